What follows belongs to an exercise in optimizing a design on an open flow for small area, a short achievable clock period and few clock cycles per item; a production flow would make more cautious choices. At most, simulation tests tie the RTL to the original design; equivalence was not proved. The runs stand in the order in which they began. Some may have run side by side, so a run need not build on the results above it, and the first need not be the original design. Some runs may be left out. An edit can pass the tests and still lose a function that they never use. The RTL of runs 3 to 6 was laid out without a check of its function.

[run.sh]
#!/bin/bash
# synth_recipe.tcl (not shown) runs the flow's synth.tcl, then flattens the netlist and writes it again
# the make line also repeats each setting of config.mk as NAME=value (left out here)
make -C /OpenROAD-flow-scripts/flow DESIGN_CONFIG=/design/flow/config.mk WORK_HOME=/design/flow/orfs CLKGATE_MAP_FILE= SYNTH_SCRIPT=/design/flow/synth_recipe.tcl finish
[config.mk]
export PLATFORM = sky130hd
export DESIGN_NAME = dct8x8_top
export DESIGN_NICKNAME = dct8x8_top
export VERILOG_FILES = /design/flow/design.v
export SDC_FILE = /design/flow/constraint.sdc
export NUM_CORES = 4
export LEC_CHECK = 0
export CAP_MARGIN = 20
export CORE_MARGIN = 2
export CORE_UTILIZATION = 40
export SLEW_MARGIN = 20
[constraint.sdc]
create_clock -name core_clock -period 10.0 [get_ports {clk}]
set_input_delay 2.0000 -clock core_clock [delete_from_list [all_inputs] [get_ports {clk}]]
set_output_delay 2.0000 -clock core_clock [all_outputs]
set_load 0.01 [all_outputs]
[design.v]
module dct8x8_cal#(
    parameter DATA_WIDTH = 8
)(
    input  [8*DATA_WIDTH-1:0]    dct8x8_cal_data_in,
    output [8*(DATA_WIDTH+4)-1:0]dct8x8_cal_data_out
);
wire signed [DATA_WIDTH-1:0]    dct8x8_i0;
wire signed [DATA_WIDTH-1:0]    dct8x8_i1;
wire signed [DATA_WIDTH-1:0]    dct8x8_i2;
wire signed [DATA_WIDTH-1:0]    dct8x8_i3;
wire signed [DATA_WIDTH-1:0]    dct8x8_i4;
wire signed [DATA_WIDTH-1:0]    dct8x8_i5;
wire signed [DATA_WIDTH-1:0]    dct8x8_i6;
wire signed [DATA_WIDTH-1:0]    dct8x8_i7;
wire signed [DATA_WIDTH:0]      dct8x8_p0;
wire signed [DATA_WIDTH:0]      dct8x8_p1;
wire signed [DATA_WIDTH:0]      dct8x8_p2;
wire signed [DATA_WIDTH:0]      dct8x8_p3;
wire signed [DATA_WIDTH:0]      dct8x8_p4;
wire signed [DATA_WIDTH:0]      dct8x8_p5;
wire signed [DATA_WIDTH:0]      dct8x8_p6;
wire signed [DATA_WIDTH:0]      dct8x8_p7;
wire signed [DATA_WIDTH+1:0]    dct8x8_q0;
wire signed [DATA_WIDTH+1:0]    dct8x8_q1;
wire signed [DATA_WIDTH+1:0]    dct8x8_q2;
wire signed [DATA_WIDTH+1:0]    dct8x8_q3;
wire signed [DATA_WIDTH+1:0]    dct8x8_q4;
wire signed [DATA_WIDTH+1:0]    dct8x8_q5;
wire signed [DATA_WIDTH+1:0]    dct8x8_q6;
wire signed [DATA_WIDTH+1:0]    dct8x8_q7;
wire signed [DATA_WIDTH+3:0]    dct8x8_tmp0;
wire signed [DATA_WIDTH+3:0]    dct8x8_tmp1;
wire signed [DATA_WIDTH+3:0]    dct8x8_tmp2;
wire signed [DATA_WIDTH+3:0]    dct8x8_tmp3;
wire signed [DATA_WIDTH+3:0]    dct8x8_tmp4;
wire signed [DATA_WIDTH+3:0]    dct8x8_tmp5;
wire signed [DATA_WIDTH+3:0]    dct8x8_tmp6;
wire signed [DATA_WIDTH+3:0]    dct8x8_tmp7;
assign dct8x8_i0 = dct8x8_cal_data_in[1*DATA_WIDTH-1:0*DATA_WIDTH];
assign dct8x8_i1 = dct8x8_cal_data_in[2*DATA_WIDTH-1:1*DATA_WIDTH];
assign dct8x8_i2 = dct8x8_cal_data_in[3*DATA_WIDTH-1:2*DATA_WIDTH];
assign dct8x8_i3 = dct8x8_cal_data_in[4*DATA_WIDTH-1:3*DATA_WIDTH];
assign dct8x8_i4 = dct8x8_cal_data_in[5*DATA_WIDTH-1:4*DATA_WIDTH];
assign dct8x8_i5 = dct8x8_cal_data_in[6*DATA_WIDTH-1:5*DATA_WIDTH];
assign dct8x8_i6 = dct8x8_cal_data_in[7*DATA_WIDTH-1:6*DATA_WIDTH];
assign dct8x8_i7 = dct8x8_cal_data_in[8*DATA_WIDTH-1:7*DATA_WIDTH];
assign dct8x8_p0 = dct8x8_i0 + dct8x8_i7;
assign dct8x8_p1 = dct8x8_i3 - dct8x8_i4;
assign dct8x8_p2 = dct8x8_i1 + dct8x8_i6;
assign dct8x8_p3 = dct8x8_i2 - dct8x8_i5;
assign dct8x8_p4 = dct8x8_i2 + dct8x8_i5;
assign dct8x8_p5 = dct8x8_i1 - dct8x8_i6;
assign dct8x8_p6 = dct8x8_i3 + dct8x8_i4;
assign dct8x8_p7 = dct8x8_i0 - dct8x8_i7;
assign dct8x8_q0 =  dct8x8_p0       +  dct8x8_p6      ;
assign dct8x8_q1 =  dct8x8_p1       - (dct8x8_p7>>>2) ;
assign dct8x8_q2 =  dct8x8_p2       +  dct8x8_p4      ;
assign dct8x8_q3 =  dct8x8_p3       + (dct8x8_p5>>>2) ;
assign dct8x8_q4 =  dct8x8_p2       -  dct8x8_p4      ;
assign dct8x8_q5 = (dct8x8_p3>>>2)  -  dct8x8_p5      ;
assign dct8x8_q6 =  dct8x8_p0       -  dct8x8_p6      ;
assign dct8x8_q7 = (dct8x8_p1>>>2)  +  dct8x8_p7      ;
assign dct8x8_tmp0 =  dct8x8_q0      + dct8x8_q2                                        ;
assign dct8x8_tmp1 =  dct8x8_q3      - dct8x8_q5     + dct8x8_q7      +(dct8x8_q7>>>1)  ;
assign dct8x8_tmp2 = (dct8x8_q4>>>1) + dct8x8_q6                                        ;
assign dct8x8_tmp3 = -dct8x8_q1      - dct8x8_q3     -(dct8x8_q3>>>1) + dct8x8_q7       ;
assign dct8x8_tmp4 =  dct8x8_q0      - dct8x8_q2                                        ;
assign dct8x8_tmp5 =  dct8x8_q1      + dct8x8_q5     +(dct8x8_q5>>>1) + dct8x8_q7       ;
assign dct8x8_tmp6 = -dct8x8_q4      +(dct8x8_q6>>>1)                                   ;
assign dct8x8_tmp7 = -dct8x8_q1      -(dct8x8_q1>>>1)+ dct8x8_q3      + dct8x8_q5       ;
assign dct8x8_cal_data_out = {dct8x8_tmp7,
                              dct8x8_tmp6,
                              dct8x8_tmp5,
                              dct8x8_tmp4,
                              dct8x8_tmp3,
                              dct8x8_tmp2,
                              dct8x8_tmp1,
                              dct8x8_tmp0};
endmodule
module dct8x8_buf_ctrl(
input            clk,
input            rst_n,
input            dct8x8_buf_vld_i,
output wire      dct8x8_buf_rdy_i,
output wire      dct8x8_buf_vld_o,
input            dct8x8_buf_rdy_o,
output wire      dct8x8_buf_wen,
output reg [2:0] dct8x8_buf_wptr,
output wire      dct8x8_buf_ren,
output reg [2:0] dct8x8_buf_rptr
);
localparam      IDLE     = 3'd0;
localparam      SAVED_01 = 3'd1;
localparam      SAVED_03 = 3'd2;
localparam      SAVED_05 = 3'd3;
localparam      SAVED_07 = 3'd4;
localparam      SENT_01  = 3'd5;
localparam      SENT_03  = 3'd6;
localparam      SENT_05  = 3'd7;
wire data_i_en;
wire data_o_en;
assign data_i_en = dct8x8_buf_vld_i && dct8x8_buf_rdy_i;
assign data_o_en = dct8x8_buf_vld_o && dct8x8_buf_rdy_o;
assign dct8x8_buf_wen = data_i_en;
assign dct8x8_buf_ren = data_o_en;
reg     [2:0]   buf_cur_state;
reg     [2:0]   buf_nxt_state;
always @( posedge clk or negedge rst_n ) begin
    if( ~rst_n ) begin
        buf_cur_state <= IDLE;
    end
    else begin
        buf_cur_state <= buf_nxt_state;
    end
end      
always @(*) begin
    case(buf_cur_state)
        IDLE     :  buf_nxt_state = dct8x8_buf_wen ? SAVED_01 : buf_cur_state;
        SAVED_01 :  buf_nxt_state = dct8x8_buf_wen ? SAVED_03 : buf_cur_state;
        SAVED_03 :  buf_nxt_state = dct8x8_buf_wen ? SAVED_05 : buf_cur_state;
        SAVED_05 :  buf_nxt_state = dct8x8_buf_wen ? SAVED_07 : buf_cur_state;
        SAVED_07 :  buf_nxt_state = dct8x8_buf_ren ? SENT_01  : buf_cur_state;
        SENT_01  :  buf_nxt_state = dct8x8_buf_ren ? SENT_03  : buf_cur_state;
        SENT_03  :  buf_nxt_state = dct8x8_buf_ren ? SENT_05  : buf_cur_state;
        default  :  buf_nxt_state = dct8x8_buf_ren ? IDLE     : buf_cur_state;
    endcase
end
assign dct8x8_buf_rdy_i = ~buf_cur_state[2];
assign dct8x8_buf_vld_o = buf_cur_state[2];
always @(*) begin
    case(buf_cur_state[1:0])
        2'b00   : dct8x8_buf_wptr = 3'd0;
        2'b01   : dct8x8_buf_wptr = 3'd2;
        2'b10   : dct8x8_buf_wptr = 3'd4;
        default : dct8x8_buf_wptr = 3'd6;
    endcase
end
always @(*) begin
    case(buf_cur_state[1:0])
        2'b00   : dct8x8_buf_rptr = 3'd0;
        2'b01   : dct8x8_buf_rptr = 3'd2;
        2'b10   : dct8x8_buf_rptr = 3'd4;
        default : dct8x8_buf_rptr = 3'd6;
    endcase
end
endmodule
module dct8x8_buf_data
#(
parameter DATA_WIDTH    = 8
)(
  input                                                  clk                           ,
  input                                                  dct8x8_buf_wen                ,
  input                                                  dct8x8_buf_wr_row_flag        ,
  input          [               2:               0]     dct8x8_buf_wptr               ,
  input          [ DATA_WIDTH*16-1:               0]     dct8x8_buf_wdata              ,
  input                                                  dct8x8_buf_rd_row_flag        ,
  input          [               2:               0]     dct8x8_buf_rptr               ,
  output reg     [ DATA_WIDTH*16-1:               0]     dct8x8_buf_rdata               
);
  reg            [  DATA_WIDTH*8-1:               0]     dct8x8_buf          [0:7]  ;
  reg            [               6:               0]     bit_offset_w_0                ;
  reg            [               6:               0]     bit_offset_r_0                ;
  reg            [               6:               0]     bit_offset_w_1                ;
  reg            [               6:               0]     bit_offset_r_1                ;
always @(*) begin
    case(dct8x8_buf_wptr[2:1])
        3'd0:   bit_offset_w_0 = 0*DATA_WIDTH;
        3'd1:   bit_offset_w_0 = 2*DATA_WIDTH;
        3'd2:   bit_offset_w_0 = 4*DATA_WIDTH;
        default:bit_offset_w_0 = 6*DATA_WIDTH;
    endcase
end
always @(*) begin
    case(dct8x8_buf_wptr[2:1])
        3'd0:   bit_offset_w_1 = 1*DATA_WIDTH;
        3'd1:   bit_offset_w_1 = 3*DATA_WIDTH;
        3'd2:   bit_offset_w_1 = 5*DATA_WIDTH;
        default:bit_offset_w_1 = 7*DATA_WIDTH;
    endcase
end
always @( posedge clk ) begin
    if(dct8x8_buf_wen)begin
        if( dct8x8_buf_wr_row_flag == 1'b1 ) begin
            dct8x8_buf[{dct8x8_buf_wptr[2:1],1'b0}] <= dct8x8_buf_wdata[ DATA_WIDTH*8 -1:0 ];
            dct8x8_buf[{dct8x8_buf_wptr[2:1],1'b1}] <= dct8x8_buf_wdata[ DATA_WIDTH*16 -1:DATA_WIDTH*8 ];
        end
        else begin
            dct8x8_buf[0][bit_offset_w_0+:DATA_WIDTH] <= dct8x8_buf_wdata[1*DATA_WIDTH-1 : 0*DATA_WIDTH];
            dct8x8_buf[1][bit_offset_w_0+:DATA_WIDTH] <= dct8x8_buf_wdata[2*DATA_WIDTH-1 : 1*DATA_WIDTH];
            dct8x8_buf[2][bit_offset_w_0+:DATA_WIDTH] <= dct8x8_buf_wdata[3*DATA_WIDTH-1 : 2*DATA_WIDTH];
            dct8x8_buf[3][bit_offset_w_0+:DATA_WIDTH] <= dct8x8_buf_wdata[4*DATA_WIDTH-1 : 3*DATA_WIDTH];
            dct8x8_buf[4][bit_offset_w_0+:DATA_WIDTH] <= dct8x8_buf_wdata[5*DATA_WIDTH-1 : 4*DATA_WIDTH];
            dct8x8_buf[5][bit_offset_w_0+:DATA_WIDTH] <= dct8x8_buf_wdata[6*DATA_WIDTH-1 : 5*DATA_WIDTH];
            dct8x8_buf[6][bit_offset_w_0+:DATA_WIDTH] <= dct8x8_buf_wdata[7*DATA_WIDTH-1 : 6*DATA_WIDTH];
            dct8x8_buf[7][bit_offset_w_0+:DATA_WIDTH] <= dct8x8_buf_wdata[8*DATA_WIDTH-1 : 7*DATA_WIDTH];
            dct8x8_buf[0][bit_offset_w_1+:DATA_WIDTH] <= dct8x8_buf_wdata[9*DATA_WIDTH-1 : 8*DATA_WIDTH];
            dct8x8_buf[1][bit_offset_w_1+:DATA_WIDTH] <= dct8x8_buf_wdata[10*DATA_WIDTH-1: 9*DATA_WIDTH];
            dct8x8_buf[2][bit_offset_w_1+:DATA_WIDTH] <= dct8x8_buf_wdata[11*DATA_WIDTH-1:10*DATA_WIDTH];
            dct8x8_buf[3][bit_offset_w_1+:DATA_WIDTH] <= dct8x8_buf_wdata[12*DATA_WIDTH-1:11*DATA_WIDTH];
            dct8x8_buf[4][bit_offset_w_1+:DATA_WIDTH] <= dct8x8_buf_wdata[13*DATA_WIDTH-1:12*DATA_WIDTH];
            dct8x8_buf[5][bit_offset_w_1+:DATA_WIDTH] <= dct8x8_buf_wdata[14*DATA_WIDTH-1:13*DATA_WIDTH];
            dct8x8_buf[6][bit_offset_w_1+:DATA_WIDTH] <= dct8x8_buf_wdata[15*DATA_WIDTH-1:14*DATA_WIDTH];
            dct8x8_buf[7][bit_offset_w_1+:DATA_WIDTH] <= dct8x8_buf_wdata[16*DATA_WIDTH-1:15*DATA_WIDTH];
        end
    end
end
always @(*) begin
    case(dct8x8_buf_rptr[2:1])
        3'd0:   bit_offset_r_0 = 0*DATA_WIDTH;
        3'd1:   bit_offset_r_0 = 2*DATA_WIDTH;
        3'd2:   bit_offset_r_0 = 4*DATA_WIDTH;
        default:bit_offset_r_0 = 6*DATA_WIDTH;
    endcase
end
always @(*) begin
    case(dct8x8_buf_rptr[2:1])
        3'd0:   bit_offset_r_1 = 1*DATA_WIDTH;
        3'd1:   bit_offset_r_1 = 3*DATA_WIDTH;
        3'd2:   bit_offset_r_1 = 5*DATA_WIDTH;
        default:bit_offset_r_1 = 7*DATA_WIDTH;
    endcase
end
always @(*) begin
    if(dct8x8_buf_rd_row_flag == 1'b1)begin
        dct8x8_buf_rdata = {dct8x8_buf[{dct8x8_buf_rptr[2:1],1'b1}],
                            dct8x8_buf[{dct8x8_buf_rptr[2:1],1'b0}]};
        end
    else begin
        dct8x8_buf_rdata = {dct8x8_buf[7][bit_offset_r_1+:DATA_WIDTH],
                            dct8x8_buf[6][bit_offset_r_1+:DATA_WIDTH],
                            dct8x8_buf[5][bit_offset_r_1+:DATA_WIDTH],
                            dct8x8_buf[4][bit_offset_r_1+:DATA_WIDTH],
                            dct8x8_buf[3][bit_offset_r_1+:DATA_WIDTH],
                            dct8x8_buf[2][bit_offset_r_1+:DATA_WIDTH],
                            dct8x8_buf[1][bit_offset_r_1+:DATA_WIDTH],
                            dct8x8_buf[0][bit_offset_r_1+:DATA_WIDTH],
                            dct8x8_buf[7][bit_offset_r_0+:DATA_WIDTH],
                            dct8x8_buf[6][bit_offset_r_0+:DATA_WIDTH],
                            dct8x8_buf[5][bit_offset_r_0+:DATA_WIDTH], 
                            dct8x8_buf[4][bit_offset_r_0+:DATA_WIDTH],
                            dct8x8_buf[3][bit_offset_r_0+:DATA_WIDTH],
                            dct8x8_buf[2][bit_offset_r_0+:DATA_WIDTH],
                            dct8x8_buf[1][bit_offset_r_0+:DATA_WIDTH],
                            dct8x8_buf[0][bit_offset_r_0+:DATA_WIDTH]};
        end
end
endmodule
module dct8x8_buf_top#(
parameter DATA_WIDTH = 8
)(
input                           clk                    ,
input                           rst_n                  ,
input                           dct8x8_buf_wr_row_flag ,
input                           dct8x8_buf_rd_row_flag ,
input                           dct8x8_buf_vld_i       ,
input  wire [DATA_WIDTH*16-1:0] dct8x8_buf_data_i      ,
output wire                     dct8x8_buf_rdy_i       ,
output wire                     dct8x8_buf_vld_o       ,
output wire [DATA_WIDTH*16-1:0] dct8x8_buf_data_o      ,
input                           dct8x8_buf_rdy_o
);
wire            dct8x8_buf_wen  ;
wire [2:0]      dct8x8_buf_wptr ;
wire            dct8x8_buf_ren  ;
wire [2:0]      dct8x8_buf_rptr ;
dct8x8_buf_ctrl dct8x8_buf_ctrl_inst(.clk                   (clk             ),
                                     .rst_n                 (rst_n           ),
                                     .dct8x8_buf_vld_i      (dct8x8_buf_vld_i),
                                     .dct8x8_buf_rdy_i      (dct8x8_buf_rdy_i),
                                     .dct8x8_buf_vld_o      (dct8x8_buf_vld_o),
                                     .dct8x8_buf_rdy_o      (dct8x8_buf_rdy_o),
                                     .dct8x8_buf_wen        (dct8x8_buf_wen  ),
                                     .dct8x8_buf_wptr       (dct8x8_buf_wptr ),
                                     .dct8x8_buf_ren        (dct8x8_buf_ren  ),
                                     .dct8x8_buf_rptr       (dct8x8_buf_rptr )
);
dct8x8_buf_data#(
.DATA_WIDTH(DATA_WIDTH)
)
dct8x8_buf_data_inst(.clk                    (clk                   ),
                     .dct8x8_buf_wen         (dct8x8_buf_wen        ),
                     .dct8x8_buf_wr_row_flag (dct8x8_buf_wr_row_flag),
                     .dct8x8_buf_wptr        (dct8x8_buf_wptr       ),
                     .dct8x8_buf_wdata       (dct8x8_buf_data_i     ),
                     .dct8x8_buf_rd_row_flag (dct8x8_buf_rd_row_flag),
                     .dct8x8_buf_rptr        (dct8x8_buf_rptr       ),
                     .dct8x8_buf_rdata       (dct8x8_buf_data_o     )
);
endmodule
module dct8x8_top#(parameter DATA_WIDTH  =  8)
(
input								clk				  ,
input                               rst_n             ,
input                               dct8x8_top_vld_i  ,
input  wire [DATA_WIDTH*16-1:0]     dct8x8_top_data_i ,
output wire                         dct8x8_top_rdy_i  ,
output wire                         dct8x8_top_vld_o  ,
output wire [(DATA_WIDTH+8)*16-1:0] dct8x8_top_data_o ,
input                               dct8x8_top_rdy_o
);
wire    [(DATA_WIDTH+4)*8-1:0]      dct8x8_1d_row0;
wire    [(DATA_WIDTH+4)*8-1:0]      dct8x8_1d_row1;
dct8x8_cal#(
.DATA_WIDTH     (DATA_WIDTH)
)
dct8x8_cal_1d_0(.dct8x8_cal_data_in (dct8x8_top_data_i[DATA_WIDTH*8-1:0]),
                .dct8x8_cal_data_out(dct8x8_1d_row0)
);
dct8x8_cal#(
.DATA_WIDTH     (DATA_WIDTH)
)
dct8x8_cal_1d_1(.dct8x8_cal_data_in (dct8x8_top_data_i[DATA_WIDTH*16-1:DATA_WIDTH*8]),
                .dct8x8_cal_data_out(dct8x8_1d_row1)
);
wire    [(DATA_WIDTH+4)*8-1:0]      dct8x8_1d_col0;
wire    [(DATA_WIDTH+4)*8-1:0]      dct8x8_1d_col1;
wire    dct8x8_buf1_rdy_o;
wire    dct8x8_buf1_vld_o;
dct8x8_buf_top#(.DATA_WIDTH(DATA_WIDTH + 4))
dct8x8_buf_inst1(
.clk                    (  clk                              ),
.rst_n                  (  rst_n                            ),
.dct8x8_buf_wr_row_flag (  1'b1                             ), 
.dct8x8_buf_rd_row_flag (  1'b0                             ), 
.dct8x8_buf_vld_i       (  dct8x8_top_vld_i                 ),
.dct8x8_buf_data_i      ( {dct8x8_1d_row1,dct8x8_1d_row0}   ),
.dct8x8_buf_rdy_i       (  dct8x8_top_rdy_i                 ),
.dct8x8_buf_vld_o       (  dct8x8_buf1_vld_o                ),
.dct8x8_buf_data_o      ( {dct8x8_1d_col1,dct8x8_1d_col0}   ),
.dct8x8_buf_rdy_o       (  dct8x8_buf1_rdy_o                )
);
wire    [(DATA_WIDTH+8)*8-1:0]  dct8x8_2d_col0;
wire    [(DATA_WIDTH+8)*8-1:0]  dct8x8_2d_col1;
dct8x8_cal #( .DATA_WIDTH(DATA_WIDTH + 4) ) 
dct8x8_cal_2d_0(
.dct8x8_cal_data_in   ( dct8x8_1d_col0 ),
.dct8x8_cal_data_out  ( dct8x8_2d_col0 )
);
dct8x8_cal #( .DATA_WIDTH(DATA_WIDTH + 4) ) 
dct8x8_cal_2d_1(
.dct8x8_cal_data_in   ( dct8x8_1d_col1 ),
.dct8x8_cal_data_out  ( dct8x8_2d_col1 )
);
wire    [(DATA_WIDTH+8)*8-1:0]  dct8x8_2d_row0;
wire    [(DATA_WIDTH+8)*8-1:0]  dct8x8_2d_row1;
dct8x8_buf_top #( .DATA_WIDTH(DATA_WIDTH+8) ) 
dct8x8_buf_inst2(
.clk                    ( clk                            ) ,
.rst_n                  ( rst_n                          ) ,
.dct8x8_buf_wr_row_flag ( 1'b0                           ) , 
.dct8x8_buf_rd_row_flag ( 1'b1                           ) , 
.dct8x8_buf_vld_i       ( dct8x8_buf1_vld_o              ) ,
.dct8x8_buf_data_i      ({dct8x8_2d_col1,dct8x8_2d_col0} ) ,
.dct8x8_buf_rdy_i       ( dct8x8_buf1_rdy_o              ) ,
.dct8x8_buf_vld_o       ( dct8x8_top_vld_o               ) ,
.dct8x8_buf_data_o      ({dct8x8_2d_row1,dct8x8_2d_row0} ) ,
.dct8x8_buf_rdy_o       ( dct8x8_top_rdy_o               )
);
assign dct8x8_top_data_o = {dct8x8_2d_row1,dct8x8_2d_row0};
endmodule
==> out/qor.yml, run 1 <==
grt_overflow: 0
nNetsFinal: 13697
crit_slowest_cell: "or4_1"
final_layout_size_suffix_gt1_share_pct: 11.4
htreeDepth: 4
syn_inst: 11515
synth_top_area_cell: "edfxtp_1"
slew_viol_final: 0
drt-wirelength-per-cell_um: 24.7
synth_top_family_by_area: "adder cells"
finalCritPeriodShare_pct: 95.4
yosys.area_share.simple_pct: 8.10
clk_transition_reported_paths_ps: 60
dpl.cell_count: 16108
portBuffers: 389
routed_wl_um: 406000
grt_start_max_net_pins: 143
synthXorXnorAreaFrac_pct: 6.38
first_global_vias: 91028
synth.most_common_cell: "edfxtp_1"
critPathKind: "reg -> reg"
ys_ff_latch: 1734
cts_buffers: 184
num_vias: 91314
synthesis.area_per_instance_sq_um: 11.3
max_freq_mhz: 105
topRoutingLayerUsed: "met5"
synth_edf_count: 1728
cts-hold-fix-buffers: 0
seq_area_frac_synth_pct: 39.9
cts_root_buffer: "clkbuf_16"
hold_viol_final: 0
place_hpwl_um: 319000
vias_per_cell: 5.55
relSlewSlack_pct: 15.7
instances_no_fill: 16444
cts_tree: "yes"
clock_path_buffers: 4
grt_usage_pct: 24.1
synth_fa_ha_area_share_pct: 17.7
fp-row-count: 209
synth_mux_area_share_pct: 12.9
status: "complete, no violations"
synth.top_cell.area_share_pct: 39.8
wl_met1_um: 180000
cpPeakStageDelay_ps: 580
critPathCaptureType: "flip-flop"
placed_area_sq_um: 141000
synth_flop_cell: "edfxtp_1"
drv_cap: 0
path_max_fanout: 6
synth_area_leaders: "edfxtp_1 (40%), ha_1 (11%), mux4_2 (11%)"
synth_compound_area_share_pct: 9.27
skew_ps: 97.8
routabilityCongestion: 0.954
hold_class: "reg -> reg"
synth_area_sq_um: 130000
fp.coreArea_sq_um: 324000
wl_met3_um: 28400
synthArstFlopShare_pct: 0.346
finalSetupViolCount: 0
die_area_sq_um: 330000
clock-sinks: 1734
post-route-min-period_ps: 9540
dr.pass1.iters: 6
syn_nets: 13224
synth_cell_type_count: 84
antenna_found_initial: 17
wl_met2_um: 187000
worst_pin_slew_ps: 1260
start_util_pct: 40.2
syn_to_final_growth_pct: 12.9
grt_first_pass_wirelength_um: 598000
crit_path_start_kind: "flip-flop"
clk_latency_ps: 890
first_iter_violations: 8796
ios: 390
rsz0062_at_grt: "no"
final_antenna_net_count: 0
yosys_warnings: 3
cpMostUsedCell: "a21oi_1"
synth_common_cells: "edfxtp_1 (1728), inv_1 (1508), nor2_1 (1433), ha_1 (1137), a21oi_1 (713)"
crit_arrival_ps: 10200
dieHeight_um: 575
final_area_sq_um: 147000
route.detailed.drc: 0
die_w_um: 575
required_ps: 10660
-- worst paths after layout --
kind	startpoint	to	slack, ps	depth (start not counted)
max	flip-flop	flip-flop	460	38
max in group asynchronous	rst_n	asynchronous set/reset pin	7630	1
min	flip-flop	flip-flop	690	2
max reg2reg	flip-flop	flip-flop	460	38
min reg2reg	flip-flop	flip-flop	690	2
min in group asynchronous	rst_n	asynchronous set/reset pin	1660	1
-- kinds of logic after synthesis --
family / count (synthesis)
AOI/OAI and AO/OA: 1958
xor gates and xnor gates: 944
adders and majority gates: 1583
buffers and inverters: 1963
DFF: 1734
muxes: 896
and+or+nand+nor: 2437
-- registers in the layout (all words and copies together), names as in the netlist --
signal,count
dct8x8_buf_inst1.dct8x8_buf_ctrl_inst.buf_cur_state,3
dct8x8_buf_inst2.dct8x8_buf_ctrl_inst.buf_cur_state,3
dct8x8_buf_inst2.dct8x8_buf_data_inst.dct8x8_buf,992
dct8x8_buf_inst1.dct8x8_buf_data_inst.dct8x8_buf,736
-- per-layer routing --
metal,GRT usage (%),vias up
met2,38.7,3397
met5,0,-
li1,-,41327
met1,34.3,46146
met4,6.29,4
met3,3.25,440
-- critical path, delay by kind of cell (launching register included) --
kind / cells / cell delay, ps
XOR/XNOR: 4 / 870
flip-flops: 1 / 490
adder cells (fa/ha/maj): 6 / 1940
AO/OA/AOI/OAI: 10 / 2430
AND/OR/NAND/NOR: 10 / 2270
multiplexers: 1 / 350
buffers and inverters: 7 / 970
-- stage by stage --
stage          worst slack [ps]  TNS, ps  util, %  hold WS, ps
2_1_floorplan              2.49        0        -          569
3_3_place_gp               26.8        0     43.5          677
3_5_place_dp               -103     -387     43.5          701
4_1_cts                    15.7        0     45.3          720
5_1_grt                    2.77        0     45.4          698
6_report                    456        0     45.4          693
-- area by class of cell --
class                      instances  area (sq um)
sequential                      1734         52100
tap                             4325          5410
multi-input combinational       7818         71200
clock inverter                   101           965
fill                           29515        177000
timing repair buffer             740          7020
clock buffer                     211          4710
inverter                        1510          5700
antenna                            5          12.5
-- repair_timing --
item / in CTS / in global routing
endpoints found under the setup margin: 8 / 41
buffers inserted: 3 / 9
pin swaps: 1 / 5
gates resized for setup: 6 / 28
gates cloned: 0 / 5
-- placed cells by master, fill, tap and decap left out, types with 385 or more instances in the layout --
cell type	synthesis	layout
xnor2_1	632	619
fa_1	440	440
mux4_2	622	622
a21oi_1	713	709
nor2_1	1433	1430
nand2_1	389	385
ha_1	1137	1133
clkdlybuf4s50_1	0	389
inv_1	1508	1504
edfxtp_1	1728	1728
Testbench counts, summed over its fixed seeds: cycles 4,128, items 512.
Power of run 1 is left out: the tool's default activity adds up to more than one toggle a clock period on the data nets, which glitch-free logic cannot reach.
==> run 2: changes to the inputs <==
==> design.v (replaced) <==
module dct8x8_cal_pq #(
    parameter IW = 8
)(
    input  [8*IW-1:0]     din,
    output [8*(IW+2)-1:0] qout
);
wire signed [IW-1:0] i0 = din[0*IW +: IW];
wire signed [IW-1:0] i1 = din[1*IW +: IW];
wire signed [IW-1:0] i2 = din[2*IW +: IW];
wire signed [IW-1:0] i3 = din[3*IW +: IW];
wire signed [IW-1:0] i4 = din[4*IW +: IW];
wire signed [IW-1:0] i5 = din[5*IW +: IW];
wire signed [IW-1:0] i6 = din[6*IW +: IW];
wire signed [IW-1:0] i7 = din[7*IW +: IW];
wire signed [IW:0] p0 = i0 + i7;
wire signed [IW:0] p1 = i3 - i4;
wire signed [IW:0] p2 = i1 + i6;
wire signed [IW:0] p3 = i2 - i5;
wire signed [IW:0] p4 = i2 + i5;
wire signed [IW:0] p5 = i1 - i6;
wire signed [IW:0] p6 = i3 + i4;
wire signed [IW:0] p7 = i0 - i7;
wire signed [IW+1:0] q0 =  p0       +  p6;
wire signed [IW+1:0] q1 =  p1       - (p7 >>> 2);
wire signed [IW+1:0] q2 =  p2       +  p4;
wire signed [IW+1:0] q3 =  p3       + (p5 >>> 2);
wire signed [IW+1:0] q4 =  p2       -  p4;
wire signed [IW+1:0] q5 = (p3 >>> 2) -  p5;
wire signed [IW+1:0] q6 =  p0       -  p6;
wire signed [IW+1:0] q7 = (p1 >>> 2) +  p7;
assign qout = {q7, q6, q5, q4, q3, q2, q1, q0};
endmodule
module dct8x8_cal_t #(
    parameter QW = 10,
    parameter OW = 11
)(
    input  [8*QW-1:0] qin,
    output [8*OW-1:0] tout
);
wire signed [QW-1:0] q0 = qin[0*QW +: QW];
wire signed [QW-1:0] q1 = qin[1*QW +: QW];
wire signed [QW-1:0] q2 = qin[2*QW +: QW];
wire signed [QW-1:0] q3 = qin[3*QW +: QW];
wire signed [QW-1:0] q4 = qin[4*QW +: QW];
wire signed [QW-1:0] q5 = qin[5*QW +: QW];
wire signed [QW-1:0] q6 = qin[6*QW +: QW];
wire signed [QW-1:0] q7 = qin[7*QW +: QW];
wire signed [OW-1:0] t0 =  q0 + q2;
wire signed [OW-1:0] t1 =  q3 - q5 + q7 + (q7 >>> 1);
wire signed [OW-1:0] t2 = (q4 >>> 1) + q6;
wire signed [OW-1:0] t3 = -q1 - q3 - (q3 >>> 1) + q7;
wire signed [OW-1:0] t4 =  q0 - q2;
wire signed [OW-1:0] t5 =  q1 + q5 + (q5 >>> 1) + q7;
wire signed [OW-1:0] t6 = -q4 + (q6 >>> 1);
wire signed [OW-1:0] t7 = -q1 - (q1 >>> 1) + q3 + q5;
assign tout = {t7, t6, t5, t4, t3, t2, t1, t0};
endmodule
module dct8x8_cal #(
    parameter IW = 8,
    parameter OW = 11
)(
    input  [8*IW-1:0] dct8x8_cal_data_in,
    output [8*OW-1:0] dct8x8_cal_data_out
);
wire [8*(IW+2)-1:0] q;
dct8x8_cal_pq #(.IW(IW)) u_pq (.din(dct8x8_cal_data_in), .qout(q));
dct8x8_cal_t #(.QW(IW+2), .OW(OW)) u_t (.qin(q), .tout(dct8x8_cal_data_out));
endmodule
module dct8x8_buf_ctrl(
    input            clk,
    input            rst_n,
    input            in_valid,
    output wire      in_ready,
    output wire      out_valid,
    input            out_ready,
    output reg       m,
    output wire [3:0] en
);
reg [1:0] n;
reg [3:0] v;
wire exit_ok = ~v[3] | out_ready;
wire step    = exit_ok & in_valid;
assign in_ready  = exit_ok;
assign out_valid = v[3];
assign en[0] = exit_ok & (in_valid | (n == 2'd0));
assign en[1] = exit_ok & (in_valid | (n <= 2'd1));
assign en[2] = exit_ok & (in_valid | (n <= 2'd2));
assign en[3] = exit_ok;
always @(posedge clk or negedge rst_n) begin
    if (~rst_n) begin
        m <= 1'b0;
        n <= 2'd0;
        v <= 4'd0;
    end else if (step) begin
        n <= n + 2'd1;
        if (n == 2'd3) begin
            m <= ~m;
            v <= 4'b1111;
        end else begin
            v <= {v[2:0], 1'b1};
        end
    end else if (exit_ok) begin
        case (n)
            2'd0: v <= {v[2:0], 1'b0};
            2'd1: v <= {v[2:1], 1'b0, v[0]};
            2'd2: v <= {v[2], 1'b0, v[1:0]};
            default: v <= {1'b0, v[2:0]};
        endcase
    end
end
endmodule
module dct8x8_buf_data #(
    parameter W = 11
)(
    input              clk,
    input              m,           
    input  [3:0]       en,          
    input  [8*W-1:0]   in_a,
    input  [8*W-1:0]   in_b,
    output [8*W-1:0]   out_a,
    output [8*W-1:0]   out_b
);
reg  [W-1:0] s [0:63];
genvar i, j;
generate
for (i = 0; i < 8; i = i + 1) begin : g_row
    for (j = 0; j < 8; j = j + 1) begin : g_col
        wire [W-1:0] src_h = (i >= 2) ? s[(i-2)*8+j] : ((i == 0) ? in_a[j*W +: W] : in_b[j*W +: W]);
        wire [W-1:0] src_v = (j >= 2) ? s[i*8+j-2]   : ((j == 0) ? in_a[i*W +: W] : in_b[i*W +: W]);
        wire         ce    = m ? en[j/2] : en[i/2];
        always @(posedge clk)
            if (ce) s[i*8+j] <= m ? src_v : src_h;
    end
end
for (i = 0; i < 8; i = i + 1) begin : g_out
    localparam integer SR = 6 - (i & 6) + (i & 1);
    assign out_a[i*W +: W] = m ? s[SR*8+6] : s[6*8+SR];
    assign out_b[i*W +: W] = m ? s[SR*8+7] : s[7*8+SR];
end
endgenerate
endmodule
module dct8x8_buf_top #(
    parameter W = 11
)(
    input            clk,
    input            rst_n,
    input            in_valid,
    output wire      in_ready,
    input  [8*W-1:0] in_a,
    input  [8*W-1:0] in_b,
    output wire      out_valid,
    input            out_ready,
    output [8*W-1:0] out_a,
    output [8*W-1:0] out_b
);
wire       m;
wire [3:0] en;
dct8x8_buf_ctrl u_ctrl (
    .clk(clk), .rst_n(rst_n),
    .in_valid(in_valid), .in_ready(in_ready),
    .out_valid(out_valid), .out_ready(out_ready),
    .m(m), .en(en)
);
dct8x8_buf_data #(.W(W)) u_data (
    .clk(clk), .m(m), .en(en),
    .in_a(in_a), .in_b(in_b),
    .out_a(out_a), .out_b(out_b)
);
endmodule
module dct8x8_top#(parameter DATA_WIDTH  =  8)
(
input                               clk               ,
input                               rst_n             ,
input                               dct8x8_top_vld_i  ,
input  wire [DATA_WIDTH*16-1:0]     dct8x8_top_data_i ,
output wire                         dct8x8_top_rdy_i  ,
output wire                         dct8x8_top_vld_o  ,
output wire [(DATA_WIDTH+8)*16-1:0] dct8x8_top_data_o ,
input                               dct8x8_top_rdy_o
);
localparam ZW = 11;    
localparam QW = 13;    
localparam YW = 14;    
reg  [127:0] r0_data;
reg          r0_vld;
reg  [127:0] sk_data;
reg          sk_vld;
wire         tp1_in_ready;
wire r0_free = ~r0_vld | tp1_in_ready;
wire accept  = dct8x8_top_vld_i & ~sk_vld;
assign dct8x8_top_rdy_i = ~sk_vld;
always @(posedge clk or negedge rst_n) begin
    if (~rst_n) begin
        r0_vld <= 1'b0;
        sk_vld <= 1'b0;
    end else begin
        if (r0_free)
            r0_vld <= sk_vld | accept;
        sk_vld <= ~r0_free & (sk_vld | accept);
    end
end
always @(posedge clk) begin
    if (r0_free)
        r0_data <= sk_vld ? sk_data : dct8x8_top_data_i;
    if (~sk_vld)
        sk_data <= dct8x8_top_data_i;
end
wire [8*ZW-1:0] za, zb;
dct8x8_cal #(.IW(8), .OW(ZW)) u_row0 (.dct8x8_cal_data_in(r0_data[63:0]),   .dct8x8_cal_data_out(za));
dct8x8_cal #(.IW(8), .OW(ZW)) u_row1 (.dct8x8_cal_data_in(r0_data[127:64]), .dct8x8_cal_data_out(zb));
wire            tp1_out_valid;
wire            p1_ready;
wire [8*ZW-1:0] ca, cb;      
dct8x8_buf_top #(.W(ZW)) u_tp1 (
    .clk(clk), .rst_n(rst_n),
    .in_valid(r0_vld), .in_ready(tp1_in_ready),
    .in_a(za), .in_b(zb),
    .out_valid(tp1_out_valid), .out_ready(p1_ready),
    .out_a(ca), .out_b(cb)
);
wire [8*QW-1:0] qa_w, qb_w;
dct8x8_cal_pq #(.IW(ZW)) u_col0_pq (.din(ca), .qout(qa_w));
dct8x8_cal_pq #(.IW(ZW)) u_col1_pq (.din(cb), .qout(qb_w));
reg  [8*QW-1:0] qa, qb;
reg             p1_vld;
wire            tp2_in_ready;
assign p1_ready = ~p1_vld | tp2_in_ready;
always @(posedge clk or negedge rst_n) begin
    if (~rst_n)
        p1_vld <= 1'b0;
    else if (p1_ready)
        p1_vld <= tp1_out_valid;
end
always @(posedge clk) begin
    if (p1_ready) begin
        qa <= qa_w;
        qb <= qb_w;
    end
end
wire [8*YW-1:0] ya, yb;      
dct8x8_cal_t #(.QW(QW), .OW(YW)) u_col0_t (.qin(qa), .tout(ya));
dct8x8_cal_t #(.QW(QW), .OW(YW)) u_col1_t (.qin(qb), .tout(yb));
wire [8*YW-1:0] ya_p, yb_p;
genvar e;
generate
for (e = 0; e < 8; e = e + 1) begin : g_perm_in
    localparam integer SE = 6 - (e & 6) + (e & 1);
    assign ya_p[e*YW +: YW] = ya[SE*YW +: YW];
    assign yb_p[e*YW +: YW] = yb[SE*YW +: YW];
end
endgenerate
wire [8*YW-1:0] oa, ob;
dct8x8_buf_top #(.W(YW)) u_tp2 (
    .clk(clk), .rst_n(rst_n),
    .in_valid(p1_vld), .in_ready(tp2_in_ready),
    .in_a(ya_p), .in_b(yb_p),
    .out_valid(dct8x8_top_vld_o), .out_ready(dct8x8_top_rdy_o),
    .out_a(oa), .out_b(ob)
);
generate
for (e = 0; e < 8; e = e + 1) begin : g_out
    localparam integer SE = 6 - (e & 6) + (e & 1);
    assign dct8x8_top_data_o[16*e +: 16]       = {{2{oa[SE*YW+YW-1]}}, oa[SE*YW +: YW]};
    assign dct8x8_top_data_o[128 + 16*e +: 16] = {{2{ob[SE*YW+YW-1]}}, ob[SE*YW +: YW]};
end
endgenerate
endmodule
==> run 2 against run 1 <==
Still clean on timing, DRC and antenna. Global-route usage is 5.4 points lower. Synthesized cell count is 2.8% lower. Synthesized area is 1.9% higher. Clock skew is 32 ps lower. Routed wire length is 22% lower. Sequential share of layout area is 5.6 points higher. Via count is 12% lower. Non-clock buffer count is 284 lower. Critical path depth is 15 lower. Hold slack worse by 220 ps. Clock-buffer cell count is 80 higher.
==> out/qor.yml, run 2 <==
status: "complete, no violations"  # unchanged
routabilityCongestion: 0.924  # was 0.954
crit_family: "compound AO/OA/AOI/OAI gates"  # unchanged
min_from: "sk_data[59]$_DFF_P_"
crit_slowest_cell: "a2111oi_0"  # was or4_1
clk_latency_ps: 910  # was 890 ps
die_area_sq_um: 336000  # was 330000 sq um
required_ps: 10600  # was 10660 ps
nNetsFinal: 13109  # was 13.7k
synth_top_area_cell: "edfxtp_1"  # unchanged
die_w_um: 580  # was 575 um
timing.rr.start: "r0_data[66]$_DFFE_PP_"
synth_cell_type_count: 81  # was 84
drv_cap: 0  # unchanged
final_layout_size_suffix_gt1_share_pct: 17.4  # was 11.4%
syn_nets: 12782  # was 13.2k
r2r-end: "u_tp1.u_data.s[15][10]$_DFFE_PP_"
fp-row-count: 211  # was 209
clock_path_buffers: 4  # unchanged
portBuffers: 389  # unchanged
seq_area_frac_synth_pct: 46.0  # was 39.9%
final_common_cell: "edfxtp_1"  # unchanged
cts-hold-fix-buffers: 0  # unchanged
largest_reg_flops: 896  # was 992
relSlewSlack_pct: 20.9  # was 15.7%
synth_edf_count: 1932  # was 1728
synth_area_sq_um: 133000  # was 130000 sq um
final_area_sq_um: 149000  # was 147000 sq um
routed_wl_um: 318000  # was 406000 um
finalSetupViolCount: 0  # unchanged
ff2ff_path_depth: 23  # was 38
synthArstFlopShare_pct: 0.818  # was 0.346%
max_freq_mhz: 133  # was 105 MHz
clk_transition_reported_paths_ps: 60  # about the same
grt_start_max_net_pins: 169  # was 143
fill_cells: 29690  # was 29.5k
layout.cells.most_common_list: "edfxtp_1 (1932), mux2_2 (1550), inv_1 (1412)"  # was edfxtp_1 (1728), inv_1 (1504), nor2_1 (1430)
skew_ps: 65.8  # was 97.8 ps
drt-wirelength-per-cell_um: 19.8  # was 24.7 um
setup_ws_ps: 2500  # was 456 ps
grt_first_pass_wirelength_um: 493000  # was 598000 um
cp_cell_sequence: "ha_1 > o211a_1 > o21a_1 > o21ai_0 > nand2_1 > ha_1 > a21o_1 > o31a_1 > a2111oi_0 > nor3_1 > nor2_1 > fa_1 > fa_1 > inv_1 > ha_1 > a21oi_1 > o21ai_0 > a21o_1 > a21oi_1 > xnor3_1 > nand2_1 > or4_1 > and3_1"
postCtsSetupBuffers: 0  # was 3
crit_path_start_kind: "flip-flop"  # unchanged
slew_viol_final: 0  # unchanged
synth_common_cells: "edfxtp_1 (1932), mux2_2 (1550), inv_1 (1416), ha_1 (1041), nand2_1 (708)"  # was edfxtp_1 (1728), inv_1 (1508), nor2_1 (1433), ha_1 (1137), a21oi_1 (713)
htreeDepth: 4  # unchanged
path_max_fanout: 7  # was 6
start_util_pct: 40.2  # about the same
placed_area_sq_um: 141000  # about the same
cts_root_buffer: "clkbuf_16"  # unchanged
synth_area_leaders: "edfxtp_1 (44%), mux2_2 (13%), ha_1 (9.8%)"  # was edfxtp_1 (40%), ha_1 (11%), mux4_2 (11%)
synthesis.area_per_instance_sq_um: 11.9  # was 11.3 sq um
synth.top_cell.area_share_pct: 43.7  # was 39.8%
cpPeakStageDelay_ps: 680  # was 580 ps
hold_class: "reg -> reg"  # unchanged
vias_per_cell: 4.98  # was 5.55
route.detailed.drc: 0  # unchanged
antenna_found_initial: 3  # was 17
hold_viol_final: 0  # unchanged
reg_top3: "u_tp2.u_data.s (896), u_tp1.u_data.s (704)"  # was dct8x8_buf_inst2.dct8x8_buf_data_inst.dct8x8_buf (992), dct8x8_buf_inst1.dct8x8_buf_data_inst.dct8x8_buf (736)
fp.coreArea_sq_um: 330000  # was 324000 sq um
dr.pass1.iters: 8  # was 6
first_global_vias: 82318  # was 91.0k
critPathCaptureType: "flip-flop"  # unchanged
cpMostUsedCell: "ha_1"  # was a21oi_1
ios: 390  # unchanged
cts_tree: "yes"  # unchanged
grt_overflow: 0  # unchanged
synth.most_common_cell: "edfxtp_1"  # unchanged
ctsResizeCount: 0  # was 6
clock-sinks: 2077  # was 1734
hold_end: "sk_data[59]$_DFF_P_"
syn_to_final_growth_pct: 12.3  # was 12.9%
place_hpwl_um: 252000  # was 319000 um
syn_inst: 11187  # was 11.5k
grt_usage_pct: 18.7  # was 24.1%
crit_buf_inv: 1  # was 7
min_path_cells: 1  # was 2
fin_setup_tns_ps: 0  # unchanged
place_ws_ps: 2470  # was -103 ps
post-route-min-period_ps: 7500  # was 9540 ps
num_vias: 80030  # was 91.3k
first_iter_violations: 4190  # was 8796
ys_ff_latch: 2077  # was 1734
finalCritPeriodShare_pct: 75.0  # was 95.4%
critPathKind: "reg -> reg"  # unchanged
fin_util_pct: 45.1  # was 45.4%
synth_flop_cell: "edfxtp_1"  # unchanged
crit_arrival_ps: 8100  # was 10200 ps
cts_buffers: 226  # was 184
dieHeight_um: 580  # was 575 um
final_antenna_net_count: 0  # unchanged
yosys_warnings: 6  # was 3
rrSetupSlack_ps: 2500  # was 460 ps
worst_pin_slew_ps: 1180  # was 1260 ps
rsz0062_at_grt: "no"  # unchanged
top_register: "u_tp2.u_data.s"  # was dct8x8_buf_inst2.dct8x8_buf_data_inst.dct8x8_buf
==> run 2: metal layers <==
metal | up-vias | global-route usage [%] | routed length [um]
li1 | 39597 | - | -
met1 | 38783 | 26.1 | 152000
met2 | 1303 | 31.2 | 148000
met3 | 347 | 1.77 | 9860
met4 | 0 | 4.49 | 7650
met5 | - | 0 | 0
==> run 2: worst max path at each step <==
stage | start | to | depth (start not counted)
after floorplan | dct8x8_top_rdy_o | u_tp1.u_data.s[16][0]$_DFFE_PP_ | 5
after global placement | r0_data[64]$_DFFE_PP_ | u_tp1.u_data.s[15][10]$_DFFE_PP_ | 28
after detailed placement | r0_data[66]$_DFFE_PP_ | u_tp1.u_data.s[15][10]$_DFFE_PP_ | 23
after CTS | r0_data[66]$_DFFE_PP_ | u_tp1.u_data.s[15][10]$_DFFE_PP_ | 23
after global routing | r0_data[121]$_DFFE_PP_ | u_tp1.u_data.s[15][10]$_DFFE_PP_ | 24
final | r0_data[66]$_DFFE_PP_ | u_tp1.u_data.s[15][10]$_DFFE_PP_ | 23
==> run 2: worst register-to-register path, cell delays in order (launching register included) <==
cell	delay (ps)
edfxtp_1	410
ha_1	420
o211a_1	270
o21a_1	170
o21ai_0	400
nand2_1	240
ha_1	380
a21o_1	200
o31a_1	310
a2111oi_0	680
nor3_1	170
nor2_1	580
fa_1	550
fa_1	510
inv_1	50
ha_1	320
a21oi_1	160
o21ai_0	170
a21o_1	220
a21oi_1	170
xnor3_1	260
nand2_1	70
or4_1	390
and3_1	170
==> run 2: cell families after synthesis <==
family	synth area share, %
and+or+nand+nor	5.30
xor gates and xnor gates	5.39
DFF	46.0
muxes	13.9
adders and majority gates	16.2
buffers and inverters	5.13
AOI/OAI and AO/OA	8.06
==> run 2: cell type report <==
class	count	area, sq um	share of cell area [%]
multi-input cells	7333	65100	43.7
flip-flops and latches	2077	61000	41.0
clock buffers	291	6160	4.13
well taps	4366	5460	3.67
inverters	1420	5340	3.59
repair buffers	456	4470	3.00
clock inverters	129	1370	0.917
diodes	1	2.50	0.00168
==> run 2: metrics by stage <==
stage / cells / hold WS, ps
after detailed placement: 15652 / 459
after global routing: 16073 / 485
after CTS: 16072 / 473
after global placement: 15651 / 457
final: 16073 / 471
after floorplan: 11187 / 426
Testbench counts for the RTL of run 2, summed over its fixed seeds: cycles 2,128, items 512.
Power of run 2 is left out for the same reason.
==> run 3: changes to the inputs <==
--- a/design.v
+++ b/design.v
@@ -1,8 +1,8 @@
-module dct8x8_cal_pq #(
+module dct8x8_cal_p #(
     parameter IW = 8
 )(
     input  [8*IW-1:0]     din,
-    output [8*(IW+2)-1:0] qout
+    output [8*(IW+1)-1:0] pout
 );
 wire signed [IW-1:0] i0 = din[0*IW +: IW];
 wire signed [IW-1:0] i1 = din[1*IW +: IW];
@@ -20,14 +20,30 @@
 wire signed [IW:0] p5 = i1 - i6;
 wire signed [IW:0] p6 = i3 + i4;
 wire signed [IW:0] p7 = i0 - i7;
-wire signed [IW+1:0] q0 =  p0       +  p6;
-wire signed [IW+1:0] q1 =  p1       - (p7 >>> 2);
-wire signed [IW+1:0] q2 =  p2       +  p4;
-wire signed [IW+1:0] q3 =  p3       + (p5 >>> 2);
-wire signed [IW+1:0] q4 =  p2       -  p4;
-wire signed [IW+1:0] q5 = (p3 >>> 2) -  p5;
-wire signed [IW+1:0] q6 =  p0       -  p6;
-wire signed [IW+1:0] q7 = (p1 >>> 2) +  p7;
+assign pout = {p7, p6, p5, p4, p3, p2, p1, p0};
+endmodule
+module dct8x8_cal_q #(
+    parameter PW = 9
+)(
+    input  [8*PW-1:0]     pin,
+    output [8*(PW+1)-1:0] qout
+);
+wire signed [PW-1:0] p0 = pin[0*PW +: PW];
+wire signed [PW-1:0] p1 = pin[1*PW +: PW];
+wire signed [PW-1:0] p2 = pin[2*PW +: PW];
+wire signed [PW-1:0] p3 = pin[3*PW +: PW];
+wire signed [PW-1:0] p4 = pin[4*PW +: PW];
+wire signed [PW-1:0] p5 = pin[5*PW +: PW];
+wire signed [PW-1:0] p6 = pin[6*PW +: PW];
+wire signed [PW-1:0] p7 = pin[7*PW +: PW];
+wire signed [PW:0] q0 =  p0        +  p6;
+wire signed [PW:0] q1 =  p1        - (p7 >>> 2);
+wire signed [PW:0] q2 =  p2        +  p4;
+wire signed [PW:0] q3 =  p3        + (p5 >>> 2);
+wire signed [PW:0] q4 =  p2        -  p4;
+wire signed [PW:0] q5 = (p3 >>> 2) -  p5;
+wire signed [PW:0] q6 =  p0        -  p6;
+wire signed [PW:0] q7 = (p1 >>> 2) +  p7;
 assign qout = {q7, q6, q5, q4, q3, q2, q1, q0};
 endmodule
 module dct8x8_cal_t #(
@@ -54,17 +70,6 @@
 wire signed [OW-1:0] t6 = -q4 + (q6 >>> 1);
 wire signed [OW-1:0] t7 = -q1 - (q1 >>> 1) + q3 + q5;
 assign tout = {t7, t6, t5, t4, t3, t2, t1, t0};
-endmodule
-module dct8x8_cal #(
-    parameter IW = 8,
-    parameter OW = 11
-)(
-    input  [8*IW-1:0] dct8x8_cal_data_in,
-    output [8*OW-1:0] dct8x8_cal_data_out
-);
-wire [8*(IW+2)-1:0] q;
-dct8x8_cal_pq #(.IW(IW)) u_pq (.din(dct8x8_cal_data_in), .qout(q));
-dct8x8_cal_t #(.QW(IW+2), .OW(OW)) u_t (.qin(q), .tout(dct8x8_cal_data_out));
 endmodule
 module dct8x8_buf_ctrl(
     input            clk,
@@ -181,11 +186,12 @@
 localparam ZW = 11;    
 localparam QW = 13;    
 localparam YW = 14;    
-reg  [127:0] r0_data;
-reg          r0_vld;
-reg  [127:0] sk_data;
-reg          sk_vld;
-wire         tp1_in_ready;
+localparam PW = 9;     
+reg  [16*PW-1:0] r0_p;
+reg              r0_vld;
+reg  [127:0]     sk_data;
+reg              sk_vld;
+wire             tp1_in_ready;
 wire r0_free = ~r0_vld | tp1_in_ready;
 wire accept  = dct8x8_top_vld_i & ~sk_vld;
 assign dct8x8_top_rdy_i = ~sk_vld;
@@ -199,15 +205,22 @@
         sk_vld <= ~r0_free & (sk_vld | accept);
     end
 end
+wire [127:0]     x_in = sk_vld ? sk_data : dct8x8_top_data_i;
+wire [16*PW-1:0] p_in;
+dct8x8_cal_p #(.IW(8)) u_row0_p (.din(x_in[63:0]),   .pout(p_in[8*PW-1:0]));
+dct8x8_cal_p #(.IW(8)) u_row1_p (.din(x_in[127:64]), .pout(p_in[16*PW-1:8*PW]));
 always @(posedge clk) begin
     if (r0_free)
-        r0_data <= sk_vld ? sk_data : dct8x8_top_data_i;
+        r0_p <= p_in;
     if (~sk_vld)
         sk_data <= dct8x8_top_data_i;
 end
 wire [8*ZW-1:0] za, zb;
-dct8x8_cal #(.IW(8), .OW(ZW)) u_row0 (.dct8x8_cal_data_in(r0_data[63:0]),   .dct8x8_cal_data_out(za));
-dct8x8_cal #(.IW(8), .OW(ZW)) u_row1 (.dct8x8_cal_data_in(r0_data[127:64]), .dct8x8_cal_data_out(zb));
+wire [8*(PW+1)-1:0] rqa, rqb;
+dct8x8_cal_q #(.PW(PW))               u_row0_q (.pin(r0_p[8*PW-1:0]),      .qout(rqa));
+dct8x8_cal_q #(.PW(PW))               u_row1_q (.pin(r0_p[16*PW-1:8*PW]),  .qout(rqb));
+dct8x8_cal_t #(.QW(PW+1), .OW(ZW))    u_row0_t (.qin(rqa), .tout(za));
+dct8x8_cal_t #(.QW(PW+1), .OW(ZW))    u_row1_t (.qin(rqb), .tout(zb));
 wire            tp1_out_valid;
 wire            p1_ready;
 wire [8*ZW-1:0] ca, cb;      
@@ -219,8 +232,11 @@
     .out_a(ca), .out_b(cb)
 );
 wire [8*QW-1:0] qa_w, qb_w;
-dct8x8_cal_pq #(.IW(ZW)) u_col0_pq (.din(ca), .qout(qa_w));
-dct8x8_cal_pq #(.IW(ZW)) u_col1_pq (.din(cb), .qout(qb_w));
+wire [8*(ZW+1)-1:0] cpa, cpb;
+dct8x8_cal_p #(.IW(ZW))   u_col0_p (.din(ca),  .pout(cpa));
+dct8x8_cal_p #(.IW(ZW))   u_col1_p (.din(cb),  .pout(cpb));
+dct8x8_cal_q #(.PW(ZW+1)) u_col0_q (.pin(cpa), .qout(qa_w));
+dct8x8_cal_q #(.PW(ZW+1)) u_col1_q (.pin(cpb), .qout(qb_w));
 reg  [8*QW-1:0] qa, qb;
 reg             p1_vld;
 wire            tp2_in_ready;
--- a/config.mk
+++ b/config.mk
@@ -5,7 +5,9 @@
 export SDC_FILE = /design/flow/constraint.sdc
 export NUM_CORES = 4
 export LEC_CHECK = 0
+export ABC_CLOCK_PERIOD_IN_PS = 4000
 export CAP_MARGIN = 20
 export CORE_MARGIN = 2
-export CORE_UTILIZATION = 40
+export CORE_UTILIZATION = 50
+export SETUP_SLACK_MARGIN = 5
 export SLEW_MARGIN = 20
==> run 3 against run 2 <==
Global-route usage grew 7.6 points. Critical path depth up 1. Hold slack lost 16 ps. Synthesized cell count up 2.7%. Flip-flop and latch count grew 8. Critical endpoint is now u_tp1.u_data.s[25][10]$_DFFE_PP_. Register-to-register slack gained 2400 ps. Clock skew hardly changed. Worst setup slack better by 2400 ps. Routed wire length grew 15%. First-iteration DRC count up 23%. Synthesized area grew 1.5%.
==> out/qor.yml, run 3 <==
status: "complete, no violations"  # unchanged
r2r-end: "u_tp1.u_data.s[25][10]$_DFFE_PP_"  # was u_tp1.u_data.s[15][10]$_DFFE_PP_
fp.coreArea_sq_um: 268000  # was 330000 sq um
start_util_pct: 50.3  # was 40.2%
top_register: "u_tp2.u_data.s"  # unchanged
grt_first_pass_wirelength_um: 543000  # was 493000 um
portBuffers: 389  # unchanged
reg_top3: "u_tp2.u_data.s (896), u_tp1.u_data.s (704), r0_p (136)"  # was u_tp2.u_data.s (896), u_tp1.u_data.s (704)
synth_top_area_cell: "edfxtp_1"  # unchanged
die_area_sq_um: 274000  # was 336000 sq um
synth_common_cells: "edfxtp_1 (1940), mux2_2 (1549), inv_1 (1417), ha_1 (1073), nand2_1 (681)"  # was edfxtp_1 (1932), mux2_2 (1550), inv_1 (1416), ha_1 (1041), nand2_1 (708)
synthesis.area_per_instance_sq_um: 11.7  # was 11.9 sq um
cts_root_buffer: "clkbuf_16"  # unchanged
clk_transition_reported_paths_ps: 60  # about the same
place_hpwl_um: 285000  # was 252000 um
yosys_warnings: 6  # unchanged
routed_wl_um: 367000  # was 318000 um
layout.cells.most_common_list: "edfxtp_1 (1940), mux2_2 (1545), inv_1 (1402)"  # was edfxtp_1 (1932), mux2_2 (1550), inv_1 (1412)
cts_buffers: 227  # was 226
multi_input_area_sq_um: 69100  # was 65100 sq um
vias_per_cell: 5.45  # was 4.98
dieHeight_um: 523  # was 580 um
hold_end: "p1_vld$_DFFE_PN0P_"  # was sk_data[59]$_DFF_P_
fp-row-count: 190  # was 211
first_global_vias: 87546  # was 82.3k
grt_overflow: 0  # unchanged
fill_cells: 21953  # was 29.7k
synthArstFlopShare_pct: 0.815  # was 0.818%
synth_cell_type_count: 87  # was 81
synth_area_leaders: "edfxtp_1 (43%), mux2_2 (13%), ha_1 (10%)"  # was edfxtp_1 (44%), mux2_2 (13%), ha_1 (9.8%)
required_ps: 10620  # was 10600 ps
antenna_found_initial: 3  # unchanged
seq_area_sq_um: 61300  # was 61000 sq um
clock-sinks: 2085  # was 2077
worst_pin_slew_ps: 1070  # was 1180 ps
relSlewSlack_pct: 27.9  # was 20.9%
seq_area_frac_synth_pct: 45.5  # was 46.0%
critPathKind: "reg -> reg"  # unchanged
cts-hold-fix-buffers: 0  # unchanged
die_w_um: 523  # was 580 um
hold_class: "reg -> reg"  # unchanged
clock_path_buffers: 4  # unchanged
dr.pass1.iters: 7  # was 8
grt_usage_pct: 26.3  # was 18.7%
syn_nets: 13074  # was 12.8k
routabilityCongestion: 0.940  # was 0.924
synth.top_cell.area_share_pct: 43.2  # was 43.7%
synth_mux_area_share_pct: 14.2  # was 13.9%
synth_top_family_by_area: "adder cells"  # unchanged
skew_ps: 66.0  # was 65.8 ps
ys_ff_latch: 2085  # was 2077
path_max_fanout: 4  # was 7
syn_to_final_growth_pct: 14.4  # was 12.3%
nNetsFinal: 13569  # was 13.1k
min_from: "u_tp1.u_ctrl.v[3]$_DFFE_PN0N_"  # was sk_data[59]$_DFF_P_
route.detailed.drc: 0  # unchanged
max_freq_mhz: 198  # was 133 MHz
largest_reg_flops: 896  # unchanged
post-route-min-period_ps: 5060  # was 7500 ps
grt_start_max_net_pins: 198  # was 169
ff2ff_path_depth: 24  # was 23
finalCritPeriodShare_pct: 50.6  # was 75.0%
htreeDepth: 4  # unchanged
cts_tree: "yes"  # unchanged
crit_path_start_kind: "flip-flop"  # unchanged
num_vias: 85688  # was 80.0k
placed_area_sq_um: 143000  # was 141000 sq um
synth_flop_cell: "edfxtp_1"  # unchanged
fin_setup_tns_ps: 0  # unchanged
critPathCaptureType: "flip-flop"  # unchanged
final_layout_size_suffix_gt1_share_pct: 20.7  # was 17.4%
slew_viol_final: 0  # unchanged
min_path_cells: 1  # unchanged
syn_inst: 11484  # was 11.2k
synth.most_common_cell: "edfxtp_1"  # unchanged
synthXorXnorAreaFrac_pct: 5.35  # was 5.39%
synth_compound_area_share_pct: 8.00  # was 8.06%
finalSetupViolCount: 0  # unchanged
final_common_cell: "edfxtp_1"  # unchanged
synth_edf_count: 1940  # was 1932
hold_viol_final: 0  # unchanged
yosys.area_share.simple_pct: 6.18  # was 5.30%
timing.rr.start: "r0_p[119]$_DFFE_PP_"  # was r0_data[66]$_DFFE_PP_
crit_arrival_ps: 5670  # was 8100 ps
clk_latency_ps: 920  # was 910 ps
first_iter_violations: 5151  # was 4190
synth_fa_ha_area_share_pct: 15.7  # was 16.2%
drv_cap: 0  # unchanged
ios: 390  # unchanged
rsz0062_at_grt: "yes"  # was no
drt-wirelength-per-cell_um: 23.3  # was 19.8 um
final_area_sq_um: 154000  # was 149000 sq um
final_antenna_net_count: 0  # unchanged
rrSetupSlack_ps: 4940  # was 2500 ps
synth_area_sq_um: 135000  # was 133000 sq um
## run 3: cell type report
class	instances	share of cell area, %
sequential	2085	39.8
inverter	1420	3.48
multi-input combinational	7622	44.9
clock buffer	282	3.92
tap	3552	2.88
timing repair buffer	623	4.30
antenna	6	0.00974
clock inverter	127	0.792
## run 3: worst max-delay path: stages (launching register included)
cell and delay (ps):
edfxtp_1 440, ha_4 200, inv_2 60, fa_2 200
nor2b_1 40, o21ai_1 150, nand2b_1 110, a21o_1 180
a21o_1 170, a21o_1 170, a21o_4 230, xor2_4 160
xnor2_1 150, ha_1 290, inv_2 40, fa_1 510
inv_2 50, ha_4 170, or3_1 330, a311o_1 370
o311ai_4 90, o21ai_1 130, xnor2_1 230, xnor2_2 190
o21ai_1 120
## run 3: stage by stage
step / utilization, % / setup WS, ps / std cells / hold WS [ps]
6_report: 57.5 / 4940 / 15717 / 456
5_1_grt: 57.5 / 4760 / 15712 / 483
4_1_cts: 56.6 / 4840 / 15607 / 458
3_5_place_dp: 53.2 / 3840 / 15150 / 443
3_3_place_gp: 53.2 / 3830 / 15150 / 433
2_1_floorplan: - / 3700 / 11484 / 426
## run 3: how the worst max path moves through the flow
| stage | start | end | depth (start not counted) |
|---|---|---|---|
| 6_report | r0_p[119]$_DFFE_PP_ | u_tp1.u_data.s[25][10]$_DFFE_PP_ | 24 |
| 3_3_place_gp | u_tp1.u_ctrl.m$_DFFE_PN0P_ | qb[25]$_DFFE_PP_ | 18 |
| 3_5_place_dp | u_tp1.u_ctrl.m$_DFFE_PN0P_ | qb[25]$_DFFE_PP_ | 19 |
| 2_1_floorplan | dct8x8_top_rdy_o | u_tp1.u_data.s[38][0]$_DFFE_PP_ | 5 |
| 5_1_grt | r0_p[119]$_DFFE_PP_ | u_tp1.u_data.s[11][10]$_DFFE_PP_ | 24 |
| 4_1_cts | u_tp1.u_ctrl.m$_DFFE_PN0P_ | qb[24]$_DFFE_PP_ | 20 |
## run 3: what timing repair did
item                       CTS  global route
hold endpoints to repair     0             0
setup endpoints to repair  382           166
setup buffers               31            96
pin swaps                   29            86
gates resized for setup    204           310
cloned                      17             8
## run 3: kinds of logic after synthesis
logic type,after synthesis
flops,2085
compound gates,1734
simple gates,1882
buf+inv,1777
mux,1724
fa+ha+maj,1461
xor+xnor,821
## run 3: layer usage
layer	routed length [um]	share of wire [%]	GRT usage, %	up-vias
li1	-	-	-	41198
met2	186000	51	47.1	1729
met3	12500	3.4	2.56	500
met5	18	0.0049	0	-
met1	152000	42	32.6	42259
met4	16400	4.5	10.3	2
Power of run 3 is left out for the same reason.
==> run 4: changes to the inputs <==
--- a/design.v
+++ b/design.v
@@ -79,6 +79,7 @@
     output wire      out_valid,
     input            out_ready,
     output reg       m,
+    output reg [7:0] mx,        
     output wire [3:0] en
 );
 reg [1:0] n;
@@ -94,12 +95,14 @@
 always @(posedge clk or negedge rst_n) begin
     if (~rst_n) begin
         m <= 1'b0;
+        mx <= 8'd0;
         n <= 2'd0;
         v <= 4'd0;
     end else if (step) begin
         n <= n + 2'd1;
         if (n == 2'd3) begin
             m <= ~m;
+            mx <= ~mx;
             v <= 4'b1111;
         end else begin
             v <= {v[2:0], 1'b1};
@@ -119,6 +122,7 @@
 )(
     input              clk,
     input              m,           
+    input  [7:0]       mx,          
     input  [3:0]       en,          
     input  [8*W-1:0]   in_a,
     input  [8*W-1:0]   in_b,
@@ -139,8 +143,8 @@
 end
 for (i = 0; i < 8; i = i + 1) begin : g_out
     localparam integer SR = 6 - (i & 6) + (i & 1);
-    assign out_a[i*W +: W] = m ? s[SR*8+6] : s[6*8+SR];
-    assign out_b[i*W +: W] = m ? s[SR*8+7] : s[7*8+SR];
+    assign out_a[i*W +: W] = mx[i] ? s[SR*8+6] : s[6*8+SR];
+    assign out_b[i*W +: W] = mx[i] ? s[SR*8+7] : s[7*8+SR];
 end
 endgenerate
 endmodule
@@ -159,15 +163,16 @@
     output [8*W-1:0] out_b
 );
 wire       m;
+wire [7:0] mx;
 wire [3:0] en;
 dct8x8_buf_ctrl u_ctrl (
     .clk(clk), .rst_n(rst_n),
     .in_valid(in_valid), .in_ready(in_ready),
     .out_valid(out_valid), .out_ready(out_ready),
-    .m(m), .en(en)
+    .m(m), .mx(mx), .en(en)
 );
 dct8x8_buf_data #(.W(W)) u_data (
-    .clk(clk), .m(m), .en(en),
+    .clk(clk), .m(m), .mx(mx), .en(en),
     .in_a(in_a), .in_b(in_b),
     .out_a(out_a), .out_b(out_b)
 );
==> run 4 against run 3 <==
Critical endpoint is now u_tp1.u_data.s[15][10]$_DFFE_PP_. Still clean. Global-route usage fell by 2.3 points. Synthesized area rose by 2.6%. Utilization fell by 1.1 points. Maximum frequency rose by 3.4%. Die area rose by 2.6%. Highest routed layer is now met4.
==> out/qor.yml, run 4 <==
min_from: "sk_data[122]$_DFF_P_"  # was u_tp1.u_ctrl.v[3]$_DFFE_PN0N_
clk_latency_ps: 900  # was 920 ps
place_hpwl_um: 269000  # was 285000 um
crit_path_start_kind: "flip-flop"  # unchanged
synth_common_cells: "edfxtp_1 (1940), mux2_2 (1527), inv_1 (1396), ha_1 (1073), nand2_1 (677)"  # was edfxtp_1 (1940), mux2_2 (1549), inv_1 (1417), ha_1 (1073), nand2_1 (681)
antenna_found_initial: 2  # was 3
ff2ff_path_depth: 22  # was 24
synthArstFlopShare_pct: 1.57  # was 0.815%
routabilityCongestion: 0.917  # was 0.940
hold_end: "sk_data[122]$_DFF_P_"  # was p1_vld$_DFFE_PN0P_
cts-hold-fix-buffers: 0  # unchanged
synth_area_sq_um: 138000  # was 135000 sq um
grt_usage_pct: 24.0  # was 26.3%
crit_family: "adder cells"  # was compound AO/OA/AOI/OAI gates
clock-sinks: 2101  # was 2085
hold_viol_final: 0  # unchanged
final_antenna_net_count: 0  # unchanged
slew_viol_final: 0  # unchanged
layout.cells.most_common_list: "edfxtp_1 (1940), mux2_2 (1526), inv_1 (1387)"  # was edfxtp_1 (1940), mux2_2 (1545), inv_1 (1402)
path_max_fanout: 4  # unchanged
route.detailed.drc: 0  # unchanged
min_path_cells: 2  # was 1
clock_path_buffers: 4  # unchanged
status: "complete, no violations"  # unchanged
worst-path-stages: 22  # was 24
rsz0062_at_grt: "yes"  # unchanged
num_vias: 87440  # was 85.7k
skew_ps: 41.4  # was 66.0 ps
fp-row-count: 193  # was 190
final_layout_size_suffix_gt1_share_pct: 18.4  # was 20.7%
rrSetupSlack_ps: 5110  # was 4940 ps
synth_top_area_cell: "edfxtp_1"  # unchanged
htreeDepth: 4  # unchanged
syn_to_final_growth_pct: 12.5  # was 14.4%
synth_edf_count: 1940  # unchanged
largest_reg_flops: 896  # unchanged
synth_cell_type_count: 92  # was 87
vias_per_cell: 5.38  # was 5.45
dr.pass1.iters: 6  # was 7
required_ps: 10630  # was 10620 ps
grt_start_max_net_pins: 218  # was 198
ios: 390  # unchanged
routed_wl_um: 341000  # was 367000 um
cpPeakStageDelay_ps: 580  # was 510 ps
fp.coreArea_sq_um: 276000  # was 268000 sq um
syn_nets: 13601  # was 13.1k
die_w_um: 530  # was 523 um
start_util_pct: 50.1  # was 50.3%
crit_buf_inv: 4  # was 3
seq_area_frac_synth_pct: 44.6  # was 45.5%
crit_arrival_ps: 5520  # was 5670 ps
syn_inst: 12011  # was 11.5k
cts_root_buffer: "clkbuf_16"  # unchanged
first_iter_violations: 4978  # was 5151
max_freq_mhz: 205  # was 198 MHz
critPathCaptureType: "flip-flop"  # unchanged
cp_cell_sequence: "ha_1 > inv_1 > fa_2 > nor2b_1 > o21ai_0 > nand2b_1 > a21o_1 > a21o_4 > a31oi_4 > xnor2_2 > buf_4 > xnor2_1 > ha_1 > inv_1 > fa_1 > inv_2 > ha_4 > a31o_1 > a21oi_2 > xnor2_1 > xnor3_2 > mux2_2"  # was ha_4 > inv_2 > fa_2 > nor2b_1 > o21ai_1 > nand2b_1 > a21o_1 > a21o_1 > a21o_1 > a21o_4 > xor2_4 > xnor2_1 > ha_1 > inv_2 > fa_1 > inv_2 > ha_4 > or3_1 > a311o_1 > o311ai_4 > o21ai_1 > xnor2_1 > xnor2_2 > o21ai_1
reg_top3: "u_tp2.u_data.s (896), u_tp1.u_data.s (704), r0_p (136)"  # unchanged
hold_class: "reg -> reg"  # unchanged
grt_overflow: 0  # unchanged
synth_area_leaders: "edfxtp_1 (42%), mux2_2 (12%), ha_1 (9.7%)"  # was edfxtp_1 (43%), mux2_2 (13%), ha_1 (10%)
crit_slowest_cell: "fa_1"  # unchanged
cts_buffers: 229  # was 227
yosys_warnings: 6  # unchanged
die_area_sq_um: 281000  # was 274000 sq um
first_global_vias: 88863  # was 87.5k
ys_ff_latch: 2101  # was 2085
synth.most_common_cell: "edfxtp_1"  # unchanged
post-route-min-period_ps: 4890  # was 5060 ps
r2r-end: "u_tp1.u_data.s[15][10]$_DFFE_PP_"  # was u_tp1.u_data.s[25][10]$_DFFE_PP_
finalCritPeriodShare_pct: 48.9  # was 50.6%
fin_setup_tns_ps: 0  # unchanged
synth.top_cell.area_share_pct: 42.1  # was 43.2%
synth_flop_cell: "edfxtp_1"  # unchanged
nNetsFinal: 13947  # was 13.6k
drt-wirelength-per-cell_um: 21.0  # was 23.3 um
critPathKind: "reg -> reg"  # unchanged
clk_transition_reported_paths_ps: 60  # about the same
dieHeight_um: 530  # was 523 um
cts_tree: "yes"  # unchanged
worst_pin_slew_ps: 1080  # was 1070 ps
fill_cells: 23164  # was 22.0k
drv_cap: 0  # unchanged
final_common_cell: "edfxtp_1"  # unchanged
top_register: "u_tp2.u_data.s"  # unchanged
finalSetupViolCount: 0  # unchanged
timing.rr.start: "r0_p[108]$_DFFE_PP_"  # was r0_p[119]$_DFFE_PP_
grt_first_pass_wirelength_um: 525000  # was 543000 um
synthesis.area_per_instance_sq_um: 11.5  # was 11.7 sq um
portBuffers: 389  # unchanged
relSlewSlack_pct: 28.1  # was 27.9%
run 4: changes by cell type in the layout (fill, tap and decap cells not counted), sizes merged, moves of 30 or more:
cell,previous run,this run
a21oi,559,622
buf,214,137
nand3,58,88
o211ai,13,43
o21ai,451,489
o21bai,169,116
o31ai,40,81
or3,26,67
xnor2,610,574
run 4: layer usage:
| metal | part of all wire [%] | track usage [%] |
|---|---|---|
| met1 | 45 | 31.7 |
| met3 | 3.2 | 2.12 |
| met2 | 49 | 41.8 |
| met4 | 3.3 | 7.08 |
| met5 | 0 | 0 |
run 4: worst max-delay path by stage:
| stage | startpoint | endpoint |
|---|---|---|
| 3_3_place_gp | dct8x8_top_rdy_o | u_tp2.u_data.s[29][10]$_DFFE_PP_ |
| 3_5_place_dp | dct8x8_top_rdy_o | u_tp2.u_data.s[29][11]$_DFFE_PP_ |
| 2_1_floorplan | dct8x8_top_rdy_o | u_tp2.u_data.s[10][0]$_DFFE_PP_ |
| 4_1_cts | r0_p[36]$_DFFE_PP_ | u_tp1.u_data.s[24][10]$_DFFE_PP_ |
| 6_report | r0_p[108]$_DFFE_PP_ | u_tp1.u_data.s[15][10]$_DFFE_PP_ |
| 5_1_grt | r0_p[138]$_DFFE_PP_ | u_tp1.u_data.s[57][10]$_DFFE_PP_ |
run 4: timing repair:
item                       4_1_cts  5_1_grt
setup buffers                    9       55
resized for setup               91      192
hold endpoints to repair         0        0
pin swaps                        8       56
setup endpoints to repair      129      118
run 4: layout make-up:
cell class / count / area [sq um] / area share, %
flip-flops and latches: 2101 / 61700 / 39.6
well taps: 3705 / 4640 / 2.98
clock inverters: 154 / 1470 / 0.943
inverters: 1399 / 5270 / 3.39
multi-input cells: 8099 / 71500 / 45.9
repair buffers: 527 / 5080 / 3.26
clock buffers: 273 / 5960 / 3.83
diodes: 3 / 7.51 / 0.00483
run 4: cells by family (layout without fill, tap and decap cells):
logic type	count (synthesis)	in the layout	share of synthesized area [%]
compound gates	1917	1917	8.60
fa+ha+maj	1463	1463	15.3
xor+xnor	811	811	5.21
buf+inv	1811	2353	5.01
flops	2101	2101	44.6
simple gates	2191	2191	7.45
other cells	0	3	0
mux	1717	1717	13.8
run 4: worst reg2reg max path, delay by kind of cell, from the launching register on:
family / cells / cell delay (ps)
AOI/OAI and AO/OA: 6 / 1170
DFF: 1 / 400
muxes: 1 / 290
xor gates and xnor gates: 4 / 680
and+or+nand+nor: 2 / 140
buffers and inverters: 4 / 370
adders and majority gates: 5 / 1590
run 4: through the flow:
step	setup slack (ps)	hold WS [ps]	instance area, sq um	util (%)	std cells
floorplan	4410	426	138000	-	12011
global placement	3640	465	146000	52.9	15766
detailed placement	3550	477	146000	52.9	15766
CTS	4930	492	154000	55.9	16202
global route	4910	513	156000	56.4	16259
finish	5110	490	156000	56.4	16261
Power of run 4 is left out for the same reason.
==> run 5: changes to the inputs <==
--- a/design.v
+++ b/design.v
@@ -74,24 +74,21 @@
 module dct8x8_buf_ctrl(
     input            clk,
     input            rst_n,
+    input            adv,
     input            in_valid,
-    output wire      in_ready,
     output wire      out_valid,
-    input            out_ready,
     output reg       m,
     output reg [7:0] mx,        
     output wire [3:0] en
 );
 reg [1:0] n;
 reg [3:0] v;
-wire exit_ok = ~v[3] | out_ready;
-wire step    = exit_ok & in_valid;
-assign in_ready  = exit_ok;
+wire step = adv & in_valid;
 assign out_valid = v[3];
-assign en[0] = exit_ok & (in_valid | (n == 2'd0));
-assign en[1] = exit_ok & (in_valid | (n <= 2'd1));
-assign en[2] = exit_ok & (in_valid | (n <= 2'd2));
-assign en[3] = exit_ok;
+assign en[0] = adv & (in_valid | (n == 2'd0));
+assign en[1] = adv & (in_valid | (n <= 2'd1));
+assign en[2] = adv & (in_valid | (n <= 2'd2));
+assign en[3] = adv;
 always @(posedge clk or negedge rst_n) begin
     if (~rst_n) begin
         m <= 1'b0;
@@ -107,7 +104,7 @@
         end else begin
             v <= {v[2:0], 1'b1};
         end
-    end else if (exit_ok) begin
+    end else if (adv) begin
         case (n)
             2'd0: v <= {v[2:0], 1'b0};
             2'd1: v <= {v[2:1], 1'b0, v[0]};
@@ -153,12 +150,11 @@
 )(
     input            clk,
     input            rst_n,
+    input            adv,
     input            in_valid,
-    output wire      in_ready,
     input  [8*W-1:0] in_a,
     input  [8*W-1:0] in_b,
     output wire      out_valid,
-    input            out_ready,
     output [8*W-1:0] out_a,
     output [8*W-1:0] out_b
 );
@@ -166,9 +162,8 @@
 wire [7:0] mx;
 wire [3:0] en;
 dct8x8_buf_ctrl u_ctrl (
-    .clk(clk), .rst_n(rst_n),
-    .in_valid(in_valid), .in_ready(in_ready),
-    .out_valid(out_valid), .out_ready(out_ready),
+    .clk(clk), .rst_n(rst_n), .adv(adv),
+    .in_valid(in_valid), .out_valid(out_valid),
     .m(m), .mx(mx), .en(en)
 );
 dct8x8_buf_data #(.W(W)) u_data (
@@ -188,16 +183,17 @@
 output wire [(DATA_WIDTH+8)*16-1:0] dct8x8_top_data_o ,
 input                               dct8x8_top_rdy_o
 );
-localparam ZW = 11;    
-localparam QW = 13;    
-localparam YW = 14;    
-localparam PW = 9;     
+localparam PW  = 9;     
+localparam RQW = 10;    
+localparam ZW  = 11;    
+localparam QW  = 13;    
+localparam YW  = 14;    
+wire adv = ~dct8x8_top_vld_o | dct8x8_top_rdy_o;
 reg  [16*PW-1:0] r0_p;
 reg              r0_vld;
 reg  [127:0]     sk_data;
 reg              sk_vld;
-wire             tp1_in_ready;
-wire r0_free = ~r0_vld | tp1_in_ready;
+wire r0_free = ~r0_vld | adv;
 wire accept  = dct8x8_top_vld_i & ~sk_vld;
 assign dct8x8_top_rdy_i = ~sk_vld;
 always @(posedge clk or negedge rst_n) begin
@@ -220,44 +216,64 @@
     if (~sk_vld)
         sk_data <= dct8x8_top_data_i;
 end
+wire [16*RQW-1:0] rq_w;
+dct8x8_cal_q #(.PW(PW)) u_row0_q (.pin(r0_p[8*PW-1:0]),     .qout(rq_w[8*RQW-1:0]));
+dct8x8_cal_q #(.PW(PW)) u_row1_q (.pin(r0_p[16*PW-1:8*PW]), .qout(rq_w[16*RQW-1:8*RQW]));
+reg [16*RQW-1:0] r1_q;
+reg              r1_vld;
+always @(posedge clk or negedge rst_n) begin
+    if (~rst_n)
+        r1_vld <= 1'b0;
+    else if (adv)
+        r1_vld <= r0_vld;
+end
+always @(posedge clk)
+    if (adv)
+        r1_q <= rq_w;
 wire [8*ZW-1:0] za, zb;
-wire [8*(PW+1)-1:0] rqa, rqb;
-dct8x8_cal_q #(.PW(PW))               u_row0_q (.pin(r0_p[8*PW-1:0]),      .qout(rqa));
-dct8x8_cal_q #(.PW(PW))               u_row1_q (.pin(r0_p[16*PW-1:8*PW]),  .qout(rqb));
-dct8x8_cal_t #(.QW(PW+1), .OW(ZW))    u_row0_t (.qin(rqa), .tout(za));
-dct8x8_cal_t #(.QW(PW+1), .OW(ZW))    u_row1_t (.qin(rqb), .tout(zb));
+dct8x8_cal_t #(.QW(RQW), .OW(ZW)) u_row0_t (.qin(r1_q[8*RQW-1:0]),      .tout(za));
+dct8x8_cal_t #(.QW(RQW), .OW(ZW)) u_row1_t (.qin(r1_q[16*RQW-1:8*RQW]), .tout(zb));
 wire            tp1_out_valid;
-wire            p1_ready;
 wire [8*ZW-1:0] ca, cb;      
 dct8x8_buf_top #(.W(ZW)) u_tp1 (
-    .clk(clk), .rst_n(rst_n),
-    .in_valid(r0_vld), .in_ready(tp1_in_ready),
+    .clk(clk), .rst_n(rst_n), .adv(adv),
+    .in_valid(r1_vld),
     .in_a(za), .in_b(zb),
-    .out_valid(tp1_out_valid), .out_ready(p1_ready),
+    .out_valid(tp1_out_valid),
     .out_a(ca), .out_b(cb)
 );
-wire [8*QW-1:0] qa_w, qb_w;
+reg [8*ZW-1:0] c0a, c0b;
+reg            p0_vld;
+always @(posedge clk or negedge rst_n) begin
+    if (~rst_n)
+        p0_vld <= 1'b0;
+    else if (adv)
+        p0_vld <= tp1_out_valid;
+end
+always @(posedge clk)
+    if (adv) begin
+        c0a <= ca;
+        c0b <= cb;
+    end
 wire [8*(ZW+1)-1:0] cpa, cpb;
-dct8x8_cal_p #(.IW(ZW))   u_col0_p (.din(ca),  .pout(cpa));
-dct8x8_cal_p #(.IW(ZW))   u_col1_p (.din(cb),  .pout(cpb));
+wire [8*QW-1:0]     qa_w, qb_w;
+dct8x8_cal_p #(.IW(ZW))   u_col0_p (.din(c0a), .pout(cpa));
+dct8x8_cal_p #(.IW(ZW))   u_col1_p (.din(c0b), .pout(cpb));
 dct8x8_cal_q #(.PW(ZW+1)) u_col0_q (.pin(cpa), .qout(qa_w));
 dct8x8_cal_q #(.PW(ZW+1)) u_col1_q (.pin(cpb), .qout(qb_w));
 reg  [8*QW-1:0] qa, qb;
 reg             p1_vld;
-wire            tp2_in_ready;
-assign p1_ready = ~p1_vld | tp2_in_ready;
 always @(posedge clk or negedge rst_n) begin
     if (~rst_n)
         p1_vld <= 1'b0;
-    else if (p1_ready)
-        p1_vld <= tp1_out_valid;
-end
-always @(posedge clk) begin
-    if (p1_ready) begin
+    else if (adv)
+        p1_vld <= p0_vld;
+end
+always @(posedge clk)
+    if (adv) begin
         qa <= qa_w;
         qb <= qb_w;
     end
-end
 wire [8*YW-1:0] ya, yb;      
 dct8x8_cal_t #(.QW(QW), .OW(YW)) u_col0_t (.qin(qa), .tout(ya));
 dct8x8_cal_t #(.QW(QW), .OW(YW)) u_col1_t (.qin(qb), .tout(yb));
@@ -272,10 +288,10 @@
 endgenerate
 wire [8*YW-1:0] oa, ob;
 dct8x8_buf_top #(.W(YW)) u_tp2 (
-    .clk(clk), .rst_n(rst_n),
-    .in_valid(p1_vld), .in_ready(tp2_in_ready),
+    .clk(clk), .rst_n(rst_n), .adv(adv),
+    .in_valid(p1_vld),
     .in_a(ya_p), .in_b(yb_p),
-    .out_valid(dct8x8_top_vld_o), .out_ready(dct8x8_top_rdy_o),
+    .out_valid(dct8x8_top_vld_o),
     .out_a(oa), .out_b(ob)
 );
 generate
--- a/config.mk
+++ b/config.mk
@@ -5,7 +5,6 @@
 export SDC_FILE = /design/flow/constraint.sdc
 export NUM_CORES = 4
 export LEC_CHECK = 0
-export ABC_CLOCK_PERIOD_IN_PS = 4000
 export CAP_MARGIN = 20
 export CORE_MARGIN = 2
 export CORE_UTILIZATION = 50
==> run 5 against run 4 <==
Sequential share of layout area is 4.3 points higher. Worst setup slack better by 48 ps. Maximum frequency is 1.0% higher. Still clean. Final area is 5.0% higher. Final cell count is 0.20% lower. Utilization is 0.27 points lower. Flip-flop and latch count is 334 higher. Routed wire length is 3.3% lower. Register-to-register slack better by 110 ps. Largest cell class is now sequential cells. Die area is 5.6% higher.
==> out/qor.yml, run 5 <==
crit_slowest_cell: "dfrtp_2"  # was fa_1
critPathKind: "reg -> out"  # was reg -> reg
nNetsFinal: 13702  # was 13.9k
fp.coreArea_sq_um: 291000  # was 276000 sq um
post-route-min-period_ps: 4840  # was 4890 ps
cts_buffers: 280  # was 229
drv_cap: 0  # unchanged
cts-hold-fix-buffers: 0  # unchanged
clock_path_buffers: 4  # unchanged
setup_ws_ps: 5160  # was 5110 ps
instances_no_fill: 16228  # was 16.3k
die_area_sq_um: 296000  # was 281000 sq um
routabilityCongestion: 0.899  # was 0.917
first_iter_violations: 4582  # was 4978
dieHeight_um: 544  # was 530 um
synth_edf_count: 2272  # was 1940
synth_common_cells: "edfxtp_1 (2272), mux2_2 (1701), inv_1 (1576), ha_1 (1040), xnor2_1 (639)"  # was edfxtp_1 (1940), mux2_2 (1527), inv_1 (1396), ha_1 (1073), nand2_1 (677)
crit_arrival_ps: 2840  # was 5520 ps
synth_area_sq_um: 146000  # was 138000 sq um
grt_overflow: 0  # unchanged
routed_wl_um: 330000  # was 341000 um
largest_reg_flops: 896  # unchanged
die_w_um: 544  # was 530 um
yosys_warnings: 6  # unchanged
num_vias: 84252  # was 87.4k
finalCritPeriodShare_pct: 48.4  # was 48.9%
layout.cells.most_common_list: "edfxtp_1 (2272), mux2_2 (1701), inv_1 (1570)"  # was edfxtp_1 (1940), mux2_2 (1526), inv_1 (1387)
synthesis.area_per_instance_sq_um: 12.5  # was 11.5 sq um
ios: 390  # unchanged
place_hpwl_um: 260000  # was 269000 um
synth_top_area_cell: "edfxtp_1"  # unchanged
dr.pass1.iters: 8  # was 6
cp_cell_sequence: "buf_4 > mux2_2 > clkdlybuf4s50_1"  # was ha_1 > inv_1 > fa_2 > nor2b_1 > o21ai_0 > nand2b_1 > a21o_1 > a21o_4 > a31oi_4 > xnor2_2 > buf_4 > xnor2_1 > ha_1 > inv_1 > fa_1 > inv_2 > ha_4 > a31o_1 > a21oi_2 > xnor2_1 > xnor3_2 > mux2_2
seq_area_frac_synth_pct: 49.1  # was 44.6%
slew_viol_final: 0  # unchanged
crit_buf_inv: 2  # was 4
required_ps: 8000  # was 10630 ps
max_freq_mhz: 207  # was 205 MHz
grt_usage_pct: 22.2  # was 24.0%
place_ws_ps: 3760  # was 3550 ps
clock-sinks: 2435  # was 2101
crit_path_start_kind: "flip-flop"  # unchanged
drt-wirelength-per-cell_um: 20.3  # was 21.0 um
status: "complete, no violations"  # unchanged
cts_tree: "yes"  # unchanged
antenna_found_initial: 3  # was 2
cpPeakStageDelay_ps: 630  # was 580 ps
worst_pin_slew_ps: 1110  # was 1080 ps
syn_nets: 13312  # was 13.6k
relSlewSlack_pct: 25.7  # was 28.1%
rsz0062_at_grt: "no"  # was yes
reg_top3: "u_tp2.u_data.s (896), u_tp1.u_data.s (704), r1_q (156)"  # was u_tp2.u_data.s (896), u_tp1.u_data.s (704), r0_p (136)
fin_setup_tns_ps: 0  # unchanged
hold_viol_final: 0  # unchanged
fp-row-count: 198  # was 193
synth_flop_cell: "edfxtp_1"  # unchanged
synth_area_leaders: "edfxtp_1 (47%), mux2_2 (13%), ha_1 (8.9%)"  # was edfxtp_1 (42%), mux2_2 (12%), ha_1 (9.7%)
crit_family: "buffers and inverters"  # was adder cells
final_area_sq_um: 163000  # was 156000 sq um
dpl.cell_count: 15720  # was 15.8k
top_register: "u_tp2.u_data.s"  # unchanged
synth_cell_type_count: 96  # was 92
portBuffers: 389  # unchanged
clk_transition_reported_paths_ps: 60  # about the same
critPathCaptureType: "output port"  # was flip-flop
syn_inst: 11712  # was 12.0k
final_layout_size_suffix_gt1_share_pct: 18.6  # was 18.4%
grt_first_pass_wirelength_um: 514000  # was 525000 um
synth.most_common_cell: "edfxtp_1"  # unchanged
final_common_cell: "edfxtp_1"  # unchanged
ys_ff_latch: 2435  # was 2101
cts_root_buffer: "clkbuf_16"  # unchanged
clk_latency_ps: 890  # was 900 ps
syn_to_final_growth_pct: 11.8  # was 12.5%
skew_ps: 64.7  # was 41.4 ps
placed_area_sq_um: 154000  # was 146000 sq um
grt_start_max_net_pins: 208  # was 218
first_global_vias: 88192  # was 88.9k
htreeDepth: 5  # was 4
path_max_fanout: 16  # was 4
synth.top_cell.area_share_pct: 46.7  # was 42.1%
vias_per_cell: 5.19  # was 5.38
final_antenna_net_count: 0  # unchanged
hold_class: "reg -> reg"  # unchanged
start_util_pct: 50.2  # was 50.1%
finalSetupViolCount: 0  # unchanged
route.detailed.drc: 0  # unchanged
synthArstFlopShare_pct: 1.44  # was 1.57%
## run 5: cell types whose count changed after synthesis, sizes merged, moves of 91 or more
cell	change
mux2	+174
o21ai	-107
edfxtp	+332
inv	+179
mux2i	-94
nor2	-145
nand2	-204
a21oi	-91
## run 5: cell type report
cell class	count	area, sq um
Antenna cell	2	5.00
Clock buffer	342	7400
Clock inverter	164	1640
Fill cell	24028	128000
Inverter	1580	5950
Multi-Input combinational cell	7338	67200
Sequential cell	2435	71700
Tap cell	3900	4880
Timing Repair Buffer	467	4580
## run 5: path summary, 6_finish.rpt
kind                                            startpoint                               end  slack [ps]  depth (start not counted)
max reg2reg                               qb[40]$_DFFE_PP_  u_tp2.u_data.s[15][13]$_DFFE_PP_        5220                         15
min in group asynchronous                            rst_n    u_tp2.u_ctrl.mx[1]$_DFFE_PN0P_        1270                          2
max in group asynchronous                            rst_n                  sk_vld$_DFF_PN0_        8020                          2
min reg2reg                u_tp1.u_data.s[63][5]$_DFFE_PP_                 c0b[16]$_DFFE_PP_         420                          0
min                        u_tp1.u_data.s[63][5]$_DFFE_PP_                 c0b[16]$_DFFE_PP_         420                          0
max                         u_tp2.u_ctrl.mx[7]$_DFFE_PN0P_            dct8x8_top_data_o[158]        5160                          3
## run 5: repair_timing
action	4_1_cts	5_1_grt
pin swaps	0	0
hold endpoints to repair	0	0
setup buffers	0	0
gates resized for setup	7	4
setup endpoints to repair	309	202
## run 5: cell families after synthesis
kind of cell | Yosys count | synth area share, %
flops | 2435 | 49.1
buf+inv | 1939 | 5.09
mux | 1797 | 13.8
compound gates | 1688 | 7.36
simple gates | 1532 | 4.79
fa+ha+maj | 1468 | 14.8
xor+xnor | 853 | 5.13
## run 5: worst reg2reg max path: stages, from the launching register on
cell	delay (ps)
edfxtp_1	480
fa_1	570
inv_1	50
fa_1	470
inv_1	40
ha_1	210
fa_1	460
a21o_1	190
a21oi_1	230
nor2b_1	80
o21a_1	190
o22ai_1	210
o21ai_0	170
o41a_1	340
xnor2_1	670
mux2_2	290
## run 5: metrics by stage
| stage | utilization (%) | hold slack (ps) |
|---|---|---|
| CTS | 56.1 | 419 |
| floorplan | - | 400 |
| finish | 56.1 | 417 |
| global placement | 53.0 | 407 |
| global route | 56.1 | 431 |
| detailed placement | 53.0 | 405 |
## run 5: metal layers
layer / share of wire (%) / up-vias / GRT usage, %
met5: 0 / - / 0
met4: 2.2 / 0 / 5.19
met3: 2.9 / 387 / 2.29
met2: 50 / 1278 / 39.9
met1: 45 / 40688 / 28.7
li1: - / 41899 / -
Power of run 5 is left out for the same reason.
==> run 6: changes to the inputs <==
==> flow/run.sh (new file) <==
#!/bin/bash
set -euo pipefail
echo "export SETUP_SLACK_MARGIN = 5.8" >> config.mk
bash standard.sh > standard.log 2>&1
==> standard.sh (new file) <==
#!/bin/bash
# synth_recipe.tcl (not shown) runs the flow's synth.tcl, then flattens the netlist and writes it again
# the make line also repeats each setting of config.mk as NAME=value (left out here)
make -C /OpenROAD-flow-scripts/flow DESIGN_CONFIG=/design/flow/config.mk WORK_HOME=/design/flow/orfs CLKGATE_MAP_FILE= SYNTH_SCRIPT=/design/flow/synth_recipe.tcl "${@:-finish}"
--- a/config.mk
+++ b/config.mk
@@ -8,5 +8,5 @@
 export CAP_MARGIN = 20
 export CORE_MARGIN = 2
 export CORE_UTILIZATION = 50
-export SETUP_SLACK_MARGIN = 5
 export SLEW_MARGIN = 20
+export SETUP_SLACK_MARGIN = 5.8
removed: run.sh
==> run 6 against run 5 <==
Still clean. Utilization is 1.1 points higher. Clock-buffer cell count grew 13. Hold slack about the same. Register-to-register slack improved by 620 ps. Final cell count up 0.84%. Worst setup slack gained 570 ps. Clock skew up 2.0 ps. Critical path type unchanged. Largest cell class unchanged. Highest routed layer unchanged.
==> out/qor.yml, run 6 <==
status: "complete, no violations"  # unchanged
synth_edf_count: 2272  # unchanged
synth_top_area_cell: "edfxtp_1"  # unchanged
cpMostUsedCell: "buf_6"
place_hpwl_um: 259000  # was 260000 um
antenna_found_initial: 1  # was 3
syn_to_final_growth_pct: 14.1  # was 11.8%
synth.top_cell.area_share_pct: 46.7  # unchanged
ff2ff_path_depth: 16  # was 15
cts_buffers: 277  # was 280
seq_area_frac_synth_pct: 49.1  # unchanged
fin_setup_tns_ps: 0  # unchanged
rsz0062_at_grt: "yes"  # was no
portBuffers: 389  # unchanged
num_vias: 85550  # was 84.3k
fp-row-count: 198  # unchanged
drt-wirelength-per-cell_um: 20.7  # was 20.3 um
clk_latency_ps: 920  # was 890 ps
dieHeight_um: 544  # unchanged
max_freq_mhz: 234  # was 207 MHz
synth_cell_type_count: 96  # unchanged
htreeDepth: 5  # unchanged
cts_tree: "yes"  # unchanged
synth.most_common_cell: "edfxtp_1"  # unchanged
cp_cell_sequence: "buf_6 > buf_12 > buf_8 > buf_6 > mux2_4 > buf_6"  # was buf_4 > mux2_2 > clkdlybuf4s50_1
relSlewSlack_pct: 25.6  # was 25.7%
worst-path-stages: 6  # was 3
cts_root_buffer: "clkbuf_16"  # unchanged
clk_transition_reported_paths_ps: 60  # about the same
crit_buf_inv: 5  # was 2
clock_path_buffers: 4  # unchanged
vias_per_cell: 5.23  # was 5.19
grt_first_pass_wirelength_um: 523000  # was 514000 um
route.detailed.drc: 0  # unchanged
clock-sinks: 2435  # unchanged
ys_ff_latch: 2435  # unchanged
critPathCaptureType: "output port"  # unchanged
slew_viol_final: 0  # unchanged
first_iter_violations: 4400  # was 4582
hold_class: "reg -> reg"  # unchanged
critPathKind: "reg -> out"  # unchanged
final_antenna_net_count: 0  # unchanged
dr.pass1.iters: 7  # was 8
fill_cells: 23744  # was 24.0k
routabilityCongestion: 0.909  # was 0.899
routed_wl_um: 338000  # was 330000 um
worst_pin_slew_ps: 1120  # was 1110 ps
synth_area_leaders: "edfxtp_1 (47%), mux2_2 (13%), ha_1 (8.9%)"  # unchanged
layout.cells.most_common_list: "edfxtp_1 (2272), mux2_2 (1650), inv_1 (1548)"  # was edfxtp_1 (2272), mux2_2 (1701), inv_1 (1570)
required_ps: 8000  # about the same
synth_common_cells: "edfxtp_1 (2272), mux2_2 (1701), inv_1 (1576), ha_1 (1040), xnor2_1 (639)"  # unchanged
crit_family: "buffers and inverters"  # unchanged
largest_reg_flops: 896  # unchanged
synthArstFlopShare_pct: 1.44  # unchanged
nNetsFinal: 13853  # was 13.7k
finalSetupViolCount: 0  # unchanged
min_from: "u_tp1.u_data.s[63][8]$_DFFE_PP_"  # was u_tp1.u_data.s[63][5]$_DFFE_PP_
grt_start_max_net_pins: 213  # was 208
die_area_sq_um: 296000  # unchanged
synth_area_sq_um: 146000  # unchanged
synth_flop_cell: "edfxtp_1"  # unchanged
cpPeakStageDelay_ps: 420  # was 630 ps
syn_inst: 11712  # unchanged
start_util_pct: 50.2  # unchanged
crit_arrival_ps: 2270  # was 2840 ps
die_w_um: 544  # unchanged
first_global_vias: 89541  # was 88.2k
finalCritPeriodShare_pct: 42.7  # was 48.4%
crit_path_start_kind: "flip-flop"  # unchanged
cp-endpoint: "dct8x8_top_data_o[61]"  # was dct8x8_top_data_o[158]
post-route-min-period_ps: 4270  # was 4840 ps
syn_nets: 13312  # unchanged
grt_usage_pct: 22.7  # was 22.2%
hold_viol_final: 0  # unchanged
timing.rr.start: "qa[40]$_DFFE_PP_"  # was qb[40]$_DFFE_PP_
ios: 390  # unchanged
crit_slowest_cell: "dfrtp_2"  # unchanged
fp.coreArea_sq_um: 291000  # unchanged
r2r-end: "u_tp2.u_data.s[7][13]$_DFFE_PP_"  # was u_tp2.u_data.s[15][13]$_DFFE_PP_
synthesis.area_per_instance_sq_um: 12.5  # unchanged
rrSetupSlack_ps: 5840  # was 5220 ps
path_max_fanout: 6  # was 16
fin_util_pct: 57.3  # was 56.1%
final_common_cell: "edfxtp_1"  # unchanged
crit_start: "u_tp2.u_ctrl.mx[5]$_DFFE_PN0P_"  # was u_tp2.u_ctrl.mx[7]$_DFFE_PN0P_
yosys_warnings: 6  # unchanged
drv_cap: 0  # unchanged
reg_top3: "u_tp2.u_data.s (896), u_tp1.u_data.s (704), r1_q (156)"  # unchanged
skew_ps: 66.7  # was 64.7 ps
final_layout_size_suffix_gt1_share_pct: 22.9  # was 18.6%
top_register: "u_tp2.u_data.s"  # unchanged
grt_overflow: 0  # unchanged
[run 6: cell counts after synthesis]
No cell type changed its count.
[run 6: metal layers]
layer	track usage, %	wire (um)	up-vias	part of all wire (%)
met5	0	0	-	0
met1	28.9	148000	41539	44
met4	6.49	10500	0	3.1
met3	2.46	10200	462	3.0
li1	-	-	42182	-
met2	40.7	170000	1367	50
[run 6: cell families after synthesis]
kind of cell | after synthesis | synth area share [%]
simple gates | 1532 | 4.79
compound gates | 1688 | 7.36
xor+xnor | 853 | 5.13
fa+ha+maj | 1468 | 14.8
mux | 1797 | 13.8
flops | 2435 | 49.1
buf+inv | 1939 | 5.09
[run 6: what timing repair did]
| item | CTS | global route |
|---|---|---|
| pin swaps | 42 | 67 |
| hold buffers | 0 | 0 |
| cloned | 14 | 1 |
| hold endpoints to repair | 0 | 0 |
| endpoints found under the setup margin | 1441 | 633 |
| gates resized for setup | 870 | 370 |
| setup buffers | 96 | 54 |
[run 6: worst min-delay path by stage]
stage                     cells after the start                end
after floorplan                               0   c0a[0]$_DFFE_PP_
after global placement                        0   c0a[3]$_DFFE_PP_
after detailed placement                      0   c0a[3]$_DFFE_PP_
after CTS                                     0  c0b[19]$_DFFE_PP_
after global routing                          0  c0b[19]$_DFFE_PP_
final                                         0  c0b[19]$_DFFE_PP_
[run 6: per-stage QoR]
stage	std cells	hold slack [ps]	area, sq um	setup WS, ps
after global routing	16363	420	167000	5660
after global placement	15709	401	154000	3620
after CTS	16307	419	165000	5620
final	16365	417	167000	5730
after detailed placement	15709	405	154000	3540
after floorplan	11712	400	146000	4540
[run 6: worst reg2reg max path, stage by stage, from the launching register on]
cell and delay [ps]:
edfxtp_1 400, buf_6 140, fa_1 530, inv_1 50
fa_1 490, inv_2 50, ha_4 160, fa_2 340
a21o_1 180, a21oi_2 170, nor2b_2 70, o21a_1 200
o22ai_2 160, o21ai_2 90, o41a_1 400, xnor2_4 200
mux2_4 300
[run 6: final cells by class]
| cell class | instances | area, sq um | share of cell area (%) |
|---|---|---|---|
| sequential | 2435 | 71700 | 43.0 |
| clock buffer | 355 | 7400 | 4.44 |
| antenna | 3 | 7.51 | 0.00451 |
| timing repair buffer | 621 | 6290 | 3.77 |
| inverter | 1580 | 5970 | 3.58 |
| tap | 3900 | 4880 | 2.93 |
| clock inverter | 133 | 1400 | 0.842 |
| multi-input combinational | 7338 | 69000 | 41.4 |
Power of run 6 is left out for the same reason.
==> run 7: changes to the inputs <==
--- a/design.v
+++ b/design.v
@@ -78,7 +78,7 @@
     input            in_valid,
     output wire      out_valid,
     output reg       m,
-    output reg [7:0] mx,        
+    output reg [15:0] mx,        
     output wire [3:0] en
 );
 reg [1:0] n;
@@ -92,7 +92,7 @@
 always @(posedge clk or negedge rst_n) begin
     if (~rst_n) begin
         m <= 1'b0;
-        mx <= 8'd0;
+        mx <= 16'd0;
         n <= 2'd0;
         v <= 4'd0;
     end else if (step) begin
@@ -119,7 +119,7 @@
 )(
     input              clk,
     input              m,           
-    input  [7:0]       mx,          
+    input  [15:0]      mx,          
     input  [3:0]       en,          
     input  [8*W-1:0]   in_a,
     input  [8*W-1:0]   in_b,
@@ -141,7 +141,7 @@
 for (i = 0; i < 8; i = i + 1) begin : g_out
     localparam integer SR = 6 - (i & 6) + (i & 1);
     assign out_a[i*W +: W] = mx[i] ? s[SR*8+6] : s[6*8+SR];
-    assign out_b[i*W +: W] = mx[i] ? s[SR*8+7] : s[7*8+SR];
+    assign out_b[i*W +: W] = mx[8+i] ? s[SR*8+7] : s[7*8+SR];
 end
 endgenerate
 endmodule
@@ -159,7 +159,7 @@
     output [8*W-1:0] out_b
 );
 wire       m;
-wire [7:0] mx;
+wire [15:0] mx;
 wire [3:0] en;
 dct8x8_buf_ctrl u_ctrl (
     .clk(clk), .rst_n(rst_n), .adv(adv),
@@ -195,15 +195,18 @@
 reg              sk_vld;
 wire r0_free = ~r0_vld | adv;
 wire accept  = dct8x8_top_vld_i & ~sk_vld;
-assign dct8x8_top_rdy_i = ~sk_vld;
+reg rdy_q;
+assign dct8x8_top_rdy_i = rdy_q;
 always @(posedge clk or negedge rst_n) begin
     if (~rst_n) begin
         r0_vld <= 1'b0;
         sk_vld <= 1'b0;
+        rdy_q  <= 1'b1;
     end else begin
         if (r0_free)
             r0_vld <= sk_vld | accept;
         sk_vld <= ~r0_free & (sk_vld | accept);
+        rdy_q  <= r0_free | ~(sk_vld | accept);
     end
 end
 wire [127:0]     x_in = sk_vld ? sk_data : dct8x8_top_data_i;
==> flow/run.sh (replaced) <==
#!/bin/bash
set -euo pipefail
echo "export SETUP_SLACK_MARGIN = 6.0" >> config.mk
bash standard.sh > standard.log 2>&1
--- a/config.mk
+++ b/config.mk
@@ -9,4 +9,4 @@
 export CORE_MARGIN = 2
 export CORE_UTILIZATION = 50
 export SLEW_MARGIN = 20
-export SETUP_SLACK_MARGIN = 5.8
+export SETUP_SLACK_MARGIN = 6.0
==> run 7 against run 6 <==
Synthesized area grew 0.16%. Worst setup slack improved by 150 ps. Hold slack got worse by 7.0 ps. Final cell count rose by 0.57%. Via count grew 2.1%. Register-to-register slack improved by 100 ps. Critical endpoint is now dct8x8_top_data_o[11].
==> out/qor.yml, run 7 <==
synth_flop_cell: "edfxtp_1"  # unchanged
synth_area_leaders: "edfxtp_1 (47%), mux2_2 (13%), ha_1 (8.9%)"  # unchanged
grt_start_max_net_pins: 200  # was 213
start_util_pct: 50.2  # about the same
clk_transition_reported_paths_ps: 70  # was 60 ps
cpPeakStageDelay_ps: 530  # was 420 ps
syn_nets: 13281  # about the same
synth_cell_type_count: 97  # was 96
synth_edf_count: 2272  # unchanged
post-route-min-period_ps: 4120  # was 4270 ps
cts_root_buffer: "clkbuf_16"  # unchanged
layout.cells.most_common_list: "edfxtp_1 (2272), mux2_2 (1601), inv_1 (1517)"  # was edfxtp_1 (2272), mux2_2 (1650), inv_1 (1548)
routabilityCongestion: 0.984  # was 0.909
synth_top_area_cell: "edfxtp_1"  # unchanged
ff2ff_path_depth: 17  # was 16
cts_tree: "yes"  # unchanged
slew_viol_final: 0  # unchanged
syn_to_final_growth_pct: 16.1  # was 14.1%
crit_start: "u_tp2.u_ctrl.mx[6]$_DFFE_PN0P_"  # was u_tp2.u_ctrl.mx[5]$_DFFE_PN0P_
dpl.cell_count: 15672  # about the same
topRoutingLayerUsed: "met5"  # was met4
top_register: "u_tp2.u_data.s"  # unchanged
nNetsFinal: 13928  # about the same
die_area_sq_um: 297000  # was 296000 sq um
dieHeight_um: 545  # was 544 um
wl_met2_um: 189000  # was 170000 um
fp.coreArea_sq_um: 291000  # about the same
synthXorXnorAreaFrac_pct: 5.25  # was 5.13%
seq_area_frac_synth_pct: 49.2  # was 49.1%
htreeDepth: 5  # unchanged
crit_path_start_kind: "flip-flop"  # unchanged
rsz0062_at_grt: "yes"  # unchanged
crit_buf_inv: 3  # was 5
synth_common_cells: "edfxtp_1 (2272), mux2_2 (1701), inv_1 (1573), ha_1 (1040), xnor2_1 (658)"  # was edfxtp_1 (2272), mux2_2 (1701), inv_1 (1576), ha_1 (1040), xnor2_1 (639)
drv_cap: 0  # unchanged
synth.top_cell.area_share_pct: 46.7  # about the same
cp_cell_sequence: "buf_8 > buf_4 > mux2_2 > buf_6"  # was buf_6 > buf_12 > buf_8 > buf_6 > mux2_4 > buf_6
ios: 390  # unchanged
worst_pin_slew_ps: 1190  # was 1120 ps
crit_arrival_ps: 2120  # was 2270 ps
required_ps: 8000  # about the same
fp-row-count: 198  # unchanged
final_antenna_net_count: 0  # unchanged
min_from: "u_tp1.u_data.s[63][4]$_DFFE_PP_"  # was u_tp1.u_data.s[63][8]$_DFFE_PP_
grt_first_pass_wirelength_um: 555000  # was 523000 um
place_hpwl_um: 284000  # was 259000 um
synth_fa_ha_area_share_pct: 14.8  # about the same
final_common_cell: "edfxtp_1"  # unchanged
critPathKind: "reg -> out"  # unchanged
hold_class: "reg -> reg"  # unchanged
critPathCaptureType: "output port"  # unchanged
min_path_cells: 0  # unchanged
grt_overflow: 0  # unchanged
cts-hold-fix-buffers: 0  # unchanged
finalCritPeriodShare_pct: 41.2  # was 42.7%
yosys.area_share.simple_pct: 4.58  # was 4.79%
wl_met1_um: 156000  # was 148000 um
route.detailed.drc: 0  # unchanged
drt-wirelength-per-cell_um: 22.7  # was 20.7 um
final_layout_size_suffix_gt1_share_pct: 25.5  # was 22.9%
first_iter_violations: 4925  # was 4400
status: "complete, no violations"  # unchanged
yosys_warnings: 6  # unchanged
synthArstFlopShare_pct: 1.96  # was 1.44%
wl_met3_um: 11500  # was 10200 um
num_vias: 87306  # was 85.6k
portBuffers: 389  # unchanged
path_max_fanout: 6  # unchanged
instances_no_fill: 16459  # was 16.4k
max_freq_mhz: 243  # was 234 MHz
worst-path-stages: 4  # was 6
die_w_um: 545  # was 544 um
largest_reg_flops: 896  # unchanged
synth_area_sq_um: 146000  # about the same
dr.pass1.iters: 5  # was 7
clk_latency_ps: 920  # about the same
routed_wl_um: 373000  # was 338000 um
hold_viol_final: 0  # unchanged
skew_ps: 56.8  # was 66.7 ps
relSlewSlack_pct: 20.5  # was 25.6%
ys_ff_latch: 2448  # was 2435
synth_compound_area_share_pct: 7.33  # was 7.36%
syn_inst: 11681  # about the same
synth.most_common_cell: "edfxtp_1"  # unchanged
synth_top_family_by_area: "adder cells"  # unchanged
fill_cells: 23340  # was 23.7k
fin_setup_tns_ps: 0  # unchanged
first_global_vias: 89584  # was 89.5k
antenna_found_initial: 6  # was 1
grt_usage_pct: 24.7  # was 22.7%
vias_per_cell: 5.30  # was 5.23
crit_family: "flip-flops"  # was buffers and inverters
synthesis.area_per_instance_sq_um: 12.5  # about the same
synth_mux_area_share_pct: 13.8  # about the same
reg_top3: "u_tp2.u_data.s (896), u_tp1.u_data.s (704), r1_q (156)"  # unchanged
clock-sinks: 2448  # was 2435
crit_slowest_cell: "dfrtp_4"  # was dfrtp_2
finalSetupViolCount: 0  # unchanged
timing.rr.start: "qa[40]$_DFFE_PP_"  # unchanged
clock_path_buffers: 4  # unchanged
cts_buffers: 280  # was 277
[run 7: cell count changes in the layout (fill, tap and decap cells not counted), sizes merged, moves of 14 or more]
cell	delta
o21ai	-14
nor2	-15
xnor2	+19
clkbuf	-34
clkdlybuf4s15	-19
dlygate4sd2	-53
buf	+195
[run 7: final timing paths]
| path | slack (ps) | end |
|---|---|---|
| hold reg to reg | 410 | c0b[15]$_DFFE_PP_ |
| max in group asynchronous | 7790 | sk_vld$_DFF_PN0_ |
| min in group asynchronous | 980 | u_tp2.u_ctrl.mx[6]$_DFFE_PN0P_ |
| setup / recovery | 5880 | dct8x8_top_data_o[11] |
| setup reg to reg | 5940 | u_tp2.u_data.s[5][12]$_DFFE_PP_ |
| hold / removal | 410 | c0b[15]$_DFFE_PP_ |
[run 7: stage by stage]
stage	instance area (sq um)	setup WS, ps	utilization (%)	hold WS (ps)
2_1_floorplan	146000	4060	-	400
3_3_place_gp	154000	3650	53.0	402
3_5_place_dp	154000	3610	53.0	405
4_1_cts	167000	5770	57.3	414
5_1_grt	170000	5760	58.3	423
6_report	170000	5880	58.3	410
[run 7: repair_timing]
action / CTS / global route
endpoints found under the setup margin: 1821 / 1406
pin swaps: 76 / 191
gates cloned: 3 / 3
gates resized for setup: 1414 / 503
setup buffers: 161 / 107
[run 7: logic make-up after synthesis]
family | count (synthesis)
mux | 1804
simple gates | 1476
xor+xnor | 873
compound gates | 1677
flops | 2448
fa+ha+maj | 1468
buf+inv | 1935
[run 7: area by class of cell]
type	instances	area, sq um	share of cell area [%]
inverters	1577	5970	3.52
repair buffers	722	7610	4.49
clock inverters	163	1880	1.11
well taps	3900	4880	2.88
clock buffers	344	7350	4.33
diodes	6	15.0	0.00885
multi-input cells	7298	70000	41.2
repair inverters	1	16.3	0.00958
flip-flops and latches	2448	72100	42.5
[run 7: worst reg2reg max path, cell delays in order (launching register included)]
cell,delay [ps]
edfxtp_1,360
buf_4,120
inv_2,30
fa_1,510
inv_2,40
fa_2,520
inv_2,50
ha_4,160
fa_2,350
a21o_1,180
a21oi_2,170
nor2b_1,80
o21ai_2,140
a21oi_2,100
a31o_2,300
o41ai_4,260
xnor2_2,180
mux2_4,290
[run 7: per-layer routing]
| metal | global-route usage [%] | vias up |
|---|---|---|
| met5 | 0 | - |
| met4 | 10.1 | 4 |
| met3 | 2.18 | 544 |
| met2 | 44.1 | 1637 |
| met1 | 30.8 | 42807 |
| li1 | - | 42314 |
Testbench counts for the RTL of run 7, summed over its fixed seeds: cycles 2,144, items 512.
Power of run 7 is left out for the same reason.
==> run 8: changes to the inputs <==
==> flow/run.sh (replaced) <==
#!/bin/bash
set -euo pipefail
echo "export SETUP_SLACK_MARGIN = 5.8" >> config.mk
bash standard.sh > standard.log 2>&1
--- a/config.mk
+++ b/config.mk
@@ -7,6 +7,8 @@
 export LEC_CHECK = 0
 export CAP_MARGIN = 20
 export CORE_MARGIN = 2
-export CORE_UTILIZATION = 50
+export CORE_UTILIZATION = 60
+export CTS_CLUSTER_DIAMETER = 100
+export CTS_CLUSTER_SIZE = 22
 export SLEW_MARGIN = 20
-export SETUP_SLACK_MARGIN = 6.0
+export SETUP_SLACK_MARGIN = 5.8
==> run 8 against run 7 <==
Still clean on timing, DRC and antenna. Final area decreased by 5.5%. Sequential share of layout area rose by 2.5 points. Critical path depth is 14 higher. Hold slack improved by 14 ps. Synthesized cell count unchanged. Flip-flop and latch count stayed put. Register-to-register slack worse by 180 ps. Clock-buffer cell count down 136. Clock skew down 6.1 ps. Highest routed layer unchanged.
==> out/qor.yml, run 8 <==
yosys.area_share.simple_pct: 4.58  # unchanged
fin_setup_tns_ps: 0  # unchanged
layout.cells.most_common_list: "edfxtp_1 (2272), mux2_2 (1691), inv_1 (1544)"  # was edfxtp_1 (2272), mux2_2 (1601), inv_1 (1517)
fp-row-count: 181  # was 198
ys_ff_latch: 2448  # unchanged
cp-endpoint: "u_tp2.u_data.s[40][12]$_DFFE_PP_"  # was dct8x8_top_data_o[11]
synthArstFlopShare_pct: 1.96  # unchanged
skew_ps: 50.7  # was 56.8 ps
required_ps: 10610  # was 8000 ps
fp.coreArea_sq_um: 243000  # was 291000 sq um
fill_cells: 18042  # was 23.3k
cts_root_buffer: "clkbuf_16"  # unchanged
num_vias: 86540  # was 87.3k
final_layout_size_suffix_gt1_share_pct: 19.8  # was 25.5%
path_max_fanout: 2  # was 6
synth.most_common_cell: "edfxtp_1"  # unchanged
critPathKind: "reg -> reg"  # was reg -> out
synth.top_cell.area_share_pct: 46.7  # unchanged
drv_cap: 0  # unchanged
hold_viol_final: 0  # unchanged
slew_viol_final: 0  # unchanged
grt_first_pass_wirelength_um: 526000  # was 555000 um
r2r-end: "u_tp2.u_data.s[40][12]$_DFFE_PP_"  # was u_tp2.u_data.s[5][12]$_DFFE_PP_
syn_inst: 11681  # unchanged
htreeDepth: 4  # was 5
post-route-min-period_ps: 4240  # was 4120 ps
max_freq_mhz: 236  # was 243 MHz
synth_mux_area_share_pct: 13.8  # unchanged
syn_to_final_growth_pct: 9.65  # was 16.1%
crit_start: "qa[40]$_DFFE_PP_"  # was u_tp2.u_ctrl.mx[6]$_DFFE_PN0P_
yosys_warnings: 6  # unchanged
crit_arrival_ps: 4850  # was 2120 ps
dieHeight_um: 498  # was 545 um
vias_per_cell: 5.63  # was 5.30
critPathCaptureType: "flip-flop"  # was output port
crit_path_start_kind: "flip-flop"  # unchanged
synthesis.area_per_instance_sq_um: 12.5  # unchanged
reg_top3: "u_tp2.u_data.s (896), u_tp1.u_data.s (704), r1_q (156)"  # unchanged
synthXorXnorAreaFrac_pct: 5.25  # unchanged
final_antenna_net_count: 0  # unchanged
synth_top_area_cell: "edfxtp_1"  # unchanged
multi_input_area_sq_um: 68400  # was 70000 sq um
nNetsFinal: 13641  # was 13.9k
synth_compound_area_share_pct: 7.33  # unchanged
synth_area_sq_um: 146000  # unchanged
routed_wl_um: 348000  # was 373000 um
finalCritPeriodShare_pct: 42.4  # was 41.2%
clk_latency_ps: 880  # was 920 ps
grt_start_max_net_pins: 211  # was 200
seq_area_frac_synth_pct: 49.2  # unchanged
synth_top_family_by_area: "adder cells"  # unchanged
synth_edf_count: 2272  # unchanged
grt_overflow: 0  # unchanged
grt_usage_pct: 27.7  # was 24.7%
timing.rr.start: "qa[40]$_DFFE_PP_"  # unchanged
status: "complete, no violations"  # unchanged
cts_tree: "yes"  # unchanged
relSlewSlack_pct: 25.1  # was 20.5%
ios: 390  # unchanged
route.detailed.drc: 0  # unchanged
cts_buffers: 140  # was 280
portBuffers: 389  # unchanged
die_area_sq_um: 248000  # was 297000 sq um
rsz0062_at_grt: "yes"  # unchanged
rrSetupSlack_ps: 5760  # was 5940 ps
synth_area_leaders: "edfxtp_1 (47%), mux2_2 (13%), ha_1 (8.9%)"  # unchanged
final_common_cell: "edfxtp_1"  # unchanged
start_util_pct: 60.2  # was 50.2%
clock_path_buffers: 3  # was 4
antenna_found_initial: 15  # was 6
ff2ff_path_depth: 18  # was 17
place_hpwl_um: 269000  # was 284000 um
worst_pin_slew_ps: 1120  # was 1190 ps
synth_fa_ha_area_share_pct: 14.8  # unchanged
synth_cell_type_count: 97  # unchanged
dr.pass1.iters: 10  # was 5
first_global_vias: 88368  # was 89.6k
routabilityCongestion: 0.971  # was 0.984
first_iter_violations: 5606  # was 4925
clk_transition_reported_paths_ps: 90  # was 70 ps
die_w_um: 498  # was 545 um
finalSetupViolCount: 0  # unchanged
largest_reg_flops: 896  # unchanged
seq_area_sq_um: 72100  # about the same
hold_class: "reg -> reg"  # unchanged
synth_common_cells: "edfxtp_1 (2272), mux2_2 (1701), inv_1 (1573), ha_1 (1040), xnor2_1 (658)"  # unchanged
drt-wirelength-per-cell_um: 22.6  # was 22.7 um
synth_flop_cell: "edfxtp_1"  # unchanged
clock-sinks: 2448  # unchanged
top_register: "u_tp2.u_data.s"  # unchanged
syn_nets: 13281  # unchanged
[run 8: worst max-delay path, stage by stage (launching register included)]
cell and delay (ps):
edfxtp_1 400, buf_6 130, buf_6 100, inv_4 30, fa_1 530, inv_2 40, fa_1 480, inv_2 50
ha_4 160, fa_2 380, a21o_1 180, a21oi_2 160, nor2b_1 70, o21ai_2 150, a21oi_2 90, a31o_2 280
o41ai_4 270, xnor2_2 190, mux2_4 290
[run 8: cell families (layout without fill, tap and decap cells)]
family,count (synthesis),in the layout
flops,2448,2448
other cells,0,6
simple gates,1476,1476
mux,1804,1804
fa+ha+maj,1468,1468
xor+xnor,873,873
buf+inv,1935,2405
compound gates,1677,1677
[run 8: how the worst min path moves through the flow]
stage	start	to	depth (start not counted)	slack, ps
after floorplan	u_tp1.u_data.s[54][0]$_DFFE_PP_	c0a[0]$_DFFE_PP_	0	400
after global placement	u_tp1.u_data.s[54][5]$_DFFE_PP_	c0a[5]$_DFFE_PP_	0	400
after detailed placement	u_tp1.u_data.s[54][0]$_DFFE_PP_	c0a[0]$_DFFE_PP_	0	400
after CTS	u_tp1.u_data.s[54][0]$_DFFE_PP_	c0a[0]$_DFFE_PP_	0	430
after global routing	u_tp1.u_data.s[63][1]$_DFFE_PP_	c0b[12]$_DFFE_PP_	0	440
final	u_tp1.u_data.s[54][4]$_DFFE_PP_	c0a[4]$_DFFE_PP_	0	420
[run 8: what timing repair did]
item	4_1_cts	5_1_grt
buffers inserted	73	51
hold buffers	0	0
resized for setup	392	204
pin swaps	23	65
cloned	1	1
setup endpoints to repair	1558	681
endpoints found under the hold margin	0	0
[run 8: final cells by class]
type | instances | area share, %
multi-input combinational | 7298 | 42.7
timing repair inverter | 2 | 0.0172
inverter | 1577 | 3.72
antenna | 6 | 0.00936
tap | 3202 | 2.50
timing repair buffer | 574 | 3.39
clock buffer | 208 | 2.36
clock inverter | 44 | 0.412
sequential | 2448 | 44.9
[run 8: routing by layer]
layer	vias up	GRT usage, %	routed length [um]
li1	41581	-	-
met1	42519	34.9	144000
met2	1900	49.0	174000
met3	528	2.78	12700
met4	12	11.3	15900
met5	-	0	80
[run 8: per-stage QoR]
| step | util [%] | instances | setup WS, ps | hold slack (ps) | area, sq um |
|---|---|---|---|---|---|
| after global placement | 63.2 | 14975 | 3740 | 405 | 153000 |
| final | 66.1 | 15359 | 5760 | 424 | 160000 |
| after global routing | 66.0 | 15355 | 5620 | 441 | 160000 |
| after detailed placement | 63.2 | 14975 | 3670 | 405 | 153000 |
| after CTS | 65.5 | 15301 | 5710 | 426 | 159000 |
| after floorplan | - | 11681 | 4060 | 400 | 146000 |
Power of run 8 is left out for the same reason.
==> run 9: changes to the inputs <==
--- a/design.v
+++ b/design.v
@@ -71,6 +71,62 @@
 wire signed [OW-1:0] t7 = -q1 - (q1 >>> 1) + q3 + q5;
 assign tout = {t7, t6, t5, t4, t3, t2, t1, t0};
 endmodule
+module dct8x8_rc_add #(
+    parameter W = 8
+)(
+    input  [W-1:0] a,
+    input  [W-1:0] b,
+    input          cin,
+    output [W-1:0] s
+);
+wire [W:0] c;
+assign c[0] = cin;
+genvar k;
+generate
+for (k = 0; k < W; k = k + 1) begin : g_bit
+    assign s[k]   = a[k] ^ b[k] ^ c[k];
+    assign c[k+1] = (a[k] & b[k]) | (c[k] & (a[k] ^ b[k]));
+end
+endgenerate
+endmodule
+module dct8x8_cal_q_rc #(
+    parameter PW = 9
+)(
+    input  [8*PW-1:0]     pin,
+    output [8*(PW+1)-1:0] qout
+);
+localparam QW = PW + 1;
+wire [PW-1:0] p0 = pin[0*PW +: PW];
+wire [PW-1:0] p1 = pin[1*PW +: PW];
+wire [PW-1:0] p2 = pin[2*PW +: PW];
+wire [PW-1:0] p3 = pin[3*PW +: PW];
+wire [PW-1:0] p4 = pin[4*PW +: PW];
+wire [PW-1:0] p5 = pin[5*PW +: PW];
+wire [PW-1:0] p6 = pin[6*PW +: PW];
+wire [PW-1:0] p7 = pin[7*PW +: PW];
+wire [QW-1:0] e0 = {p0[PW-1], p0};
+wire [QW-1:0] e1 = {p1[PW-1], p1};
+wire [QW-1:0] e2 = {p2[PW-1], p2};
+wire [QW-1:0] e3 = {p3[PW-1], p3};
+wire [QW-1:0] e4 = {p4[PW-1], p4};
+wire [QW-1:0] e5 = {p5[PW-1], p5};
+wire [QW-1:0] e6 = {p6[PW-1], p6};
+wire [QW-1:0] e7 = {p7[PW-1], p7};
+wire [QW-1:0] f1 = {{3{p1[PW-1]}}, p1[PW-1:2]};
+wire [QW-1:0] f3 = {{3{p3[PW-1]}}, p3[PW-1:2]};
+wire [QW-1:0] f5 = {{3{p5[PW-1]}}, p5[PW-1:2]};
+wire [QW-1:0] f7 = {{3{p7[PW-1]}}, p7[PW-1:2]};
+wire [QW-1:0] q0, q1, q2, q3, q4, q5, q6, q7;
+dct8x8_rc_add #(QW) u_q0 (.a(e0), .b( e6), .cin(1'b0), .s(q0));    
+dct8x8_rc_add #(QW) u_q1 (.a(e1), .b(~f7), .cin(1'b1), .s(q1));    
+dct8x8_rc_add #(QW) u_q2 (.a(e2), .b( e4), .cin(1'b0), .s(q2));    
+dct8x8_rc_add #(QW) u_q3 (.a(e3), .b( f5), .cin(1'b0), .s(q3));    
+dct8x8_rc_add #(QW) u_q4 (.a(e2), .b(~e4), .cin(1'b1), .s(q4));    
+dct8x8_rc_add #(QW) u_q5 (.a(f3), .b(~e5), .cin(1'b1), .s(q5));    
+dct8x8_rc_add #(QW) u_q6 (.a(e0), .b(~e6), .cin(1'b1), .s(q6));    
+dct8x8_rc_add #(QW) u_q7 (.a(f1), .b( e7), .cin(1'b0), .s(q7));    
+assign qout = {q7, q6, q5, q4, q3, q2, q1, q0};
+endmodule
 module dct8x8_buf_ctrl(
     input            clk,
     input            rst_n,
@@ -220,8 +276,8 @@
         sk_data <= dct8x8_top_data_i;
 end
 wire [16*RQW-1:0] rq_w;
-dct8x8_cal_q #(.PW(PW)) u_row0_q (.pin(r0_p[8*PW-1:0]),     .qout(rq_w[8*RQW-1:0]));
-dct8x8_cal_q #(.PW(PW)) u_row1_q (.pin(r0_p[16*PW-1:8*PW]), .qout(rq_w[16*RQW-1:8*RQW]));
+dct8x8_cal_q_rc #(.PW(PW)) u_row0_q (.pin(r0_p[8*PW-1:0]),     .qout(rq_w[8*RQW-1:0]));
+dct8x8_cal_q_rc #(.PW(PW)) u_row1_q (.pin(r0_p[16*PW-1:8*PW]), .qout(rq_w[16*RQW-1:8*RQW]));
 reg [16*RQW-1:0] r1_q;
 reg              r1_vld;
 always @(posedge clk or negedge rst_n) begin
==> flow/run.sh (replaced) <==
#!/bin/bash
set -euo pipefail
echo "export SETUP_SLACK_MARGIN = 5.9" >> config.mk
bash standard.sh > standard.log 2>&1
--- a/config.mk
+++ b/config.mk
@@ -7,8 +7,8 @@
 export LEC_CHECK = 0
 export CAP_MARGIN = 20
 export CORE_MARGIN = 2
-export CORE_UTILIZATION = 60
+export CORE_UTILIZATION = 65
 export CTS_CLUSTER_DIAMETER = 100
 export CTS_CLUSTER_SIZE = 22
 export SLEW_MARGIN = 20
-export SETUP_SLACK_MARGIN = 5.8
+export SETUP_SLACK_MARGIN = 5.9
==> run 9 against run 8 <==
Still clean on timing, DRC and antenna. Routed wire length up 3.2%. Die area shrank 5.5%. Clock skew down 3.8 ps. Clock-buffer cell count down 4. Via count up 8.5%. Utilization grew 4.8 points.
==> out/qor.yml, run 9 <==
hold_class: "reg -> reg"  # unchanged
required_ps: 8000  # was 10610 ps
syn_nets: 13868  # was 13.3k
vias_per_cell: 6.00  # was 5.63
synth_cell_type_count: 83  # was 97
crit_slowest_cell: "dfrtp_4"  # was fa_1
placed_area_sq_um: 156000  # was 153000 sq um
top_register: "u_tp2.u_data.s"  # unchanged
routed_wl_um: 359000  # was 348000 um
max_freq_mhz: 239  # was 236 MHz
clk_transition_reported_paths_ps: 100  # was 90 ps
dieHeight_um: 484  # was 498 um
fp.coreArea_sq_um: 229000  # was 243000 sq um
synth_edf_count: 2272  # unchanged
cp_cell_sequence: "buf_6 > buf_6 > buf_12 > mux2_4 > buf_6"  # was buf_6 > buf_6 > inv_4 > fa_1 > inv_2 > fa_1 > inv_2 > ha_4 > fa_2 > a21o_1 > a21oi_2 > nor2b_1 > o21ai_2 > a21oi_2 > a31o_2 > o41ai_4 > xnor2_2 > mux2_4
routabilityCongestion: 0.939  # was 0.971
relSlewSlack_pct: 22.2  # was 25.1%
synthArstFlopShare_pct: 1.96  # unchanged
clock_path_buffers: 3  # unchanged
syn_inst: 12266  # was 11.7k
clock-sinks: 2448  # unchanged
ys_ff_latch: 2448  # unchanged
yosys_warnings: 6  # unchanged
final_common_cell: "edfxtp_1"  # unchanged
synth_common_cells: "edfxtp_1 (2272), mux2_2 (1562), inv_1 (1467), ha_1 (914), nand2_1 (590)"  # was edfxtp_1 (2272), mux2_2 (1701), inv_1 (1573), ha_1 (1040), xnor2_1 (658)
synth.most_common_cell: "edfxtp_1"  # unchanged
portBuffers: 389  # unchanged
crit_path_start_kind: "flip-flop"  # unchanged
cts_tree: "yes"  # unchanged
die_w_um: 484  # was 498 um
critPathKind: "reg -> out"  # was reg -> reg
cts-hold-fix-buffers: 0  # unchanged
grt_busiest_layer: "met2"  # unchanged
synth.top_cell.area_share_pct: 45.6  # was 46.7%
met2_usage_pct: 53.8  # was 49.0%
num_vias: 93877  # was 86.5k
rsz0062_at_grt: "yes"  # unchanged
post-route-min-period_ps: 4180  # was 4240 ps
timing.rr.start: "c0b[12]$_DFFE_PN_"  # was qa[40]$_DFFE_PP_
final_antenna_net_count: 0  # unchanged
route.detailed.drc: 0  # unchanged
grt_start_max_net_pins: 219  # was 211
die_area_sq_um: 234000  # was 248000 sq um
finalSetupViolCount: 0  # unchanged
ios: 390  # unchanged
first_iter_violations: 8035  # was 5606
clk_latency_ps: 860  # was 880 ps
synth_top_area_cell: "edfxtp_1"  # unchanged
layout.cells.most_common_list: "edfxtp_1 (2272), mux2_2 (1537), inv_1 (1454)"  # was edfxtp_1 (2272), mux2_2 (1691), inv_1 (1544)
synthesis.area_per_instance_sq_um: 12.2  # was 12.5 sq um
cts_root_buffer: "clkbuf_16"  # unchanged
largest_reg_flops: 896  # unchanged
fp-row-count: 176  # was 181
critPathCaptureType: "output port"  # was flip-flop
finalCritPeriodShare_pct: 41.8  # was 42.4%
synth_area_leaders: "edfxtp_1 (46%), mux2_2 (12%), ha_1 (7.6%)"  # was edfxtp_1 (47%), mux2_2 (13%), ha_1 (8.9%)
status: "complete, no violations"  # unchanged
htreeDepth: 4  # unchanged
first_global_vias: 95477  # was 88.4k
cts_buffers: 134  # was 140
fill_cells: 15469  # was 18.0k
antenna_found_initial: 5  # was 15
grt_util_met1_pct: 38.8  # was 34.9%
dr.pass1.iters: 6  # was 10
cpMostUsedCell: "buf_6"
fin_setup_tns_ps: 0  # unchanged
grt_usage_pct: 30.2  # was 27.7%
place_hpwl_um: 274000  # was 269000 um
crit_start: "u_tp2.u_ctrl.mx[2]$_DFFE_PN0P_"  # was qa[40]$_DFFE_PP_
grt_first_pass_wirelength_um: 552000  # was 526000 um
crit_arrival_ps: 2180  # was 4850 ps
grt_use_met3_pct: 2.66  # was 2.78%
final_area_sq_um: 163000  # was 160000 sq um
reg_top3: "u_tp2.u_data.s (896), u_tp1.u_data.s (704), r1_q (156)"  # unchanged
hold_viol_final: 0  # unchanged
synth_area_sq_um: 150000  # was 146000 sq um
worst_pin_slew_ps: 1170  # was 1120 ps
seq_area_frac_synth_pct: 48.1  # was 49.2%
synth_flop_cell: "edfxtp_1"  # unchanged
cpPeakStageDelay_ps: 510  # was 530 ps
grt_overflow: 0  # unchanged
syn_to_final_growth_pct: 8.72  # was 9.65%
min_from: "u_tp1.u_data.s[63][1]$_DFFE_PN_"  # was u_tp1.u_data.s[54][4]$_DFFE_PP_
slew_viol_final: 0  # unchanged
final_layout_size_suffix_gt1_share_pct: 18.9  # was 19.8%
start_util_pct: 65.2  # was 60.2%
path_max_fanout: 8  # was 2
nNetsFinal: 14128  # was 13.6k
drv_cap: 0  # unchanged
skew_ps: 46.9  # was 50.7 ps
drt-wirelength-per-cell_um: 22.9  # was 22.6 um
run 9: cell count changes after synthesis, moves of 106 or more:
cell,before,now
fa_1,428,556
ha_1,1040,914
inv_1,1573,1467
mux2_2,1701,1562
nand2_1,461,590
nor3_1,105,216
o21bai_1,192,84
xnor2_1,658,491
run 9: worst max-delay path: cells and delay by family, from the launching register on:
kind     cells  cell delay [ps]
mux          1              330
buf+inv      4              510
flops        1              510
run 9: cell type report:
class | count | area, sq um | share of cell area, %
Multi-Input combinational cell | 7899 | 71900 | 44.2
Inverter | 1470 | 5560 | 3.42
Tap cell | 3026 | 3790 | 2.33
Clock buffer | 204 | 3690 | 2.27
Sequential cell | 2448 | 72100 | 44.3
Clock inverter | 24 | 289 | 0.178
Timing Repair Buffer | 573 | 5390 | 3.32
Antenna cell | 3 | 7.51 | 0.00462
run 9: path summary, 6_finish.rpt:
| kind | end | slack, ps | depth (start not counted) |
|---|---|---|---|
| min reg2reg | c0b[12]$_DFFE_PN_ | 420 | 0 |
| max | dct8x8_top_data_o[77] | 5820 | 5 |
| max reg2reg | qb[50]$_DFFE_PN_ | 5880 | 13 |
| min | c0b[12]$_DFFE_PN_ | 420 | 0 |
| min in group asynchronous | u_tp2.u_ctrl.mx[2]$_DFFE_PN0P_ | 990 | 1 |
| max in group asynchronous | sk_vld$_DFF_PN0_ | 7780 | 2 |
run 9: kinds of logic after synthesis:
kind of cell,after synthesis,share of synthesized area (%)
simple gates,2116,6.86
compound gates,1999,8.78
flops,2448,48.1
fa+ha+maj,1470,15.1
xor+xnor,642,3.76
buf+inv,1919,4.90
mux,1672,12.5
run 9: timing repair:
action                                  CTS  global route
setup buffers                            66            51
gates cloned                              0             0
resized for setup                       653           379
pin swaps                                30            69
endpoints found under the setup margin  468           643
run 9: metal layers:
layer / up-vias / part of all wire, %
li1: 44237 / -
met1: 46394 / 41
met2: 2717 / 51
met3: 527 / 4.4
met4: 2 / 3.8
met5: - / 0.0033
run 9: per-stage QoR:
stage / hold slack (ps) / instances / setup slack (ps) / util (%)
final: 420 / 15647 / 5820 / 70.9
after global routing: 428 / 15647 / 5720 / 70.9
after CTS: 414 / 15593 / 5780 / 70.4
after detailed placement: 406 / 15299 / 4400 / 68.1
after global placement: 401 / 15299 / 4420 / 68.1
after floorplan: 400 / 12266 / 4820 / -
Testbench counts for the RTL of run 9, summed over its fixed seeds: cycles 2,144, items 512.
Power of run 9 is left out for the same reason.
==> run 10: changes to the inputs <==
--- a/config.mk
+++ b/config.mk
@@ -7,7 +7,7 @@
 export LEC_CHECK = 0
 export CAP_MARGIN = 20
 export CORE_MARGIN = 2
-export CORE_UTILIZATION = 65
+export CORE_UTILIZATION = 70
 export CTS_CLUSTER_DIAMETER = 100
 export CTS_CLUSTER_SIZE = 22
 export SLEW_MARGIN = 20
==> run 10 against run 9 <==
Register-to-register slack got worse by 100 ps. Synthesized cell count unchanged. Utilization increased by 5.9 points. Still clean. Critical path type is now reg -> reg. Global-route usage increased by 3.4 points. Largest cell class unchanged. Synthesized area unchanged. Routed wire length increased by 4.6%. Final area increased by 0.19%. Clock skew decreased by 16 ps.
==> out/qor.yml, run 10 <==
fin_util_pct: 76.8  # was 70.9%
synth.most_common_cell: "edfxtp_1"  # unchanged
reg_top3: "u_tp2.u_data.s (896), u_tp1.u_data.s (704), r1_q (156)"  # unchanged
yosys_warnings: 6  # unchanged
synthesis.area_per_instance_sq_um: 12.2  # unchanged
top_register: "u_tp2.u_data.s"  # unchanged
max_freq_mhz: 237  # was 239 MHz
cp-endpoint: "r1_q[18]$_DFFE_PN_"  # was dct8x8_top_data_o[77]
synth_edf_count: 2272  # unchanged
cts_root_buffer: "clkbuf_16"  # unchanged
finalCritPeriodShare_pct: 42.2  # was 41.8%
cts-hold-fix-buffers: 0  # unchanged
ff2ff_path_depth: 13  # unchanged
ios: 390  # unchanged
synthArstFlopShare_pct: 1.96  # unchanged
drt-wirelength-per-cell_um: 24.2  # was 22.9 um
crit_path_start_kind: "flip-flop"  # unchanged
dieHeight_um: 466  # was 484 um
post-route-min-period_ps: 4220  # was 4180 ps
timing.rr.start: "r0_p[54]$_DFFE_PP_"  # was c0b[12]$_DFFE_PN_
dr.pass1.iters: 8  # was 6
critPathCaptureType: "flip-flop"  # was output port
ys_ff_latch: 2448  # unchanged
syn_nets: 13868  # unchanged
synth_area_sq_um: 150000  # unchanged
final_common_cell: "edfxtp_1"  # unchanged
relSlewSlack_pct: 19.1  # was 22.2%
finalSetupViolCount: 0  # unchanged
synth_cell_type_count: 83  # unchanged
grt_usage_pct: 33.6  # was 30.2%
r2r-end: "r1_q[18]$_DFFE_PN_"  # was qb[50]$_DFFE_PN_
required_ps: 10610  # was 8000 ps
syn_inst: 12266  # unchanged
place_hpwl_um: 274000  # about the same
worst_pin_slew_ps: 1200  # was 1170 ps
synth_common_cells: "edfxtp_1 (2272), mux2_2 (1562), inv_1 (1467), ha_1 (914), nand2_1 (590)"  # unchanged
die_w_um: 466  # was 484 um
final_layout_size_suffix_gt1_share_pct: 19.7  # was 18.9%
drv_cap: 0  # unchanged
synth_top_area_cell: "edfxtp_1"  # unchanged
status: "complete, no violations"  # unchanged
hold_viol_final: 0  # unchanged
skew_ps: 31.1  # was 46.9 ps
nNetsFinal: 14155  # was 14.1k
crit_start: "r0_p[54]$_DFFE_PP_"  # was u_tp2.u_ctrl.mx[2]$_DFFE_PN0P_
fp-row-count: 169  # was 176
htreeDepth: 4  # unchanged
rsz0062_at_grt: "yes"  # unchanged
layout.cells.most_common_list: "edfxtp_1 (2272), mux2_2 (1539), inv_1 (1449)"  # was edfxtp_1 (2272), mux2_2 (1537), inv_1 (1454)
fin_setup_tns_ps: 0  # unchanged
route.detailed.drc: 0  # unchanged
clock-sinks: 2448  # unchanged
first_global_vias: 97735  # was 95.5k
cts_buffers: 134  # unchanged
cts_tree: "yes"  # unchanged
rrSetupSlack_ps: 5780  # was 5880 ps
start_util_pct: 70.5  # was 65.2%
clock_path_buffers: 3  # unchanged
fill_cells: 12533  # was 15.5k
synth_area_leaders: "edfxtp_1 (46%), mux2_2 (12%), ha_1 (7.6%)"  # unchanged
die_area_sq_um: 217000  # was 234000 sq um
routed_wl_um: 375000  # was 359000 um
clk_transition_reported_paths_ps: 100  # about the same
path_max_fanout: 3  # was 8
seq_area_frac_synth_pct: 48.1  # unchanged
grt_start_max_net_pins: 202  # was 219
largest_reg_flops: 896  # unchanged
synth_flop_cell: "edfxtp_1"  # unchanged
crit_arrival_ps: 4830  # was 2180 ps
first_iter_violations: 8972  # was 8035
slew_viol_final: 0  # unchanged
hold_class: "reg -> reg"  # unchanged
routabilityCongestion: 0.983  # was 0.939
grt_overflow: 0  # unchanged
synth.top_cell.area_share_pct: 45.6  # unchanged
num_vias: 96985  # was 93.9k
final_antenna_net_count: 0  # unchanged
fp.coreArea_sq_um: 212000  # was 229000 sq um
critPathKind: "reg -> reg"  # was reg -> out
syn_to_final_growth_pct: 8.93  # was 8.72%
portBuffers: 389  # unchanged
clk_latency_ps: 850  # was 860 ps
antenna_found_initial: 3  # was 5
vias_per_cell: 6.26  # was 6.00
grt_first_pass_wirelength_um: 567000  # was 552000 um
-- run 10: kinds of logic after synthesis --
logic type	share of synthesized area [%]
flip-flops	48.1
AND/OR/NAND/NOR	6.86
AO/OA/AOI/OAI	8.78
buffers and inverters	4.90
multiplexers	12.5
adder cells (fa/ha/maj)	15.1
XOR/XNOR	3.76
-- run 10: timing repair --
item	in CTS	in global routing
setup endpoints to repair	1081	556
setup buffers	81	63
gates cloned	1	3
pin swaps	39	77
hold endpoints to repair	0	0
gates resized for setup	683	451
-- run 10: how the worst min path moves through the flow --
stage	start	endpoint	depth (start not counted)
after floorplan	u_tp1.u_data.s[54][0]$_DFFE_PN_	c0a[0]$_DFFE_PN_	0
after global placement	u_tp1.u_data.s[63][6]$_DFFE_PN_	c0b[17]$_DFFE_PN_	0
after detailed placement	u_tp1.u_data.s[54][5]$_DFFE_PN_	c0a[5]$_DFFE_PN_	0
after CTS	u_tp1.u_data.s[54][9]$_DFFE_PN_	c0a[9]$_DFFE_PN_	0
after global routing	u_tp1.u_data.s[63][3]$_DFFE_PN_	c0b[14]$_DFFE_PN_	0
final	u_tp1.u_data.s[54][9]$_DFFE_PN_	c0a[9]$_DFFE_PN_	0
-- run 10: metal layers --
layer  GRT usage, %  routed length, um
met5              0                  0
met4           14.6              20000
met3           3.51              19400
met2           59.4             190000
met1           42.2             146000
-- run 10: metrics by stage --
stage / hold WS [ps] / instances / setup WS (ps) / area, sq um
after global routing: 427 / 15481 / 5720 / 163000
final: 415 / 15482 / 5780 / 163000
after CTS: 416 / 15413 / 5720 / 162000
after detailed placement: 405 / 15089 / 3910 / 156000
after floorplan: 400 / 12266 / 4820 / 150000
after global placement: 401 / 15089 / 3960 / 156000
-- run 10: layout make-up --
class	instances	area [sq um]	area share, %
sequential	2448	72100	44.2
antenna	2	5.00	0.00307
clock buffer	213	3730	2.29
clock inverter	29	372	0.228
timing repair buffer	597	5650	3.47
multi-input combinational	7901	72000	44.2
timing repair inverter	1	8.76	0.00538
inverter	1470	5550	3.41
tap	2821	3530	2.17
-- run 10: worst max-delay path: stages, from the launching register on --
cell and delay, ps:
edfxtp_1 410, buf_4 130, buf_4 90, inv_1 40, ha_2 180, fa_2 370
fa_2 370, fa_2 380, fa_2 370, fa_2 370, fa_2 370, fa_2 380
fa_1 500, inv_1 40
Power of run 10 is left out for the same reason.
==> run 11: changes to the inputs <==
==> flow/run.sh (replaced) <==
#!/bin/bash
set -euo pipefail
echo "export SETUP_SLACK_MARGIN = 6.2" >> config.mk
bash standard.sh > standard.log 2>&1
--- a/config.mk
+++ b/config.mk
@@ -7,8 +7,8 @@
 export LEC_CHECK = 0
 export CAP_MARGIN = 20
 export CORE_MARGIN = 2
-export CORE_UTILIZATION = 70
+export CORE_UTILIZATION = 60
 export CTS_CLUSTER_DIAMETER = 100
 export CTS_CLUSTER_SIZE = 22
 export SLEW_MARGIN = 20
-export SETUP_SLACK_MARGIN = 5.9
+export SETUP_SLACK_MARGIN = 6.2
==> run 11 against run 10 <==
Global-route usage decreased by 5.5 points. Synthesized cell count unchanged. Clock-buffer cell count down 12. Non-clock buffer count up 176. Synthesized area unchanged. Final area increased by 3.4%. Still clean. Routed wire length shrank 3.1%. Critical endpoint is now dct8x8_top_data_o[80].
==> out/qor.yml, run 11 <==
yosys_warnings: 6  # unchanged
synth_common_cells: "edfxtp_1 (2272), mux2_2 (1562), inv_1 (1467), ha_1 (914), nand2_1 (590)"  # unchanged
synth.top_cell.area_share_pct: 45.6  # unchanged
reg_top3: "u_tp2.u_data.s (896), u_tp1.u_data.s (704), r1_q (156)"  # unchanged
skew_ps: 36.4  # was 31.1 ps
first_iter_violations: 6864  # was 8972
hold_class: "reg -> reg"  # unchanged
clock_path_buffers: 3  # unchanged
grt_overflow: 0  # unchanged
synth_area_sq_um: 150000  # unchanged
status: "complete, no violations"  # unchanged
clk_latency_ps: 820  # was 850 ps
routabilityCongestion: 0.961  # was 0.983
die_w_um: 503  # was 466 um
finalSetupViolCount: 0  # unchanged
cts_root_buffer: "clkbuf_16"  # unchanged
dr.pass1.iters: 7  # was 8
largest_reg_flops: 896  # unchanged
dieHeight_um: 503  # was 466 um
place_hpwl_um: 273000  # was 274000 um
seq_area_frac_synth_pct: 48.1  # unchanged
syn_nets: 13868  # unchanged
rsz0062_at_grt: "yes"  # unchanged
required_ps: 8000  # was 10610 ps
cts_tree: "yes"  # unchanged
grt_start_max_net_pins: 228  # was 202
route.detailed.drc: 0  # unchanged
crit_path_start_kind: "flip-flop"  # unchanged
synth_flop_cell: "edfxtp_1"  # unchanged
drt-wirelength-per-cell_um: 22.5  # was 24.2 um
slew_viol_final: 0  # unchanged
path_max_fanout: 7  # was 3
portBuffers: 389  # unchanged
crit_slowest_cell: "dfrtp_4"  # was fa_1
post-route-min-period_ps: 4050  # was 4220 ps
cpPeakStageDelay_ps: 510  # was 500 ps
clock-sinks: 2448  # unchanged
top_register: "u_tp2.u_data.s"  # unchanged
critPathCaptureType: "output port"  # was flip-flop
syn_inst: 12266  # unchanged
antenna_found_initial: 1  # was 3
synth_edf_count: 2272  # unchanged
critPathKind: "reg -> out"  # was reg -> reg
ys_ff_latch: 2448  # unchanged
finalCritPeriodShare_pct: 40.5  # was 42.2%
final_common_cell: "edfxtp_1"  # unchanged
grt_first_pass_wirelength_um: 553000  # was 567000 um
final_layout_size_suffix_gt1_share_pct: 24.5  # was 19.7%
htreeDepth: 4  # unchanged
clk_transition_reported_paths_ps: 90  # was 100 ps
die_area_sq_um: 253000  # was 217000 sq um
max_freq_mhz: 247  # was 237 MHz
syn_to_final_growth_pct: 12.6  # was 8.93%
grt_usage_pct: 28.1  # was 33.6%
synth_top_area_cell: "edfxtp_1"  # unchanged
layout.cells.most_common_list: "edfxtp_1 (2272), mux2_2 (1502), inv_1 (1412)"  # was edfxtp_1 (2272), mux2_2 (1539), inv_1 (1449)
crit_family: "flip-flops"  # was adder cells
cts-hold-fix-buffers: 0  # unchanged
cp_cell_sequence: "buf_6 > buf_12 > mux2_2 > buf_6"  # was buf_4 > buf_4 > inv_1 > ha_2 > fa_2 > fa_2 > fa_2 > fa_2 > fa_2 > fa_2 > fa_2 > fa_1 > inv_1
crit_arrival_ps: 2050  # was 4830 ps
vias_per_cell: 5.82  # was 6.26
crit_buf_inv: 3  # was 4
num_vias: 94047  # was 97.0k
synthArstFlopShare_pct: 1.96  # unchanged
drv_cap: 0  # unchanged
synth.most_common_cell: "edfxtp_1"  # unchanged
first_global_vias: 95008  # was 97.7k
synth_cell_type_count: 83  # unchanged
hold_viol_final: 0  # unchanged
ios: 390  # unchanged
relSlewSlack_pct: 17.8  # was 19.1%
nNetsFinal: 14333  # was 14.2k
cpMostUsedCell: "buf_6"  # was fa_2
cts_buffers: 137  # was 134
synthesis.area_per_instance_sq_um: 12.2  # unchanged
fin_setup_tns_ps: 0  # unchanged
worst_pin_slew_ps: 1230  # was 1200 ps
start_util_pct: 60.3  # was 70.5%
fill_cells: 17918  # was 12.5k
synth_area_leaders: "edfxtp_1 (46%), mux2_2 (12%), ha_1 (7.6%)"  # unchanged
fp-row-count: 183  # was 169
fp.coreArea_sq_um: 248000  # was 212000 sq um
final_antenna_net_count: 0  # unchanged
routed_wl_um: 363000  # was 375000 um
## run 11: cell count changes in the layout (fill, tap and decap cells not counted), sizes merged
cell / before / now
clkbuf: 279 / 204
clkinv: 13 / 17
dlygate4sd2: 42 / 3
nand2: 592 / 590
clkdlybuf4s50: 164 / 159
clkdlybuf4s15: 70 / 0
bufbuf: 0 / 3
bufinv: 4 / 0
clkinvlp: 4 / 1
inv: 1479 / 1483
buf: 255 / 603
dlymetal6s2s: 0 / 2
## run 11: layout make-up
| class | count | area (sq um) | share of cell area [%] |
|---|---|---|---|
| multi-input cells | 7899 | 74500 | 44.2 |
| flip-flops and latches | 2448 | 72100 | 42.8 |
| repair buffers | 773 | 8060 | 4.79 |
| inverters | 1470 | 5560 | 3.30 |
| well taps | 3330 | 4170 | 2.47 |
| clock buffers | 201 | 3730 | 2.21 |
| clock inverters | 29 | 347 | 0.206 |
| repair inverters | 2 | 17.5 | 0.0104 |
| diodes | 2 | 5.00 | 0.00297 |
## run 11: logic make-up (layout without fill, tap and decap cells)
kind of cell,after synthesis,count (layout),synth area share (%)
compound gates,1999,1999,8.78
mux,1672,1672,12.5
fa+ha+maj,1470,1470,15.1
buf+inv,1919,2475,4.90
flops,2448,2448,48.1
xor+xnor,642,642,3.76
other cells,0,2,0
simple gates,2116,2116,6.86
## run 11: routing by layer
layer / GRT usage [%] / vias up / part of all wire, %
li1: - / 44615 / -
met1: 36.0 / 46621 / 41
met2: 50.2 / 2328 / 51
met3: 2.37 / 483 / 3.8
met4: 9.35 / 0 / 3.6
met5: 0 / - / 0
## run 11: what timing repair did
action	4_1_cts	5_1_grt
cloned	8	3
pin swaps	129	205
setup endpoints to repair	2102	1288
setup buffers	170	140
endpoints found under the hold margin	0	0
gates resized for setup	1745	523
## run 11: worst paths after layout
path	start	end	cells after the start	slack, ps
max	u_tp2.u_ctrl.mx[3]$_DFFE_PN0P_	dct8x8_top_data_o[80]	4	5950
min	u_tp1.u_data.s[63][1]$_DFFE_PN_	c0b[12]$_DFFE_PN_	0	420
max reg2reg	r0_p[54]$_DFFE_PP_	r1_q[8]$_DFFE_PN_	13	5980
min reg2reg	u_tp1.u_data.s[63][1]$_DFFE_PN_	c0b[12]$_DFFE_PN_	0	420
max in group asynchronous	rst_n	sk_vld$_DFF_PN0_	2	7680
min in group asynchronous	rst_n	u_tp2.u_ctrl.mx[2]$_DFFE_PN0P_	1	1130
## run 11: stage by stage
stage | setup WS, ps | instance area (sq um) | hold slack (ps) | std cells | util [%]
global route | 5890 | 168000 | 433 | 16154 | 67.9
CTS | 5890 | 165000 | 422 | 16009 | 66.5
global placement | 4000 | 157000 | 402 | 15601 | 63.1
floorplan | 4820 | 150000 | 400 | 12266 | -
finish | 5950 | 168000 | 417 | 16154 | 67.9
detailed placement | 3950 | 157000 | 405 | 15601 | 63.1
Power of run 11 is left out for the same reason.
==> run 12: changes to the inputs <==
==> flow/run.sh (replaced) <==
#!/bin/bash
set -euo pipefail
echo "export SETUP_SLACK_MARGIN = 6.0" >> config.mk
bash standard.sh > standard.log 2>&1
--- a/config.mk
+++ b/config.mk
@@ -11,4 +11,4 @@
 export CTS_CLUSTER_DIAMETER = 100
 export CTS_CLUSTER_SIZE = 22
 export SLEW_MARGIN = 20
-export SETUP_SLACK_MARGIN = 6.2
+export SETUP_SLACK_MARGIN = 6.0
==> run 12 against run 11 <==
Still clean. Worst setup slack got worse by 89 ps. Clock skew fell by 0.93 ps. Clock-buffer cell count did not move. Die area did not move. Flip-flop and latch count did not move. Sequential share of layout area rose by 0.95 points. Maximum frequency fell by 2.1%. Routed wire length fell by 1.7%. First-iteration DRC count rose by 1.6%.
==> out/qor.yml, run 12 <==
status: "complete, no violations"  # unchanged
cts_buffers: 137  # unchanged
synth.most_common_cell: "edfxtp_1"  # unchanged
syn_inst: 12266  # unchanged
synth_area_sq_um: 150000  # unchanged
ys_ff_latch: 2448  # unchanged
synth_area_leaders: "edfxtp_1 (46%), mux2_2 (12%), ha_1 (7.6%)"  # unchanged
finalSetupViolCount: 0  # unchanged
crit_arrival_ps: 2140  # was 2050 ps
synth_cell_type_count: 83  # unchanged
fp-row-count: 183  # unchanged
ff2ff_path_depth: 16  # was 13
grt_overflow: 0  # unchanged
start_util_pct: 60.3  # unchanged
die_w_um: 503  # unchanged
yosys_warnings: 6  # unchanged
r2r-end: "qb[24]$_DFFE_PN_"  # was r1_q[8]$_DFFE_PN_
first_global_vias: 94182  # was 95.0k
place_hpwl_um: 273000  # unchanged
routed_wl_um: 357000  # was 363000 um
synth.top_cell.area_share_pct: 45.6  # unchanged
slew_viol_final: 0  # unchanged
cts_tree: "yes"  # unchanged
cts-hold-fix-buffers: 0  # unchanged
cts_root_buffer: "clkbuf_16"  # unchanged
largest_reg_flops: 896  # unchanged
antenna_found_initial: 2  # was 1
clk_transition_reported_paths_ps: 90  # about the same
num_vias: 92977  # was 94.0k
hold_end: "c0b[12]$_DFFE_PN_"  # unchanged
layout.cells.most_common_list: "edfxtp_1 (2272), mux2_2 (1510), inv_1 (1444)"  # was edfxtp_1 (2272), mux2_2 (1502), inv_1 (1412)
syn_to_final_growth_pct: 10.2  # was 12.6%
path_max_fanout: 7  # unchanged
fill_cells: 18335  # was 17.9k
required_ps: 8000  # about the same
portBuffers: 389  # unchanged
clock_path_buffers: 3  # unchanged
fin_setup_tns_ps: 0  # unchanged
relSlewSlack_pct: 22.3  # was 17.8%
die_area_sq_um: 253000  # unchanged
rrSetupSlack_ps: 5950  # was 5980 ps
synth_common_cells: "edfxtp_1 (2272), mux2_2 (1562), inv_1 (1467), ha_1 (914), nand2_1 (590)"  # unchanged
worst_pin_slew_ps: 1170  # was 1230 ps
rsz0062_at_grt: "yes"  # unchanged
synthArstFlopShare_pct: 1.96  # unchanged
critPathKind: "reg -> out"  # unchanged
grt_usage_pct: 27.8  # was 28.1%
synthesis.area_per_instance_sq_um: 12.2  # unchanged
fp.coreArea_sq_um: 248000  # unchanged
synth_top_area_cell: "edfxtp_1"  # unchanged
post-route-min-period_ps: 4140  # was 4050 ps
dieHeight_um: 503  # unchanged
route.detailed.drc: 0  # unchanged
synth_flop_cell: "edfxtp_1"  # unchanged
skew_ps: 35.5  # was 36.4 ps
nNetsFinal: 14193  # was 14.3k
final_antenna_net_count: 0  # unchanged
final_common_cell: "edfxtp_1"  # unchanged
final_layout_size_suffix_gt1_share_pct: 21.4  # was 24.5%
finalCritPeriodShare_pct: 41.4  # was 40.5%
hold_class: "reg -> reg"  # unchanged
syn_nets: 13868  # unchanged
hold_viol_final: 0  # unchanged
ios: 390  # unchanged
htreeDepth: 4  # unchanged
dr.pass1.iters: 8  # was 7
clock-sinks: 2448  # unchanged
grt_start_max_net_pins: 228  # unchanged
grt_first_pass_wirelength_um: 548000  # was 553000 um
min_path_cells: 0  # unchanged
drv_cap: 0  # unchanged
vias_per_cell: 5.81  # was 5.82
first_iter_violations: 6974  # was 6864
synth_edf_count: 2272  # unchanged
crit_path_start_kind: "flip-flop"  # unchanged
top_register: "u_tp2.u_data.s"  # unchanged
timing.rr.start: "c0b[0]$_DFFE_PN_"  # was r0_p[54]$_DFFE_PP_
seq_area_frac_synth_pct: 48.1  # unchanged
reg_top3: "u_tp2.u_data.s (896), u_tp1.u_data.s (704), r1_q (156)"  # unchanged
critPathCaptureType: "output port"  # unchanged
routabilityCongestion: 0.961  # unchanged
clk_latency_ps: 820  # about the same
min_from: "u_tp1.u_data.s[63][1]$_DFFE_PN_"  # unchanged
drt-wirelength-per-cell_um: 22.3  # was 22.5 um
max_freq_mhz: 241  # was 247 MHz
[run 12: cell counts after synthesis]
No cell type changed its count.
[run 12: critical path: stages (launching register included)]
cell and delay, ps:
dfrtp_4 480, buf_6 130, buf_12 140, mux2_4 340, buf_6 130, buf_6 110
[run 12: worst max path at each step]
stage                                              start                                to  depth (start not counted)  slack, ps
final                     u_tp2.u_ctrl.mx[7]$_DFFE_PN0P_             dct8x8_top_data_o[31]                          5       5860
after global routing                    c0b[0]$_DFFE_PN_                  qb[24]$_DFFE_PN_                         16       5780
after CTS                 u_tp2.u_ctrl.mx[6]$_DFFE_PN0P_              dct8x8_top_data_o[2]                          5       5750
after detailed placement                dct8x8_top_rdy_o   u_tp2.u_data.s[32][9]$_DFFE_PP_                         10       3950
after global placement                  dct8x8_top_rdy_o  u_tp2.u_data.s[32][10]$_DFFE_PP_                         10       4000
after floorplan                         dct8x8_top_rdy_o   u_tp1.u_data.s[12][0]$_DFFE_PP_                          5       4820
[run 12: final cells by class]
type	count	area, sq um	area share, %
diodes	3	7.51	0.00456
clock buffers	201	3730	2.26
clock inverters	29	347	0.210
inverters	1470	5550	3.37
multi-input cells	7899	72700	44.1
flip-flops and latches	2448	72100	43.7
well taps	3330	4170	2.53
repair buffers	634	6250	3.79
repair inverters	1	8.76	0.00532
[run 12: stage by stage]
stage	hold slack, ps	utilization (%)	std cells	instance area, sq um	worst slack, ps
2_1_floorplan	400	-	12266	150000	4820
3_3_place_gp	402	63.1	15601	157000	4000
5_1_grt	433	66.4	16014	165000	5780
3_5_place_dp	405	63.1	15601	157000	3950
4_1_cts	422	65.4	15943	162000	5750
6_report	418	66.4	16015	165000	5860
[run 12: cell families after synthesis]
group / synth area share (%)
adder cells (fa/ha/maj): 15.1
XOR/XNOR: 3.76
AO/OA/AOI/OAI: 8.78
buffers and inverters: 4.90
flip-flops: 48.1
multiplexers: 12.5
AND/OR/NAND/NOR: 6.86
[run 12: routing by layer]
metal | track usage (%) | wire length, um | part of all wire (%)
met5 | 0 | 13 | 0.0036
met4 | 8.84 | 13200 | 3.7
met3 | 2.40 | 13400 | 3.8
met2 | 49.5 | 181000 | 51
met1 | 35.9 | 150000 | 42
[run 12: repair_timing]
item                       in CTS  in global routing
buffers inserted              108                 68
gates resized for setup      1267                453
setup endpoints to repair    1355                681
pin swaps                      54                 96
gates cloned                    4                  1
Power of run 12 is left out for the same reason.
==> run 13: changes to the inputs <==
--- a/design.v
+++ b/design.v
@@ -301,8 +301,11 @@
     .out_valid(tp1_out_valid),
     .out_a(ca), .out_b(cb)
 );
-reg [8*ZW-1:0] c0a, c0b;
-reg            p0_vld;
+wire [8*(ZW+1)-1:0] cpa_w, cpb_w;
+dct8x8_cal_p #(.IW(ZW))   u_col0_p (.din(ca), .pout(cpa_w));
+dct8x8_cal_p #(.IW(ZW))   u_col1_p (.din(cb), .pout(cpb_w));
+reg [8*(ZW+1)-1:0] cpa, cpb;
+reg                p0_vld;
 always @(posedge clk or negedge rst_n) begin
     if (~rst_n)
         p0_vld <= 1'b0;
@@ -311,13 +314,10 @@
 end
 always @(posedge clk)
     if (adv) begin
-        c0a <= ca;
-        c0b <= cb;
+        cpa <= cpa_w;
+        cpb <= cpb_w;
     end
-wire [8*(ZW+1)-1:0] cpa, cpb;
 wire [8*QW-1:0]     qa_w, qb_w;
-dct8x8_cal_p #(.IW(ZW))   u_col0_p (.din(c0a), .pout(cpa));
-dct8x8_cal_p #(.IW(ZW))   u_col1_p (.din(c0b), .pout(cpb));
 dct8x8_cal_q #(.PW(ZW+1)) u_col0_q (.pin(cpa), .qout(qa_w));
 dct8x8_cal_q #(.PW(ZW+1)) u_col1_q (.pin(cpb), .qout(qb_w));
 reg  [8*QW-1:0] qa, qb;
==> run 13 against run 12 <==
Still clean. First-iteration DRC count up 14%. Final cell count up 0.28%. Utilization down 0.38 points. Clock skew down 5.2 ps. Worst setup slack better by 63 ps. Via count up 1.9%. Maximum frequency up 1.5%. Sequential share of layout area up 0.36 points. Clock-buffer cell count down 4. Largest cell class is now sequential cells. Highest routed layer is now met4.
==> out/qor.yml, run 13 <==
synth_top_area_cell: "edfxtp_1"  # unchanged
finalSetupViolCount: 0  # unchanged
status: "complete, no violations"  # unchanged
routed_wl_um: 387000  # was 357000 um
min_from: "sk_data[103]$_DFF_P_"  # was u_tp1.u_data.s[63][1]$_DFFE_PN_
dieHeight_um: 504  # was 503 um
cpPeakStageDelay_ps: 460  # was 480 ps
clk_transition_reported_paths_ps: 90  # about the same
syn_inst: 12330  # about the same
first_iter_violations: 7929  # was 6974
finalCritPeriodShare_pct: 40.8  # was 41.4%
r2r-end: "r1_q[158]$_DFFE_PP_"  # was qb[24]$_DFFE_PN_
rrSetupSlack_ps: 5920  # was 5950 ps
crit_path_start_kind: "flip-flop"  # unchanged
timing.rr.start: "r0_p[135]$_DFFE_PP_"  # was c0b[0]$_DFFE_PN_
vias_per_cell: 5.90  # was 5.81
fill_cells: 18327  # about the same
syn_nets: 13933  # about the same
max_freq_mhz: 245  # was 241 MHz
htreeDepth: 4  # unchanged
slew_viol_final: 0  # unchanged
hold_viol_final: 0  # unchanged
crit_family: "adder cells"  # was buffers and inverters
clock-sinks: 2456  # was 2448
synth_area_leaders: "edfxtp_1 (46%), mux2_2 (11%), ha_1 (7.6%)"  # was edfxtp_1 (46%), mux2_2 (12%), ha_1 (7.6%)
cts_tree: "yes"  # unchanged
synth_edf_count: 2280  # was 2272
grt_usage_pct: 30.1  # was 27.8%
rsz0062_at_grt: "yes"  # unchanged
path_max_fanout: 2  # was 7
wl_met1_um: 159000  # was 150000 um
fp-row-count: 183  # unchanged
die_w_um: 504  # was 503 um
post-route-min-period_ps: 4080  # was 4140 ps
synth_flop_cell: "edfxtp_1"  # unchanged
drt-wirelength-per-cell_um: 24.1  # was 22.3 um
grt_overflow: 0  # unchanged
first_global_vias: 94020  # was 94.2k
topRoutingLayerUsed: "met4"  # was met5
critPathCaptureType: "flip-flop"  # was output port
synth_area_sq_um: 150000  # about the same
layout.cells.most_common_list: "edfxtp_1 (2280), inv_1 (1527), mux2_2 (1440)"  # was edfxtp_1 (2272), mux2_2 (1510), inv_1 (1444)
synth_compound_area_share_pct: 8.54  # was 8.78%
final_common_cell: "edfxtp_1"  # unchanged
syn_to_final_growth_pct: 9.47  # was 10.2%
skew_ps: 30.3  # was 35.5 ps
cts_buffers: 139  # was 137
hold_class: "reg -> reg"  # unchanged
min_path_cells: 2  # was 0
synth.most_common_cell: "edfxtp_1"  # unchanged
ios: 390  # unchanged
synth_top_family_by_area: "adder cells"  # unchanged
place_hpwl_um: 296000  # was 273000 um
wl_met3_um: 18200  # was 13400 um
wl_met2_um: 192000  # was 181000 um
synth_fa_ha_area_share_pct: 15.1  # about the same
die_area_sq_um: 254000  # was 253000 sq um
required_ps: 10570  # was 8000 ps
largest_reg_flops: 896  # unchanged
drv_cap: 0  # unchanged
synthXorXnorAreaFrac_pct: 3.70  # was 3.76%
worst_pin_slew_ps: 1100  # was 1170 ps
crit_slowest_cell: "fa_1"  # was dfrtp_4
route.detailed.drc: 0  # unchanged
crit_arrival_ps: 4650  # was 2140 ps
cpMostUsedCell: "fa_2"  # was buf_6
num_vias: 94772  # was 93.0k
synth_cell_type_count: 90  # was 83
start_util_pct: 60.3  # about the same
ff2ff_path_depth: 11  # was 16
seq_area_frac_synth_pct: 48.2  # was 48.1%
synth_mux_area_share_pct: 12.4  # was 12.5%
cp_cell_sequence: "buf_4 > buf_4 > ha_1 > fa_2 > fa_2 > fa_2 > fa_2 > fa_2 > fa_2 > fa_2 > fa_1"  # was buf_6 > buf_12 > mux2_4 > buf_6 > buf_6
multi_input_area_sq_um: 71400  # was 72700 sq um
critPathKind: "reg -> reg"  # was reg -> out
final_antenna_net_count: 0  # unchanged
yosys.area_share.simple_pct: 6.89  # was 6.86%
clock_path_buffers: 3  # unchanged
hold_end: "sk_data[103]$_DFF_P_"  # was c0b[12]$_DFFE_PN_
crit_buf_inv: 2  # was 4
dr.pass1.iters: 9  # was 8
fp.coreArea_sq_um: 248000  # about the same
synthArstFlopShare_pct: 1.95  # was 1.96%
synth.top_cell.area_share_pct: 45.7  # was 45.6%
grt_first_pass_wirelength_um: 576000  # was 548000 um
cts-hold-fix-buffers: 0  # unchanged
cts_root_buffer: "clkbuf_16"  # unchanged
yosys_warnings: 6  # unchanged
nNetsFinal: 14234  # about the same
grt_start_max_net_pins: 200  # was 228
portBuffers: 389  # unchanged
final_layout_size_suffix_gt1_share_pct: 19.4  # was 21.4%
fin_setup_tns_ps: 0  # unchanged
seq_area_sq_um: 72300  # was 72100 sq um
crit_start: "r0_p[135]$_DFFE_PP_"  # was u_tp2.u_ctrl.mx[7]$_DFFE_PN0P_
clk_latency_ps: 830  # was 820 ps
antenna_found_initial: 4  # was 2
synthesis.area_per_instance_sq_um: 12.1  # was 12.2 sq um
reg_top3: "u_tp2.u_data.s (896), u_tp1.u_data.s (704), r1_q (156)"  # unchanged
ys_ff_latch: 2456  # was 2448
relSlewSlack_pct: 24.2  # was 22.3%
synth_common_cells: "edfxtp_1 (2280), inv_1 (1556), mux2_2 (1479), ha_1 (915), nand2_1 (559)"  # was edfxtp_1 (2272), mux2_2 (1562), inv_1 (1467), ha_1 (914), nand2_1 (590)
top_register: "u_tp2.u_data.s"  # unchanged
routabilityCongestion: 0.971  # was 0.961
## run 13: logic make-up after synthesis
family,Yosys count
AO/OA/AOI/OAI,1958
XOR/XNOR,632
adder cells (fa/ha/maj),1471
buffers and inverters,2019
flip-flops,2456
multiplexers,1676
AND/OR/NAND/NOR,2118
## run 13: worst max-delay path by stage
stage	to	depth (start not counted)
after floorplan	u_tp1.u_data.s[10][0]$_DFFE_PP_	7
after global placement	u_tp2.u_data.s[2][5]$_DFFE_PP_	11
after detailed placement	u_tp2.u_data.s[2][6]$_DFFE_PP_	11
after CTS	r1_q[128]$_DFFE_PP_	11
after global routing	r1_q[158]$_DFFE_PP_	11
final	r1_q[158]$_DFFE_PP_	11
## run 13: cell type report
class                           instances  area share [%]
Clock buffer                          197            2.28
Multi-Input combinational cell       7855            43.6
Sequential cell                      2456            44.1
Timing Repair inverter                  1         0.00992
Inverter                             1563            3.61
Tap cell                             3330            2.54
Timing Repair Buffer                  615            3.57
Clock inverter                         38           0.335
Antenna cell                            5         0.00763
## run 13: per-stage QoR
step           worst slack [ps]  cell area, sq um  hold slack (ps)  instances  utilization, %
4_1_cts                    5820            162000              496      15995            65.4
3_3_place_gp               3020            157000              468      15656            63.2
6_report                   5920            164000              493      16060            66.0
5_1_grt                    5820            164000              520      16058            66.0
3_5_place_dp               2980            157000              474      15656            63.2
2_1_floorplan              4040            150000              439      12330               -
## run 13: tightest hold or removal path, cell delays in order, from the launching register on
cell and delay, ps:
dfxtp_1 310, mux2i_1 80, inv_1 70
## run 13: layer usage
metal  global-route usage (%)  up-vias
met2                     52.0     2764
met1                     39.4    46979
met3                     2.76      573
met5                        0        -
li1                         -    44456
met4                     11.5        0
## run 13: what timing repair did
action,in CTS,in global routing
gates cloned,6,1
pin swaps,43,75
buffers inserted,98,59
endpoints found under the setup margin,1786,472
resized for setup,1217,273
Testbench counts for the RTL of run 13, summed over its fixed seeds: cycles 2,144, items 512.
Power of run 13 is left out for the same reason.

[afterwards: timing with drivers on the ports]
How much do the figures lean on ideal ports? The routed layouts below were timed once more, with nothing changed but the port constraints. Step 1 (the two cells are an assumption about what drives the block):
set clk [get_ports {clk}]
set_driving_cell -lib_cell sky130_fd_sc_hd__clkbuf_16 $clk
set_driving_cell -lib_cell sky130_fd_sc_hd__buf_2 [delete_from_list [all_inputs] $clk]
Step 2 times the ports against the registers' clock, not the clock port: input delays grow and output delays shrink by t, the midpoint of the rising clock arrivals with the driver on. a / b / c = ideal ports / drivers / drivers and shift; a / b = the first two.
| run | shift t [ns] | setup WS [ns] | slew at the worst register clock pin (ns) | cell pins on the clock port's net |
|---|---|---|---|---|
| run 1 | 0.946 | 0.456 / 0.456 / 0.456 | 0.07 / 0.07 | 1 |
| run 2 | 0.978 | 2.503 / 2.503 / 2.503 | 0.08 / 0.08 | 1 |
| run 3 | 0.992 | 4.945 / 4.874 / 4.417 | 0.07 / 0.07 | 1 |
| run 4 | 0.980 | 5.112 / 5.112 / 4.440 | 0.07 / 0.07 | 1 |
| run 5 | 0.962 | 5.161 / 5.061 / 4.325 | 0.07 / 0.07 | 1 |
| run 6 | 0.987 | 5.732 / 5.629 / 5.003 | 0.07 / 0.07 | 1 |
| run 7 | 0.996 | 5.880 / 5.779 / 5.177 | 0.07 / 0.07 | 1 |
| run 8 | 0.954 | 5.758 / 5.758 / 4.997 | 0.10 / 0.10 | 1 |
| run 9 | 0.917 | 5.822 / 5.741 / 5.183 | 0.10 / 0.10 | 1 |
| run 10 | 0.931 | 5.780 / 5.697 / 5.098 | 0.10 / 0.10 | 1 |
| run 11 | 0.897 | 5.946 / 5.851 / 5.441 | 0.09 / 0.09 | 1 |
| run 12 | 0.899 | 5.857 / 5.762 / 5.207 | 0.09 / 0.09 | 1 |
| run 13 | 0.917 | 5.920 / 5.834 / 5.227 | 0.10 / 0.10 | 1 |
After both steps setup and hold are still met in every run listed. The setup slack of run 5, which loses most, moves by -0.100 ns with the drivers and by -0.836 ns with both steps.
